Source: an optimization exercise on an open RTL-to-GDS flow (aim: a short achievable clock period and few clock cycles). Production flows keep margins and buffers that such runs may drop.
At most, simulation tests tie the RTL to the original design; equivalence was not proved.
Order is by start time. A run may have started before the one above it ended, and the first run may already hold edits.
The series may have gaps, and a smaller design here may also do less where the tests do not look.
Only the layout flow was run in run 4; the RTL was not checked for function there.
Power is estimated from default activity; no workload was simulated.

**design/flow/design.v**
```verilog
`timescale 1ns / 1ps
module mux4to1(
		input [4 * WIDTH - 1:0] in,
		input [1:0] select,
		output [WIDTH - 1:0] out
		);
	parameter WIDTH = 1;
	assign out =
			select == 2'b00 ? in[WIDTH - 1:0] :
			select == 2'b01 ? in[2 * WIDTH - 1: WIDTH] :
			select == 2'b10 ? in[3 * WIDTH - 1: 2 * WIDTH] :
			in[4 * WIDTH - 1: 3 * WIDTH];
endmodule
`timescale 1ns / 1ps
module mux16to1(
		input [16 * WIDTH - 1:0] in,
		input [3:0] select,
		output [WIDTH - 1:0] out
		);
	parameter WIDTH = 1;
	assign out =
			select == 4'b0000 ? in[WIDTH - 1:0] :
			select == 4'b0001 ? in[2 * WIDTH - 1: WIDTH] :
			select == 4'b0010 ? in[3 * WIDTH - 1: 2 * WIDTH] :
			select == 4'b0011 ? in[4 * WIDTH - 1: 3 * WIDTH] :
			select == 4'b0100 ? in[5 * WIDTH - 1: 4 * WIDTH] :
			select == 4'b0101 ? in[6 * WIDTH - 1: 5 * WIDTH] :
			select == 4'b0110 ? in[7 * WIDTH - 1: 6 * WIDTH] :
			select == 4'b0111 ? in[8 * WIDTH - 1: 7 * WIDTH] :
			select == 4'b1000 ? in[9 * WIDTH - 1: 8 * WIDTH] :
			select == 4'b1001 ? in[10 * WIDTH - 1: 9 * WIDTH] :
			select == 4'b1010 ? in[11 * WIDTH - 1: 10 * WIDTH] :
			select == 4'b1011 ? in[12 * WIDTH - 1: 11 * WIDTH] :
			select == 4'b1100 ? in[13 * WIDTH - 1: 12 * WIDTH] :
			select == 4'b1101 ? in[14 * WIDTH - 1: 13 * WIDTH] :
			select == 4'b1110 ? in[15 * WIDTH - 1: 14 * WIDTH] :
			in[16 * WIDTH - 1: 15 * WIDTH];
endmodule
`timescale 1ns / 1ps
module Ext_32(
		input [15:0] Imm_16,
		output [31:0] Imm_32
		);
	assign Imm_32 = {{16{Imm_16[15]}}, Imm_16};
endmodule
`timescale 1ns / 1ps
module REG32(
		input clk,
		input rst,
		input CE,
		input [31:0] D,
		output reg [31:0] Q
	);
	always @(posedge clk or posedge rst) begin
		if (rst) begin
			Q <= 0;
		end else if (CE) begin
			Q <= D;
		end
	end
endmodule
`timescale 1ns / 1ps
module Regs(
		input clk,
		input rst,
		input L_S,
		input [4:0] R_addr_A,
		input [4:0] R_addr_B,
		input [4:0] Wt_addr,
		input [31:0] Wt_data,
		output [31:0] rdata_A,
		output [31:0] rdata_B
		);
	reg [31:0] register [1:31];
	integer i;
	assign rdata_A = R_addr_A == 0 ? 0 : register[R_addr_A];
	assign rdata_B = R_addr_B == 0 ? 0 : register[R_addr_B];
	always @(posedge clk or posedge rst) begin
		if (rst) begin
			for (i = 1; i < 32; i = i + 1) begin
				register[i] <= 0;
			end
		end else if (L_S == 1 && Wt_addr != 0) begin
			register[Wt_addr] <= Wt_data;
		end
	end
endmodule
`timescale 1ns / 1ps
module ALU(
		input [31:0] A,
		input [3:0] ALU_operation,
		input [31:0] B,
		output overflow,
		output [31:0] res,
		output zero
	);
	mux16to1 #(32) ALU_MUX (
			.in({
				{6{32'b0}},
				{31'b0, $signed(A) < $signed(B)},
				B << A[4:0],
				{31'b0, A < B},
				$signed(A) - $signed(B),
				B >> A[4:0],
				~(A | B),
				A ^ B,
				$signed(A) + $signed(B),
				A | B,
				A & B
			}),
			.select(ALU_operation),
			.out(res)
	);
	assign zero = ~|res;
	assign overflow = 0;
endmodule
`timescale 1ns / 1ps
module M_datapath(
		input clk,
		input reset,
		input MIO_ready,
		input IorD,
		input IRWrite,
		input [1:0] RegDst,
		input RegWrite,
		input [1:0] MemtoReg,
		input ALUSrcA,
		input [1:0] ALUSrcB,
		input [1:0] PCSource,
		input PCWrite,
		input PCWriteCond,
		input Branch,
		input [3:0] ALU_operation,
		output [31:0] PC_Current,
		input [31:0] Data_in,
		output [31:0] Inst,
		output [31:0] data_out,
		output [31:0] M_addr,
		output zero,
		output overflow
	);
	wire [31:0] MDR;
	wire [4:0] Wt_addr;
	wire [31:0] Wt_data;
	wire [31:0] rdata_A;
	wire [31:0] Imm_32;
	wire [31:0] A;
	wire [31:0] B;
	wire [31:0] res;
	wire [31:0] ALUOut;
	wire [31:0] PC_Next;
	REG32 U_IR (
			.clk(clk),
			.rst(1'b0),
			.CE(IRWrite),
			.D(Data_in[31:0]),
			.Q(Inst[31:0])
	);
	REG32 U_MDR (
			.clk(clk),
			.rst(1'b0),
			.CE(1'b1),
			.D(Data_in[31:0]),
			.Q(MDR[31:0])
	);
	mux4to1 #(5) U_mux_Wt_addr (
			.in({
				5'b0,	 
				5'd31,	 
				Inst[15:11],	 
				Inst[20:16]	 
			}),
			.select(RegDst[1:0]),
			.out(Wt_addr[4:0])
	);
	mux4to1 #(32) U_mux_Wt_data (
			.in({
				PC_Current[31:0],	 
				{Inst[15:0], 16'b0},	 
				MDR[31:0],	 
				ALUOut[31:0]	 
			}),
			.select(MemtoReg[1:0]),
			.out(Wt_data[31:0])
	);
	Regs U2 (
			.clk(clk),
			.rst(reset),
			.R_addr_A(Inst[25:21]),
			.R_addr_B(Inst[20:16]),
			.Wt_addr(Wt_addr[4:0]),
			.Wt_data(Wt_data[31:0]),
			.L_S(RegWrite),
			.rdata_A(rdata_A[31:0]),
			.rdata_B(data_out[31:0])
	);
	Ext_32 U_Ext (
			.Imm_16(Inst[15:0]),
			.Imm_32(Imm_32[31:0])
	);
	assign A = ALUSrcA ? rdata_A : PC_Current;
	mux4to1 #(32) U_mux_B (
			.in({
				{Imm_32[29:0], 2'b00},	 
				Imm_32[31:0],	 
				32'd4,	 
				data_out[31:0]	 
			}),
			.select(ALUSrcB[1:0]),
			.out(B[31:0])
	);
	ALU U1 (
			.A(A[31:0]),
			.B(B[31:0]),
			.ALU_operation(ALU_operation[3:0]),
			.zero(zero),
			.res(res[31:0]),
			.overflow(overflow)
	);
	REG32 U_ALUOut (
			.clk(clk),
			.rst(1'b0),
			.CE(1'b1),
			.D(res[31:0]),
			.Q(ALUOut[31:0])
	);
	mux4to1 #(32) U_mux_PC_next (
			.in({
				ALUOut[31:0],	 
				{PC_Current[31:28], Inst[25:0], 2'b00},	 
				ALUOut[31:0],	 
				res[31:0]	 
			}),
			.select(PCSource[1:0]),
			.out(PC_Next[31:0])
	);
	REG32 U_PC (
			.clk(clk),
			.rst(reset),
			.CE(MIO_ready && (PCWrite || (PCWriteCond && (Branch == zero)))),
			.D(PC_Next[31:0]),
			.Q(PC_Current[31:0])
	);
	assign M_addr = IorD ? ALUOut : PC_Current;
endmodule
`timescale 1ns / 1ps
module ctrl(
		input clk,
		input reset,
		input [31:0] Inst_in,
		input zero,
		input overflow,
		input MIO_ready,
		output reg MemRead,
		output reg MemWrite,
		output reg [3:0] ALU_operation,
		output [4:0] state_out,
		output reg CPU_MIO,
		output reg IorD,
		output reg IRWrite,
		output reg [1:0] RegDst,
		output reg RegWrite,
		output reg [1:0] MemtoReg,
		output reg ALUSrcA,
		output reg [1:0] ALUSrcB,
		output reg [1:0] PCSource,
		output reg PCWrite,
		output reg PCWriteCond,
		output reg Branch
	);
	localparam
			IF = 4'b0000,
			ID = 4'b0001,
			Mem_Ex = 4'b0010,
			Mem_RD = 4'b0011,
			LW_WB = 4'b0100,
			Mem_WD = 4'b0101,
			R_Exe = 4'b0110,
			R_WB = 4'b0111,
			Beq_Exe = 4'b1000,
			J = 4'b1001,
			I_Exe = 4'b1010,
			I_WB = 4'b1011,
			Lui_WB = 4'b1100,
			Bne_Exe = 4'b1101,
			Jr = 4'b1110,
			Jal = 4'b1111;
	localparam
			ALU_AND = 4'b0000,
			ALU_OR = 4'b0001,
			ALU_ADD = 4'b0010,
			ALU_XOR = 4'b0011,
			ALU_NOR = 4'b0100,
			ALU_SRLV = 4'b0101,
			ALU_SUB = 4'b0110,
			ALU_SLTU = 4'b0111,
			ALU_SLLV = 4'b1000,
			ALU_SLT = 4'b1001;
	reg [3:0] state;
	assign state_out = {1'b0, state};
	task GoToIF;
		begin
			{PCWrite, PCWriteCond, IorD, MemRead, MemWrite, IRWrite, MemtoReg[1:0], PCSource[1:0], ALUSrcB[1:0], ALUSrcA, RegWrite, RegDst[1:0], CPU_MIO} <= 17'h12821;
			ALU_operation <= ALU_ADD;
			state <= IF;
		end
	endtask
	always @(posedge clk or posedge reset) begin
		if (reset) begin
			GoToIF;
		end else begin
			ALU_operation <= ALU_ADD;
			case (state)
				IF: begin
					if (MIO_ready) begin
						{PCWrite, PCWriteCond, IorD, MemRead, MemWrite, IRWrite, MemtoReg[1:0], PCSource[1:0], ALUSrcB[1:0], ALUSrcA, RegWrite, RegDst[1:0], CPU_MIO} <= 17'h00060;
						ALU_operation <= ALU_ADD;
						state <= ID;
					end else begin
						GoToIF;
					end
				end
				ID: begin
					case (Inst_in[31:26])
						6'b000000: begin	 
							{PCWrite, PCWriteCond, IorD, MemRead, MemWrite, IRWrite, MemtoReg[1:0], PCSource[1:0], ALUSrcB[1:0], ALUSrcA, RegWrite, RegDst[1:0], CPU_MIO} <= 17'h00010;
							state <= R_Exe;
							case (Inst_in[5:0])
								6'b100000: begin ALU_operation <= ALU_ADD; end
								6'b100010: begin ALU_operation <= ALU_SUB; end
								6'b100100: begin ALU_operation <= ALU_AND; end
								6'b100101: begin ALU_operation <= ALU_OR; end
								6'b100110: begin ALU_operation <= ALU_XOR; end
								6'b100111: begin ALU_operation <= ALU_NOR; end
								6'b101010: begin ALU_operation <= ALU_SLT; end
								6'b101011: begin ALU_operation <= ALU_SLTU; end
								6'b000110: begin ALU_operation <= ALU_SRLV; end
								6'b000100: begin ALU_operation <= ALU_SLLV; end
								6'b001000: begin	 
									{PCWrite, PCWriteCond, IorD, MemRead, MemWrite, IRWrite, MemtoReg[1:0], PCSource[1:0], ALUSrcB[1:0], ALUSrcA, RegWrite, RegDst[1:0], CPU_MIO} <= 17'h10010;
									state <= Jr;
								end
								default: begin	 
									GoToIF;
								end
							endcase
						end
						6'b001000: begin	 
							{PCWrite, PCWriteCond, IorD, MemRead, MemWrite, IRWrite, MemtoReg[1:0], PCSource[1:0], ALUSrcB[1:0], ALUSrcA, RegWrite, RegDst[1:0], CPU_MIO} <= 17'h00050;
							ALU_operation <= ALU_ADD;
							state <= I_Exe;
						end
						6'b001100: begin	 
							{PCWrite, PCWriteCond, IorD, MemRead, MemWrite, IRWrite, MemtoReg[1:0], PCSource[1:0], ALUSrcB[1:0], ALUSrcA, RegWrite, RegDst[1:0], CPU_MIO} <= 17'h00050;
							ALU_operation <= ALU_AND;
							state <= I_Exe;
						end
						6'b001101: begin	 
							{PCWrite, PCWriteCond, IorD, MemRead, MemWrite, IRWrite, MemtoReg[1:0], PCSource[1:0], ALUSrcB[1:0], ALUSrcA, RegWrite, RegDst[1:0], CPU_MIO} <= 17'h00050;
							ALU_operation <= ALU_OR;
							state <= I_Exe;
						end
						6'b001110: begin	 
							{PCWrite, PCWriteCond, IorD, MemRead, MemWrite, IRWrite, MemtoReg[1:0], PCSource[1:0], ALUSrcB[1:0], ALUSrcA, RegWrite, RegDst[1:0], CPU_MIO} <= 17'h00050;
							ALU_operation <= ALU_XOR;
							state <= I_Exe;
						end
						6'b001010: begin	 
							{PCWrite, PCWriteCond, IorD, MemRead, MemWrite, IRWrite, MemtoReg[1:0], PCSource[1:0], ALUSrcB[1:0], ALUSrcA, RegWrite, RegDst[1:0], CPU_MIO} <= 17'h00050;
							ALU_operation <= ALU_SLT;
							state <= I_Exe;
						end
						6'b001011: begin	 
							{PCWrite, PCWriteCond, IorD, MemRead, MemWrite, IRWrite, MemtoReg[1:0], PCSource[1:0], ALUSrcB[1:0], ALUSrcA, RegWrite, RegDst[1:0], CPU_MIO} <= 17'h00050;
							ALU_operation <= ALU_SLTU;
							state <= I_Exe;
						end
						6'b001111: begin	 
							{PCWrite, PCWriteCond, IorD, MemRead, MemWrite, IRWrite, MemtoReg[1:0], PCSource[1:0], ALUSrcB[1:0], ALUSrcA, RegWrite, RegDst[1:0], CPU_MIO} <= 17'h00468;
							state <= Lui_WB;
						end
						6'b100011, 6'b101011: begin	 
							{PCWrite, PCWriteCond, IorD, MemRead, MemWrite, IRWrite, MemtoReg[1:0], PCSource[1:0], ALUSrcB[1:0], ALUSrcA, RegWrite, RegDst[1:0], CPU_MIO} <= 17'h00050;
							ALU_operation <= ALU_ADD;
							state <= Mem_Ex;
						end
						6'b000100: begin	 
							Branch <= 1;
							{PCWrite, PCWriteCond, IorD, MemRead, MemWrite, IRWrite, MemtoReg[1:0], PCSource[1:0], ALUSrcB[1:0], ALUSrcA, RegWrite, RegDst[1:0], CPU_MIO} <= 17'h08090;
							ALU_operation <= ALU_SUB;
							state <= Beq_Exe;
						end
						6'b000101: begin	 
							Branch <= 0;
							{PCWrite, PCWriteCond, IorD, MemRead, MemWrite, IRWrite, MemtoReg[1:0], PCSource[1:0], ALUSrcB[1:0], ALUSrcA, RegWrite, RegDst[1:0], CPU_MIO} <= 17'h08090;
							ALU_operation <= ALU_SUB;
							state <= Bne_Exe;
						end
						6'b000010: begin	 
							{PCWrite, PCWriteCond, IorD, MemRead, MemWrite, IRWrite, MemtoReg[1:0], PCSource[1:0], ALUSrcB[1:0], ALUSrcA, RegWrite, RegDst[1:0], CPU_MIO} <= 17'h10160;
							state <= J;
						end
						6'b000011: begin	 
							{PCWrite, PCWriteCond, IorD, MemRead, MemWrite, IRWrite, MemtoReg[1:0], PCSource[1:0], ALUSrcB[1:0], ALUSrcA, RegWrite, RegDst[1:0], CPU_MIO} <= 17'h1076C;
							state <= Jal;
						end
						default: begin	 
							GoToIF;
						end
					endcase
				end
				Mem_Ex: begin
					case (Inst_in[31:26])
						6'b100011: begin	 
							{PCWrite, PCWriteCond, IorD, MemRead, MemWrite, IRWrite, MemtoReg[1:0], PCSource[1:0], ALUSrcB[1:0], ALUSrcA, RegWrite, RegDst[1:0], CPU_MIO} <= 17'h06051;
							state <= Mem_RD;
						end
						6'b101011: begin	 
							{PCWrite, PCWriteCond, IorD, MemRead, MemWrite, IRWrite, MemtoReg[1:0], PCSource[1:0], ALUSrcB[1:0], ALUSrcA, RegWrite, RegDst[1:0], CPU_MIO} <= 17'h05051;
							state <= Mem_WD;
						end
						default: begin	 
							GoToIF;
						end
					endcase
				end
				Mem_RD: begin
					if (MIO_ready) begin
						{PCWrite, PCWriteCond, IorD, MemRead, MemWrite, IRWrite, MemtoReg[1:0], PCSource[1:0], ALUSrcB[1:0], ALUSrcA, RegWrite, RegDst[1:0], CPU_MIO} <= 17'h00208;
						state <= LW_WB;
					end else begin
						{PCWrite, PCWriteCond, IorD, MemRead, MemWrite, IRWrite, MemtoReg[1:0], PCSource[1:0], ALUSrcB[1:0], ALUSrcA, RegWrite, RegDst[1:0], CPU_MIO} <= 17'h06051;
						state <= Mem_RD;
					end
				end
				LW_WB: begin
					GoToIF;
				end
				Mem_WD: begin
					if (MIO_ready) begin
						GoToIF;
					end else begin
						{PCWrite, PCWriteCond, IorD, MemRead, MemWrite, IRWrite, MemtoReg[1:0], PCSource[1:0], ALUSrcB[1:0], ALUSrcA, RegWrite, RegDst[1:0], CPU_MIO} <= 17'h05051;
						state <= Mem_WD;
					end
				end
				R_Exe: begin
					{PCWrite, PCWriteCond, IorD, MemRead, MemWrite, IRWrite, MemtoReg[1:0], PCSource[1:0], ALUSrcB[1:0], ALUSrcA, RegWrite, RegDst[1:0], CPU_MIO} <= 17'h0001A;
					state <= R_WB;
				end
				R_WB: begin
					GoToIF;
				end
				Beq_Exe: begin
					GoToIF;
				end
				J: begin
					GoToIF;
				end
				I_Exe: begin
					{PCWrite, PCWriteCond, IorD, MemRead, MemWrite, IRWrite, MemtoReg[1:0], PCSource[1:0], ALUSrcB[1:0], ALUSrcA, RegWrite, RegDst[1:0], CPU_MIO} <= 17'h00058;
					state <= I_WB;
				end
				I_WB: begin
					GoToIF;
				end
				Lui_WB: begin
					GoToIF;
				end
				Bne_Exe: begin
					GoToIF;
				end
				Jr: begin
					GoToIF;
				end
				Jal: begin
					GoToIF;
				end
				default begin	 
					GoToIF;
				end
			endcase
		end
	end
endmodule
`timescale 1ns / 1ps
module Multi_CPU(
		input clk,
		input reset,
		input MIO_ready,	 
		output mem_w,	
		output [31:0] Addr_out,	
		output [31:0] Data_out,	
		input [31:0] Data_in,	
		output CPU_MIO,	 
		input INT	
	);
	wire [31:0] PC_out;
	wire [31:0] inst_out;
	wire [4:0] state;
	wire MemRead;
	wire MemWrite;
	wire IorD;
	wire IRWrite;
	wire RegWrite;
	wire ALUSrcA;
	wire PCWrite;
	wire PCWriteCond;
	wire Branch;
	wire [1:0] RegDst;
	wire [1:0] MemtoReg;
	wire [1:0] ALUSrcB;
	wire [1:0] PCSource;
	wire [3:0] ALU_operation;
	wire zero;
	wire overflow;
	ctrl U11(
			.clk(clk),
			.reset(reset),
			.zero(zero),
			.overflow(overflow),
			.MIO_ready(MIO_ready),
			.Inst_in(inst_out[31:0]),
			.MemRead(MemRead),
			.MemWrite(MemWrite),
			.CPU_MIO(CPU_MIO),
			.IorD(IorD),
			.IRWrite(IRWrite),
			.RegWrite(RegWrite),
			.ALUSrcA(ALUSrcA),
			.PCWrite(PCWrite),
			.PCWriteCond(PCWriteCond),
			.Branch(Branch),
			.RegDst(RegDst[1:0]),
			.MemtoReg(MemtoReg[1:0]),
			.ALUSrcB(ALUSrcB[1:0]),
			.PCSource(PCSource[1:0]),
			.ALU_operation(ALU_operation[3:0]),
			.state_out(state[4:0])
	);
	assign mem_w = MemWrite && (!MemRead);
	M_datapath U12(
			.clk(clk),
			.reset(reset),
			.MIO_ready(MIO_ready),
			.IorD(IorD),
			.IRWrite(IRWrite),
			.RegWrite(RegWrite),
			.ALUSrcA(ALUSrcA),
			.PCWrite(PCWrite),
			.PCWriteCond(PCWriteCond),
			.Branch(Branch),
			.RegDst(RegDst[1:0]),
			.MemtoReg(MemtoReg[1:0]),
			.ALUSrcB(ALUSrcB[1:0]),
			.PCSource(PCSource[1:0]),
			.ALU_operation(ALU_operation[3:0]),
			.Data_in(Data_in[31:0]),
			.zero(zero),
			.overflow(overflow),
			.PC_Current(PC_out[31:0]),
			.Inst(inst_out[31:0]),
			.data_out(Data_out[31:0]),
			.M_addr(Addr_out[31:0])
	);
endmodule
```
**design/flow/run.sh**
```bash
#!/bin/bash
# synth_recipe.tcl (not shown) runs the flow's synth.tcl, then flattens the netlist and writes it again
# the make line also repeats each setting of config.mk as NAME=value (left out here)
make -C /OpenROAD-flow-scripts/flow DESIGN_CONFIG=/design/flow/config.mk WORK_HOME=/design/flow/orfs CLKGATE_MAP_FILE= SYNTH_SCRIPT=/design/flow/synth_recipe.tcl finish
```
**design/flow/config.mk**
```make
export PLATFORM = sky130hd
export DESIGN_NAME = Multi_CPU
export DESIGN_NICKNAME = Multi_CPU
export VERILOG_FILES = /design/flow/design.v
export SDC_FILE = /design/flow/constraint.sdc
export NUM_CORES = 4
export LEC_CHECK = 0
export CAP_MARGIN = 30
export CORE_MARGIN = 2
export CORE_UTILIZATION = 30
export PLACE_DENSITY = 0.45
export SLEW_MARGIN = 30
```
**design/flow/constraint.sdc**
```tcl
create_clock -name core_clock -period 11.0 [get_ports {clk}]
set_input_delay 2.2000 -clock core_clock [delete_from_list [all_inputs] [get_ports {clk}]]
set_output_delay 2.2000 -clock core_clock [all_outputs]
set_load 0.01 [all_outputs]
```
==> results_dict.tcl, run 1 <==
set metrics [dict create \
    report.final.hold_viol_count 0 \
    fin_ws_ns 0.583 \
    wirelength_um 427000 \
    final_common_cell "nand2_1" \
    postSynthAreaPerCell_um2 8.48 \
    p_per_area_nw_per_um2 201 \
    final_cell_mix "nand2_1, o21ai_0, dfrtp_1" \
    rows 173 \
    syn_inst 7945 \
    area_growth_pct 15.0 \
    multi_input_area_um2 36200 \
    grt_usage_pct 36.1 \
    grt_pass1_wl_um 574000 \
    utilization_pct 34.8 \
    synth_edf_count 33 \
    seq_area_frac_synth_pct 42.3 \
    post_cts_buffers 0 \
    r2r-start "U12.U_IR.Q[18]" \
    crit_arrival_ns 11.11 \
    dr.pass1.iters 7 \
    setup_viol 0 \
    grt_pass1_vias 65192 \
    via_count 70329 \
    hold_class "flop to flop" \
    hold-path-cell-count 2 \
    outcome "timing/DRC/antenna clean" \
    startpoint_type "flop" \
    dp_slack_ns 1.12 \
    leakage_nw 32.8 \
    slew_viol_final 0 \
    ir_drop_mv 0.107 \
    dr.first_iter.drc_count 10907 \
    synthesis.nets 8080 \
    syn_area_um2 67400 \
    hpwl_um 281000 \
    fmaxAchievable_mhz 96.0 \
    timing.rr.end "U12.U_PC.Q[12]" \
    min_period_ns 10.42 \
    cts_sinks 1145 \
    h-tree-depth 4 \
    ctsResizeCount 0 \
    clk-insertion-delay-late_ns 0.85 \
    hold-path-endpoint "U12.U2.register[2][1]" \
    skew_ns 0.0499 \
    rsz0062_at_grt "no" \
    tightest_slew_ns 1.18 \
    ant_nets 0 \
    worstPathRequired_ns 11.69 \
    grt_overflow 0 \
    dieArea_um2 228000 \
    die_h_um 478 \
    timing.final.crit_share_pct 94.7 \
    synthFlopType "dfrtp_1" \
    maxCapViolCount 0 \
    drive_gt1_share_pct 11.9 \
    layout.nets 7930 \
    seq_area_um2 28500 \
    cts_tree "built" \
    core_um2 223000 \
    gp_congestion 1.03 \
    postCtsHoldBufs 0 \
    crit_fanout 13 \
    die_x_um 478 \
    yosysWarnings 4 \
    grt_max_degree 160 \
    endpoint_kind "flop" \
    slew_headroom_pct 21.0 \
    detail_route.wl_per_cell_um 39.2 \
    antenna_found_initial 36 \
    initial_core_util_pct 30.2 \
    min-delay-start "U12.U2.register[2][1]" \
    route.detailed.drc 0 \
    r2r_slack_ns 0.58 \
    critical_path_class "flop to flop" \
    reg2reg_depth 25 \
    io_pins 102 \
    synthArstFlopShare_pct 91.5 \
    fill_cells 23104 \
    io_buffers 100 \
    path_clk_slew_ns 0.06 \
    clockBufferDepth 3 \
    cts-root-buf "clkbuf_16" \
    synth.distinct_cells 119 \
    avgViaCountPerCell 6.46 \
    ys_seq_elements 1145 \
    numCtsBuffers 136 \
]
report_power, final:
group          internal, mW  switching (mW)
clock                  2.71            2.03
combinational          1.69            4.33
sequential             4.49           0.329
final cells by class:
type	count	share of cell area, %
Multi-Input combinational cell	5926	46.7
Sequential cell	1145	36.8
Timing Repair Buffer	456	5.17
Clock buffer	189	5.05
Tap cell	2975	4.80
Clock inverter	46	0.788
Inverter	130	0.635
Antenna cell	20	0.0646
cell usage after synthesis, types with 61 or more instances:
cell type	instances	area, um^2
a2111oi_0	89	780
nand2_1	1327	4980
a21oi_1	358	1790
buf_2	95	475
nor3_1	130	651
mux2_2	83	935
and3_1	337	2110
a22oi_1	498	3740
a211oi_1	98	736
inv_1	124	465
dfxtp_1	64	1280
nand3_1	164	821
nand4_1	119	744
nor2b_1	61	382
mux2i_1	98	981
nor2_1	337	1260
clkbuf_1	567	2130
o21ai_0	1185	5930
ha_1	97	1210
dfrtp_1	1042	26100
layer usage:
layer | vias to the layer above | part of all wire, % | routed length [um] | GRT usage (%)
met5 | - | 0.060 | 255 | 0.105
met4 | 30 | 8.0 | 34000 | 24.3
met3 | 1354 | 12 | 50300 | 11.0
met2 | 4955 | 41 | 174000 | 50.8
met1 | 35131 | 39 | 168000 | 47.2
li1 | 28859 | - | - | -
flip-flops by register name (all words and copies together) (netlist names), 2 cells and up:
| register | cells |
|---|---|
| U11.ALUSrcB | 2 |
| U11.ALU_operation | 4 |
| U11.MemtoReg | 2 |
| U11.PCSource | 2 |
| U11.RegDst | 2 |
| U11.state | 4 |
| U12.U2.register | 992 |
| U12.U_ALUOut.Q | 32 |
| U12.U_IR.Q | 32 |
| U12.U_MDR.Q | 32 |
| U12.U_PC.Q | 32 |
kinds of logic (layout without fill, tap and decap cells):
group / Yosys count / in the layout / share of synthesized area (%)
AO/OA/AOI/OAI: 2784 / 2784 / 26.5
buffers and inverters: 874 / 821 / 5.35
multiplexers: 218 / 218 / 3.74
adder cells (fa/ha/maj): 99 / 99 / 1.86
other: 0 / 20 / 0
flip-flops: 1145 / 1145 / 42.3
XOR/XNOR: 41 / 41 / 0.533
AND/OR/NAND/NOR: 2784 / 2784 / 19.7
worst max-delay path, cell delays in order, from the launching register on:
cell	delay, ns
edfxtp_1	0.78
nor3b_2	0.79
buf_4	0.26
and2_1	0.73
a2111oi_0	0.24
and4_1	0.24
a21oi_1	0.83
a21oi_1	0.57
ha_1	0.68
and3_1	0.29
o21ai_0	0.10
a21oi_1	0.28
o211ai_1	0.22
a21oi_1	0.32
o211ai_1	0.19
a21oi_1	0.29
o2111a_1	0.25
o21ai_0	0.19
a211oi_1	0.56
o221ai_1	0.22
a21bo_2	0.34
or4_4	0.55
or3_4	0.37
a221oi_4	0.31
buf_4	0.31
mux2_4	0.32
how the worst max path moves through the flow:
| stage | end | start | slack [ns] | cells after the start |
|---|---|---|---|---|
| 3_5_place_dp | U12.U_PC.Q[11] | U12.U_IR.Q[18] | 1.12 | 28 |
| 3_3_place_gp | U12.U_PC.Q[13] | U12.U_IR.Q[18] | 1.01 | 26 |
| 6_report | U12.U_PC.Q[12] | U12.U_IR.Q[18] | 0.58 | 25 |
| 2_1_floorplan | U11.Branch | reset | -8.03 | 2 |
| 4_1_cts | U12.U_PC.Q[12] | U12.U_IR.Q[18] | 1.10 | 28 |
| 5_1_grt | U12.U_PC.Q[12] | U12.U_IR.Q[18] | 0.63 | 28 |
stage by stage:
| stage | TNS (ns) | power [mW] | area [um^2] | hold slack, ns | cells |
|---|---|---|---|---|---|
| final | 0 | 15.6 | 77500 | 0.481 | 10887 |
| after global routing | 0 | 15.9 | 77400 | 0.491 | 10873 |
| after CTS | 0 | 15.3 | 77300 | 0.484 | 10863 |
| after detailed placement | 0 | 10.6 | 72800 | 0.471 | 10628 |
| after global placement | 0 | 10.6 | 72600 | 0.462 | 10623 |
| after floorplan | -5904.85 | 7.87 | 67400 | 0.450 | 7945 |
Testbench counts, summed over its fixed seeds: cycles 281,034.
==> run 2: changes to the inputs <==
--- a/design/flow/design.v
+++ b/design/flow/design.v
@@ -488,79 +488,164 @@
 		input clk,
 		input reset,
-		input MIO_ready,	 
-		output mem_w,	
-		output [31:0] Addr_out,	
-		output [31:0] Data_out,	
-		input [31:0] Data_in,	
-		output CPU_MIO,	 
-		input INT	
-	);
-	wire [31:0] PC_out;
-	wire [31:0] inst_out;
-	wire [4:0] state;
-	wire MemRead;
-	wire MemWrite;
-	wire IorD;
-	wire IRWrite;
-	wire RegWrite;
-	wire ALUSrcA;
-	wire PCWrite;
-	wire PCWriteCond;
-	wire Branch;
-	wire [1:0] RegDst;
-	wire [1:0] MemtoReg;
-	wire [1:0] ALUSrcB;
-	wire [1:0] PCSource;
-	wire [3:0] ALU_operation;
-	wire zero;
-	wire overflow;
-	ctrl U11(
-			.clk(clk),
-			.reset(reset),
-			.zero(zero),
-			.overflow(overflow),
-			.MIO_ready(MIO_ready),
-			.Inst_in(inst_out[31:0]),
-			.MemRead(MemRead),
-			.MemWrite(MemWrite),
-			.CPU_MIO(CPU_MIO),
-			.IorD(IorD),
-			.IRWrite(IRWrite),
-			.RegWrite(RegWrite),
-			.ALUSrcA(ALUSrcA),
-			.PCWrite(PCWrite),
-			.PCWriteCond(PCWriteCond),
-			.Branch(Branch),
-			.RegDst(RegDst[1:0]),
-			.MemtoReg(MemtoReg[1:0]),
-			.ALUSrcB(ALUSrcB[1:0]),
-			.PCSource(PCSource[1:0]),
-			.ALU_operation(ALU_operation[3:0]),
-			.state_out(state[4:0])
-	);
-	assign mem_w = MemWrite && (!MemRead);
-	M_datapath U12(
-			.clk(clk),
-			.reset(reset),
-			.MIO_ready(MIO_ready),
-			.IorD(IorD),
-			.IRWrite(IRWrite),
-			.RegWrite(RegWrite),
-			.ALUSrcA(ALUSrcA),
-			.PCWrite(PCWrite),
-			.PCWriteCond(PCWriteCond),
-			.Branch(Branch),
-			.RegDst(RegDst[1:0]),
-			.MemtoReg(MemtoReg[1:0]),
-			.ALUSrcB(ALUSrcB[1:0]),
-			.PCSource(PCSource[1:0]),
-			.ALU_operation(ALU_operation[3:0]),
-			.Data_in(Data_in[31:0]),
-			.zero(zero),
-			.overflow(overflow),
-			.PC_Current(PC_out[31:0]),
-			.Inst(inst_out[31:0]),
-			.data_out(Data_out[31:0]),
-			.M_addr(Addr_out[31:0])
+		input MIO_ready,
+		output mem_w,
+		output [31:0] Addr_out,
+		output [31:0] Data_out,
+		input [31:0] Data_in,
+		output CPU_MIO,
+		input INT
 	);
+	wire run = MIO_ready;
+	reg [31:0] rf [1:31];
+	reg [31:0] pc_f;
+	reg v_d;
+	reg [31:0] ir_d;
+	reg [31:0] pc_d;
+	reg [31:0] a_e, b_e, sd_e, alt_e;
+	reg fa_e, fb_e, fs_e;
+	reg [4:0] rd_e;
+	reg ld_e, st_e, br_e, bne_e, jr_e, pt_e;
+	reg o_add, o_sub, o_and, o_or, o_xor, o_nor, o_slt, o_sltu, o_sll, o_srl, o_pass;
+	reg [31:0] res_m, sd_m;
+	reg [4:0] rd_m;
+	reg ld_m, st_m, jr_m;
+	wire [5:0] op = ir_d[31:26];
+	wire [5:0] fn = ir_d[5:0];
+	wire [4:0] rs = ir_d[25:21];
+	wire [4:0] rt = ir_d[20:16];
+	wire [4:0] rdf = ir_d[15:11];
+	wire [15:0] imm16 = ir_d[15:0];
+	wire [31:0] imm = {{16{imm16[15]}}, imm16};
+	wire is_r = v_d && op == 6'h00;
+	wire f_add = fn == 6'h20, f_sub = fn == 6'h22, f_and = fn == 6'h24, f_or = fn == 6'h25;
+	wire f_xor = fn == 6'h26, f_nor = fn == 6'h27, f_slt = fn == 6'h2a, f_sltu = fn == 6'h2b;
+	wire f_sll = fn == 6'h04, f_srl = fn == 6'h06, f_jr = fn == 6'h08;
+	wire r_alu = is_r && (f_add || f_sub || f_and || f_or || f_xor || f_nor || f_slt || f_sltu || f_sll || f_srl);
+	wire r_jr = is_r && f_jr;
+	wire i_addi = v_d && op == 6'h08;
+	wire i_andi = v_d && op == 6'h0c;
+	wire i_ori = v_d && op == 6'h0d;
+	wire i_xori = v_d && op == 6'h0e;
+	wire i_slti = v_d && op == 6'h0a;
+	wire i_sltiu = v_d && op == 6'h0b;
+	wire i_lui = v_d && op == 6'h0f;
+	wire i_lw = v_d && op == 6'h23;
+	wire i_sw = v_d && op == 6'h2b;
+	wire i_beq = v_d && op == 6'h04;
+	wire i_bne = v_d && op == 6'h05;
+	wire i_j = v_d && op == 6'h02;
+	wire i_jal = v_d && op == 6'h03;
+	wire i_alu = i_addi || i_andi || i_ori || i_xori || i_slti || i_sltiu;
+	wire i_br = i_beq || i_bne;
+	wire [4:0] dst = r_alu ? rdf : (i_alu || i_lui || i_lw) ? rt : i_jal ? 5'd31 : 5'd0;
+	wire use_rs = r_alu || r_jr || i_alu || i_lw || i_sw || i_br;
+	wire use_rt = r_alu || r_jr || i_br;
+	wire use_imm = i_alu || i_lw || i_sw;
+	wire stall_d = ld_e && rd_e != 5'd0 &&
+			((use_rs && rs == rd_e) || (use_rt && rt == rd_e));
+	wire [31:0] wd_m = ld_m ? Data_in : res_m;
+	wire [31:0] rf_a = rs == 5'd0 ? 32'd0 : rf[rs];
+	wire [31:0] rf_b = rt == 5'd0 ? 32'd0 : rf[rt];
+	wire [31:0] rs_val = (rd_m != 5'd0 && rd_m == rs) ? wd_m : rf_a;
+	wire [31:0] rt_val = (rd_m != 5'd0 && rd_m == rt) ? wd_m : rf_b;
+	wire [31:0] pc4_d = pc_d + 32'd4;
+	wire [31:0] btgt_d = pc4_d + {imm[29:0], 2'b00};
+	wire [31:0] jtgt_d = {pc4_d[31:28], ir_d[25:0], 2'b00};
+	wire pt_d = i_br && imm16[15];	 
+	wire redirect_d = i_j || i_jal || pt_d;
+	wire [31:0] dtgt = (i_j || i_jal) ? jtgt_d : btgt_d;
+	wire [31:0] A = fa_e ? res_m : a_e;
+	wire [31:0] B = fb_e ? res_m : b_e;
+	wire sub_mode = o_sub || o_slt || o_sltu;
+	wire [31:0] Bx = sub_mode ? ~B : B;
+	wire [32:0] sum = {1'b0, A} + {1'b0, Bx} + {32'd0, sub_mode};
+	wire lt_u = ~sum[32];
+	wire lt_s = (A[31] ^ B[31]) ? A[31] : sum[31];
+	wire [31:0] res =
+			({32{o_add || o_sub}} & sum[31:0]) |
+			({32{o_and}} & (A & B)) |
+			({32{o_or}} & (A | B)) |
+			({32{o_xor}} & (A ^ B)) |
+			({32{o_nor}} & ~(A | B)) |
+			{31'd0, (o_slt && lt_s) || (o_sltu && lt_u)} |
+			({32{o_sll}} & (B << A[4:0])) |
+			({32{o_srl}} & (B >> A[4:0])) |
+			({32{o_pass}} & B);
+	wire eq = A == B;
+	wire taken_e = br_e && (bne_e ? !eq : eq);
+	wire redirect_e = br_e && (taken_e != pt_e);
+	wire mem_m = ld_m || st_m;
+	wire redirect_m = jr_m;
+	assign Addr_out = mem_m ? res_m : pc_f;
+	assign Data_out = sd_m;
+	assign mem_w = st_m;
+	assign CPU_MIO = mem_m || !stall_d;
+	integer i;
+	always @(posedge clk or posedge reset) begin
+		if (reset) begin
+			for (i = 1; i < 32; i = i + 1) rf[i] <= 32'd0;
+		end else if (rd_m != 5'd0) begin
+			rf[rd_m] <= wd_m;
+		end
+	end
+	always @(posedge clk or posedge reset) begin
+		if (reset) begin
+			pc_f <= 32'd0;
+			v_d <= 1'b0;
+			rd_e <= 5'd0; ld_e <= 1'b0; st_e <= 1'b0; br_e <= 1'b0; jr_e <= 1'b0;
+			rd_m <= 5'd0; ld_m <= 1'b0; st_m <= 1'b0; jr_m <= 1'b0;
+		end else if (run) begin
+			if (redirect_m) begin
+				rd_m <= 5'd0; ld_m <= 1'b0; st_m <= 1'b0; jr_m <= 1'b0;
+			end else begin
+				rd_m <= rd_e; ld_m <= ld_e; st_m <= st_e; jr_m <= jr_e;
+			end
+			if (redirect_m || redirect_e || stall_d) begin
+				rd_e <= 5'd0; ld_e <= 1'b0; st_e <= 1'b0; br_e <= 1'b0; jr_e <= 1'b0;
+			end else begin
+				rd_e <= dst; ld_e <= i_lw; st_e <= i_sw; br_e <= i_br; jr_e <= r_jr;
+			end
+			if (redirect_m || redirect_e) begin
+				v_d <= 1'b0;
+			end else if (!stall_d) begin
+				v_d <= !redirect_d && !mem_m;
+			end
+			if (redirect_m) pc_f <= res_m;
+			else if (redirect_e) pc_f <= alt_e;
+			else if (!stall_d) begin
+				if (redirect_d) pc_f <= dtgt;
+				else if (!mem_m) pc_f <= pc_f + 32'd4;
+			end
+		end
+	end
+	always @(posedge clk) begin
+		if (run) begin
+			res_m <= res;
+			sd_m <= fs_e ? wd_m : sd_e;
+			if (!stall_d) begin
+				ir_d <= Data_in;
+				pc_d <= pc_f;
+				a_e <= rs_val;
+				b_e <= i_lw || i_sw || i_alu ? imm : i_lui ? {imm16, 16'd0} : i_jal ? pc4_d : rt_val;
+				sd_e <= rt_val;
+				fa_e <= rd_e != 5'd0 && rd_e == rs;
+				fb_e <= rd_e != 5'd0 && rd_e == rt && !use_imm && !i_lui && !i_jal;
+				fs_e <= rd_e != 5'd0 && rd_e == rt;
+				alt_e <= pt_d ? pc4_d : btgt_d;
+				bne_e <= i_bne;
+				pt_e <= pt_d;
+				o_add <= (r_alu && f_add) || i_addi || i_lw || i_sw || r_jr;
+				o_sub <= r_alu && f_sub;
+				o_and <= (r_alu && f_and) || i_andi;
+				o_or <= (r_alu && f_or) || i_ori;
+				o_xor <= (r_alu && f_xor) || i_xori;
+				o_nor <= r_alu && f_nor;
+				o_slt <= (r_alu && f_slt) || i_slti;
+				o_sltu <= (r_alu && f_sltu) || i_sltiu;
+				o_sll <= r_alu && f_sll;
+				o_srl <= r_alu && f_srl;
+				o_pass <= i_lui || i_jal;
+			end
+		end
+	end
 endmodule
==> run 2 against run 1 <==
  * Synthesized cell count fell by 1.6%
  * Global-route usage fell by 4.6 points
  * Routed wire length fell by 7.6%
  * Critical path depth fell by 18
  * Largest power group is now registers
  * Utilization rose by 0.32 points
  * Design area rose by 6.9%
  * Worst hold slack got worse by 0.011 ns
  * Combinational power fell by 22%
  * Highest routed layer unchanged
  * Count of clock-buffer cells in the layout rose by 23
  * Clock skew rose by 0.020 ns
  * Critical endpoint is now CPU_MIO
  * Register-to-register slack improved by 4.2 ns
==> results_dict.tcl, run 2 <==
set metrics [dict create \
    slew_headroom_pct 20.9 \
    detail_route.wl_per_cell_um 36.1 \
    dr.pass1.iters 9 \
    die_x_um 492 \
    drive_gt1_share_pct 10.0 \
    crit_arrival_ns 4.22 \
    reg2reg_depth 13 \
    final_cells 10936 \
    cts-root-buf "clkbuf_16" \
    core_um2 236000 \
    setup_viol 0 \
    cts_tree "built" \
    r2r-start "fa_e" \
    dieArea_um2 242000 \
    clk-insertion-delay-late_ns 0.86 \
    clockBufferDepth 3 \
    hpwl_um 244000 \
    crit_fanout 10 \
    yosys.area.top_type "dfrtp_1" \
    seq_area_frac_synth_pct 48.0 \
    synth_top_area_share_pct 36.6 \
    slew_viol_final 0 \
    min_period_ns 6.42 \
    worstPathRequired_ns 8.80 \
    cp-startpoint "ir_d[1]" \
    layout.nets 7816 \
    startpoint_type "flop" \
    endpoint_kind "output pin" \
    synthArstFlopShare_pct 79.3 \
    cp-endpoint "CPU_MIO" \
    synthFlopType "dfrtp_1" \
    p_per_area_nw_per_um2 204 \
    grt_max_degree 151 \
    top_register "rf" \
    grt_pass1_wl_um 537000 \
    synth.distinct_cells 95 \
    tightest_slew_ns 1.18 \
    utilization_pct 35.1 \
    post_cts_buffers 0 \
    critical_path_class "flop to output pin" \
    syn_inst 7816 \
    syn_area_um2 71300 \
    hold_class "flop to flop" \
    power_mw 16.9 \
    synthesis.nets 7981 \
    grt_pass1_vias 64044 \
    yosysWarnings 2 \
    maxCapViolCount 0 \
    initial_core_util_pct 30.2 \
    antenna_found_initial 20 \
    dr_wl_met3_um 46000 \
    top_layer "met5" \
    dr.first_iter.drc_count 11308 \
    gp_congestion 0.949 \
    grt_overflow 0 \
    ir_drop_mv 0.134 \
    rsz0062_at_grt "no" \
    wirelength_um 394000 \
    skew_ns 0.0703 \
    ys_seq_elements 1314 \
    via_count 68900 \
    dr_wl_met2_um 166000 \
    postCtsHoldBufs 0 \
    wl_met1_um 159000 \
    synth_edf_count 272 \
    postSynthAreaPerCell_um2 9.12 \
    io_pins 102 \
    die_h_um 492 \
    route.detailed.drc 0 \
    outcome "timing/DRC/antenna clean" \
    timing.final.crit_share_pct 58.4 \
    dp_cells 10637 \
    final_common_cell "dfrtp_1" \
    path_clk_slew_ns 0.06 \
    area_growth_pct 16.1 \
    synth.area.top_cells "dfrtp_1, edfxtp_1, a22oi_1, a21oi_1, nor2_1" \
    synth_most_common_cell "dfrtp_1" \
    timing.rr.end "pc_f[28]" \
    rows 178 \
    fmaxAchievable_mhz 156 \
    r2r_slack_ns 4.82 \
    cts_sinks 1314 \
    ctsResizeCount 0 \
    h-tree-depth 4 \
    io_buffers 100 \
    report.final.hold_viol_count 0 \
    ant_nets 0 \
    synth_commonest_cells "dfrtp_1, a21oi_1, nor2_1" \
    avgViaCountPerCell 6.30 \
    final_cell_mix "dfrtp_1, a21oi_1, nor2_1" \
    largest_reg_flops 992 \
    leakage_nw 31.0 \
    numCtsBuffers 157 \
    grt_usage_pct 31.5 \
]
run 2: power breakdown:
group | switching, mW | internal, mW
logic | 3.12 | 1.57
clock network | 2.36 | 3.21
registers | 0.827 | 5.79
total | 6.31 | 10.6
run 2: logic make-up after synthesis:
family	synth area share (%)
AOI/OAI and AO/OA	25.4
and+or+nand+nor	14.3
DFF	48.0
buffers and inverters	4.36
muxes	3.71
xor gates and xnor gates	1.89
adders and majority gates	2.28
run 2: worst max-delay path, stage by stage, from the launching register on:
cell and delay, ns:
edfxtp_1 0.71, or2_2 0.28, nor4_2 0.07, a211oi_1 0.62
a211oi_1 0.14, o21ai_0 0.83, nand2b_1 0.21, clkdlybuf4s50_1 0.53
run 2: worst min path at each step:
stage | slack [ns] | cells after the start | from | endpoint
floorplan | 0.42 | 0 | pc_f[7] | pc_d[7]
global placement | 0.45 | 0 | pc_f[0] | pc_d[0]
detailed placement | 0.46 | 0 | pc_f[1] | pc_d[1]
CTS | 0.47 | 0 | pc_f[0] | pc_d[0]
global route | 0.49 | 0 | pc_f[0] | pc_d[0]
finish | 0.47 | 0 | pc_f[0] | pc_d[0]
run 2: area by class of cell:
type                    count  area (um^2)
fillers                 23961       153000
multi-input cells        5711        35300
flip-flops and latches   1314        34200
clock buffers             212         4430
well taps                3150         3940
repair buffers            363         3460
clock inverters            77         1020
inverters                 104          394
diodes                      5         12.5
run 2: per-stage QoR:
stage / hold WS [ns] / setup TNS [ns] / instance area [um^2] / setup slack [ns]
global route: 0.488 / 0 / 82800 / 4.57
CTS: 0.468 / 0 / 82600 / 4.67
global placement: 0.453 / 0 / 76600 / 4.89
detailed placement: 0.460 / 0 / 77200 / 5.01
floorplan: 0.423 / -5799.47 / 71300 / -5.57
finish: 0.470 / 0 / 82800 / 4.58
run 2: metal layers:
layer | vias to the layer above | track usage (%)
met1 | 34467 | 41.9
met3 | 1179 | 9.82
met4 | 18 | 16.0
met2 | 4696 | 45.9
met5 | - | 0
li1 | 28540 | -
Testbench counts for the RTL of run 2, summed over its fixed seeds: cycles 107,940.
==> run 3: changes to the inputs <==
--- a/design/flow/design.v
+++ b/design/flow/design.v
@@ -499,4 +499,24 @@
 	reg [31:0] rf [1:31];
 	reg [31:0] pc_f;
+	reg hq;	 
+	reg [31:0] pf_addr;	 
+	reg pf_ok;	 
+	reg pf_near;	 
+	localparam CI = 6;	 
+	localparam CN = 1 << CI;
+	localparam TW = 10 - CI;	 
+	localparam [31:0] PF_LIMIT = (CN - 16) * 4;
+	reg [31:0] cdat [0:CN-1];
+	reg [TW-1:0] ctag [0:CN-1];
+	reg [CN-1:0] cval;
+	function [CI-1:0] cidx(input [31:0] a);
+		cidx = a[CI+1:2];
+	endfunction
+	function [TW-1:0] ctg(input [31:0] a);
+		ctg = a[11:CI+2];
+	endfunction
+	function cacheable(input [31:0] a);
+		cacheable = a[31:12] == 20'd0;
+	endfunction
 	reg v_d;
 	reg [31:0] ir_d;
@@ -577,8 +597,23 @@
 	wire mem_m = ld_m || st_m;
 	wire redirect_m = jr_m;
-	assign Addr_out = mem_m ? res_m : pc_f;
+	wire [31:0] pc_f4 = pc_f + 32'd4;
+	wire [31:0] pf4 = pf_addr + 32'd4;
+	wire hit = cval[cidx(pc_f)] && ctag[cidx(pc_f)] == ctg(pc_f) && cacheable(pc_f);
+	wire seq_raw = cval[cidx(pc_f4)] && ctag[cidx(pc_f4)] == ctg(pc_f4) && cacheable(pc_f4);
+	wire pf4_raw = cval[cidx(pf4)] && ctag[cidx(pf4)] == ctg(pf4);
+	wire pf_go = pf_ok && pf_near;
+	wire fetch_mem = !mem_m && (!hq || pf_go);
+	wire issue = fetch_mem && hq;
+	wire demand_miss = fetch_mem && !hq && !hit;
+	wire [31:0] fa = hq ? pf_addr : pc_f;
+	wire deliver = hit || (!mem_m && !hq);
+	wire [31:0] idata = hit ? cdat[cidx(pc_f)] : Data_in;
+	wire seq_hit = (fetch_mem && cidx(fa) == cidx(pc_f4)) ?
+			(fa == pc_f4 && cacheable(pc_f4)) : seq_raw;
+	wire keep_hit = hit && !(issue && cidx(pf_addr) == cidx(pc_f));
+	assign Addr_out = mem_m ? res_m : fa;
 	assign Data_out = sd_m;
 	assign mem_w = st_m;
-	assign CPU_MIO = mem_m || !stall_d;
+	assign CPU_MIO = mem_m || !hq || pf_go;
 	integer i;
 	always @(posedge clk or posedge reset) begin
@@ -589,7 +624,37 @@
 		end
 	end
+	always @(posedge clk) begin
+		if (fetch_mem) begin
+			cdat[cidx(fa)] <= Data_in;
+			ctag[cidx(fa)] <= ctg(fa);
+		end
+	end
+	always @(posedge clk or posedge reset) begin
+		if (reset) begin
+			cval <= {CN{1'b0}};
+		end else if (fetch_mem) begin
+			cval[cidx(fa)] <= run && cacheable(fa);
+		end
+	end
+	always @(posedge clk or posedge reset) begin
+		if (reset) begin
+			pf_addr <= 32'd4;
+			pf_ok <= 1'b0;
+			pf_near <= 1'b0;
+		end else if (run) begin
+			if (demand_miss) begin
+				pf_addr <= pc_f4;
+				pf_ok <= !seq_raw && cacheable(pc_f4);
+			end else if (issue || !pf_ok) begin
+				pf_addr <= pf4;
+				pf_ok <= !pf4_raw && cacheable(pf4);
+			end
+			pf_near <= (pf_addr - pc_f) < PF_LIMIT;
+		end
+	end
 	always @(posedge clk or posedge reset) begin
 		if (reset) begin
 			pc_f <= 32'd0;
+			hq <= 1'b0;
 			v_d <= 1'b0;
 			rd_e <= 5'd0; ld_e <= 1'b0; st_e <= 1'b0; br_e <= 1'b0; jr_e <= 1'b0;
@@ -609,11 +674,18 @@
 				v_d <= 1'b0;
 			end else if (!stall_d) begin
-				v_d <= !redirect_d && !mem_m;
+				v_d <= !redirect_d && deliver;
 			end
-			if (redirect_m) pc_f <= res_m;
-			else if (redirect_e) pc_f <= alt_e;
-			else if (!stall_d) begin
-				if (redirect_d) pc_f <= dtgt;
-				else if (!mem_m) pc_f <= pc_f + 32'd4;
+			if (redirect_m) begin
+				pc_f <= res_m; hq <= 1'b0;
+			end else if (redirect_e) begin
+				pc_f <= alt_e; hq <= 1'b0;
+			end else if (stall_d) begin
+				hq <= keep_hit && hq;
+			end else if (redirect_d) begin
+				pc_f <= dtgt; hq <= 1'b0;
+			end else if (deliver) begin
+				pc_f <= pc_f4; hq <= seq_hit;
+			end else begin
+				hq <= keep_hit && hq;
 			end
 		end
@@ -624,5 +696,5 @@
 			sd_m <= fs_e ? wd_m : sd_e;
 			if (!stall_d) begin
-				ir_d <= Data_in;
+				ir_d <= idata;
 				pc_d <= pc_f;
 				a_e <= rs_val;
--- a/design/flow/config.mk
+++ b/design/flow/config.mk
@@ -10,3 +10,5 @@
 export CORE_UTILIZATION = 30
 export PLACE_DENSITY = 0.45
+export SETUP_SLACK_MARGIN = 5
 export SLEW_MARGIN = 30
+export TNS_END_PERCENT = 100
==> run 3 against run 2 <==
  * Global-route usage down 7.0 points
  * First-iteration DRC count increased by 56%
  * Utilization decreased by 0.51 points
  * Maximum frequency is 7.5% higher
  * Worst setup slack better by 0.45 ns
  * Critical endpoint is now Addr_out[2]
  * Combinational power grew to 3.0 times the previous value
  * Sequential share of layout area up 12 points
  * Flip-flop and latch count grew 2403
  * Synthesized area increased by 140%
==> results_dict.tcl, run 3 <==
set metrics [dict create \
    dieArea_um2 580000 \
    io_buffers 100 \
    slew_viol_final 0 \
    min-delay-start "jr_e" \
    clk-insertion-delay-late_ns 1.09 \
    cts_tree "built" \
    syn_inst 12691 \
    hold-path-endpoint "jr_m" \
    setup_viol 0 \
    r2r_slack_ns 5.07 \
    via_count 122565 \
    hold-path-cell-count 2 \
    top_register "cdat" \
    ir_drop_mv 0.218 \
    synth.area.top_cells "edfxtp_1, dfrtp_1, mux4_2, a22oi_1, a21oi_1" \
    utilization_pct 34.6 \
    leakage_nw 67.1 \
    hpwl_um 443000 \
    cp-startpoint "pc_f[2]" \
    maxCapViolCount 0 \
    antenna_found_initial 34 \
    hold_class "flop to flop" \
    grt_max_degree 148 \
    grt_overflow 0 \
    numCtsBuffers 400 \
    h-tree-depth 5 \
    skew_ns 0.0893 \
    report.final.hold_viol_count 0 \
    crit_fanout 16 \
    synth.distinct_cells 100 \
    dr.pass1.iters 9 \
    yosysWarnings 2 \
    largest_reg_flops 2048 \
    die_x_um 762 \
    dr.first_iter.drc_count 17611 \
    timing.rr.end "pc_f[17]" \
    die_h_um 762 \
    synth_edf_count 2576 \
    cts-root-buf "clkbuf_16" \
    path_clk_slew_ns 0.06 \
    startpoint_type "flop" \
    synth_top_area_share_pct 44.9 \
    area_growth_pct 15.0 \
    io_pins 102 \
    dp_slack_ns 4.64 \
    endpoint_kind "output pin" \
    cts_sinks 3717 \
    seq_area_frac_synth_pct 61.5 \
    min_period_ns 5.97 \
    worstPathRequired_ns 8.80 \
    grt_usage_pct 24.5 \
    grt_pass1_wl_um 1010000 \
    ys_seq_elements 3717 \
    final_cell_mix "edfxtp_1, dfrtp_1, nand2_1" \
    slew_headroom_pct 18.8 \
    synthesis.nets 12888 \
    fmaxAchievable_mhz 167 \
    ant_nets 0 \
    grt_pass1_vias 118271 \
    stdcell_area_um2 198000 \
    postSynthAreaPerCell_um2 13.6 \
    synthFlopType "edfxtp_1" \
    rsz0062_at_grt "yes" \
    rows 278 \
    gp_congestion 0.905 \
    avgViaCountPerCell 5.94 \
    layout.nets 12903 \
    outcome "timing/DRC/antenna clean" \
    route.detailed.drc 0 \
    critical_path_class "flop to output pin" \
    yosys.area.top_type "edfxtp_1" \
    crit_arrival_ns 3.77 \
    clockBufferDepth 4 \
    p_per_area_nw_per_um2 230 \
    core_um2 573000 \
    reg2reg_depth 13 \
    syn_area_um2 172000 \
    place_area_um2 185000 \
    initial_core_util_pct 30.1 \
    r2r-start "res_m[16]" \
    drive_gt1_share_pct 18.7 \
    fin_hold_ws_ns 0.494 \
    timing.final.crit_share_pct 54.3 \
    tightest_slew_ns 1.20 \
    detail_route.wl_per_cell_um 35.6 \
    synthArstFlopShare_pct 30.7 \
    synth_most_common_cell "edfxtp_1" \
    wirelength_um 734000 \
    synth_commonest_cells "edfxtp_1, dfrtp_1, nor2_1" \
    final_common_cell "edfxtp_1" \
    largest_registers "cdat: 2048 flops, rf: 992 flops, ctag: 256 flops" \
    fin_ws_ns 5.03 \
]
==> run 3: what timing repair did <==
item	4_1_cts	5_1_grt
setup endpoints to repair	69	23
buffers inserted	5	5
hold buffers	0	0
pin swaps	1	0
gates resized for setup	11	12
cloned	0	0
==> run 3: worst max-delay path: stages (launching register included) <==
cell             delay [ns]
dfrtp_4                0.72
clkinv_2               0.40
o21ai_4                0.47
clkinvlp_4             0.32
o21ai_0                0.25
clkdlybuf4s50_1        0.57
==> run 3: worst max-delay path by stage <==
stage               slack, ns     endpoint
floorplan               -6.95         br_e
global placement         4.59  pf_addr[17]
detailed placement       4.64  pf_addr[10]
CTS                      4.87  Addr_out[2]
global route             4.95  Addr_out[2]
finish                   5.03  Addr_out[2]
==> run 3: cell families after synthesis <==
kind of cell | count (synthesis) | share of synthesized area [%]
DFF | 3717 | 61.5
AOI/OAI and AO/OA | 3154 | 11.7
and+or+nand+nor | 3006 | 7.62
muxes | 1262 | 14.1
buffers and inverters | 1147 | 2.61
xor gates and xnor gates | 243 | 1.29
adders and majority gates | 162 | 1.18
==> run 3: through the flow <==
| step | instances | power (mW) | setup TNS, ns |
|---|---|---|---|
| finish | 20622 | 45.5 | 0 |
| global route | 20599 | 47.1 | 0 |
| CTS | 20588 | 45.6 | 0 |
| detailed placement | 19850 | 31.8 | 0 |
| global placement | 19832 | 31.7 | 0 |
| floorplan | 12691 | 26.1 | -7925.03 |
==> run 3: layer usage <==
layer / wire length (um) / part of all wire, % / vias to the layer above / global-route usage [%]
li1: - / - / 49634 / -
met1: 307000 / 42 / 64566 / 34.4
met2: 323000 / 44 / 6793 / 37.3
met3: 67000 / 9.1 / 1566 / 4.80
met4: 36600 / 5.0 / 6 / 10.1
met5: 46 / 0.0063 / - / 0.0328
==> run 3: layout make-up <==
type / instances / area, um^2
clock inverters: 216 / 2410
fillers: 55852 / 374000
clock buffers: 517 / 10800
inverters: 156 / 611
repair buffers: 604 / 5110
diodes: 25 / 62.6
flip-flops and latches: 3717 / 106000
multi-input cells: 7827 / 63700
well taps: 7560 / 9460
==> run 3: report_power, final <==
part           internal, mW  switching (mW)
Combinational          5.45            8.74
Sequential             16.4            1.11
Clock                  7.76            6.08
Testbench counts for the RTL of run 3, summed over its fixed seeds: cycles 90,907.
==> run 4: changes to the inputs <==
--- a/design/flow/design.v
+++ b/design/flow/design.v
@@ -503,4 +503,6 @@
 	reg pf_ok;	 
 	reg pf_near;	 
+	reg [31:0] addr_q;	 
+	reg mio_q;	 
 	localparam CI = 6;	 
 	localparam CN = 1 << CI;
@@ -603,8 +605,8 @@
 	wire pf4_raw = cval[cidx(pf4)] && ctag[cidx(pf4)] == ctg(pf4);
 	wire pf_go = pf_ok && pf_near;
-	wire fetch_mem = !mem_m && (!hq || pf_go);
+	wire fetch_mem = mio_q && !mem_m;
 	wire issue = fetch_mem && hq;
 	wire demand_miss = fetch_mem && !hq && !hit;
-	wire [31:0] fa = hq ? pf_addr : pc_f;
+	wire [31:0] fa = addr_q;	 
 	wire deliver = hit || (!mem_m && !hq);
 	wire [31:0] idata = hit ? cdat[cidx(pc_f)] : Data_in;
@@ -612,8 +614,47 @@
 			(fa == pc_f4 && cacheable(pc_f4)) : seq_raw;
 	wire keep_hit = hit && !(issue && cidx(pf_addr) == cidx(pc_f));
-	assign Addr_out = mem_m ? res_m : fa;
+	reg [31:0] pc_f_n, pf_addr_n;
+	reg hq_n, pf_ok_n;
+	always @(*) begin
+		pc_f_n = pc_f;
+		hq_n = keep_hit && hq;
+		if (redirect_m) begin
+			pc_f_n = res_m; hq_n = 1'b0;
+		end else if (redirect_e) begin
+			pc_f_n = alt_e; hq_n = 1'b0;
+		end else if (!stall_d) begin
+			if (redirect_d) begin
+				pc_f_n = dtgt; hq_n = 1'b0;
+			end else if (deliver) begin
+				pc_f_n = pc_f4; hq_n = seq_hit;
+			end
+		end
+		pf_addr_n = pf_addr;
+		pf_ok_n = pf_ok;
+		if (demand_miss) begin
+			pf_addr_n = pc_f4;
+			pf_ok_n = !seq_raw && cacheable(pc_f4);
+		end else if (issue || !pf_ok) begin
+			pf_addr_n = pf4;
+			pf_ok_n = !pf4_raw && cacheable(pf4);
+		end
+	end
+	wire pf_near_n = (pf_addr - pc_f) < PF_LIMIT;
+	wire mem_n = !redirect_m && (ld_e || st_e);
+	wire [31:0] addr_n = mem_n ? res : hq_n ? pf_addr_n : pc_f_n;
+	wire mio_n = mem_n || !hq_n || (pf_ok_n && pf_near_n);
+	always @(posedge clk or posedge reset) begin
+		if (reset) begin
+			addr_q <= 32'd0;
+			mio_q <= 1'b1;
+		end else if (run) begin
+			addr_q <= addr_n;
+			mio_q <= mio_n;
+		end
+	end
+	assign Addr_out = addr_q;
 	assign Data_out = sd_m;
 	assign mem_w = st_m;
-	assign CPU_MIO = mem_m || !hq || pf_go;
+	assign CPU_MIO = mio_q;
 	integer i;
 	always @(posedge clk or posedge reset) begin
@@ -643,12 +684,7 @@
 			pf_near <= 1'b0;
 		end else if (run) begin
-			if (demand_miss) begin
-				pf_addr <= pc_f4;
-				pf_ok <= !seq_raw && cacheable(pc_f4);
-			end else if (issue || !pf_ok) begin
-				pf_addr <= pf4;
-				pf_ok <= !pf4_raw && cacheable(pf4);
-			end
-			pf_near <= (pf_addr - pc_f) < PF_LIMIT;
+			pf_addr <= pf_addr_n;
+			pf_ok <= pf_ok_n;
+			pf_near <= pf_near_n;
 		end
 	end
@@ -676,17 +712,6 @@
 				v_d <= !redirect_d && deliver;
 			end
-			if (redirect_m) begin
-				pc_f <= res_m; hq <= 1'b0;
-			end else if (redirect_e) begin
-				pc_f <= alt_e; hq <= 1'b0;
-			end else if (stall_d) begin
-				hq <= keep_hit && hq;
-			end else if (redirect_d) begin
-				pc_f <= dtgt; hq <= 1'b0;
-			end else if (deliver) begin
-				pc_f <= pc_f4; hq <= seq_hit;
-			end else begin
-				hq <= keep_hit && hq;
-			end
+			pc_f <= pc_f_n;
+			hq <= hq_n;
 		end
 	end
==> design/flow/flow/run.sh (new file) <==
#!/bin/bash
# Standard layout flow; timing repair asks for extra setup slack so that the
# layout runs faster than the constraint's clock period requires.
export SETUP_SLACK_MARGIN=7.5
bash standard.sh > standard_flow.log 2>&1
==> design/flow/standard.sh (new file) <==
#!/bin/bash
# synth_recipe.tcl (not shown) runs the flow's synth.tcl, then flattens the netlist and writes it again
# the make line also repeats each setting of config.mk as NAME=value (left out here)
make -C /OpenROAD-flow-scripts/flow DESIGN_CONFIG=/design/flow/config.mk WORK_HOME=/design/flow/orfs CLKGATE_MAP_FILE= SYNTH_SCRIPT=/design/flow/synth_recipe.tcl "${@:-finish}"
--- a/design/flow/config.mk
+++ b/design/flow/config.mk
@@ -10,5 +10,4 @@
 export CORE_UTILIZATION = 30
 export PLACE_DENSITY = 0.45
-export SETUP_SLACK_MARGIN = 5
 export SLEW_MARGIN = 30
 export TNS_END_PERCENT = 100
removed: design/flow/run.sh
==> run 4 against run 3 <==
  * Still clean on timing, DRC and antenna
  * Utilization up 2.9 points
  * Combinational power up 9.9%
  * Design area grew 10%
  * First-iteration DRC count up 13%
  * Die area up 1.4%
  * Non-clock buffer count rose by 817
  * Register-to-register slack better by 1.3 ns
  * Sequential share of layout area down 4.5 points
  * Final cell count increased by 6.4%
  * Worst hold slack better by 0.011 ns
  * Flip-flop and latch count grew 32
==> results_dict.tcl, run 4 <==
set metrics [dict create \
    wirelength_um 811000 \
    io_buffers 100 \
    swShare_pct 34.6 \
    timing.final.crit_share_pct 42.2 \
    min-delay-start "rf[1][10]" \
    h-tree-depth 5 \
    skew_ns 0.106 \
    final_common_cell "edfxtp_1" \
    report.final.hold_viol_count 0 \
    synth.area.top_cells "edfxtp_1, dfrtp_1, mux4_2, a21oi_1, a22oi_1" \
    p_sw_mw 16.2 \
    r2r_slack_ns 6.35 \
    synth_top_area_share_pct 44.3 \
    dieArea_um2 588000 \
    startpoint_type "flop" \
    cts_sinks 3749 \
    yosys.area.top_type "edfxtp_1" \
    avgViaCountPerCell 6.02 \
    syn_inst 13014 \
    fin_hold_ws_ns 0.505 \
    slew_viol_final 0 \
    p_comb_share_pct 33.2 \
    outcome "timing/DRC/antenna clean" \
    largest_registers "cdat: 2048 flops, rf: 992 flops, ctag: 256 flops" \
    postSynthAreaPerCell_um2 13.4 \
    hold_class "flop to flop" \
    grt_overflow 0 \
    detail_route.wl_per_cell_um 36.9 \
    crit_fanout 8 \
    grt_pass1_wl_um 1090000 \
    grt_max_degree 147 \
    ant_nets 0 \
    numCtsBuffers 402 \
    synth.distinct_cells 106 \
    top_layer "met5" \
    route.detailed.drc 0 \
    die_x_um 767 \
    cts-root-buf "clkbuf_16" \
    r2r-start "pc_f[2]" \
    internal-power_mw 30.7 \
    postCtsHoldBufs 0 \
    largest_reg_flops 2048 \
    antenna_found_initial 56 \
    leakage_nw 75.2 \
    layout.nets 14031 \
    area_growth_pct 24.8 \
    maxCapViolCount 0 \
    endpoint_kind "flop" \
    io_pins 102 \
    yosysWarnings 2 \
    dr_wl_met2_um 356000 \
    dr.pass1.iters 12 \
    ir_drop_mv 0.154 \
    grt_usage_pct 26.5 \
    drive_gt1_share_pct 28.9 \
    synth_commonest_cells "edfxtp_1, dfrtp_1, nor2_1" \
    min_period_ns 4.65 \
    clk-insertion-delay-late_ns 1.08 \
    dr.first_iter.drc_count 19944 \
    core_um2 581000 \
    worstPathRequired_ns 11.94 \
    rsz0062_at_grt "yes" \
    path_clk_slew_ns 0.07 \
    wl_met1_um 324000 \
    die_h_um 767 \
    seq_area_frac_synth_pct 61.1 \
    cp-startpoint "pc_f[2]" \
    hpwl_um 464000 \
    synth_edf_count 2576 \
    crit_arrival_ns 5.59 \
    final_cell_mix "edfxtp_1, dfrtp_1, a21oi_1" \
    critical_path_class "flop to flop" \
    syn_area_um2 175000 \
    place_area_um2 187000 \
    rows 280 \
    gp_congestion 0.923 \
    synthArstFlopShare_pct 31.3 \
    power_frac_seq_pct 37.4 \
    tightest_slew_ns 1.11 \
    via_count 132177 \
    setup_viol 0 \
    stdcell_area_um2 218000 \
    grt_pass1_vias 125971 \
    fmaxAchievable_mhz 215 \
    initial_core_util_pct 30.1 \
    dr_wl_met3_um 84100 \
    cts_tree "built" \
    p_per_area_nw_per_um2 215 \
    p_clk_share_pct 29.5 \
    clockBufferDepth 4 \
    top_register "cdat" \
    ys_seq_elements 3749 \
    slew_headroom_pct 26.2 \
    synthesis.nets 13214 \
    synth_most_common_cell "edfxtp_1" \
    synthFlopType "edfxtp_1" \
]
[run 4: cell count changes in the layout (fill, tap and decap cells not counted), sizes merged, moves of 31 or more]
cell	before	now
clkdlybuf4s50	67	1
a22oi	683	571
a21oi	990	1075
mux2	113	81
o21ai	688	785
dfrtp	1140	1171
a22o	105	168
a221oi	161	215
buf	537	1365
bufbuf	0	41
[run 4: power by group through the flow]
stage	combinational [mW]	sequential, mW	clock (mW)
after floorplan	7.76	17.3	0
after global placement	12.1	17.9	0
after detailed placement	12.2	17.9	0
after CTS	14.7	17.5	14.0
after global routing	16.2	17.6	14.5
final	15.6	17.5	13.8
[run 4: what timing repair did]
action,in CTS,in global routing
setup endpoints to repair,1528,1409
pin swaps,351,281
cloned,75,14
gates resized for setup,1749,514
buffers inserted,553,167
[run 4: per-stage QoR]
| stage | std cells | power, mW | TNS (ns) | utilization (%) | worst slack, ns |
|---|---|---|---|---|---|
| 5_1_grt | 21923 | 48.3 | 0 | 37.5 | 6.35 |
| 3_5_place_dp | 20369 | 30.1 | 0 | 32.2 | 4.12 |
| 2_1_floorplan | 13014 | 25.1 | -8666.70 | - | -7.40 |
| 3_3_place_gp | 20337 | 30.0 | 0 | 32.1 | 4.02 |
| 4_1_cts | 21737 | 46.2 | 0 | 36.8 | 6.48 |
| 6_report | 21942 | 46.9 | 0 | 37.5 | 6.35 |
[run 4: layer usage]
| metal | GRT usage [%] | vias up |
|---|---|---|
| met3 | 6.10 | 2123 |
| met2 | 40.1 | 8292 |
| met1 | 36.2 | 69156 |
| met4 | 11.9 | 20 |
| met5 | 0 | - |
| li1 | - | 52586 |
[run 4: cell type report]
cell class	instances	area, um^2
Fill cell	55177	363000
Sequential cell	3749	107000
Multi-Input combinational cell	8091	71000
Timing Repair Buffer	1421	16600
Clock buffer	520	10900
Tap cell	7755	9700
Clock inverter	220	2170
Inverter	166	706
Antenna cell	20	50.0
[run 4: critical path: stages (launching register included)]
cell	delay, ns
dfrtp_4	0.53
buf_6	0.15
ha_4	0.31
buf_12	0.14
buf_16	0.15
buf_4	0.12
mux4_2	0.48
mux2i_1	0.48
xnor2_1	0.19
a32oi_1	0.14
o311a_1	0.37
nor4_4	0.24
buf_6	0.17
a2bb2oi_4	0.08
o41ai_4	0.40
buf_4	0.19
mux2_4	0.30
a21oi_2	0.12
[run 4: worst paths after layout]
kind | to | cells past startpoint
worst min-delay path | rf[1][10] | 2
worst max register to register | addr_q[6] | 17
max in group asynchronous | rf[6][6] | 4
worst min register to register | rf[1][10] | 2
min in group asynchronous | rf[31][19] | 2
worst max-delay path | addr_q[6] | 17
[run 4: kinds of logic after synthesis]
| family | after synthesis | share of synthesized area, % |
|---|---|---|
| DFF | 3749 | 61.1 |
| AOI/OAI and AO/OA | 3364 | 12.4 |
| and+or+nand+nor | 3077 | 7.80 |
| muxes | 1211 | 13.4 |
| buffers and inverters | 1178 | 2.73 |
| xor gates and xnor gates | 271 | 1.41 |
| adders and majority gates | 164 | 1.18 |
==> run 5: changes to the inputs <==
--- a/design/flow/design.v
+++ b/design/flow/design.v
@@ -498,6 +498,10 @@
 	wire run = MIO_ready;
 	reg [31:0] rf [1:31];
+	reg [31:1] rvalid;
 	reg [31:0] pc_f;
 	reg hq;	 
+	reg hs;	 
+	reg pq, ps;	 
+	reg [9:0] tq, ts;	 
 	reg [31:0] pf_addr;	 
 	reg pf_ok;	 
@@ -512,4 +516,6 @@
 	reg [TW-1:0] ctag [0:CN-1];
 	reg [CN-1:0] cval;
+	reg [CN-1:0] cpt;	 
+	reg [9:0] ctgt [0:CN-1];	 
 	function [CI-1:0] cidx(input [31:0] a);
 		cidx = a[CI+1:2];
@@ -522,4 +528,5 @@
 	endfunction
 	reg v_d;
+	reg fp_d;	 
 	reg [31:0] ir_d;
 	reg [31:0] pc_d;
@@ -567,6 +574,6 @@
 			((use_rs && rs == rd_e) || (use_rt && rt == rd_e));
 	wire [31:0] wd_m = ld_m ? Data_in : res_m;
-	wire [31:0] rf_a = rs == 5'd0 ? 32'd0 : rf[rs];
-	wire [31:0] rf_b = rt == 5'd0 ? 32'd0 : rf[rt];
+	wire [31:0] rf_a = (rs != 5'd0 && rvalid[rs]) ? rf[rs] : 32'd0;
+	wire [31:0] rf_b = (rt != 5'd0 && rvalid[rt]) ? rf[rt] : 32'd0;
 	wire [31:0] rs_val = (rd_m != 5'd0 && rd_m == rs) ? wd_m : rf_a;
 	wire [31:0] rt_val = (rd_m != 5'd0 && rd_m == rt) ? wd_m : rf_b;
@@ -574,7 +581,8 @@
 	wire [31:0] btgt_d = pc4_d + {imm[29:0], 2'b00};
 	wire [31:0] jtgt_d = {pc4_d[31:28], ir_d[25:0], 2'b00};
-	wire pt_d = i_br && imm16[15];	 
-	wire redirect_d = i_j || i_jal || pt_d;
-	wire [31:0] dtgt = (i_j || i_jal) ? jtgt_d : btgt_d;
+	wire pt_d = fp_d ? i_br : (i_bne || (i_beq && imm16[15]));
+	wire fp_bad = fp_d && v_d && !(i_j || i_jal || i_br);
+	wire redirect_d = fp_d ? fp_bad : (i_j || i_jal || pt_d);
+	wire [31:0] dtgt = fp_bad ? pc4_d : (i_j || i_jal) ? jtgt_d : btgt_d;
 	wire [31:0] A = fa_e ? res_m : a_e;
 	wire [31:0] B = fb_e ? res_m : b_e;
@@ -599,33 +607,80 @@
 	wire mem_m = ld_m || st_m;
 	wire redirect_m = jr_m;
-	wire [31:0] pc_f4 = pc_f + 32'd4;
-	wire [31:0] pf4 = pf_addr + 32'd4;
-	wire hit = cval[cidx(pc_f)] && ctag[cidx(pc_f)] == ctg(pc_f) && cacheable(pc_f);
-	wire seq_raw = cval[cidx(pc_f4)] && ctag[cidx(pc_f4)] == ctg(pc_f4) && cacheable(pc_f4);
-	wire pf4_raw = cval[cidx(pf4)] && ctag[cidx(pf4)] == ctg(pf4);
+	function lookup(input [31:0] a);
+		lookup = cval[cidx(a)] && ctag[cidx(a)] == ctg(a) && cacheable(a);
+	endfunction
 	wire pf_go = pf_ok && pf_near;
 	wire fetch_mem = mio_q && !mem_m;
+	wire [31:0] fa = addr_q;	 
 	wire issue = fetch_mem && hq;
+	wire [5:0] fop = Data_in[31:26];
+	wire f_isj = fop == 6'h02 || fop == 6'h03;
+	wire f_isb = fop == 6'h05 || (fop == 6'h04 && Data_in[15]);
+	wire [16:0] f_bsum = {7'd0, fa[11:2]} + 17'd1 + {Data_in[15], Data_in[15:0]};
+	wire f_pt = (f_isj && Data_in[25:10] == 16'd0) || (f_isb && f_bsum[16:10] == 7'd0);
+	wire [9:0] f_tgt = f_isj ? Data_in[9:0] : f_bsum[9:0];
+	function cached_after(input raw, input [31:0] x);
+		cached_after = (fetch_mem && cidx(fa) == cidx(x)) ? (fa == x && cacheable(x)) : raw;
+	endfunction
+	function pt_after(input raw, input [31:0] x);
+		pt_after = (fetch_mem && cidx(fa) == cidx(x)) ? f_pt : raw;
+	endfunction
+	function [9:0] tg_after(input [9:0] raw, input [31:0] x);
+		tg_after = (fetch_mem && cidx(fa) == cidx(x)) ? f_tgt : raw;
+	endfunction
+	wire [31:0] pc_f4 = pc_f + 32'd4;
+	wire [31:0] pc_f8 = pc_f + 32'd8;
+	wire [31:0] pf4 = pf_addr + 32'd4;
+	wire hit = lookup(pc_f);
 	wire demand_miss = fetch_mem && !hq && !hit;
-	wire [31:0] fa = addr_q;	 
-	wire deliver = hit || (!mem_m && !hq);
-	wire [31:0] idata = hit ? cdat[cidx(pc_f)] : Data_in;
-	wire seq_hit = (fetch_mem && cidx(fa) == cidx(pc_f4)) ?
-			(fa == pc_f4 && cacheable(pc_f4)) : seq_raw;
-	wire keep_hit = hit && !(issue && cidx(pf_addr) == cidx(pc_f));
+	wire deliver = hq || !mem_m;
+	wire [31:0] idata = hq ? cdat[cidx(pc_f)] : Data_in;
+	wire fjump = hq && pq;	 
+	wire [31:0] ftgt = {20'd0, tq, 2'b00};
+	wire [31:0] ftgt4 = ftgt + 32'd4;
+	wire hq_keep = cached_after(hq, pc_f);
+	wire hs_keep = cached_after(hs, pc_f4);
+	wire ps_keep = pt_after(ps, pc_f4);
+	wire [9:0] ts_keep = tg_after(ts, pc_f4);
+	wire h8 = cached_after(lookup(pc_f8), pc_f8);
+	wire p8 = pt_after(cpt[cidx(pc_f8)], pc_f8);
+	wire [9:0] t8 = tg_after(ctgt[cidx(pc_f8)], pc_f8);
+	wire [31:0] alt4 = alt_e + 32'd4;
+	wire ha0 = cached_after(lookup(alt_e), alt_e);
+	wire pa0 = pt_after(cpt[cidx(alt_e)], alt_e);
+	wire [9:0] ta0 = tg_after(ctgt[cidx(alt_e)], alt_e);
+	wire ha4 = cached_after(lookup(alt4), alt4);
+	wire pa4 = pt_after(cpt[cidx(alt4)], alt4);
+	wire [9:0] ta4 = tg_after(ctgt[cidx(alt4)], alt4);
+	wire hj0 = cached_after(lookup(ftgt), ftgt);
+	wire pj0 = pt_after(cpt[cidx(ftgt)], ftgt);
+	wire [9:0] tj0 = tg_after(ctgt[cidx(ftgt)], ftgt);
+	wire hj4 = cached_after(lookup(ftgt4), ftgt4);
+	wire pj4 = pt_after(cpt[cidx(ftgt4)], ftgt4);
+	wire [9:0] tj4 = tg_after(ctgt[cidx(ftgt4)], ftgt4);
 	reg [31:0] pc_f_n, pf_addr_n;
-	reg hq_n, pf_ok_n;
+	reg hq_n, hs_n, pq_n, ps_n, pf_ok_n;
+	reg [9:0] tq_n, ts_n;
 	always @(*) begin
 		pc_f_n = pc_f;
-		hq_n = keep_hit && hq;
+		hq_n = hq_keep; pq_n = pq; tq_n = tq;
+		hs_n = hs_keep; ps_n = ps_keep; ts_n = ts_keep;
 		if (redirect_m) begin
-			pc_f_n = res_m; hq_n = 1'b0;
+			pc_f_n = res_m; hq_n = 1'b0; hs_n = 1'b0;
 		end else if (redirect_e) begin
-			pc_f_n = alt_e; hq_n = 1'b0;
+			pc_f_n = alt_e;
+			hq_n = ha0; pq_n = pa0; tq_n = ta0;
+			hs_n = ha4; ps_n = pa4; ts_n = ta4;
 		end else if (!stall_d) begin
 			if (redirect_d) begin
-				pc_f_n = dtgt; hq_n = 1'b0;
+				pc_f_n = dtgt; hq_n = 1'b0; hs_n = 1'b0;
+			end else if (fjump) begin
+				pc_f_n = ftgt;
+				hq_n = hj0; pq_n = pj0; tq_n = tj0;
+				hs_n = hj4; ps_n = pj4; ts_n = tj4;
 			end else if (deliver) begin
-				pc_f_n = pc_f4; hq_n = seq_hit;
+				pc_f_n = pc_f4;
+				hq_n = hs_keep; pq_n = ps_keep; tq_n = ts_keep;
+				hs_n = h8; ps_n = p8; ts_n = t8;
 			end
 		end
@@ -634,11 +689,11 @@
 		if (demand_miss) begin
 			pf_addr_n = pc_f4;
-			pf_ok_n = !seq_raw && cacheable(pc_f4);
+			pf_ok_n = !lookup(pc_f4) && cacheable(pc_f4);
 		end else if (issue || !pf_ok) begin
 			pf_addr_n = pf4;
-			pf_ok_n = !pf4_raw && cacheable(pf4);
+			pf_ok_n = !lookup(pf4) && cacheable(pf4);
 		end
 	end
-	wire pf_near_n = (pf_addr - pc_f) < PF_LIMIT;
+	wire pf_near_n = (pf_addr - pc_f) < PF_LIMIT && !fjump;
 	wire mem_n = !redirect_m && (ld_e || st_e);
 	wire [31:0] addr_n = mem_n ? res : hq_n ? pf_addr_n : pc_f_n;
@@ -657,16 +712,19 @@
 	assign mem_w = st_m;
 	assign CPU_MIO = mio_q;
-	integer i;
+	always @(posedge clk) begin
+		if (rd_m != 5'd0) rf[rd_m] <= wd_m;
+	end
 	always @(posedge clk or posedge reset) begin
 		if (reset) begin
-			for (i = 1; i < 32; i = i + 1) rf[i] <= 32'd0;
+			rvalid <= 31'd0;
 		end else if (rd_m != 5'd0) begin
-			rf[rd_m] <= wd_m;
+			rvalid[rd_m] <= 1'b1;
 		end
 	end
 	always @(posedge clk) begin
-		if (fetch_mem) begin
+		if (fetch_mem && run) begin
 			cdat[cidx(fa)] <= Data_in;
 			ctag[cidx(fa)] <= ctg(fa);
+			ctgt[cidx(fa)] <= f_tgt;
 		end
 	end
@@ -674,6 +732,8 @@
 		if (reset) begin
 			cval <= {CN{1'b0}};
-		end else if (fetch_mem) begin
-			cval[cidx(fa)] <= run && cacheable(fa);
+			cpt <= {CN{1'b0}};
+		end else if (fetch_mem && run) begin
+			cval[cidx(fa)] <= cacheable(fa);
+			cpt[cidx(fa)] <= f_pt;
 		end
 	end
@@ -693,5 +753,9 @@
 			pc_f <= 32'd0;
 			hq <= 1'b0;
+			hs <= 1'b0;
+			pq <= 1'b0;
+			ps <= 1'b0;
 			v_d <= 1'b0;
+			fp_d <= 1'b0;
 			rd_e <= 5'd0; ld_e <= 1'b0; st_e <= 1'b0; br_e <= 1'b0; jr_e <= 1'b0;
 			rd_m <= 5'd0; ld_m <= 1'b0; st_m <= 1'b0; jr_m <= 1'b0;
@@ -711,7 +775,13 @@
 			end else if (!stall_d) begin
 				v_d <= !redirect_d && deliver;
+				fp_d <= fjump;
 			end
 			pc_f <= pc_f_n;
 			hq <= hq_n;
+			hs <= hs_n;
+			pq <= pq_n;
+			ps <= ps_n;
+			tq <= tq_n;
+			ts <= ts_n;
 		end
 	end
==> run 5 against run 4 <==
  * Worst hold slack worse by 0.013 ns
  * Design area up 41%
  * Routed wire length up 41%
  * Critical path depth is 3 lower
  * Maximum frequency decreased by 0.87%
  * Clock power is about 30% higher
  * Still clean
  * First-iteration DRC count up 26%
  * Flip-flop and latch count increased by 781
  * Register-to-register slack worse by 0.04 ns
  * Non-clock buffer count is 481 higher
  * Die area is 40% higher
  * Sequential power is 29% higher
==> results_dict.tcl, run 5 <==
set metrics [dict create \
    largest_reg_flops 2048 \
    tightest_slew_ns 1.09 \
    reg2reg_depth 14 \
    area_growth_pct 25.3 \
    yosys.area_share.adder_pct 1.00 \
    route.detailed.drc 0 \
    critical_path_class "flop to flop" \
    final_common_cell "edfxtp_1" \
    worstPathCellList "inv_2, buf_6, mux2_2, nand3_1, nand4_1, o21ai_2, xnor2_1, nor3_2, a211oi_2, buf_4, or3_4, buf_12, a32o_2, a311o_1" \
    seq_area_um2 135000 \
    seq_area_frac_synth_pct 54.7 \
    fmaxAchievable_mhz 213 \
    p_per_area_nw_per_um2 267 \
    avgViaCountPerCell 6.26 \
    synthFlopType "edfxtp_1" \
    wirelength_um 1140000 \
    ant_nets 0 \
    grt_pass1_wl_um 1510000 \
    synth_edf_count 4228 \
    syn_area_um2 246000 \
    crit_arrival_ns 5.70 \
    power_mw 82.1 \
    synth_commonest_cells "edfxtp_1, mux4_2, nand2_1" \
    gp_congestion 0.948 \
    synthMuxAreaShare_pct 30.9 \
    slowest_stage "buf_6" \
    leakage_nw 101 \
    grt_usage_pct 26.6 \
    hold-path-cell-count 1 \
    crit_family "buffers and inverters" \
    hold_class "flop to flop" \
    top_register "cdat" \
    dieArea_um2 826000 \
    fill_cells 75485 \
    setup_viol 0 \
    layout.nets 16172 \
    synth-xor-area-share_pct 1.61 \
    worstPathRequired_ns 12.02 \
    endpoint_kind "flop" \
    hold-path-endpoint "rvalid[7]" \
    skew_ns 0.129 \
    maxCapViolCount 0 \
    syn_inst 14664 \
    die_h_um 909 \
    min-delay-start "rvalid[7]" \
    rows 332 \
    slew_headroom_pct 27.6 \
    startpoint_type "flop" \
    h-tree-depth 6 \
    largest_registers "cdat: 2048 flops, rf: 992 flops, ctgt: 640 flops" \
    slew_viol_final 0 \
    yosysWarnings 1 \
    io_buffers 100 \
    detail_route.wl_per_cell_um 41.8 \
    crit_fanout 12 \
    cts-root-buf "clkbuf_16" \
    path_clk_slew_ns 0.06 \
    dr.first_iter.drc_count 25173 \
    grt_overflow 0 \
    grt_max_degree 148 \
    numCtsBuffers 541 \
    ys_seq_elements 4530 \
    postSynthAreaPerCell_um2 16.7 \
    drive_gt1_share_pct 43.6 \
    utilization_pct 37.7 \
    clockBufferDepth 4 \
    worst-path-stages 14 \
    clk-insertion-delay-late_ns 1.14 \
    hpwl_um 655000 \
    ir_drop_mv 0.315 \
    yosys.area.top_type "edfxtp_1" \
    multi_input_area_um2 115000 \
    synth_top_area_share_pct 51.7 \
    outcome "timing/DRC/antenna clean" \
    grt_pass1_vias 163537 \
    synthesis.nets 14895 \
    r2r_slack_ns 6.31 \
    synth.distinct_cells 94 \
    dr.pass1.iters 11 \
    synth.area.top_cells "edfxtp_1, mux4_2, mux2i_1, dfrtp_1, nand2_1" \
    core_um2 817000 \
    synth_most_common_cell "edfxtp_1" \
    final_cell_mix "edfxtp_1, mux4_2, buf_4" \
    synth_compound_area_share_pct 5.05 \
    synthArstFlopShare_pct 6.18 \
    timing.rr.end "addr_q[0]" \
    min_period_ns 4.69 \
    fin_tns_setup_ns 0 \
    report.final.hold_viol_count 0 \
    timing.final.crit_share_pct 42.6 \
    io_pins 102 \
    die_x_um 909 \
    cts_tree "built" \
    max_stage_delay_ns 0.49 \
    synth_simple_gate_area_share_pct 4.32 \
    postCtsHoldBufs 0 \
    crit_buf_inv 4 \
    initial_core_util_pct 30.1 \
    rsz0062_at_grt "yes" \
    antenna_found_initial 66 \
    via_count 170575 \
    synth_top_family_by_area "multiplexers" \
    cts_sinks 4530 \
]
==> run 5: changes by cell type after synthesis, sizes merged, moves of 346 or more <==
cell | previous run | this run
mux4 | 891 | 2980
edfxtp | 2576 | 4228
dfrtp | 1171 | 278
a21oi | 1075 | 457
a22oi | 571 | 72
mux2i | 239 | 722
nor2 | 1121 | 698
o21ai | 784 | 438
==> run 5: cell type report <==
type                       count  share of cell area (%)
sequential                  4530                    43.8
multi-input combinational   8710                    37.3
timing repair buffer        1902                    8.50
clock buffer                 663                    4.62
tap                        10855                    4.42
clock inverter               305                    1.02
inverter                     244                   0.358
antenna                       42                  0.0342
timing repair inverter        12                  0.0277
==> run 5: where the power goes <==
| group | internal, mW | switching [mW] |
|---|---|---|
| registers | 21.2 | 1.32 |
| logic | 17.7 | 24.0 |
| clock network | 10.2 | 7.80 |
==> run 5: worst max path at each step <==
| stage | start | slack [ns] | to |
|---|---|---|---|
| after floorplan | reset | 5.09 | addr_q[0] |
| after global placement | pc_f[2] | 4.04 | addr_q[24] |
| after detailed placement | pc_f[2] | 4.20 | mio_q |
| after CTS | pc_f[7] | 6.59 | addr_q[0] |
| after global routing | pc_f[3] | 6.42 | addr_q[0] |
| final | flop | 6.31 | addr_q[0] |
==> run 5: worst register-to-register path, delay by kind of cell, from the launching register on <==
kind	cells	cell delay (ns)
and+or+nand+nor	4	1.12
xor gates and xnor gates	1	0.18
DFF	1	0.46
AOI/OAI and AO/OA	4	1.18
buffers and inverters	4	1.20
muxes	1	0.46
==> run 5: kinds of logic after synthesis <==
logic type / count (synthesis)
buffers and inverters: 1432
muxes: 3842
adders and majority gates: 195
AOI/OAI and AO/OA: 1905
xor gates and xnor gates: 452
and+or+nand+nor: 2308
DFF: 4530
==> run 5: stage by stage <==
step | cells | setup WS [ns] | area (um^2) | hold WS (ns)
after floorplan | 14664 | 5.09 | 248000 | 0.420
after global placement | 24990 | 4.04 | 262000 | 0.472
after detailed placement | 25021 | 4.20 | 263000 | 0.477
after CTS | 26914 | 6.59 | 301000 | 0.493
after global routing | 27236 | 6.42 | 308000 | 0.512
final | 27263 | 6.31 | 308000 | 0.492
==> run 5: routing by layer <==
metal	up-vias	GRT usage [%]	wire, um
met5	-	0.145	387
li1	64577	-	-
met4	34	13.7	75600
met1	92365	35.3	442000
met3	2619	7.17	118000
met2	10980	40.2	504000
==> run 5: what timing repair did <==
item,4_1_cts,5_1_grt
buffers inserted,749,257
setup endpoints to repair,4616,2070
pin swaps,349,290
gates cloned,176,45
gates resized for setup,2301,661
Testbench counts for the RTL of run 5, summed over its fixed seeds: cycles 86,142.
==> run 6: changes to the inputs <==
--- a/design/flow/design.v
+++ b/design/flow/design.v
@@ -531,9 +531,10 @@
 	reg [31:0] ir_d;
 	reg [31:0] pc_d;
+	reg [31:0] pc4_d;	 
 	reg [31:0] a_e, b_e, sd_e, alt_e;
 	reg fa_e, fb_e, fs_e;
 	reg [4:0] rd_e;
 	reg ld_e, st_e, br_e, bne_e, jr_e, pt_e;
-	reg o_add, o_sub, o_and, o_or, o_xor, o_nor, o_slt, o_sltu, o_sll, o_srl, o_pass;
+	reg o_arith, o_sub, o_and, o_or, o_xor, o_nor, o_slt, o_sltu, o_sll, o_srl, o_pass;
 	reg [31:0] res_m, sd_m;
 	reg [4:0] rd_m;
@@ -578,5 +579,4 @@
 	wire [31:0] rs_val = (rd_m != 5'd0 && rd_m == rs) ? wd_m : rf_a;
 	wire [31:0] rt_val = (rd_m != 5'd0 && rd_m == rt) ? wd_m : rf_b;
-	wire [31:0] pc4_d = pc_d + 32'd4;
 	wire [31:0] btgt_d = pc4_d + {imm[29:0], 2'b00};
 	wire [31:0] jtgt_d = {pc4_d[31:28], ir_d[25:0], 2'b00};
@@ -585,78 +585,113 @@
 	wire redirect_d = fp_d ? fp_bad : (i_j || i_jal || pt_d);
 	wire [31:0] dtgt = fp_bad ? pc4_d : (i_j || i_jal) ? jtgt_d : btgt_d;
-	wire [31:0] A = fa_e ? res_m : a_e;
-	wire [31:0] B = fb_e ? res_m : b_e;
 	wire sub_mode = o_sub || o_slt || o_sltu;
-	wire [31:0] Bx = sub_mode ? ~B : B;
-	wire [32:0] sum = {1'b0, A} + {1'b0, Bx} + {32'd0, sub_mode};
-	wire lt_u = ~sum[32];
-	wire lt_s = (A[31] ^ B[31]) ? A[31] : sum[31];
-	wire [31:0] res =
-			({32{o_add || o_sub}} & sum[31:0]) |
+	wire [31:0] A = fa_e ? res_m : a_e;
+	wire [31:0] Bx = fb_e ? (res_m ^ {32{sub_mode}}) : b_e;
+	wire [31:0] B = fb_e ? res_m : b_e;	 
+	wire [32:0] sum_a = {1'b0, A} + {1'b0, Bx};
+	wire [32:0] sum_s = {1'b0, A} - {1'b0, ~Bx};
+	wire [31:0] sum = sub_mode ? sum_s[31:0] : sum_a[31:0];
+	wire lt_u = sum_s[32];	 
+	wire lt_s = (A[31] ^ ~Bx[31]) ? A[31] : sum_s[31];
+	wire [31:0] mem_addr = A + b_e;
+	wire [31:0] res_oth =
 			({32{o_and}} & (A & B)) |
 			({32{o_or}} & (A | B)) |
 			({32{o_xor}} & (A ^ B)) |
 			({32{o_nor}} & ~(A | B)) |
-			{31'd0, (o_slt && lt_s) || (o_sltu && lt_u)} |
 			({32{o_sll}} & (B << A[4:0])) |
 			({32{o_srl}} & (B >> A[4:0])) |
 			({32{o_pass}} & B);
-	wire eq = A == B;
+	wire slt_bit = (o_slt && lt_s) || (o_sltu && lt_u);
+	wire [31:0] res = o_arith ? sum[31:0] : {res_oth[31:1], res_oth[0] | slt_bit};
+	wire eq = fa_e ? (fb_e || res_m == b_e) : (fb_e ? a_e == res_m : a_e == b_e);
 	wire taken_e = br_e && (bne_e ? !eq : eq);
 	wire redirect_e = br_e && (taken_e != pt_e);
 	wire mem_m = ld_m || st_m;
 	wire redirect_m = jr_m;
-	function lookup(input [31:0] a);
-		lookup = cval[cidx(a)] && ctag[cidx(a)] == ctg(a) && cacheable(a);
-	endfunction
 	wire pf_go = pf_ok && pf_near;
 	wire fetch_mem = mio_q && !mem_m;
 	wire [31:0] fa = addr_q;	 
 	wire issue = fetch_mem && hq;
-	wire [5:0] fop = Data_in[31:26];
-	wire f_isj = fop == 6'h02 || fop == 6'h03;
-	wire f_isb = fop == 6'h05 || (fop == 6'h04 && Data_in[15]);
-	wire [16:0] f_bsum = {7'd0, fa[11:2]} + 17'd1 + {Data_in[15], Data_in[15:0]};
-	wire f_pt = (f_isj && Data_in[25:10] == 16'd0) || (f_isb && f_bsum[16:10] == 7'd0);
-	wire [9:0] f_tgt = f_isj ? Data_in[9:0] : f_bsum[9:0];
-	function cached_after(input raw, input [31:0] x);
-		cached_after = (fetch_mem && cidx(fa) == cidx(x)) ? (fa == x && cacheable(x)) : raw;
+	reg pd_v;	 
+	reg [CI-1:0] pd_idx;
+	reg [9:0] pd_w;	 
+	reg [31:0] pd_data;
+	wire [5:0] pd_op = pd_data[31:26];
+	wire pd_isj = pd_op == 6'h02 || pd_op == 6'h03;
+	wire pd_isb = pd_op == 6'h05 || (pd_op == 6'h04 && pd_data[15]);
+	wire [17:0] pd_bsum2 = {7'd0, pd_w, 1'b1} + {pd_data[15], pd_data[15:0], 1'b1};
+	wire [16:0] pd_bsum = pd_bsum2[17:1];	 
+	wire pd_pt = (pd_isj && pd_data[25:10] == 16'd0) || (pd_isb && pd_bsum[16:10] == 7'd0);
+	wire [9:0] pd_tgt = pd_isj ? pd_data[9:0] : pd_bsum[9:0];
+	function lk(input ok, input [9:0] w);
+		lk = ok && cval[w[CI-1:0]] && ctag[w[CI-1:0]] == w[9:CI];
+	endfunction
+	wire fa_ok = fa[31:12] == 20'd0;
+	wire [9:0] fw = fa[11:2];
+	function ca(input raw, input ok, input [9:0] w);
+		ca = (fetch_mem && fw[CI-1:0] == w[CI-1:0]) ? (ok && fa_ok && fw == w) : raw;
 	endfunction
-	function pt_after(input raw, input [31:0] x);
-		pt_after = (fetch_mem && cidx(fa) == cidx(x)) ? f_pt : raw;
+	function ptn(input [9:0] w);
+		ptn = (pd_v && pd_idx == w[CI-1:0]) ? pd_pt : cpt[w[CI-1:0]];
 	endfunction
-	function [9:0] tg_after(input [9:0] raw, input [31:0] x);
-		tg_after = (fetch_mem && cidx(fa) == cidx(x)) ? f_tgt : raw;
+	function [9:0] tgn(input [9:0] w);
+		tgn = (pd_v && pd_idx == w[CI-1:0]) ? pd_tgt : ctgt[w[CI-1:0]];
+	endfunction
+	function pa(input raw, input [9:0] w);
+		pa = (fetch_mem && fw[CI-1:0] == w[CI-1:0]) ? 1'b0 : raw;
 	endfunction
 	wire [31:0] pc_f4 = pc_f + 32'd4;
-	wire [31:0] pc_f8 = pc_f + 32'd8;
 	wire [31:0] pf4 = pf_addr + 32'd4;
-	wire hit = lookup(pc_f);
+	wire ok_q = pc_f[31:12] == 20'd0;
+	wire [9:0] w_q = pc_f[11:2];
+	wire [10:0] w_s = {1'b0, w_q} + 11'd1;
+	wire [10:0] w_8 = {1'b0, w_q} + 11'd2;
+	wire ok_s = ok_q && !w_s[10];
+	wire ok_8 = ok_q && !w_8[10];
+	wire hit = lk(ok_q, w_q);
 	wire demand_miss = fetch_mem && !hq && !hit;
+	reg dm_q;
+	reg [31:0] dm_a;
 	wire deliver = hq || !mem_m;
-	wire [31:0] idata = hq ? cdat[cidx(pc_f)] : Data_in;
+	wire [31:0] idata = hq ? cdat[w_q[CI-1:0]] : Data_in;
 	wire fjump = hq && pq;	 
 	wire [31:0] ftgt = {20'd0, tq, 2'b00};
-	wire [31:0] ftgt4 = ftgt + 32'd4;
-	wire hq_keep = cached_after(hq, pc_f);
-	wire hs_keep = cached_after(hs, pc_f4);
-	wire ps_keep = pt_after(ps, pc_f4);
-	wire [9:0] ts_keep = tg_after(ts, pc_f4);
-	wire h8 = cached_after(lookup(pc_f8), pc_f8);
-	wire p8 = pt_after(cpt[cidx(pc_f8)], pc_f8);
-	wire [9:0] t8 = tg_after(ctgt[cidx(pc_f8)], pc_f8);
+	wire [10:0] w_j4 = {1'b0, tq} + 11'd1;
+	wire ok_j4 = !w_j4[10];
+	wire hq_keep = ca(hq, ok_q, w_q);
+	wire hs_keep = ca(hs, ok_s, w_s[9:0]);
+	wire ps_keep = pa(ps, w_s[9:0]);
+	wire [9:0] ts_keep = ts;
+	wire h8 = ca(lk(ok_8, w_8[9:0]), ok_8, w_8[9:0]);
+	wire p8 = pa(ptn(w_8[9:0]), w_8[9:0]);
+	wire [9:0] t8 = tgn(w_8[9:0]);
 	wire [31:0] alt4 = alt_e + 32'd4;
-	wire ha0 = cached_after(lookup(alt_e), alt_e);
-	wire pa0 = pt_after(cpt[cidx(alt_e)], alt_e);
-	wire [9:0] ta0 = tg_after(ctgt[cidx(alt_e)], alt_e);
-	wire ha4 = cached_after(lookup(alt4), alt4);
-	wire pa4 = pt_after(cpt[cidx(alt4)], alt4);
-	wire [9:0] ta4 = tg_after(ctgt[cidx(alt4)], alt4);
-	wire hj0 = cached_after(lookup(ftgt), ftgt);
-	wire pj0 = pt_after(cpt[cidx(ftgt)], ftgt);
-	wire [9:0] tj0 = tg_after(ctgt[cidx(ftgt)], ftgt);
-	wire hj4 = cached_after(lookup(ftgt4), ftgt4);
-	wire pj4 = pt_after(cpt[cidx(ftgt4)], ftgt4);
-	wire [9:0] tj4 = tg_after(ctgt[cidx(ftgt4)], ftgt4);
+	wire ok_a0 = alt_e[31:12] == 20'd0;
+	wire [9:0] w_a0 = alt_e[11:2];
+	wire [10:0] w_a4 = {1'b0, w_a0} + 11'd1;
+	wire [10:0] w_a8 = {1'b0, w_a0} + 11'd2;
+	wire ok_a4 = ok_a0 && !w_a4[10];
+	wire ok_a8 = ok_a0 && !w_a8[10];
+	wire ha0 = ca(lk(ok_a0, w_a0), ok_a0, w_a0);
+	wire pa0 = pa(ptn(w_a0), w_a0);
+	wire [9:0] ta0 = tgn(w_a0);
+	wire ha4 = ca(lk(ok_a4, w_a4[9:0]), ok_a4, w_a4[9:0]);
+	wire pa4 = pa(ptn(w_a4[9:0]), w_a4[9:0]);
+	wire [9:0] ta4 = tgn(w_a4[9:0]);
+	wire ha8 = ca(lk(ok_a8, w_a8[9:0]), ok_a8, w_a8[9:0]);
+	wire pa8 = pa(ptn(w_a8[9:0]), w_a8[9:0]);
+	wire [9:0] ta8 = tgn(w_a8[9:0]);
+	wire alt_hit = lk(ok_a0, w_a0);
+	wire [31:0] alt_data = cdat[w_a0[CI-1:0]];
+	wire hj0 = ca(lk(1'b1, tq), 1'b1, tq);
+	wire pj0 = pa(ptn(tq), tq);
+	wire [9:0] tj0 = tgn(tq);
+	wire hj4 = ca(lk(ok_j4, w_j4[9:0]), ok_j4, w_j4[9:0]);
+	wire pj4 = pa(ptn(w_j4[9:0]), w_j4[9:0]);
+	wire [9:0] tj4 = tgn(w_j4[9:0]);
+	wire [10:0] w_p4 = {1'b0, pf_addr[11:2]} + 11'd1;
+	wire ok_p4 = pf_addr[31:12] == 20'd0 && !w_p4[10];
+	wire ok_dm = dm_a[31:12] == 20'd0;
 	reg [31:0] pc_f_n, pf_addr_n;
 	reg hq_n, hs_n, pq_n, ps_n, pf_ok_n;
@@ -668,4 +703,8 @@
 		if (redirect_m) begin
 			pc_f_n = res_m; hq_n = 1'b0; hs_n = 1'b0;
+		end else if (redirect_e && alt_hit) begin
+			pc_f_n = alt4;
+			hq_n = ha4; pq_n = pa4; tq_n = ta4;
+			hs_n = ha8; ps_n = pa8; ts_n = ta8;
 		end else if (redirect_e) begin
 			pc_f_n = alt_e;
@@ -687,17 +726,17 @@
 		pf_addr_n = pf_addr;
 		pf_ok_n = pf_ok;
-		if (demand_miss) begin
-			pf_addr_n = pc_f4;
-			pf_ok_n = !lookup(pc_f4) && cacheable(pc_f4);
+		if (dm_q) begin
+			pf_addr_n = dm_a;
+			pf_ok_n = ok_dm && !lk(ok_dm, dm_a[11:2]);
 		end else if (issue || !pf_ok) begin
 			pf_addr_n = pf4;
-			pf_ok_n = !lookup(pf4) && cacheable(pf4);
+			pf_ok_n = ok_p4 && !lk(ok_p4, w_p4[9:0]);
 		end
 	end
 	wire pf_near_n = (pf_addr - pc_f) < PF_LIMIT && !fjump;
 	wire mem_n = !redirect_m && (ld_e || st_e);
-	wire [31:0] addr_n = mem_n ? res : hq_n ? pf_addr_n : pc_f_n;
+	wire [31:0] addr_n = mem_n ? mem_addr : hq_n ? pf_addr_n : pc_f_n;
 	wire mio_n = mem_n || !hq_n || (pf_ok_n && pf_near_n);
-	always @(posedge clk or posedge reset) begin
+	always @(posedge clk) begin
 		if (reset) begin
 			addr_q <= 32'd0;
@@ -726,5 +765,4 @@
 			cdat[cidx(fa)] <= Data_in;
 			ctag[cidx(fa)] <= ctg(fa);
-			ctgt[cidx(fa)] <= f_tgt;
 		end
 	end
@@ -733,9 +771,21 @@
 			cval <= {CN{1'b0}};
 			cpt <= {CN{1'b0}};
-		end else if (fetch_mem && run) begin
-			cval[cidx(fa)] <= cacheable(fa);
-			cpt[cidx(fa)] <= f_pt;
+		end else begin
+			if (fetch_mem && run) cval[cidx(fa)] <= cacheable(fa);
+			if (pd_v) cpt[pd_idx] <= pd_pt;
 		end
 	end
+	always @(posedge clk) begin
+		if (pd_v) ctgt[pd_idx] <= pd_tgt;
+		if (run) begin
+			pd_idx <= cidx(fa);
+			pd_w <= fa[11:2];
+			pd_data <= Data_in;
+		end
+	end
+	always @(posedge clk or posedge reset) begin
+		if (reset) pd_v <= 1'b0;
+		else if (run) pd_v <= fetch_mem;
+	end
 	always @(posedge clk or posedge reset) begin
 		if (reset) begin
@@ -751,4 +801,14 @@
 	always @(posedge clk or posedge reset) begin
 		if (reset) begin
+			dm_q <= 1'b0;
+		end else if (run) begin
+			dm_q <= demand_miss;
+		end
+	end
+	always @(posedge clk) begin
+		if (run) dm_a <= pc_f4;
+	end
+	always @(posedge clk or posedge reset) begin
+		if (reset) begin
 			pc_f <= 32'd0;
 			hq <= 1'b0;
@@ -771,6 +831,9 @@
 				rd_e <= dst; ld_e <= i_lw; st_e <= i_sw; br_e <= i_br; jr_e <= r_jr;
 			end
-			if (redirect_m || redirect_e) begin
+			if (redirect_m) begin
 				v_d <= 1'b0;
+			end else if (redirect_e) begin
+				v_d <= alt_hit;
+				fp_d <= 1'b0;
 			end else if (!stall_d) begin
 				v_d <= !redirect_d && deliver;
@@ -790,9 +853,19 @@
 			res_m <= res;
 			sd_m <= fs_e ? wd_m : sd_e;
-			if (!stall_d) begin
+			if (redirect_e) begin
+				ir_d <= alt_data;
+				pc_d <= alt_e;
+				pc4_d <= alt4;
+			end else if (!stall_d) begin
 				ir_d <= idata;
 				pc_d <= pc_f;
+				pc4_d <= pc_f4;
+			end
+			if (!stall_d) begin
 				a_e <= rs_val;
-				b_e <= i_lw || i_sw || i_alu ? imm : i_lui ? {imm16, 16'd0} : i_jal ? pc4_d : rt_val;
+				b_e <= i_lw || i_sw || i_addi || i_andi || i_ori || i_xori ? imm :
+						i_slti || i_sltiu ? ~imm :
+						i_lui ? {imm16, 16'd0} : i_jal ? pc4_d :
+						r_alu && (f_sub || f_slt || f_sltu) ? ~rt_val : rt_val;
 				sd_e <= rt_val;
 				fa_e <= rd_e != 5'd0 && rd_e == rs;
@@ -802,5 +875,5 @@
 				bne_e <= i_bne;
 				pt_e <= pt_d;
-				o_add <= (r_alu && f_add) || i_addi || i_lw || i_sw || r_jr;
+				o_arith <= (r_alu && (f_add || f_sub)) || i_addi || i_lw || i_sw || r_jr;
 				o_sub <= r_alu && f_sub;
 				o_and <= (r_alu && f_and) || i_andi;
==> run 6 against run 5 <==
  * Non-clock buffer count fell by 215
  * Critical path depth rose by 6
  * Routed wire length rose by 14%
  * Count of clock-buffer cells in the layout rose by 23
  * Maximum frequency fell by 2.1%
  * First-iteration DRC count rose by 11%
  * Worst setup slack got worse by 0.10 ns
  * Clock power rose by 6%
  * Largest cell class is now multi-input gates
  * Highest routed layer unchanged
==> results_dict.tcl, run 6 <==
set metrics [dict create \
    syn_inst 16704 \
    synth_top_area_share_pct 47.0 \
    hpwl_um 770000 \
    numCtsBuffers 566 \
    yosysWarnings 1 \
    ys_seq_elements 4612 \
    report.final.hold_viol_count 0 \
    yosys.area.top_type "edfxtp_1" \
    path_clk_slew_ns 0.06 \
    place_area_um2 294000 \
    postSynthAreaPerCell_um2 16.5 \
    skew_ns 0.111 \
    gp_congestion 0.929 \
    synth_most_common_cell "edfxtp_1" \
    largest_reg_flops 2048 \
    avgViaCountPerCell 6.39 \
    synthArstFlopShare_pct 5.40 \
    critical_path_class "flop to flop" \
    hold_class "flop to flop" \
    cts_tree "built" \
    ir_drop_mv 0.261 \
    grt_pass1_wl_um 1730000 \
    startpoint_type "flop" \
    cts_sinks 4612 \
    route.detailed.drc 0 \
    stdcell_area_um2 334000 \
    leakage_nw 108 \
    crit_fanout 6 \
    tightest_slew_ns 1.20 \
    rows 351 \
    detail_route.wl_per_cell_um 42.9 \
    die_h_um 961 \
    via_count 192997 \
    synth_edf_count 4302 \
    synth.distinct_cells 104 \
    top_register "cdat" \
    final_common_cell "edfxtp_1" \
    seq_area_frac_synth_pct 49.7 \
    rsz0062_at_grt "yes" \
    wirelength_um 1300000 \
    fin_tns_setup_ns 0 \
    initial_core_util_pct 30.1 \
    synthesis.nets 16974 \
    cts-root-buf "clkbuf_16" \
    multi_input_area_um2 139000 \
    antenna_found_initial 63 \
    min_period_ns 4.79 \
    area_growth_pct 21.5 \
    grt_overflow 0 \
    final_cell_mix "edfxtp_1, mux4_2, nand2_1" \
    synth_commonest_cells "edfxtp_1, mux4_2, nor2_1" \
    slew_viol_final 0 \
    maxCapViolCount 0 \
    drive_gt1_share_pct 42.9 \
    largest_registers "cdat: 2048 flops, rf: 992 flops, ctgt: 640 flops" \
    syn_area_um2 275000 \
    seq_area_um2 137000 \
    io_buffers 100 \
    endpoint_kind "flop" \
    worstPathRequired_ns 11.99 \
    clockBufferDepth 4 \
    grt_usage_pct 27.2 \
    timing.final.crit_share_pct 43.5 \
    crit_arrival_ns 5.78 \
    p_per_area_nw_per_um2 243 \
    grt_max_degree 133 \
    fmaxAchievable_mhz 209 \
    io_pins 102 \
    core_um2 913000 \
    dieArea_um2 924000 \
    grt_pass1_vias 187776 \
    dr.pass1.iters 9 \
    fill_cells 84990 \
    outcome "timing/DRC/antenna clean" \
    setup_viol 0 \
    slew_headroom_pct 20.1 \
    synth.area.top_cells "edfxtp_1, mux4_2, mux2i_1, dfrtp_1, nor2_1" \
    synthFlopType "edfxtp_1" \
    utilization_pct 36.6 \
    h-tree-depth 6 \
    dr.first_iter.drc_count 27908 \
    layout.nets 17773 \
    die_x_um 961 \
    clk-insertion-delay-late_ns 1.20 \
    ant_nets 0 \
]
==> run 6: cell types whose count changed after synthesis, moves of 70 or more <==
cell / previous run / this run
mux2i_1: 722 / 643
edfxtp_1: 4228 / 4302
clkbuf_1: 717 / 839
mux4_2: 2980 / 3931
buf_2: 158 / 299
nor2_1: 698 / 912
o21ai_0: 433 / 503
a21oi_1: 457 / 540
nand2_1: 756 / 838
==> run 6: power by group <==
group / total (mW) / internal [mW] / switching (mW)
clock: 19.0 / 10.8 / 8.21
sequential: 21.7 / 20.5 / 1.14
combinational: 40.4 / 17.5 / 23.0
==> run 6: logic make-up (layout without fill, tap and decap cells) <==
group / count (synthesis) / count (layout) / synth area share (%)
multiplexers: 4806 / 4806 / 35.5
buffers and inverters: 1698 / 2950 / 2.53
AO/OA/AOI/OAI: 2218 / 2219 / 5.21
adder cells (fa/ha/maj): 234 / 234 / 1.08
AND/OR/NAND/NOR: 2623 / 2624 / 4.29
other: 0 / 57 / 0
flip-flops: 4612 / 4612 / 49.7
XOR/XNOR: 513 / 513 / 1.64
==> run 6: worst paths after layout <==
| kind | cells after the start | slack [ns] | startpoint | to |
|---|---|---|---|---|
| max | 20 | 6.21 | alt_e[3] | addr_q[2] |
| min | 1 | 0.48 | rvalid[18] | rvalid[18] |
| max reg2reg | 20 | 6.21 | alt_e[3] | addr_q[2] |
| min reg2reg | 1 | 0.48 | rvalid[18] | rvalid[18] |
| max in group asynchronous | 6 | 7.64 | reset | rd_m[0] |
| min in group asynchronous | 4 | 1.83 | reset | pf_addr[29] |
==> run 6: stage by stage <==
step	power [mW]	cells	setup slack [ns]	hold slack [ns]
after global routing	82.9	30156	6.18	0.492
final	81.1	30193	6.21	0.476
after floorplan	43.5	16704	3.59	0.439
after detailed placement	56.1	28203	3.60	0.440
after CTS	80.0	29990	6.33	0.472
after global placement	56.2	28150	3.62	0.446
==> run 6: worst max-delay path, cell delays in order (launching register included) <==
cell      delay, ns
edfxtp_1       0.51
buf_12         0.19
ha_4           0.30
buf_12         0.13
buf_12         0.12
buf_16         0.16
mux4_2         0.50
mux4_2         0.49
mux2i_4        0.34
xnor2_2        0.17
nand2_2        0.09
a21oi_4        0.29
a211oi_4       0.09
buf_6          0.14
nor3_4         0.29
buf_6          0.19
buf_12         0.11
buf_16         0.14
buf_12         0.13
a211o_1        0.11
a41oi_2        0.11
==> run 6: what timing repair did <==
action                                 in CTS  in global routing
pin swaps                                 334                178
setup buffers                             605                130
hold buffers                                0                  0
resized for setup                        2075                433
endpoints found under the hold margin       0                  0
setup endpoints to repair                3418               1129
gates cloned                              159                 12
==> run 6: layer usage <==
metal	vias to the layer above	track usage (%)	wire [um]
li1	72852	-	-
met1	104683	35.3	493000
met2	12641	41.2	580000
met3	2811	6.95	129000
met4	10	16.2	94900
met5	-	0	69
==> run 6: cell type report <==
| type | instances | share of cell area [%] |
|---|---|---|
| Antenna cell | 57 | 0.0427 |
| Clock buffer | 686 | 4.44 |
| Clock inverter | 337 | 1.11 |
| Inverter | 233 | 0.305 |
| Multi-Input combinational cell | 10396 | 41.5 |
| Sequential cell | 4612 | 41.0 |
| Tap cell | 12178 | 4.56 |
| Timing Repair Buffer | 1687 | 7.00 |
| Timing Repair inverter | 7 | 0.0348 |
Testbench counts for the RTL of run 6, summed over its fixed seeds: cycles 84,224.
==> run 7: changes to the inputs <==
--- a/design/flow/design.v
+++ b/design/flow/design.v
@@ -501,4 +501,5 @@
 	reg [31:0] pc_f;
 	reg hq;	 
+	reg hqa;	 
 	reg hs;	 
 	reg pq, ps;	 
@@ -533,11 +534,15 @@
 	reg [31:0] pc4_d;	 
 	reg [31:0] a_e, b_e, sd_e, alt_e;
+	reg [31:0] alt4_e;
+	reg [9:0] alt_w1_e, alt_w2_e;
+	reg alt_ok0_e, alt_ok1_e, alt_ok2_e;
 	reg fa_e, fb_e, fs_e;
 	reg [4:0] rd_e;
 	reg ld_e, st_e, br_e, bne_e, jr_e, pt_e;
-	reg o_arith, o_sub, o_and, o_or, o_xor, o_nor, o_slt, o_sltu, o_sll, o_srl, o_pass;
+	reg o_arith, o_submode, eq_ab_e, o_and, o_or, o_xor, o_nor, o_slt, o_sltu, o_sll, o_srl, o_pass;
 	reg [31:0] res_m, sd_m;
 	reg [4:0] rd_m;
 	reg ld_m, st_m, jr_m;
+	reg mw_q;	 
 	wire [5:0] op = ir_d[31:26];
 	wire [5:0] fn = ir_d[5:0];
@@ -585,5 +590,9 @@
 	wire redirect_d = fp_d ? fp_bad : (i_j || i_jal || pt_d);
 	wire [31:0] dtgt = fp_bad ? pc4_d : (i_j || i_jal) ? jtgt_d : btgt_d;
-	wire sub_mode = o_sub || o_slt || o_sltu;
+	wire [31:0] alt_d = pt_d ? pc4_d : btgt_d;
+	wire alt_ok0_d = alt_d[31:12] == 20'd0;
+	wire [10:0] alt_w1_d = {1'b0, alt_d[11:2]} + 11'd1;
+	wire [10:0] alt_w2_d = {1'b0, alt_d[11:2]} + 11'd2;
+	wire sub_mode = o_submode;
 	wire [31:0] A = fa_e ? res_m : a_e;
 	wire [31:0] Bx = fb_e ? (res_m ^ {32{sub_mode}}) : b_e;
@@ -605,5 +614,5 @@
 	wire slt_bit = (o_slt && lt_s) || (o_sltu && lt_u);
 	wire [31:0] res = o_arith ? sum[31:0] : {res_oth[31:1], res_oth[0] | slt_bit};
-	wire eq = fa_e ? (fb_e || res_m == b_e) : (fb_e ? a_e == res_m : a_e == b_e);
+	wire eq = fa_e ? (fb_e || res_m == b_e) : (fb_e ? a_e == res_m : eq_ab_e);
 	wire taken_e = br_e && (bne_e ? !eq : eq);
 	wire redirect_e = br_e && (taken_e != pt_e);
@@ -611,7 +620,7 @@
 	wire redirect_m = jr_m;
 	wire pf_go = pf_ok && pf_near;
-	wire fetch_mem = mio_q && !mem_m;
-	wire [31:0] fa = addr_q;	 
-	wire issue = fetch_mem && hq;
+	wire fetch_mem = !mem_m && (!hqa || pf_go);
+	wire [31:0] fa = hqa ? pf_addr : pc_f;
+	wire issue = fetch_mem && hqa;
 	reg pd_v;	 
 	reg [CI-1:0] pd_idx;
@@ -651,5 +660,5 @@
 	wire ok_8 = ok_q && !w_8[10];
 	wire hit = lk(ok_q, w_q);
-	wire demand_miss = fetch_mem && !hq && !hit;
+	wire demand_miss = fetch_mem && !hqa && !hit;
 	reg dm_q;
 	reg [31:0] dm_a;
@@ -657,4 +666,10 @@
 	wire [31:0] idata = hq ? cdat[w_q[CI-1:0]] : Data_in;
 	wire fjump = hq && pq;	 
+	wire [5:0] dop = Data_in[31:26];
+	wire d_isj = dop == 6'h02 || dop == 6'h03;
+	wire d_isb = dop == 6'h05 || (dop == 6'h04 && Data_in[15]);
+	wire djump = !hq && !mem_m && (d_isj || d_isb);
+	wire [31:0] dj_tgt = d_isj ? {pc_f4[31:28], Data_in[25:0], 2'b00} :
+			pc_f4 + {{14{Data_in[15]}}, Data_in[15:0], 2'b00};
 	wire [31:0] ftgt = {20'd0, tq, 2'b00};
 	wire [10:0] w_j4 = {1'b0, tq} + 11'd1;
@@ -667,11 +682,11 @@
 	wire p8 = pa(ptn(w_8[9:0]), w_8[9:0]);
 	wire [9:0] t8 = tgn(w_8[9:0]);
-	wire [31:0] alt4 = alt_e + 32'd4;
-	wire ok_a0 = alt_e[31:12] == 20'd0;
+	wire [31:0] alt4 = alt4_e;
+	wire ok_a0 = alt_ok0_e;
 	wire [9:0] w_a0 = alt_e[11:2];
-	wire [10:0] w_a4 = {1'b0, w_a0} + 11'd1;
-	wire [10:0] w_a8 = {1'b0, w_a0} + 11'd2;
-	wire ok_a4 = ok_a0 && !w_a4[10];
-	wire ok_a8 = ok_a0 && !w_a8[10];
+	wire [10:0] w_a4 = {1'b0, alt_w1_e};
+	wire [10:0] w_a8 = {1'b0, alt_w2_e};
+	wire ok_a4 = alt_ok1_e;
+	wire ok_a8 = alt_ok2_e;
 	wire ha0 = ca(lk(ok_a0, w_a0), ok_a0, w_a0);
 	wire pa0 = pa(ptn(w_a0), w_a0);
@@ -695,30 +710,33 @@
 	wire ok_dm = dm_a[31:12] == 20'd0;
 	reg [31:0] pc_f_n, pf_addr_n;
-	reg hq_n, hs_n, pq_n, ps_n, pf_ok_n;
+	reg hq_n, hqa_n, hs_n, pq_n, ps_n, pf_ok_n;
 	reg [9:0] tq_n, ts_n;
 	always @(*) begin
 		pc_f_n = pc_f;
 		hq_n = hq_keep; pq_n = pq; tq_n = tq;
+		hqa_n = hqa && hq_keep;
 		hs_n = hs_keep; ps_n = ps_keep; ts_n = ts_keep;
 		if (redirect_m) begin
-			pc_f_n = res_m; hq_n = 1'b0; hs_n = 1'b0;
+			pc_f_n = res_m; hq_n = 1'b0; hs_n = 1'b0; hqa_n = 1'b0;
 		end else if (redirect_e && alt_hit) begin
 			pc_f_n = alt4;
-			hq_n = ha4; pq_n = pa4; tq_n = ta4;
+			hq_n = ha4; pq_n = pa4; tq_n = ta4; hqa_n = 1'b0;
 			hs_n = ha8; ps_n = pa8; ts_n = ta8;
 		end else if (redirect_e) begin
 			pc_f_n = alt_e;
-			hq_n = ha0; pq_n = pa0; tq_n = ta0;
+			hq_n = ha0; pq_n = pa0; tq_n = ta0; hqa_n = 1'b0;
 			hs_n = ha4; ps_n = pa4; ts_n = ta4;
 		end else if (!stall_d) begin
 			if (redirect_d) begin
-				pc_f_n = dtgt; hq_n = 1'b0; hs_n = 1'b0;
+				pc_f_n = dtgt; hq_n = 1'b0; hs_n = 1'b0; hqa_n = 1'b0;
 			end else if (fjump) begin
 				pc_f_n = ftgt;
-				hq_n = hj0; pq_n = pj0; tq_n = tj0;
+				hq_n = hj0; pq_n = pj0; tq_n = tj0; hqa_n = 1'b0;
 				hs_n = hj4; ps_n = pj4; ts_n = tj4;
+			end else if (djump) begin
+				pc_f_n = dj_tgt; hq_n = 1'b0; hs_n = 1'b0; hqa_n = 1'b0;
 			end else if (deliver) begin
 				pc_f_n = pc_f4;
-				hq_n = hs_keep; pq_n = ps_keep; tq_n = ts_keep;
+				hq_n = hs_keep; pq_n = ps_keep; tq_n = ts_keep; hqa_n = hs_keep;
 				hs_n = h8; ps_n = p8; ts_n = t8;
 			end
@@ -736,6 +754,6 @@
 	wire pf_near_n = (pf_addr - pc_f) < PF_LIMIT && !fjump;
 	wire mem_n = !redirect_m && (ld_e || st_e);
-	wire [31:0] addr_n = mem_n ? mem_addr : hq_n ? pf_addr_n : pc_f_n;
-	wire mio_n = mem_n || !hq_n || (pf_ok_n && pf_near_n);
+	wire [31:0] addr_n = mem_n ? mem_addr : hqa_n ? pf_addr_n : pc_f_n;
+	wire mio_n = mem_n || !hqa_n || (pf_ok_n && pf_near_n);
 	always @(posedge clk) begin
 		if (reset) begin
@@ -749,5 +767,5 @@
 	assign Addr_out = addr_q;
 	assign Data_out = sd_m;
-	assign mem_w = st_m;
+	assign mem_w = mw_q;
 	assign CPU_MIO = mio_q;
 	always @(posedge clk) begin
@@ -813,4 +831,5 @@
 			pc_f <= 32'd0;
 			hq <= 1'b0;
+			hqa <= 1'b0;
 			hs <= 1'b0;
 			pq <= 1'b0;
@@ -820,5 +839,7 @@
 			rd_e <= 5'd0; ld_e <= 1'b0; st_e <= 1'b0; br_e <= 1'b0; jr_e <= 1'b0;
 			rd_m <= 5'd0; ld_m <= 1'b0; st_m <= 1'b0; jr_m <= 1'b0;
+			mw_q <= 1'b0;
 		end else if (run) begin
+			mw_q <= mem_n && !ld_e;
 			if (redirect_m) begin
 				rd_m <= 5'd0; ld_m <= 1'b0; st_m <= 1'b0; jr_m <= 1'b0;
@@ -838,8 +859,9 @@
 			end else if (!stall_d) begin
 				v_d <= !redirect_d && deliver;
-				fp_d <= fjump;
+				fp_d <= fjump || djump;
 			end
 			pc_f <= pc_f_n;
 			hq <= hq_n;
+			hqa <= hqa_n;
 			hs <= hs_n;
 			pq <= pq_n;
@@ -872,9 +894,16 @@
 				fb_e <= rd_e != 5'd0 && rd_e == rt && !use_imm && !i_lui && !i_jal;
 				fs_e <= rd_e != 5'd0 && rd_e == rt;
-				alt_e <= pt_d ? pc4_d : btgt_d;
+				alt_e <= alt_d;
+				alt4_e <= alt_d + 32'd4;
+				alt_w1_e <= alt_w1_d[9:0];
+				alt_w2_e <= alt_w2_d[9:0];
+				alt_ok0_e <= alt_ok0_d;
+				alt_ok1_e <= alt_ok0_d && !alt_w1_d[10];
+				alt_ok2_e <= alt_ok0_d && !alt_w2_d[10];
 				bne_e <= i_bne;
 				pt_e <= pt_d;
 				o_arith <= (r_alu && (f_add || f_sub)) || i_addi || i_lw || i_sw || r_jr;
-				o_sub <= r_alu && f_sub;
+				o_submode <= (r_alu && (f_sub || f_slt || f_sltu)) || i_slti || i_sltiu;
+				eq_ab_e <= rs_val == rt_val;
 				o_and <= (r_alu && f_and) || i_andi;
 				o_or <= (r_alu && f_or) || i_ori;
==> run 7 against run 6 <==
  * Global-route usage rose by 0.73 points
  * Count of clock-buffer cells in the layout increased by 68
  * Worst setup slack better by 0.22 ns
  * Maximum frequency rose by 4.9%
  * Clock power is essentially flat
  * Sequential power is 5% higher
==> results_dict.tcl, run 7 <==
set metrics [dict create \
    final_cell_mix "edfxtp_1, mux4_2, buf_4" \
    postCtsHoldBufs 0 \
    antenna_found_initial 98 \
    seq_area_frac_synth_pct 49.4 \
    crit_fanout 35 \
    synth_edf_count 4345 \
    largest_registers "cdat: 2048 flops, rf: 992 flops, ctgt: 640 flops" \
    skew_ns 0.0961 \
    path_common_cell "mux4_2" \
    fill_cells 85461 \
    dieArea_um2 940000 \
    core_um2 929000 \
    layout.nets 18714 \
    clockBufferDepth 5 \
    io_pins 102 \
    outcome "timing/DRC/antenna clean" \
    synthesis.nets 17346 \
    rows 354 \
    seq_area_um2 139000 \
    grt_pass1_wl_um 1790000 \
    synth_most_common_cell "edfxtp_1" \
    top_register "cdat" \
    crit_arrival_ns 5.57 \
    slew_viol_final 0 \
    cts_sinks 4669 \
    maxCapViolCount 0 \
    grt_max_degree 154 \
    dr.pass1.iters 9 \
    slowest_stage "or4_4" \
    synthArstFlopShare_pct 5.40 \
    clk-insertion-delay-late_ns 1.12 \
    hold_class "flop to flop" \
    fin_tns_setup_ns 0 \
    largest_reg_flops 2048 \
    cts-root-buf "clkbuf_16" \
    drive_gt1_share_pct 46.8 \
    gp_congestion 0.933 \
    path_clk_slew_ns 0.07 \
    dr.first_iter.drc_count 30915 \
    hpwl_um 776000 \
    route.detailed.drc 0 \
    postSynthAreaPerCell_um2 16.4 \
    ys_seq_elements 4669 \
    startpoint_type "flop" \
    leakage_nw 115 \
    avgViaCountPerCell 6.46 \
    numCtsBuffers 605 \
    min_period_ns 4.56 \
    synth.distinct_cells 103 \
    detail_route.wl_per_cell_um 43.5 \
    grt_usage_pct 27.9 \
    worstPathCellList "buf_6, mux4_2, mux2i_1, mux4_2, mux2i_2, nand3b_1, or4_4, nand2_8, buf_12, mux2_4, a222oi_1, buf_4, nor2_2, o221a_2" \
    initial_core_util_pct 30.1 \
    area_growth_pct 25.0 \
    ant_nets 0 \
    place_area_um2 298000 \
    ir_drop_mv 0.262 \
    yosysWarnings 1 \
    rsz0062_at_grt "yes" \
    die_x_um 969 \
    final_common_cell "edfxtp_1" \
    critical_path_class "flop to flop" \
    stdcell_area_um2 349000 \
    syn_inst 17048 \
    grt_pass1_vias 191607 \
    max_stage_delay_ns 0.67 \
    yosys.area.top_type "edfxtp_1" \
    synthFlopType "edfxtp_1" \
    report.final.hold_viol_count 0 \
    multi_input_area_um2 145000 \
    grt_overflow 0 \
    endpoint_kind "flop" \
    cts_tree "built" \
    fmaxAchievable_mhz 219 \
    die_h_um 969 \
    synth_commonest_cells "edfxtp_1, mux4_2, nand2_1" \
    timing.final.crit_share_pct 41.5 \
    synth_top_area_share_pct 46.7 \
    slew_headroom_pct 22.6 \
    worstPathRequired_ns 12.01 \
    tightest_slew_ns 1.16 \
    p_per_area_nw_per_um2 236 \
    via_count 201873 \
    h-tree-depth 6 \
    io_buffers 100 \
    wirelength_um 1360000 \
    fin_hold_ws_ns 0.471 \
    setup_viol 0 \
    synth.area.top_cells "edfxtp_1, mux4_2, mux2i_1, dfrtp_1, xnor2_1" \
    syn_area_um2 280000 \
]
-- run 7: repair_timing --
item,in CTS,in global routing
gates resized for setup,2810,754
setup endpoints to repair,3590,1013
gates cloned,237,42
setup buffers,900,312
pin swaps,469,415
-- run 7: final timing paths --
kind	from	endpoint	slack, ns	depth (start not counted)
max in group asynchronous	reset	cpt[0]	7.78	6
worst max-delay path	alt_e[3]	addr_q[22]	6.44	14
min in group asynchronous	reset	pf_addr[30]	1.43	3
worst min-delay path	rvalid[10]	rvalid[10]	0.47	1
worst max register to register	alt_e[3]	addr_q[22]	6.44	14
worst min register to register	rvalid[10]	rvalid[10]	0.47	1
-- run 7: logic make-up (layout without fill, tap and decap cells) --
family	after synthesis	after routing	share of synthesized area, %
AOI/OAI and AO/OA	2281	2281	5.26
other	0	145	0
DFF	4669	4669	49.4
buffers and inverters	1761	3533	2.58
muxes	4889	4896	35.5
xor gates and xnor gates	579	579	1.82
adders and majority gates	263	263	1.19
and+or+nand+nor	2606	2612	4.18
-- run 7: area by class of cell --
type                            count  share of cell area (%)
Clock inverter                    270                   0.686
Timing Repair inverter             19                  0.0824
Timing Repair Buffer             2229                    8.75
Antenna cell                      145                   0.104
Sequential cell                  4669                    39.6
Multi-Input combinational cell  10631                    41.4
Clock buffer                      754                    4.60
Tap cell                        12282                    4.40
Inverter                          261                   0.354
-- run 7: critical path, delay by kind of cell (launching register included) --
family	cells	cell delay (ns)
multiplexers	5	1.66
AND/OR/NAND/NOR	4	1.09
buffers and inverters	3	0.73
AO/OA/AOI/OAI	2	0.52
flip-flops	1	0.38
-- run 7: per-stage QoR --
| stage | power, mW | utilization, % | setup WS (ns) | std cells |
|---|---|---|---|---|
| finish | 82.6 | 37.6 | 6.44 | 31260 |
| global route | 84.2 | 37.6 | 6.48 | 31218 |
| CTS | 80.6 | 36.8 | 6.54 | 30760 |
| detailed placement | 55.4 | 32.0 | 3.89 | 28599 |
| global placement | 55.4 | 32.0 | 3.96 | 28574 |
| floorplan | 42.9 | - | 6.29 | 17048 |
-- run 7: routing by layer --
metal	global-route usage, %	vias to the layer above	routed length, um
met5	0	-	324
met4	14.9	32	92600
met3	8.07	2961	151000
met2	41.7	13777	597000
met1	36.8	109600	520000
li1	-	75503	-
-- run 7: report_power, final --
part / switching [mW] / leakage, nW / internal [mW] / total [mW]
combinational: 23.0 / 62.3 / 17.6 / 40.6
sequential: 1.47 / 43.3 / 21.2 / 22.7
clock: 8.13 / 9.01 / 11.2 / 19.3
total: 32.6 / 115 / 50.0 / 82.6
Testbench counts for the RTL of run 7, summed over its fixed seeds: cycles 84,236.
==> run 8: changes to the inputs <==
--- a/design/flow/design.v
+++ b/design/flow/design.v
@@ -537,4 +537,5 @@
 	reg [9:0] alt_w1_e, alt_w2_e;
 	reg alt_ok0_e, alt_ok1_e, alt_ok2_e;
+	reg alt_hit_e;	 
 	reg fa_e, fb_e, fs_e;
 	reg [4:0] rd_e;
@@ -670,6 +671,7 @@
 	wire d_isb = dop == 6'h05 || (dop == 6'h04 && Data_in[15]);
 	wire djump = !hq && !mem_m && (d_isj || d_isb);
+	wire [31:0] dj_bsum = {pc_f[31:2], 1'b1} + {{15{Data_in[15]}}, Data_in[15:0], 1'b1};
 	wire [31:0] dj_tgt = d_isj ? {pc_f4[31:28], Data_in[25:0], 2'b00} :
-			pc_f4 + {{14{Data_in[15]}}, Data_in[15:0], 2'b00};
+			{dj_bsum[31:1], 2'b00};
 	wire [31:0] ftgt = {20'd0, tq, 2'b00};
 	wire [10:0] w_j4 = {1'b0, tq} + 11'd1;
@@ -690,13 +692,10 @@
 	wire ok_a8 = alt_ok2_e;
 	wire ha0 = ca(lk(ok_a0, w_a0), ok_a0, w_a0);
-	wire pa0 = pa(ptn(w_a0), w_a0);
-	wire [9:0] ta0 = tgn(w_a0);
 	wire ha4 = ca(lk(ok_a4, w_a4[9:0]), ok_a4, w_a4[9:0]);
-	wire pa4 = pa(ptn(w_a4[9:0]), w_a4[9:0]);
-	wire [9:0] ta4 = tgn(w_a4[9:0]);
 	wire ha8 = ca(lk(ok_a8, w_a8[9:0]), ok_a8, w_a8[9:0]);
 	wire pa8 = pa(ptn(w_a8[9:0]), w_a8[9:0]);
 	wire [9:0] ta8 = tgn(w_a8[9:0]);
-	wire alt_hit = lk(ok_a0, w_a0);
+	wire alt_hit = alt_hit_e;
+	wire alt_hit_d = ca(lk(alt_ok0_d, alt_d[11:2]), alt_ok0_d, alt_d[11:2]);
 	wire [31:0] alt_data = cdat[w_a0[CI-1:0]];
 	wire hj0 = ca(lk(1'b1, tq), 1'b1, tq);
@@ -721,10 +720,10 @@
 		end else if (redirect_e && alt_hit) begin
 			pc_f_n = alt4;
-			hq_n = ha4; pq_n = pa4; tq_n = ta4; hqa_n = 1'b0;
+			hq_n = ha4; pq_n = 1'b0; hqa_n = 1'b0;
 			hs_n = ha8; ps_n = pa8; ts_n = ta8;
 		end else if (redirect_e) begin
 			pc_f_n = alt_e;
-			hq_n = ha0; pq_n = pa0; tq_n = ta0; hqa_n = 1'b0;
-			hs_n = ha4; ps_n = pa4; ts_n = ta4;
+			hq_n = ha0; pq_n = 1'b0; hqa_n = 1'b0;
+			hs_n = ha4; ps_n = 1'b0;
 		end else if (!stall_d) begin
 			if (redirect_d) begin
@@ -765,4 +764,8 @@
 		end
 	end
+	always @(posedge clk) begin
+		if (reset) sd_m <= 32'd0;
+		else if (run) sd_m <= fs_e ? wd_m : sd_e;
+	end
 	assign Addr_out = addr_q;
 	assign Data_out = sd_m;
@@ -874,5 +877,4 @@
 		if (run) begin
 			res_m <= res;
-			sd_m <= fs_e ? wd_m : sd_e;
 			if (redirect_e) begin
 				ir_d <= alt_data;
@@ -899,4 +901,5 @@
 				alt_w2_e <= alt_w2_d[9:0];
 				alt_ok0_e <= alt_ok0_d;
+				alt_hit_e <= alt_hit_d;
 				alt_ok1_e <= alt_ok0_d && !alt_w1_d[10];
 				alt_ok2_e <= alt_ok0_d && !alt_w2_d[10];
==> run 8 against run 7 <==
  * First-iteration DRC count fell by 4.5%
  * Sequential share of layout area rose by 1.2 points
  * Sequential power barely moved
  * Worst hold slack improved by 0.011 ns
  * Routed wire length fell by 2.9%
  * Still clean
  * Count of clock-buffer cells in the layout fell by 30
  * Critical path depth rose by 1
  * Global-route usage fell by 0.088 points
  * Final cell count fell by 1.9%
==> results_dict.tcl, run 8 <==
set metrics [dict create \
    outcome "timing/DRC/antenna clean" \
    synth_top_area_share_pct 47.9 \
    synthesis.nets 17222 \
    wirelength_um 1320000 \
    grt_pass1_wl_um 1740000 \
    fill_cells 83328 \
    fmaxAchievable_mhz 226 \
    core_um2 899000 \
    syn_inst 16924 \
    cts_sinks 4670 \
    grt_usage_pct 27.8 \
    slew_viol_final 0 \
    ys_seq_elements 4670 \
    fin_ws_ns 6.58 \
    cts-root-buf "clkbuf_16" \
    grt_max_degree 94 \
    h-tree-depth 6 \
    antenna_found_initial 94 \
    hold_class "flop to flop" \
    synth.distinct_cells 114 \
    top_register "cdat" \
    yosys.area.top_type "edfxtp_1" \
    crit_arrival_ns 5.36 \
    grt_pass1_vias 186839 \
    skew_ns 0.102 \
    rows 348 \
    place_area_um2 289000 \
    p_per_area_nw_per_um2 249 \
    stdcell_area_um2 339000 \
    dp_slack_ns 4.47 \
    largest_registers "cdat: 2048 flops, rf: 992 flops, ctgt: 640 flops" \
    timing.final.crit_share_pct 40.2 \
    min-delay-start "rvalid[11]" \
    die_x_um 954 \
    initial_core_util_pct 30.1 \
    leakage_nw 112 \
    yosysWarnings 1 \
    detail_route.wl_per_cell_um 43.1 \
    cp-startpoint "ir_d[27]" \
    endpoint_kind "flop" \
    synth_most_common_cell "edfxtp_1" \
    setup_viol 0 \
    via_count 195851 \
    layout.nets 18550 \
    die_h_um 954 \
    seq_area_frac_synth_pct 51.0 \
    io_pins 102 \
    path_clk_slew_ns 0.06 \
    ant_nets 0 \
    ir_drop_mv 0.263 \
    drive_gt1_share_pct 44.5 \
    final_common_cell "edfxtp_1" \
    rsz0062_at_grt "yes" \
    critical_path_class "flop to flop" \
    postSynthAreaPerCell_um2 16.0 \
    avgViaCountPerCell 6.39 \
    synthArstFlopShare_pct 5.40 \
    clk-insertion-delay-late_ns 1.18 \
    dieArea_um2 910000 \
    syn_area_um2 271000 \
    crit_fanout 20 \
    tightest_slew_ns 1.12 \
    synth_commonest_cells "edfxtp_1, mux4_2, nand2_1" \
    largest_reg_flops 2048 \
    dr.pass1.iters 6 \
    hpwl_um 766000 \
    fin_tns_setup_ns 0 \
    synthFlopType "edfxtp_1" \
    synth_edf_count 4314 \
    report.final.hold_viol_count 0 \
    area_growth_pct 25.1 \
    startpoint_type "flop" \
    synth.area.top_cells "edfxtp_1, mux4_2, mux2i_1, dfrtp_1, nand2_1" \
    r2r-start "ir_d[27]" \
    worstPathRequired_ns 11.94 \
    numCtsBuffers 558 \
    slew_headroom_pct 25.0 \
    postCtsHoldBufs 0 \
    clockBufferDepth 4 \
    final_cell_mix "edfxtp_1, mux4_2, buf_4" \
    min_period_ns 4.42 \
    grt_overflow 0 \
    route.detailed.drc 0 \
    cts_tree "built" \
    r2r_slack_ns 6.58 \
    gp_congestion 0.929 \
    maxCapViolCount 0 \
    io_buffers 100 \
    dr.first_iter.drc_count 29512 \
]
run 8: per-stage QoR:
stage / hold slack [ns] / total power [mW] / util [%] / std cells
2_1_floorplan: 0.448 / 43.2 / - / 16924
3_3_place_gp: 0.469 / 56.5 / 32.1 / 28078
3_5_place_dp: 0.467 / 56.6 / 32.2 / 28112
4_1_cts: 0.483 / 81.9 / 37.0 / 30272
5_1_grt: 0.508 / 85.7 / 37.7 / 30628
6_report: 0.482 / 84.2 / 37.7 / 30655
run 8: repair_timing:
item	CTS	global route
buffers inserted	930	282
pin swaps	404	352
gates cloned	228	38
gates resized for setup	2677	696
endpoints found under the setup margin	3674	1378
run 8: final cells by class:
| type | count | area [um^2] | area share (%) |
|---|---|---|---|
| clock buffers | 724 | 15100 | 4.45 |
| flip-flops and latches | 4670 | 138000 | 40.8 |
| repair inverters | 11 | 170 | 0.0502 |
| clock inverters | 278 | 2630 | 0.777 |
| inverters | 293 | 1600 | 0.471 |
| multi-input cells | 10466 | 135000 | 39.9 |
| well taps | 11900 | 14900 | 4.40 |
| repair buffers | 2252 | 30600 | 9.03 |
| diodes | 61 | 153 | 0.0451 |
run 8: power by group:
| part | internal, mW | switching [mW] |
|---|---|---|
| Sequential | 21.4 | 1.55 |
| Clock | 10.5 | 8.05 |
| Combinational | 17.9 | 24.8 |
run 8: critical path, stage by stage (launching register included):
cell and delay, ns:
edfxtp_1 0.45, buf_6 0.15, nor4b_4 0.38, buf_6 0.16
buf_4 0.18, nand4_1 0.16, o31a_4 0.21, buf_8 0.22
buf_12 0.20, nand2_1 0.34, o22ai_1 0.14, or4_1 0.52
nand4_1 0.41, xnor2_1 0.17, nand4_1 0.26, o22ai_1 0.21
run 8: path summary, 6_finish.rpt:
| path | to | cells after the start |
|---|---|---|
| max in group asynchronous | cpt[3] | 4 |
| worst min-delay path | rvalid[11] | 1 |
| worst min register to register | rvalid[11] | 1 |
| worst max-delay path | alt_hit_e | 15 |
| worst max register to register | alt_hit_e | 15 |
| min in group asynchronous | pc_f[5] | 2 |
run 8: cell families after synthesis:
group / after synthesis / share of synthesized area, %
flip-flops: 4670 / 51.0
multiplexers: 4374 / 32.8
AND/OR/NAND/NOR: 2881 / 4.74
AO/OA/AOI/OAI: 2351 / 5.64
buffers and inverters: 1796 / 2.74
XOR/XNOR: 590 / 1.92
adder cells (fa/ha/maj): 262 / 1.23
run 8: metal layers:
layer  track usage [%]  part of all wire (%)  vias to the layer above
li1                  -                     -                    73777
met1              37.9                    39                   106384
met2              41.2                    43                    13164
met3              8.00                    12                     2492
met4              12.8                   5.8                       34
met5                 0                 0.030                        -
Testbench counts for the RTL of run 8, summed over its fixed seeds: cycles 84,394.
==> run 9: changes to the inputs <==
--- a/design/flow/config.mk
+++ b/design/flow/config.mk
@@ -8,6 +8,6 @@
 export CAP_MARGIN = 30
 export CORE_MARGIN = 2
-export CORE_UTILIZATION = 30
-export PLACE_DENSITY = 0.45
+export CORE_UTILIZATION = 36
+export PLACE_DENSITY = 0.5
 export SLEW_MARGIN = 30
 export TNS_END_PERCENT = 100
==> run 9 against run 8 <==
  * Still clean
  * Synthesized cell count did not move
  * Flip-flop and latch count unchanged
  * Design area fell by 0.23%
==> results_dict.tcl, run 9 <==
set metrics [dict create \
    synthesis.nets 17222 \
    dr.pass1.iters 9 \
    grt_pass1_vias 186001 \
    crit_buf_inv 6 \
    top_register "cdat" \
    final_common_cell "edfxtp_1" \
    timing.rr.end "alt_hit_e" \
    report.final.hold_viol_count 0 \
    core_um2 750000 \
    timing.final.crit_share_pct 39.2 \
    synth_commonest_cells "edfxtp_1, mux4_2, nand2_1" \
    synth_compound_area_share_pct 5.64 \
    yosys.area_share.adder_pct 1.23 \
    area_growth_pct 24.8 \
    crit_family "simple AND/OR/NAND/NOR gates" \
    max_stage_delay_ns 0.46 \
    min-delay-start "sd_m[30]" \
    synth.area.top_cells "edfxtp_1, mux4_2, mux2i_1, dfrtp_1, nand2_1" \
    ant_nets 0 \
    synth.distinct_cells 114 \
    h-tree-depth 6 \
    postSynthAreaPerCell_um2 16.0 \
    grt_overflow 0 \
    postCtsHoldBufs 0 \
    r2r-start "ir_d[31]" \
    hold-path-endpoint "sd_m[30]" \
    clockBufferDepth 4 \
    grt_max_degree 117 \
    fin_tns_setup_ns 0 \
    syn_inst 16924 \
    layout.nets 18645 \
    worstPathCellList "buf_4, buf_6, nor4b_4, buf_4, nand3_4, buf_6, mux2i_4, buf_12, buf_4, nand2_1, o22ai_1, or4_1, nand4_1, xnor2_1, nand4_1, o22ai_1" \
    route.detailed.drc 0 \
    initial_core_util_pct 36.1 \
    cts_sinks 4670 \
    detail_route.wl_per_cell_um 44.4 \
    leakage_nw 113 \
    synthFlopType "edfxtp_1" \
    grt_pass1_wl_um 1680000 \
    largest_reg_flops 2048 \
    antenna_found_initial 89 \
    fin_hold_ws_ns 0.491 \
    slowest_stage "edfxtp_1" \
    numCtsBuffers 556 \
    synthArstFlopShare_pct 5.40 \
    outcome "timing/DRC/antenna clean" \
    clk-insertion-delay-late_ns 1.16 \
    maxCapViolCount 0 \
    critical_path_class "flop to flop" \
    cts-root-buf "clkbuf_16" \
    setup_viol 0 \
    die_x_um 871 \
    synth_simple_gate_area_share_pct 4.74 \
    dieArea_um2 759000 \
    slew_viol_final 0 \
    skew_ns 0.0968 \
    rsz0062_at_grt "yes" \
    rows 318 \
    io_pins 102 \
    final_cell_mix "edfxtp_1, mux4_2, buf_4" \
    wirelength_um 1280000 \
    largest_registers "cdat: 2048 flops, rf: 992 flops, ctgt: 640 flops" \
    r2r_slack_ns 6.69 \
    synthMuxAreaShare_pct 32.8 \
    hpwl_um 712000 \
    grt_usage_pct 32.2 \
    min_period_ns 4.31 \
    synth_edf_count 4314 \
    fmaxAchievable_mhz 232 \
    crit_arrival_ns 5.31 \
    synth_top_area_share_pct 47.9 \
    crit_fanout 10 \
    synth_most_common_cell "edfxtp_1" \
    gp_congestion 0.963 \
    yosys.area.top_type "edfxtp_1" \
    via_count 197966 \
    path_clk_slew_ns 0.06 \
    endpoint_kind "flop" \
    io_buffers 100 \
    yosysWarnings 1 \
    reg2reg_depth 16 \
    ys_seq_elements 4670 \
    ir_drop_mv 0.236 \
    avgViaCountPerCell 6.88 \
    synth_top_family_by_area "multiplexers" \
    die_h_um 871 \
    path_common_cell "buf_4" \
    cts_tree "built" \
    p_per_area_nw_per_um2 250 \
    dr.first_iter.drc_count 30999 \
    worstPathRequired_ns 12.00 \
    startpoint_type "flop" \
    synth-xor-area-share_pct 1.92 \
    seq_area_frac_synth_pct 51.0 \
    slew_headroom_pct 22.0 \
    drive_gt1_share_pct 44.8 \
    tightest_slew_ns 1.16 \
    syn_area_um2 271000 \
    hold_class "flop to flop" \
    hold-path-cell-count 2 \
]
[run 9: cell counts after synthesis]
Identical to the previous run, type by type.
[run 9: per-stage QoR]
stage	cell area, um^2	instances	utilization (%)	worst slack, ns	total power, mW
final	338000	28789	45.1	6.69	84.5
after global routing	338000	28727	45.1	6.67	85.7
after CTS	329000	28236	43.9	6.79	80.6
after detailed placement	286000	26095	38.2	4.07	55.4
after global placement	286000	26075	38.1	3.73	55.3
after floorplan	273000	16924	-	6.01	43.2
[run 9: cell type report]
cell class	instances	area, um^2
Inverter	293	1620
Clock inverter	308	3210
Fill cell	64956	412000
Timing Repair Buffer	2343	31900
Sequential cell	4670	138000
Tap cell	9920	12400
Clock buffer	694	14800
Multi-Input combinational cell	10467	135000
Timing Repair inverter	16	193
Antenna cell	78	195
[run 9: worst max path at each step]
stage                  to  slack (ns)  startpoint  depth (start not counted)
6_report        alt_hit_e        6.69    ir_d[31]                         16
5_1_grt        addr_q[12]        6.67  Data_in[0]                         18
4_1_cts         res_m[30]        6.79        fa_e                         18
3_5_place_dp    alt_hit_e        4.07         v_d                         14
3_3_place_gp    alt_hit_e        3.73    ir_d[28]                         14
2_1_floorplan    pc_f[30]        6.01  Data_in[0]                         15
[run 9: where the power goes]
group | switching (mW) | internal, mW | total [mW]
clock | 8.05 | 10.6 | 18.6
sequential | 1.43 | 21.4 | 22.8
combinational | 24.6 | 18.5 | 43.1
total | 34.1 | 50.4 | 84.5
[run 9: tightest hold or removal path: cells and delay by family, from the launching register on]
family / cells / cell delay, ns
and+or+nand+nor: 1 / 0.07
DFF: 1 / 0.33
AOI/OAI and AO/OA: 1 / 0.06
[run 9: cells by family (layout without fill, tap and decap cells)]
kind of cell | count (synthesis) | count (layout)
and+or+nand+nor | 2881 | 2887
other | 0 | 78
xor gates and xnor gates | 590 | 590
muxes | 4374 | 4376
buffers and inverters | 1796 | 3654
DFF | 4670 | 4670
adders and majority gates | 262 | 262
AOI/OAI and AO/OA | 2351 | 2352
[run 9: timing repair]
item | CTS | global route
resized for setup | 2530 | 897
gates cloned | 232 | 65
pin swaps | 418 | 440
buffers inserted | 907 | 410
setup endpoints to repair | 3315 | 1338
[run 9: layer usage]
metal  up-vias  track usage (%)  share of wire (%)
li1      73932                -                  -
met4        47             19.3                7.9
met2     14974             47.2                 43
met1    105516             41.4                 36
met5         -            0.194              0.071
met3      3497             10.9                 13

[port drivers added, routing unchanged]
The flow's constraints put no driver on any port. The routed layouts listed below were extracted and timed again, unchanged, in two steps.
Step 1, drivers: a clkbuf_16 drives clk and a buf_2 each remaining input, both assumed.
Step 2, shift: input delay + t, output delay - t, t = (earliest + latest rising clock arrival at the registers) / 2. This alone moves slack from input paths to output paths.
a / b / c = ideal ports / drivers / drivers and shift; a / b = the first two.
| run | t (ns) | setup slack, ns | worst setup path after step 2 | cell pins on the clock port's net |
|---|---|---|---|---|
| run 1 | 0.914 | 0.583 / 0.583 / 0.583 | register to register | 1 |
| run 2 | 0.922 | 4.577 / 4.479 / 4.820 | register to register | 1 |
| run 3 | 1.155 | 5.025 / 4.902 / 5.067 | register to register | 1 |
| run 4 | 1.166 | 6.354 / 6.354 / 5.454 | input to register | 1 |
| run 5 | 1.229 | 6.313 / 6.313 / 5.403 | input to register | 1 |
| run 6 | 1.321 | 6.212 / 6.212 / 5.310 | input to register | 1 |
| run 7 | 1.227 | 6.437 / 6.437 / 5.290 | input to register | 1 |
| run 8 | 1.267 | 6.575 / 6.575 / 5.362 | input to register | 1 |
| run 9 | 1.252 | 6.689 / 6.588 / 5.336 | input to register | 1 |
After both steps every run listed still meets setup and hold. For run 9, which loses most, drivers alone change the setup slack by -0.101 ns; drivers and shift together by -1.353 ns.
